This is an optimization exercise on Yosys and OpenROAD, whose aim is small area, not a production implementation. Only simulation tests tie the RTL to the original design; equivalence was not proved. Runs are listed by start time; runs that overlapped did not see each other's results, and the first one shown may already differ from the original design. Some runs may be left out. An edit can pass the tests and still lose a function that they never use.

==> flow/design.v <==
module keyboard_PS2(
	clock,
	rst_n,
	ps2_clk,
	ps2_dat,
	gun_dir,
	bombing,
	shooting);
	input			clock;
	input			rst_n;									 
	input			ps2_clk;								 
	input			ps2_dat;								 
	output	[1:0]	gun_dir;
	output			bombing;								
	output			shooting;
	reg		[1:0]	gun_dir;	
	reg				bombing;							
	reg		 		shooting;
	reg				dat_ready;
	reg				ps2_clk_delay1;						 
	reg				ps2_clk_delay2;
	reg				ps2_clk_delay3;	
	wire			ps2_clk_neg;							 
	always @ (posedge clock ) begin
		if(!rst_n) begin
			ps2_clk_delay1 <= 1'b0;
			ps2_clk_delay2 <= 1'b0;
			ps2_clk_delay3 <= 1'b0;
		end
		else begin
			ps2_clk_delay1 <= ps2_clk;
			ps2_clk_delay2 <= ps2_clk_delay1;
			ps2_clk_delay3 <= ps2_clk_delay2;
		end
	end
	assign ps2_clk_neg = ~ps2_clk_delay2 & ps2_clk_delay3;	
	reg	[7:0]	ps2_byte;								 
	reg	[7:0]	temp_data;								
	reg	[3:0] 	num;								
	reg 		ps2_state;								 
	reg			ps2_state_delay1;								
	reg			ps2_state_delay2;
	reg 		key_flag;								 
	always@(posedge clock)begin
		if(!rst_n) begin
			ps2_state_delay1<=1'b0;
			ps2_state_delay2<=1'b0;
			dat_ready<=1'b0;
		end
		else begin
			ps2_state_delay1<=ps2_state;
			ps2_state_delay2<=ps2_state_delay1;
			dat_ready<=(~ps2_state_delay2) &  ps2_state_delay1;
		end
	end
	always @ (posedge clock ) begin
		if(!rst_n) begin
			num <= 4'd0;
			temp_data <= 8'd0;
		end
		else if(ps2_clk_neg) begin						 
			case (num)
				4'd0:	num <= num+1'b1;
				4'd1:	begin
						num <= num+1'b1;
						temp_data[0] <= ps2_dat;	 
						end
				4'd2:	begin
						num <= num+1'b1;
						temp_data[1] <= ps2_dat;	 
						end
				4'd3:	begin
						num <= num+1'b1;
						temp_data[2] <= ps2_dat;	 
						end
				4'd4:	begin
						num <= num+1'b1;
						temp_data[3] <= ps2_dat;	 
						end
				4'd5:	begin
						num <= num+1'b1;
						temp_data[4] <= ps2_dat;	 
						end
				4'd6:	begin
						num <= num+1'b1;
						temp_data[5] <= ps2_dat;	 
						end
				4'd7:	begin
						num <= num+1'b1;
						temp_data[6] <= ps2_dat;	 
						end
				4'd8:	begin
						num <= num+1'b1;
						temp_data[7] <= ps2_dat;	 
						end
				4'd9:	begin
						num <= num+1'b1;			
						end
				4'd10:  begin
						num <= 4'd0;				 
						end
				default:;
			endcase
		end	
	end 
	always @ (posedge clock)begin	 
		if(!rst_n) begin
			key_flag <= 1'b0;
			ps2_state <= 1'b1;
			ps2_byte <= 8'd0;
		end
		else if(num==4'd10) begin	
			if(temp_data == 8'hf0) 
				key_flag <= 1'b1;
			else begin
				if(!key_flag) begin	
					ps2_state <= 1'b1;
					ps2_byte <= temp_data;	
				end
				else begin
					ps2_state <= 1'b0;
					key_flag <= 1'b0;
				end
			end
		end
	end
	always @ (posedge clock)begin
		if(!rst_n)
			gun_dir <= 2'b00;
		else
		case (ps2_byte)
			8'h1d: gun_dir <= 2'b01; 
			8'h1c: gun_dir <= 2'b10; 
			8'h1b: gun_dir <= 2'b11; 
			8'h23: gun_dir <= 2'b00; 
			default:gun_dir<=gun_dir;
		endcase
	end
	always @ (posedge clock)begin
		if(!rst_n) begin
			bombing	<=1'b0;
			shooting<=1'b0;
		end
		else if (ps2_byte==8'h44 && dat_ready==1)begin
			shooting<=1'b1;
		end
		else if (ps2_byte==8'h32 && dat_ready==1)begin
			bombing	<=1'b1;
		end		
		else begin
			bombing	<=1'b0;
			shooting<=1'b0;
		end
	end	
endmodule
module game_ctrl(
	clock,
	rst_n,
	reset,
	start,
	gun_dir,
	bombing,
	shooting,
	disp_state,
	size_monster,
	monster_pos_x_vector,
	monster_pos_y_vector,
	ball_x_vector,
	ball_y_vector,
	num_bomb,
	play_hp,
	play_score);
	input			clock;
	input			rst_n;		 
	input			reset;
	input			start;
	input	[1:0]	gun_dir;
	input			bombing;
	input			shooting;
	output	[3:0]	disp_state;
	output	[3:0]	size_monster;
	output	[31:0]	monster_pos_x_vector;
	output	[27:0]	monster_pos_y_vector;	
	output	[63:0]	ball_x_vector	;
	output	[55:0]	ball_y_vector	;
	output	[3:0]	num_bomb	;		
	output	[3:0]	play_hp		;
	output  [7:0]	play_score	;
	parameter	IDLE 	= 4'b0001,
				RUN 	= 4'b0010,
				SUCESS 	= 4'b0100,
				FAIL 	= 4'b1000;
	reg		[3:0]	state;
	(* mem2reg *)
	reg		[7:0]	monster_pos_x[3:0];
	(* mem2reg *)
	reg		[6:0]	monster_pos_y[3:0];	
	(* mem2reg *)
	reg		[7:0]	ball_x	[7:0];
	(* mem2reg *)
	reg		[6:0]	ball_y	[7:0];	
	(* mem2reg *)
	reg		[1:0]	dir_monster	[3:0];
	reg		[3:0]	size_monster;
	(* mem2reg *)
	reg		[1:0]	dir_ball	[7:0];	
	reg		[3:0]	num_bomb;
	reg		[3:0]	play_hp;
	reg		[7:0]	play_score;
	reg		[4:0]	addr_ball;
	reg		[4:0]	addr_monster;
	integer			i;
	assign	monster_pos_x_vector={monster_pos_x[0],monster_pos_x[1],monster_pos_x[2],monster_pos_x[3]};
	assign	monster_pos_y_vector={monster_pos_y[0],monster_pos_y[1],monster_pos_y[2],monster_pos_y[3]};
	assign	ball_x_vector={ball_x[0],ball_x[1],ball_x[2],ball_x[3],ball_x[4],ball_x[5],ball_x[6],ball_x[7]};
	assign	ball_y_vector={ball_y[0],ball_y[1],ball_y[2],ball_y[3],ball_y[4],ball_y[5],ball_y[6],ball_y[7]};
	reg		[39:0]	cnt_pixel_updata; 
	reg				clk_pixel_updata;
	reg		[39:0]	cnt_pixel_updata_2; 
	reg				clk_pixel_updata_2;	
	wire	[3:0]	monster_sel;
	assign	monster_sel[0]=(monster_pos_x[0]<159) ? 1'b1 : 1'b0;
	assign	monster_sel[1]=(monster_pos_x[1]<159) ? 1'b1 : 1'b0;
	assign	monster_sel[2]=(monster_pos_x[2]<159) ? 1'b1 : 1'b0;
	assign	monster_sel[3]=(monster_pos_x[3]<159) ? 1'b1 : 1'b0;
	assign disp_state=state;
	always@(posedge clock)begin
		if(!rst_n)begin
			cnt_pixel_updata<=0;
			clk_pixel_updata<=0;
		end
		else if(cnt_pixel_updata<100)begin
			cnt_pixel_updata<=cnt_pixel_updata+1;
			clk_pixel_updata<=0;
		end
		else begin
			cnt_pixel_updata<=0;
			clk_pixel_updata<=1;
		end
	end
	always@(posedge clock)begin
		if(!rst_n)begin
			cnt_pixel_updata_2<=0;
			clk_pixel_updata_2<=0;
		end
		else if(cnt_pixel_updata_2<200)begin
			cnt_pixel_updata_2<=cnt_pixel_updata_2+1;
			clk_pixel_updata_2<=0;
		end
		else begin
			cnt_pixel_updata_2<=0;
			clk_pixel_updata_2<=1;
		end
	end	
	reg	[15:0]	tmp;
	reg	[39:0]	cnt_random;
	reg			clk_random;
	always@(posedge clock)begin
		if(!rst_n)begin
			cnt_random<=0;
			clk_random<=0;
			tmp<=16'h5555;
		end
		else if(cnt_random<20000)begin
			cnt_random<=cnt_random+1;
			clk_random<=0;
		end
		else begin
			cnt_random<=0;
			clk_random<=1;
			tmp[15:1]<=tmp[14:0];
			tmp[0]<=tmp[15]^tmp[11]^tmp[2]^tmp[0];
		end
	end
	always@(posedge clock)begin
		if(!rst_n)begin
			state<=IDLE;
			num_bomb<=3;
			play_hp<=3;
			play_score<=0;
			addr_ball<=0;
			addr_monster<=0;
			size_monster<=4'b0000;
			for(i=0;i<4;i=i+1)begin
				monster_pos_x[i]<=159;
				monster_pos_y[i]<=119;
				dir_monster[i]<=2'b00;
			end
			for(i=0;i<8;i=i+1)begin
				ball_x[i]<=0;
				ball_y[i]<=0;
				dir_ball[i]<=2'b00;
			end
		end
		else
		case(state)
			IDLE:begin
				if(start==1)begin
					state<=RUN;
					num_bomb<=3;
					play_hp<=3;
					play_score<=0;
				end
				else begin
					state<=IDLE;
					monster_pos_x[0]<=159;
					monster_pos_x[1]<=159;
					monster_pos_x[2]<=159;
					monster_pos_x[3]<=159;
					monster_pos_y[0]<=119;
					monster_pos_y[1]<=119;
					monster_pos_y[2]<=119;
					monster_pos_y[3]<=119;
					ball_x[0]<=0;
					ball_x[1]<=0;
					ball_x[2]<=0;
					ball_x[3]<=0;
					ball_x[4]<=0;
					ball_x[5]<=0;
					ball_x[6]<=0;
					ball_x[7]<=0;
					ball_y[0]<=0;
					ball_y[1]<=0;
					ball_y[2]<=0;
					ball_y[3]<=0;
					ball_y[4]<=0;
					ball_y[5]<=0;
					ball_y[6]<=0;
					ball_y[7]<=0;
					num_bomb<=3;
					play_hp<=3;
					play_score<=0;							
				end
			end
			RUN:begin
				if(reset==1)begin
					state<=IDLE;
				end
				else if(shooting==1)begin
					if(addr_ball<7)
						addr_ball<=addr_ball+1;
					else
						addr_ball<=0;
					dir_ball[addr_ball]<=gun_dir;
					case(gun_dir)
						2'b00:begin
							ball_x[addr_ball]<=85;
							ball_y[addr_ball]<=60;
						end
						2'b01:begin
							ball_x[addr_ball]<=80;
							ball_y[addr_ball]<=55;
						end
						2'b10:begin
							ball_x[addr_ball]<=75;
							ball_y[addr_ball]<=60;
						end
						2'b11:begin
							ball_x[addr_ball]<=80;
							ball_y[addr_ball]<=65;
						end
						default:begin
							ball_x[addr_ball]<=85;
							ball_y[addr_ball]<=60;
						end
					endcase
				end
				else if(clk_random==1)begin
					if(addr_monster<3)
						addr_monster<=addr_monster+1;
					else
						addr_monster<=0;
					dir_monster[addr_monster]<=tmp[9:8];
					size_monster[addr_monster]<=tmp[7];
					case(tmp[9:8])
						2'b00:begin
							monster_pos_x[addr_monster]<=150;
							monster_pos_y[addr_monster]<=60;
						end
						2'b01:begin
							monster_pos_x[addr_monster]<=80;
							monster_pos_y[addr_monster]<=10;
						end
						2'b10:begin
							monster_pos_x[addr_monster]<=10;
							monster_pos_y[addr_monster]<=60;
						end
						2'b11:begin
							monster_pos_x[addr_monster]<=80;
							monster_pos_y[addr_monster]<=110;
						end
						default:begin
							monster_pos_x[addr_ball]<=85;
							monster_pos_y[addr_ball]<=60;
						end
					endcase																								
				end
				else if(clk_pixel_updata==1)begin
					if(ball_x[0]>5 && ball_y[0]>5 && ball_x[0]<155 && ball_y[0]<115)begin
						case(dir_ball[0])
							2'b00:begin
								ball_x[0]<=ball_x[0]+1;
							end
							2'b01:begin
								ball_y[0]<=ball_y[0]-1;
							end
							2'b10:begin
								ball_x[0]<=ball_x[0]-1;
							end
							2'b11:begin
								ball_y[0]<=ball_y[0]+1;
							end
							default:begin
								ball_x[0]<=ball_x[0]+1;
							end
						endcase																											
					end
					else begin
						ball_x[0]<=0;
						ball_y[0]<=0;
					end
					if(ball_x[1]>5 && ball_y[1]>5 && ball_x[1]<155 && ball_y[1]<115)begin
						case(dir_ball[1])
							2'b00:begin
								ball_x[1]<=ball_x[1]+1;
							end
							2'b01:begin
								ball_y[1]<=ball_y[1]-1;
							end
							2'b10:begin
								ball_x[1]<=ball_x[1]-1;
							end
							2'b11:begin
								ball_y[1]<=ball_y[1]+1;
							end
							default:begin
								ball_x[1]<=ball_x[1]+1;
							end
						endcase																											
					end
					else begin
						ball_x[1]<=0;
						ball_y[1]<=0;
					end
					if(ball_x[2]>5 && ball_y[2]>5 && ball_x[2]<155 && ball_y[2]<115)begin
						case(dir_ball[2])
							2'b00:begin
								ball_x[2]<=ball_x[2]+1;
							end
							2'b01:begin
								ball_y[2]<=ball_y[2]-1;
							end
							2'b10:begin
								ball_x[2]<=ball_x[2]-1;
							end
							2'b11:begin
								ball_y[2]<=ball_y[2]+1;
							end
							default:begin
								ball_x[2]<=ball_x[2]+1;
							end
						endcase																											
					end
					else begin
						ball_x[2]<=0;
						ball_y[2]<=0;
					end
					if(ball_x[3]>5 && ball_y[3]>5 && ball_x[3]<155 && ball_y[3]<115)begin
						case(dir_ball[3])
							2'b00:begin
								ball_x[3]<=ball_x[3]+1;
							end
							2'b01:begin
								ball_y[3]<=ball_y[3]-1;
							end
							2'b10:begin
								ball_x[3]<=ball_x[3]-1;
							end
							2'b11:begin
								ball_y[3]<=ball_y[3]+1;
							end
							default:begin
								ball_x[3]<=ball_x[3]+1;
							end
						endcase																											
					end
					else begin
						ball_x[3]<=0;
						ball_y[3]<=0;
					end
					if(ball_x[4]>5 && ball_y[4]>5 && ball_x[4]<155 && ball_y[4]<115)begin
						case(dir_ball[4])
							2'b00:begin
								ball_x[4]<=ball_x[4]+1;
							end
							2'b01:begin
								ball_y[4]<=ball_y[4]-1;
							end
							2'b10:begin
								ball_x[4]<=ball_x[4]-1;
							end
							2'b11:begin
								ball_y[4]<=ball_y[4]+1;
							end
							default:begin
								ball_x[4]<=ball_x[4]+1;
							end
						endcase																											
					end
					else begin
						ball_x[4]<=0;
						ball_y[4]<=0;
					end					
					if(ball_x[5]>5 && ball_y[5]>5 && ball_x[5]<155 && ball_y[5]<115)begin
						case(dir_ball[5])
							2'b00:begin
								ball_x[5]<=ball_x[5]+1;
							end
							2'b01:begin
								ball_y[5]<=ball_y[5]-1;
							end
							2'b10:begin
								ball_x[5]<=ball_x[5]-1;
							end
							2'b11:begin
								ball_y[5]<=ball_y[5]+1;
							end
							default:begin
								ball_x[5]<=ball_x[5]+1;
							end
						endcase																											
					end
					else begin
						ball_x[5]<=0;
						ball_y[5]<=0;
					end
					if(ball_x[6]>5 && ball_y[6]>5 && ball_x[6]<155 && ball_y[6]<115)begin
						case(dir_ball[6])
							2'b00:begin
								ball_x[6]<=ball_x[6]+1;
							end
							2'b01:begin
								ball_y[6]<=ball_y[6]-1;
							end
							2'b10:begin
								ball_x[6]<=ball_x[6]-1;
							end
							2'b11:begin
								ball_y[6]<=ball_y[6]+1;
							end
							default:begin
								ball_x[6]<=ball_x[6]+1;
							end
						endcase																											
					end
					else begin
						ball_x[6]<=0;
						ball_y[6]<=0;
					end
					if(ball_x[7]>5 && ball_y[7]>5 && ball_x[7]<155 && ball_y[7]<115)begin
						case(dir_ball[7])
							2'b00:begin
								ball_x[7]<=ball_x[7]+1;
							end
							2'b01:begin
								ball_y[7]<=ball_y[7]-1;
							end
							2'b10:begin
								ball_x[7]<=ball_x[7]-1;
							end
							2'b11:begin
								ball_y[7]<=ball_y[7]+1;
							end
							default:begin
								ball_x[7]<=ball_x[7]+1;
							end
						endcase																											
					end
					else begin
						ball_x[7]<=0;
						ball_y[7]<=0;
					end				
				end
				else if(clk_pixel_updata_2==1)begin									
					if(monster_pos_x[0]>5 && monster_pos_y[0]>5 && monster_pos_x[0]<155 && monster_pos_y[0]<115)begin
						case(dir_monster[0])
							2'b00:begin
								monster_pos_x[0]<=monster_pos_x[0]-1;
							end
							2'b01:begin
								monster_pos_y[0]<=monster_pos_y[0]+1;
							end
							2'b10:begin
								monster_pos_x[0]<=monster_pos_x[0]+1;
							end
							2'b11:begin
								monster_pos_y[0]<=monster_pos_y[0]-1;
							end
							default:begin
								monster_pos_x[0]<=monster_pos_x[0]-1;
							end
						endcase																											
					end
					else begin
						monster_pos_x[0]<=159;
						monster_pos_y[0]<=119;
					end
					if(monster_pos_x[1]>5 && monster_pos_y[1]>5 && monster_pos_x[1]<155 && monster_pos_y[1]<115)begin
						case(dir_monster[1])
							2'b00:begin
								monster_pos_x[1]<=monster_pos_x[1]-1;
							end
							2'b01:begin
								monster_pos_y[1]<=monster_pos_y[1]+1;
							end
							2'b10:begin
								monster_pos_x[1]<=monster_pos_x[1]+1;
							end
							2'b11:begin
								monster_pos_y[1]<=monster_pos_y[1]-1;
							end
							default:begin
								monster_pos_x[1]<=monster_pos_x[1]-1;
							end
						endcase																											
					end
					else begin
						monster_pos_x[1]<=159;
						monster_pos_y[1]<=119;
					end
					if(monster_pos_x[2]>5 && monster_pos_y[2]>5 && monster_pos_x[2]<155 && monster_pos_y[2]<115)begin
						case(dir_monster[2])
							2'b00:begin
								monster_pos_x[2]<=monster_pos_x[2]-1;
							end
							2'b01:begin
								monster_pos_y[2]<=monster_pos_y[2]+1;
							end
							2'b10:begin
								monster_pos_x[2]<=monster_pos_x[2]+1;
							end
							2'b11:begin
								monster_pos_y[2]<=monster_pos_y[2]-1;
							end
							default:begin
								monster_pos_x[2]<=monster_pos_x[2]-1;
							end
						endcase																											
					end
					else begin
						monster_pos_x[2]<=159;
						monster_pos_y[2]<=119;
					end
					if(monster_pos_x[3]>5 && monster_pos_y[3]>5 && monster_pos_x[3]<155 && monster_pos_y[3]<115)begin
						case(dir_monster[3])
							2'b00:begin
								monster_pos_x[3]<=monster_pos_x[3]-1;
							end
							2'b01:begin
								monster_pos_y[3]<=monster_pos_y[3]+1;
							end
							2'b10:begin
								monster_pos_x[3]<=monster_pos_x[3]+1;
							end
							2'b11:begin
								monster_pos_y[3]<=monster_pos_y[3]-1;
							end
							default:begin
								monster_pos_x[3]<=monster_pos_x[3]-1;
							end
						endcase																											
					end
					else begin
						monster_pos_x[3]<=159;
						monster_pos_y[3]<=119;
					end				
				end				
				else if((ball_x[0]-monster_pos_x[0])*(ball_x[0]-monster_pos_x[0])+(ball_y[0]-monster_pos_y[0])*(ball_y[0]-monster_pos_y[0])<=25)begin
					if(play_score+2<99)begin
						play_score<=play_score+2;
					end
					else begin
						play_score<=99;
					end
					ball_x[0]<=0;
					ball_y[0]<=0;
					monster_pos_x[0]<=159;
					monster_pos_y[0]<=119;
				end
				else if((ball_x[0]-monster_pos_x[1])*(ball_x[0]-monster_pos_x[1])+(ball_y[0]-monster_pos_y[1])*(ball_y[0]-monster_pos_y[1])<=25)begin
					if(play_score+2<99)begin
						play_score<=play_score+2;
					end
					else begin
						play_score<=99;
					end
					ball_x[0]<=0;
					ball_y[0]<=0;
					monster_pos_x[1]<=159;
					monster_pos_y[1]<=119;
				end
				else if((ball_x[0]-monster_pos_x[2])*(ball_x[0]-monster_pos_x[2])+(ball_y[0]-monster_pos_y[2])*(ball_y[0]-monster_pos_y[2])<=25)begin
					if(play_score+2<99)begin
						play_score<=play_score+2;
					end
					else begin
						play_score<=99;
					end
					ball_x[0]<=0;
					ball_y[0]<=0;
					monster_pos_x[2]<=159;
					monster_pos_y[2]<=119;
				end
				else if((ball_x[0]-monster_pos_x[3])*(ball_x[0]-monster_pos_x[3])+(ball_y[0]-monster_pos_y[3])*(ball_y[0]-monster_pos_y[3])<=25)begin
					if(play_score+2<99)begin
						play_score<=play_score+2;
					end
					else begin
						play_score<=99;
					end
					ball_x[0]<=0;
					ball_y[0]<=0;
					monster_pos_x[3]<=159;
					monster_pos_y[3]<=119;
				end
				else if((ball_x[1]-monster_pos_x[0])*(ball_x[1]-monster_pos_x[0])+(ball_y[1]-monster_pos_y[0])*(ball_y[1]-monster_pos_y[0])<=25)begin
					if(play_score+2<99)begin
						play_score<=play_score+2;
					end
					else begin
						play_score<=99;
					end
					ball_x[1]<=0;
					ball_y[1]<=0;
					monster_pos_x[0]<=159;
					monster_pos_y[0]<=119;
				end
				else if((ball_x[1]-monster_pos_x[1])*(ball_x[1]-monster_pos_x[1])+(ball_y[1]-monster_pos_y[1])*(ball_y[1]-monster_pos_y[1])<=25)begin
					if(play_score+2<99)begin
						play_score<=play_score+2;
					end
					else begin
						play_score<=99;
					end
					ball_x[1]<=0;
					ball_y[1]<=0;
					monster_pos_x[1]<=159;
					monster_pos_y[1]<=119;
				end
				else if((ball_x[1]-monster_pos_x[2])*(ball_x[1]-monster_pos_x[2])+(ball_y[1]-monster_pos_y[2])*(ball_y[1]-monster_pos_y[2])<=25)begin
					if(play_score+2<99)begin
						play_score<=play_score+2;
					end
					else begin
						play_score<=99;
					end
					ball_x[1]<=0;
					ball_y[1]<=0;
					monster_pos_x[2]<=159;
					monster_pos_y[2]<=119;
				end
				else if((ball_x[1]-monster_pos_x[3])*(ball_x[1]-monster_pos_x[3])+(ball_y[1]-monster_pos_y[3])*(ball_y[1]-monster_pos_y[3])<=25)begin
					if(play_score+2<99)begin
						play_score<=play_score+2;
					end
					else begin
						play_score<=99;
					end
					ball_x[1]<=0;
					ball_y[1]<=0;
					monster_pos_x[3]<=159;
					monster_pos_y[3]<=119;
				end
				else if((ball_x[2]-monster_pos_x[0])*(ball_x[2]-monster_pos_x[0])+(ball_y[2]-monster_pos_y[0])*(ball_y[2]-monster_pos_y[0])<=25)begin
					if(play_score+2<99)begin
						play_score<=play_score+2;
					end
					else begin
						play_score<=99;
					end
					ball_x[2]<=0;
					ball_y[2]<=0;
					monster_pos_x[0]<=159;
					monster_pos_y[0]<=119;
				end
				else if((ball_x[2]-monster_pos_x[1])*(ball_x[2]-monster_pos_x[1])+(ball_y[2]-monster_pos_y[1])*(ball_y[2]-monster_pos_y[1])<=25)begin
					if(play_score+2<99)begin
						play_score<=play_score+2;
					end
					else begin
						play_score<=99;
					end
					ball_x[2]<=0;
					ball_y[2]<=0;
					monster_pos_x[1]<=159;
					monster_pos_y[1]<=119;
				end
				else if((ball_x[2]-monster_pos_x[2])*(ball_x[2]-monster_pos_x[2])+(ball_y[2]-monster_pos_y[2])*(ball_y[2]-monster_pos_y[2])<=25)begin
					if(play_score+2<99)begin
						play_score<=play_score+2;
					end
					else begin
						play_score<=99;
					end
					ball_x[2]<=0;
					ball_y[2]<=0;
					monster_pos_x[2]<=159;
					monster_pos_y[2]<=119;
				end
				else if((ball_x[2]-monster_pos_x[3])*(ball_x[2]-monster_pos_x[3])+(ball_y[2]-monster_pos_y[3])*(ball_y[2]-monster_pos_y[3])<=25)begin
					if(play_score+2<99)begin
						play_score<=play_score+2;
					end
					else begin
						play_score<=99;
					end
					ball_x[2]<=0;
					ball_y[2]<=0;
					monster_pos_x[3]<=159;
					monster_pos_y[3]<=119;
				end
				else if((ball_x[3]-monster_pos_x[0])*(ball_x[3]-monster_pos_x[0])+(ball_y[3]-monster_pos_y[0])*(ball_y[3]-monster_pos_y[0])<=25)begin
					if(play_score+2<99)begin
						play_score<=play_score+2;
					end
					else begin
						play_score<=99;
					end
					ball_x[3]<=0;
					ball_y[3]<=0;
					monster_pos_x[0]<=159;
					monster_pos_y[0]<=119;
				end
				else if((ball_x[3]-monster_pos_x[1])*(ball_x[3]-monster_pos_x[1])+(ball_y[3]-monster_pos_y[1])*(ball_y[3]-monster_pos_y[1])<=25)begin
					if(play_score+2<99)begin
						play_score<=play_score+2;
					end
					else begin
						play_score<=99;
					end
					ball_x[3]<=0;
					ball_y[3]<=0;
					monster_pos_x[1]<=159;
					monster_pos_y[1]<=119;
				end
				else if((ball_x[3]-monster_pos_x[2])*(ball_x[3]-monster_pos_x[2])+(ball_y[3]-monster_pos_y[2])*(ball_y[3]-monster_pos_y[2])<=25)begin
					if(play_score+2<99)begin
						play_score<=play_score+2;
					end
					else begin
						play_score<=99;
					end
					ball_x[3]<=0;
					ball_y[3]<=0;
					monster_pos_x[2]<=159;
					monster_pos_y[2]<=119;
				end
				else if((ball_x[3]-monster_pos_x[3])*(ball_x[3]-monster_pos_x[3])+(ball_y[3]-monster_pos_y[3])*(ball_y[3]-monster_pos_y[3])<=25)begin
					if(play_score+2<99)begin
						play_score<=play_score+2;
					end
					else begin
						play_score<=99;
					end
					ball_x[3]<=0;
					ball_y[3]<=0;
					monster_pos_x[3]<=159;
					monster_pos_y[3]<=119;
				end
				else if((ball_x[4]-monster_pos_x[0])*(ball_x[4]-monster_pos_x[0])+(ball_y[4]-monster_pos_y[0])*(ball_y[4]-monster_pos_y[0])<=25)begin
					if(play_score+2<99)begin
						play_score<=play_score+2;
					end
					else begin
						play_score<=99;
					end
					ball_x[4]<=0;
					ball_y[4]<=0;
					monster_pos_x[0]<=159;
					monster_pos_y[0]<=119;
				end
				else if((ball_x[4]-monster_pos_x[1])*(ball_x[4]-monster_pos_x[1])+(ball_y[4]-monster_pos_y[1])*(ball_y[4]-monster_pos_y[1])<=25)begin
					if(play_score+2<99)begin
						play_score<=play_score+2;
					end
					else begin
						play_score<=99;
					end
					ball_x[4]<=0;
					ball_y[4]<=0;
					monster_pos_x[1]<=159;
					monster_pos_y[1]<=119;
				end
				else if((ball_x[4]-monster_pos_x[2])*(ball_x[4]-monster_pos_x[2])+(ball_y[4]-monster_pos_y[2])*(ball_y[4]-monster_pos_y[2])<=25)begin
					if(play_score+2<99)begin
						play_score<=play_score+2;
					end
					else begin
						play_score<=99;
					end
					ball_x[4]<=0;
					ball_y[4]<=0;
					monster_pos_x[2]<=159;
					monster_pos_y[2]<=119;
				end
				else if((ball_x[4]-monster_pos_x[3])*(ball_x[4]-monster_pos_x[3])+(ball_y[4]-monster_pos_y[3])*(ball_y[4]-monster_pos_y[3])<=25)begin
					if(play_score+2<99)begin
						play_score<=play_score+2;
					end
					else begin
						play_score<=99;
					end
					ball_x[4]<=0;
					ball_y[4]<=0;
					monster_pos_x[3]<=159;
					monster_pos_y[3]<=119;
				end
				else if((ball_x[5]-monster_pos_x[0])*(ball_x[5]-monster_pos_x[0])+(ball_y[5]-monster_pos_y[0])*(ball_y[5]-monster_pos_y[0])<=25)begin
					if(play_score+2<99)begin
						play_score<=play_score+2;
					end
					else begin
						play_score<=99;
					end
					ball_x[5]<=0;
					ball_y[5]<=0;
					monster_pos_x[0]<=159;
					monster_pos_y[0]<=119;
				end
				else if((ball_x[5]-monster_pos_x[1])*(ball_x[5]-monster_pos_x[1])+(ball_y[5]-monster_pos_y[1])*(ball_y[5]-monster_pos_y[1])<=25)begin
					if(play_score+2<99)begin
						play_score<=play_score+2;
					end
					else begin
						play_score<=99;
					end
					ball_x[5]<=0;
					ball_y[5]<=0;
					monster_pos_x[1]<=159;
					monster_pos_y[1]<=119;
				end
				else if((ball_x[5]-monster_pos_x[2])*(ball_x[5]-monster_pos_x[2])+(ball_y[5]-monster_pos_y[2])*(ball_y[5]-monster_pos_y[2])<=25)begin
					if(play_score+2<99)begin
						play_score<=play_score+2;
					end
					else begin
						play_score<=99;
					end
					ball_x[5]<=0;
					ball_y[5]<=0;
					monster_pos_x[2]<=159;
					monster_pos_y[2]<=119;
				end
				else if((ball_x[5]-monster_pos_x[3])*(ball_x[5]-monster_pos_x[3])+(ball_y[5]-monster_pos_y[3])*(ball_y[5]-monster_pos_y[3])<=25)begin
					if(play_score+2<99)begin
						play_score<=play_score+2;
					end
					else begin
						play_score<=99;
					end
					ball_x[5]<=0;
					ball_y[5]<=0;
					monster_pos_x[3]<=159;
					monster_pos_y[3]<=119;
				end
				else if((ball_x[6]-monster_pos_x[0])*(ball_x[6]-monster_pos_x[0])+(ball_y[6]-monster_pos_y[0])*(ball_y[6]-monster_pos_y[0])<=25)begin
					if(play_score+2<99)begin
						play_score<=play_score+2;
					end
					else begin
						play_score<=99;
					end
					ball_x[6]<=0;
					ball_y[6]<=0;
					monster_pos_x[0]<=159;
					monster_pos_y[0]<=119;
				end
				else if((ball_x[6]-monster_pos_x[1])*(ball_x[6]-monster_pos_x[1])+(ball_y[6]-monster_pos_y[1])*(ball_y[6]-monster_pos_y[1])<=25)begin
					if(play_score+2<99)begin
						play_score<=play_score+2;
					end
					else begin
						play_score<=99;
					end
					ball_x[6]<=0;
					ball_y[6]<=0;
					monster_pos_x[1]<=159;
					monster_pos_y[1]<=119;
				end
				else if((ball_x[6]-monster_pos_x[2])*(ball_x[6]-monster_pos_x[2])+(ball_y[6]-monster_pos_y[2])*(ball_y[6]-monster_pos_y[2])<=25)begin
					if(play_score+2<99)begin
						play_score<=play_score+2;
					end
					else begin
						play_score<=99;
					end
					ball_x[6]<=0;
					ball_y[6]<=0;
					monster_pos_x[2]<=159;
					monster_pos_y[2]<=119;
				end
				else if((ball_x[6]-monster_pos_x[3])*(ball_x[6]-monster_pos_x[3])+(ball_y[6]-monster_pos_y[3])*(ball_y[6]-monster_pos_y[3])<=25)begin
					if(play_score+2<99)begin
						play_score<=play_score+2;
					end
					else begin
						play_score<=99;
					end
					ball_x[6]<=0;
					ball_y[6]<=0;
					monster_pos_x[3]<=159;
					monster_pos_y[3]<=119;
				end
				else if((ball_x[7]-monster_pos_x[0])*(ball_x[7]-monster_pos_x[0])+(ball_y[7]-monster_pos_y[0])*(ball_y[7]-monster_pos_y[0])<=25)begin
					if(play_score+2<99)begin
						play_score<=play_score+2;
					end
					else begin
						play_score<=99;
					end
					ball_x[7]<=0;
					ball_y[7]<=0;
					monster_pos_x[0]<=159;
					monster_pos_y[0]<=119;
				end
				else if((ball_x[7]-monster_pos_x[1])*(ball_x[7]-monster_pos_x[1])+(ball_y[7]-monster_pos_y[1])*(ball_y[7]-monster_pos_y[1])<=25)begin
					if(play_score+2<99)begin
						play_score<=play_score+2;
					end
					else begin
						play_score<=99;
					end
					ball_x[7]<=0;
					ball_y[7]<=0;
					monster_pos_x[1]<=159;
					monster_pos_y[1]<=119;
				end
				else if((ball_x[7]-monster_pos_x[2])*(ball_x[7]-monster_pos_x[2])+(ball_y[7]-monster_pos_y[2])*(ball_y[7]-monster_pos_y[2])<=25)begin
					if(play_score+2<99)begin
						play_score<=play_score+2;
					end
					else begin
						play_score<=99;
					end
					ball_x[7]<=0;
					ball_y[7]<=0;
					monster_pos_x[2]<=159;
					monster_pos_y[2]<=119;
				end
				else if((ball_x[7]-monster_pos_x[3])*(ball_x[7]-monster_pos_x[3])+(ball_y[7]-monster_pos_y[3])*(ball_y[7]-monster_pos_y[3])<=25)begin
					if(play_score+2<99)begin
						play_score<=play_score+2;
					end
					else begin
						play_score<=99;
					end
					ball_x[7]<=0;
					ball_y[7]<=0;
					monster_pos_x[3]<=159;
					monster_pos_y[3]<=119;
				end
				else if((monster_pos_x[0]-80)*(monster_pos_x[0]-80)+(monster_pos_y[0]-60)*(monster_pos_y[0]-60)<=81)begin	
					if(play_hp>0)begin
						play_hp<=play_hp-1;
					end
					else begin
						play_hp<=0;
						state<=FAIL;
					end
					monster_pos_x[0]<=159;
					monster_pos_x[1]<=159;
					monster_pos_x[2]<=159;
					monster_pos_x[3]<=159;
					monster_pos_y[0]<=119;
					monster_pos_y[1]<=119;
					monster_pos_y[2]<=119;
					monster_pos_y[3]<=119;
					ball_x[0]<=0;
					ball_x[1]<=0;
					ball_x[2]<=0;
					ball_x[3]<=0;
					ball_x[4]<=0;
					ball_x[5]<=0;
					ball_x[6]<=0;
					ball_x[7]<=0;
					ball_y[0]<=0;
					ball_y[1]<=0;
					ball_y[2]<=0;
					ball_y[3]<=0;
					ball_y[4]<=0;
					ball_y[5]<=0;
					ball_y[6]<=0;
					ball_y[7]<=0;				
				end
				else if((monster_pos_x[1]-80)*(monster_pos_x[1]-80)+(monster_pos_y[1]-60)*(monster_pos_y[1]-60)<=81)begin	
					if(play_hp>0)begin
						play_hp<=play_hp-1;
					end
					else begin
						play_hp<=0;
						state<=FAIL;
					end
					monster_pos_x[0]<=159;
					monster_pos_x[1]<=159;
					monster_pos_x[2]<=159;
					monster_pos_x[3]<=159;
					monster_pos_y[0]<=119;
					monster_pos_y[1]<=119;
					monster_pos_y[2]<=119;
					monster_pos_y[3]<=119;
					ball_x[0]<=0;
					ball_x[1]<=0;
					ball_x[2]<=0;
					ball_x[3]<=0;
					ball_x[4]<=0;
					ball_x[5]<=0;
					ball_x[6]<=0;
					ball_x[7]<=0;
					ball_y[0]<=0;
					ball_y[1]<=0;
					ball_y[2]<=0;
					ball_y[3]<=0;
					ball_y[4]<=0;
					ball_y[5]<=0;
					ball_y[6]<=0;
					ball_y[7]<=0;
				end
				else if((monster_pos_x[2]-80)*(monster_pos_x[2]-80)+(monster_pos_y[2]-60)*(monster_pos_y[2]-60)<=81)begin	
					if(play_hp>0)begin
						play_hp<=play_hp-1;
					end
					else begin
						play_hp<=0;
						state<=FAIL;
					end
					monster_pos_x[0]<=159;
					monster_pos_x[1]<=159;
					monster_pos_x[2]<=159;
					monster_pos_x[3]<=159;
					monster_pos_y[0]<=119;
					monster_pos_y[1]<=119;
					monster_pos_y[2]<=119;
					monster_pos_y[3]<=119;
					ball_x[0]<=0;
					ball_x[1]<=0;
					ball_x[2]<=0;
					ball_x[3]<=0;
					ball_x[4]<=0;
					ball_x[5]<=0;
					ball_x[6]<=0;
					ball_x[7]<=0;
					ball_y[0]<=0;
					ball_y[1]<=0;
					ball_y[2]<=0;
					ball_y[3]<=0;
					ball_y[4]<=0;
					ball_y[5]<=0;
					ball_y[6]<=0;
					ball_y[7]<=0;						
				end
				else if((monster_pos_x[3]-80)*(monster_pos_x[3]-80)+(monster_pos_y[3]-60)*(monster_pos_y[3]-60)<=81)begin	
					if(play_hp>0)begin
						play_hp<=play_hp-1;
					end
					else begin
						play_hp<=0;
						state<=FAIL;
					end
					monster_pos_x[0]<=159;
					monster_pos_x[1]<=159;
					monster_pos_x[2]<=159;
					monster_pos_x[3]<=159;
					monster_pos_y[0]<=119;
					monster_pos_y[1]<=119;
					monster_pos_y[2]<=119;
					monster_pos_y[3]<=119;
					ball_x[0]<=0;
					ball_x[1]<=0;
					ball_x[2]<=0;
					ball_x[3]<=0;
					ball_x[4]<=0;
					ball_x[5]<=0;
					ball_x[6]<=0;
					ball_x[7]<=0;
					ball_y[0]<=0;
					ball_y[1]<=0;
					ball_y[2]<=0;
					ball_y[3]<=0;
					ball_y[4]<=0;
					ball_y[5]<=0;
					ball_y[6]<=0;
					ball_y[7]<=0;					
				end
				else begin
					state<=RUN;
				end
				if(play_score==99)begin
					state<=SUCESS;
				end
				if(bombing==1)begin
					if(num_bomb>0)begin						
						if(monster_sel==4'b0001 || monster_sel==4'b0010 || monster_sel==4'b0100 || monster_sel==4'b1000)begin
							if(play_score+2<99)begin
								play_score<=play_score+2;
							end
							else begin
								play_score<=99;
							end
						end
						else if(monster_sel==4'b0011 || monster_sel==4'b0110 || monster_sel==4'b1100 || monster_sel==4'b1001 || monster_sel==4'b0101 || monster_sel==4'b1010)begin
							if(play_score+4<99)begin
								play_score<=play_score+4;
							end
							else begin
								play_score<=99;
							end
						end
						else if(monster_sel==4'b1110 || monster_sel==4'b1101 || monster_sel==4'b1011 || monster_sel==4'b0111)begin
							if(play_score+6<99)begin
								play_score<=play_score+6;
							end
							else begin
								play_score<=99;
							end
						end
						else if(monster_sel==4'b1111)begin
							if(play_score+8<99)begin
								play_score<=play_score+6;
							end
							else begin
								play_score<=99;
							end
						end
						else begin
							play_score<=play_score;
						end
						monster_pos_x[0]<=159;
						monster_pos_x[1]<=159;
						monster_pos_x[2]<=159;
						monster_pos_x[3]<=159;
						monster_pos_y[0]<=119;
						monster_pos_y[1]<=119;
						monster_pos_y[2]<=119;
						monster_pos_y[3]<=119;
						ball_x[0]<=0;
						ball_x[1]<=0;
						ball_x[2]<=0;
						ball_x[3]<=0;
						ball_x[4]<=0;
						ball_x[5]<=0;
						ball_x[6]<=0;
						ball_x[7]<=0;
						ball_y[0]<=0;
						ball_y[1]<=0;
						ball_y[2]<=0;
						ball_y[3]<=0;
						ball_y[4]<=0;
						ball_y[5]<=0;
						ball_y[6]<=0;
						ball_y[7]<=0;
						num_bomb<=num_bomb-1;
					end
					else begin
						num_bomb<=0;
					end
				end
			end
			SUCESS:begin
				if(reset==1)begin
					state<=IDLE;
				end
				else begin
					state<=SUCESS;
				end
			end
			FAIL:begin
				if(reset==1)begin
					state<=IDLE;
				end
				else begin
					state<=FAIL;
				end				
			end			
			default:begin
				state<=IDLE;
			end
		endcase			
	end
endmodule
module bin2bcd(
	clock,		
	rst_n,
	bin,		
	y1,			
	y2,			
	y3);		
	input			clock;
	input			rst_n;
	input	[7:0]	bin;
	output	[3:0]	y1;
	output	[3:0]	y2;
	output	[3:0]	y3;
	reg		[3:0]	y1;
	reg		[3:0]	y2;
	reg		[3:0]	y3;
	reg		[3:0]	state;
	reg		[7:0]	A;		
	reg		[3:0]	temp;		
	always@(posedge clock)begin
		if(!rst_n) begin
			state<=0;
			A<=0;
			temp<=0;
			y1<=0;
			y2<=0;
			y3<=0;
		end
		else
		case(state)
			0:begin
				A<=bin;
				temp<=0;
				state<=1;
			end
			1:begin
				if(A>=100)begin 
					A<=A-100;
					temp<=temp+1;
					state<=1;
				end
				else begin
					y1<=temp; 
					temp<=0;
					state<=2;
				end
			end
			2:begin
				if(A>=10)begin 
					A<=A-10;
					temp<=temp+1;
					state<=2;
				end
				else begin 
					y2<=temp;
					y3<=A[3:0];
					state<=0;
				end
			end
			default:state<=0;
		endcase		
	end
endmodule
module seg7_decoder(
	dat1_i,
	dat2_i,
	dat3_i,
	dat4_i,
	seg1_o,
	seg2_o,
	seg3_o,
	seg4_o
	); 
	input	[3:0]	dat1_i;				 
	input	[3:0]	dat2_i;				 
	input	[3:0]	dat3_i;				 
	input	[3:0]	dat4_i;				 
	output	[6:0]	seg1_o;				 
	output	[6:0]	seg2_o;				 
	output	[6:0]	seg3_o;				 
	output	[6:0]	seg4_o;				 
	reg		[6:0]	seg1_o;				
	reg		[6:0]	seg2_o;				
	reg		[6:0]	seg3_o;				
	reg		[6:0]	seg4_o;
	always @(*)begin
		case(dat1_i)				 
			4'h0:seg1_o=7'b1000000;	 
			4'h1:seg1_o=7'b1111001;	 
			4'h2:seg1_o=7'b0100100;	 
			4'h3:seg1_o=7'b0110000;	 
			4'h4:seg1_o=7'b0011001;	 
			4'h5:seg1_o=7'b0010010;	 
			4'h6:seg1_o=7'b0000010;	 
			4'h7:seg1_o=7'b1111000;	 
			4'h8:seg1_o=7'b0000000;	 
			4'h9:seg1_o=7'b0011000;	 
			default:seg1_o=7'b1111111;
		endcase
	end
	always @(*)begin
		case(dat2_i)				 
			4'h0:seg2_o=7'b1000000;	 
			4'h1:seg2_o=7'b1111001;	 
			4'h2:seg2_o=7'b0100100;	 
			4'h3:seg2_o=7'b0110000;	 
			4'h4:seg2_o=7'b0011001;	 
			4'h5:seg2_o=7'b0010010;	 
			4'h6:seg2_o=7'b0000010;	 
			4'h7:seg2_o=7'b1111000;	 
			4'h8:seg2_o=7'b0000000;	 
			4'h9:seg2_o=7'b0011000;	 
			default:seg2_o=7'b1111111;
		endcase
	end
	always @(*)begin
		case(dat3_i)				 
			4'h0:seg3_o=7'b1000000;	 
			4'h1:seg3_o=7'b1111001;	 
			4'h2:seg3_o=7'b0100100;	 
			4'h3:seg3_o=7'b0110000;	 
			4'h4:seg3_o=7'b0011001;	 
			4'h5:seg3_o=7'b0010010;	 
			4'h6:seg3_o=7'b0000010;	 
			4'h7:seg3_o=7'b1111000;	 
			4'h8:seg3_o=7'b0000000;	 
			4'h9:seg3_o=7'b0011000;	 
			default:seg3_o=7'b1111111;
		endcase
	end
	always @(*)begin
		case(dat4_i)				 
			4'h0:seg4_o=7'b1000000;	 
			4'h1:seg4_o=7'b1111001;	 
			4'h2:seg4_o=7'b0100100;	 
			4'h3:seg4_o=7'b0110000;	 
			4'h4:seg4_o=7'b0011001;	 
			4'h5:seg4_o=7'b0010010;	 
			4'h6:seg4_o=7'b0000010;	 
			4'h7:seg4_o=7'b1111000;	 
			4'h8:seg4_o=7'b0000000;	 
			4'h9:seg4_o=7'b0011000;	 
			default:seg4_o=7'b1111111;
		endcase
	end
endmodule
module display_ctrl(
	clock,
	rst_n,
	gun_dir,
	disp_state,
	size_monster,
	monster_pos_x_vector,
	monster_pos_y_vector,
	ball_x_vector,
	ball_y_vector,
	colour,
	x,
	y);
	input			clock;
	input			rst_n;								
	input	[1:0]	gun_dir;
	input	[3:0]	disp_state	;
	input	[19:0]	size_monster;
	input	[31:0]	monster_pos_x_vector;
	input	[27:0]	monster_pos_y_vector;	
	input	[63:0]	ball_x_vector	;
	input	[55:0]	ball_y_vector	;	
	output	[2:0]	colour	;
	output  [7:0]	x		;
	output  [6:0]	y		;
	reg		[2:0]	colour	;
	reg		[7:0]	x		;
	reg		[6:0]	y		;
	wire	[7:0]	gun_pos_x=80;
	wire	[6:0]	gun_pos_y=60;
	wire	[7:0]	monster_pos_x[19:0];
	wire	[6:0]	monster_pos_y[19:0];	
	wire	[7:0]	ball_x	[19:0];
	wire	[6:0]	ball_y	[19:0];	
	assign	{monster_pos_x[0],monster_pos_x[1],monster_pos_x[2],monster_pos_x[3]}=monster_pos_x_vector;
	assign	{monster_pos_y[0],monster_pos_y[1],monster_pos_y[2],monster_pos_y[3]}=monster_pos_y_vector;
	assign	{ball_x[0],ball_x[1],ball_x[2],ball_x[3],ball_x[4],ball_x[5],ball_x[6],ball_x[7]}=ball_x_vector;
	assign	{ball_y[0],ball_y[1],ball_y[2],ball_y[3],ball_y[4],ball_y[5],ball_y[6],ball_y[7]}=ball_y_vector;
	always@(posedge clock)begin
		if(!rst_n)begin
			x<=0;
			y<=0;
		end
		else if(x<8'd159)begin
			x<=x+8'b1;
		end
		else if(y<7'd119)begin
			x<=0;
			y<=y+7'b1;
		end
		else begin
			x<=0;
			y<=0;
		end
	end
	always@(posedge clock)begin
		if(!rst_n)begin
			colour<=3'b000;
		end
		else if(disp_state==4'b0001)begin
			colour<=3'b000;
		end
		else if(disp_state==4'b0010)begin
			if(x>=10 && x<=150 && y>=10 && y<=110)begin
				if(x>=gun_pos_x-8'd5 && x<=gun_pos_x+8'd5 && y>=gun_pos_y-7'd5 && y<=gun_pos_y+7'd5)begin
					case(gun_dir)
						2'b00: begin
							if(x<=gun_pos_x)begin
								colour<=3'b100;
							end
							else if(y>=gun_pos_y-7'd2 && y<=gun_pos_y+7'd2)begin
								colour<=3'b100;
							end
							else begin
								colour<=3'b000;
							end
						end
						2'b01: begin
							if(y>=gun_pos_y)begin
								colour<=3'b100;
							end
							else if(x>=gun_pos_x-8'd2 && x<=gun_pos_x+8'd2)begin
								colour<=3'b100;
							end
							else begin
								colour<=3'b000;
							end
						end				
						2'b10: begin
							if(x>=gun_pos_x)begin
								colour<=3'b100;
							end
							else if(y>=gun_pos_y-7'd2 && y<=gun_pos_y+7'd2)begin
								colour<=3'b100;
							end
							else begin
								colour<=3'b000;
							end
						end
						2'b11: begin
							if(y<=gun_pos_y)begin
								colour<=3'b100;
							end
							else if(x>=gun_pos_x-8'd2 && x<=gun_pos_x+8'd2)begin
								colour<=3'b100;
							end
							else begin
								colour<=3'b000;
							end
						end
						default:begin
							if(x<=gun_pos_x)begin
								colour<=3'b100;
							end
							else if(y>=gun_pos_y-7'd2 && y<=gun_pos_y+7'd2)begin
								colour<=3'b100;
							end
							else begin
								colour<=3'b000;
							end
						end
					endcase						
				end
				else if(x>=ball_x[0]-1 && x<=ball_x[0]+1 && y>=ball_y[0]-1 && y<=ball_y[0]+1)
					colour<=3'b010;	
				else if(x>=ball_x[1]-1 && x<=ball_x[1]+1 && y>=ball_y[1]-1 && y<=ball_y[1]+1)
					colour<=3'b010;
				else if(x>=ball_x[2]-1 && x<=ball_x[2]+1 && y>=ball_y[2]-1 && y<=ball_y[2]+1)
					colour<=3'b010;
				else if(x>=ball_x[3]-1 && x<=ball_x[3]+1 && y>=ball_y[3]-1 && y<=ball_y[3]+1)
					colour<=3'b010;
				else if(x>=ball_x[4]-1 && x<=ball_x[4]+1 && y>=ball_y[4]-1 && y<=ball_y[4]+1)
					colour<=3'b010;
				else if(x>=ball_x[5]-1 && x<=ball_x[5]+1 && y>=ball_y[5]-1 && y<=ball_y[5]+1)
					colour<=3'b010;
				else if(x>=ball_x[6]-1 && x<=ball_x[6]+1 && y>=ball_y[6]-1 && y<=ball_y[6]+1)
					colour<=3'b010;
				else if(x>=ball_x[7]-1 && x<=ball_x[7]+1 && y>=ball_y[7]-1 && y<=ball_y[7]+1)
					colour<=3'b010;						
				else if((x>=monster_pos_x[0]-3 && x<=monster_pos_x[0]+3 && y>=monster_pos_y[0]-3 && y<=monster_pos_y[0]+3) && size_monster[0]==0)
					colour<=3'b001;
				else if((x>=monster_pos_x[0]-3 && x<=monster_pos_x[0]+3 && y>=monster_pos_y[0]-3 && y<=monster_pos_y[0]+3) && size_monster[0]==1)
					colour<=3'b100;				
				else if((x>=monster_pos_x[1]-3 && x<=monster_pos_x[1]+3 && y>=monster_pos_y[1]-3 && y<=monster_pos_y[1]+3) && size_monster[1]==0)
					colour<=3'b001;
				else if((x>=monster_pos_x[1]-3 && x<=monster_pos_x[1]+3 && y>=monster_pos_y[1]-3 && y<=monster_pos_y[1]+3) && size_monster[1]==1)
					colour<=3'b100;					
				else if((x>=monster_pos_x[2]-3 && x<=monster_pos_x[2]+3 && y>=monster_pos_y[2]-3 && y<=monster_pos_y[2]+3) && size_monster[2]==0)
					colour<=3'b001;
				else if((x>=monster_pos_x[2]-3 && x<=monster_pos_x[2]+3 && y>=monster_pos_y[2]-3 && y<=monster_pos_y[2]+3) && size_monster[2]==1)
					colour<=3'b100;	
				else if((x>=monster_pos_x[3]-3 && x<=monster_pos_x[3]+3 && y>=monster_pos_y[3]-3 && y<=monster_pos_y[3]+3) && size_monster[3]==0)
					colour<=3'b001;
				else if((x>=monster_pos_x[3]-3 && x<=monster_pos_x[3]+3 && y>=monster_pos_y[3]-3 && y<=monster_pos_y[3]+3) && size_monster[3]==1)
					colour<=3'b100;					
				else
					colour<=3'b000;
			end
			else begin
				colour<=3'b000;
			end
		end
		else if(disp_state==4'b0100)begin
			colour<=3'b010;
		end
		else if(disp_state==4'b1000)begin
			colour<=3'b100;
		end
		else begin
			colour<=3'b000;
		end				
	end
endmodule
module Shooter_top
	(
		CLOCK_50,						 
		RESETN,							 
        SW,
        PS2_CLK,
        PS2_DAT,
        HEX3,
        HEX2,
        HEX1,
        HEX0, 
        LEDR,  
		PIX_X,
		PIX_Y,
		PIX_COLOUR
	);
	input			CLOCK_50;				 
	input			RESETN;
	input   [17:0]  SW;
    input     		PS2_CLK;
    input   	    PS2_DAT; 
	output	[6:0]	HEX3;
	output	[6:0]	HEX2;
	output	[6:0]	HEX1;
	output	[6:0]	HEX0;
	output	[15:0]	LEDR;
	output	[7:0]	PIX_X;
	output	[6:0]	PIX_Y;
	output	[2:0]	PIX_COLOUR;
	wire	[2:0]	colour	;
	wire	[7:0]	x		;
	wire	[6:0]	y		;
	wire	[1:0]	gun_dir	;
	wire			shooting;
	wire	[31:0]	monster_pos_x_vector;
	wire	[27:0]	monster_pos_y_vector;	
	wire	[63:0]	ball_x_vector	;
	wire	[55:0]	ball_y_vector	;
	wire	[3:0]	dat1;
	wire	[3:0]	dat2;
	wire	[3:0]	play_hp		;
	wire	[7:0]	play_score	;
	wire	[3:0]	disp_state	;
	wire	[3:0]	size_monster;
	wire			bombing		;
	wire	[3:0]	num_bomb	;
	assign	LEDR={play_hp,play_score};
	keyboard_PS2 u1(
		.clock(CLOCK_50),
		.rst_n(RESETN),
		.ps2_clk(PS2_CLK),
		.ps2_dat(PS2_DAT),
		.gun_dir(gun_dir),
		.bombing(bombing),
		.shooting(shooting));
	game_ctrl u2(
		.clock(CLOCK_50),
		.rst_n(RESETN),
		.reset(SW[0]),
		.start(SW[1]),		
		.gun_dir(gun_dir),
		.bombing(bombing),
		.shooting(shooting),
		.disp_state(disp_state),
		.size_monster(size_monster),
		.monster_pos_x_vector(monster_pos_x_vector),
		.monster_pos_y_vector(monster_pos_y_vector),
		.ball_x_vector(ball_x_vector),
		.ball_y_vector(ball_y_vector),	
		.num_bomb(num_bomb),
		.play_hp(play_hp),
		.play_score(play_score));
	bin2bcd u3(
		.clock(CLOCK_50),
		.rst_n(RESETN),
		.bin(play_score),
		.y1(),
		.y2(dat1),
		.y3(dat2));
	seg7_decoder u4(
		.dat1_i(num_bomb),
		.dat2_i(play_hp),
		.dat3_i(dat1),
		.dat4_i(dat2),
		.seg1_o(HEX3),
		.seg2_o(HEX2),
		.seg3_o(HEX1),
		.seg4_o(HEX0)); 
	display_ctrl u5(
		.clock(CLOCK_50),
		.rst_n(RESETN),
		.gun_dir(gun_dir),
		.disp_state(disp_state),
		.size_monster({16'b0,size_monster}),		
		.monster_pos_x_vector(monster_pos_x_vector),
		.monster_pos_y_vector(monster_pos_y_vector),
		.ball_x_vector(ball_x_vector),
		.ball_y_vector(ball_y_vector),		
		.colour(colour),
		.x(x),
		.y(y));
	assign	PIX_X		= x;
	assign	PIX_Y		= y;
	assign	PIX_COLOUR	= colour;
endmodule
==> flow/run.sh <==
#!/bin/bash
# synth_recipe.tcl (not shown) runs the flow's synth.tcl, then flattens the netlist and writes it again
# the make line also repeats each setting of config.mk as NAME=value (left out here)
make -C /OpenROAD-flow-scripts/flow DESIGN_CONFIG=/design/flow/config.mk WORK_HOME=/design/flow/orfs CLKGATE_MAP_FILE= SYNTH_SCRIPT=/design/flow/synth_recipe.tcl finish
==> flow/config.mk <==
export PLATFORM = sky130hd
export DESIGN_NAME = Shooter_top
export DESIGN_NICKNAME = Shooter_top
export VERILOG_FILES = /design/flow/design.v
export SDC_FILE = /design/flow/constraint.sdc
export NUM_CORES = 8
export LEC_CHECK = 0
export CAP_MARGIN = 20
export CORE_MARGIN = 2
export CORE_UTILIZATION = 35
export GPL_ROUTABILITY_DRIVEN = 1
export SLEW_MARGIN = 20
==> flow/constraint.sdc <==
create_clock -name core_clock -period 20.0 [get_ports {CLOCK_50}]
set_input_delay 4.0000 -clock core_clock [delete_from_list [all_inputs] [get_ports {CLOCK_50}]]
set_output_delay 4.0000 -clock core_clock [all_outputs]
set_load 0.01 [all_outputs]
==> results of run 1 <==
cells in the mapped netlist (all sizes together) (54+ instances only):
library cell,n
and2,162
a22oi,61
fa,15300
nand3,413
o21ai,1410
xnor2,2407
a221oi,63
a21boi,57
inv,19200
nand3b,56
clkinv,96
nor2b,331
nor4b,54
o211ai,168
nor4,218
dfxtp,477
nand4,261
a31oi,180
mux2i,226
nor3b,93
or2,208
a21oi,1646
and3,167
xor2,666
a2111oi,90
nand2b,569
o22ai,150
ha,8637
o31a,56
o31ai,118
nand2,2228
or4,76
mux2,72
o21a,234
or3,145
clkbuf,935
o21bai,201
o221ai,67
nor3,513
a21o,715
nor2,2979
o2111ai,72
a211o,60
a211oi,231
buf,80
logic make-up after synthesis:
| kind of cell | synth area share |
|---|---|
| adders and majority gates | 0.678 |
| and+or+nand+nor | 0.0667 |
| xor gates and xnor gates | 0.0448 |
| DFF | 0.0156 |
| AOI/OAI and AO/OA | 0.0653 |
| muxes | 0.00503 |
| buffers and inverters | 0.124 |
| other | 0.00000613 |
worst max-delay path: cells and delay by family (launching register included):
family / cells / cell delay [ns]
and+or+nand+nor: 8 / 3.91
DFF: 1 / 0.71
muxes: 2 / 0.79
AOI/OAI and AO/OA: 10 / 2.75
buffers and inverters: 12 / 2.96
adders and majority gates: 13 / 7.12
layout make-up:
| cell class | count | area, sq um | share of cell area |
|---|---|---|---|
| diodes | 162 | 405 | 0.000626 |
| well taps | 23100 | 28900 | 0.0447 |
| inverters | 19300 | 72400 | 0.112 |
| clock buffers | 90 | 1920 | 0.00296 |
| repair buffers | 823 | 6370 | 0.00984 |
| multi-input cells | 42300 | 528000 | 0.815 |
| flip-flops and latches | 477 | 9670 | 0.0149 |
| clock inverters | 30 | 362 | 0.000558 |
per-stage QoR:
stage | setup slack (ns) | hold WS [ns] | instances | utilization | area, sq um
2_1_floorplan | 5.00 | 0.367 | 63000 | - | 612000
3_3_place_gp | 2.27 | 0.374 | 86000 | 0.370 | 645000
3_5_place_dp | 2.01 | 0.378 | 86000 | 0.370 | 645000
4_1_cts | 1.93 | 0.389 | 86100 | 0.371 | 647000
5_1_grt | 1.18 | 0.422 | 86100 | 0.371 | 647000
6_report | 1.54 | 0.386 | 86300 | 0.371 | 648000
layer usage:
| layer | vias up | track usage | routed length [um] | share of wire |
|---|---|---|---|---|
| li1 | 190000 | - | - | - |
| met1 | 215000 | 0.277 | 764000 | 0.42 |
| met2 | 12300 | 0.334 | 831000 | 0.46 |
| met3 | 2225 | 0.0401 | 128000 | 0.071 |
| met4 | 68 | 0.0759 | 78100 | 0.043 |
| met5 | - | 0 | 471 | 0.00026 |
worst min-delay path by stage:
| stage | endpoint | depth (start not counted) | start |
|---|---|---|---|
| floorplan | u1.dat_ready$_SDFF_PN0_ | 1 | u1.ps2_state_delay2$_SDFF_PN0_ |
| global placement | u1.dat_ready$_SDFF_PN0_ | 1 | u1.ps2_state_delay2$_SDFF_PN0_ |
| detailed placement | u1.dat_ready$_SDFF_PN0_ | 1 | u1.ps2_state_delay2$_SDFF_PN0_ |
| CTS | u1.dat_ready$_SDFF_PN0_ | 1 | u1.ps2_state_delay2$_SDFF_PN0_ |
| global route | u1.dat_ready$_SDFF_PN0_ | 1 | u1.ps2_state_delay2$_SDFF_PN0_ |
| finish | u1.dat_ready$_SDFF_PN0_ | 1 | u1.ps2_state_delay2$_SDFF_PN0_ |
registers in the layout, indices dropped and copies added, names as in the netlist, 8 cells and up:
name,flops
u2.ball_x,64
u1.temp_data,8
u2.cnt_pixel_updata_2,40
u2.monster_pos_x,32
u2.cnt_pixel_updata,40
u2.cnt_random,40
u1.ps2_byte,8
u2.dir_monster,8
u5.x,8
u2.monster_pos_y,28
u2.ball_y,56
u2.play_score,8
u2.dir_ball,16
u2.tmp,16
u3.A,8
==> results.ini, run 1 <==
[clocking]
clock_sink_count = 477
clkTransAtPathRegs_ns = 0.06
tritoncts = built
post_cts_buffers = 0
postCtsResizedCells = 0
cts_root_buf = clkbuf_16
htree_levels = 3
clockBufferDepth = 4
postCtsHoldBufs = 0
clock_latency_ns = 0.86
cts_buffers = 70

[worst_setup_path]
path_max_fanout = 15
cp-endpoint = HEX2[3]$_DFF_P_
rr_endpoint = HEX2[3]$_DFF_P_
reg2reg_slack_ns = 1.54
startpoint = u2.monster_pos_y[2][4]$_SDFFE_PN1P_
crit_arrival_ns = 19.13
cp-start-kind = flip-flop
critical_path_class = reg2reg
cpMaxStageDelayCell = nand4_1
reg2reg_depth = 45
crit_path_end_kind = flip-flop
critPathMostFrequentCell = inv_1
r2r-start = u2.monster_pos_y[2][4]$_SDFFE_PN1P_
cp_slowest_stage_delay_ns = 0.97
worstPathRequired_ns = 20.67

[floorplan]
rows = 485
initial_core_util = 0.351
ios = 84
fp.dieArea_sq_um = 1760000
die_w_mm = 1.33
coreArea_sq_um = 1740000
die_h_mm = 1.33

[synthesis]
synth_warnings = 5
synthFlopType = dfxtp_1
synth_top_area_cell = fa_1
ys_seq_elements = 477
synth_area_leaders = fa_1 (50%), ha_1 (18%), inv_1 (12%)
ys_types = 119
syn_inst = 62900
synth.top_cell.area_share = 0.501
synth_edf_count = 0
ys_seq_area_frac = 0.0156
netlist_area_sq_um = 612000
synthArstFlopShare = 0
avgSynthCellArea_sq_um = 9.72

[sta]
hold_viol = 0
slew_violations = 0
rsz0062_at_grt = false
period_needed_ns = 18.46
skew_ns = 0.115
min_period_over_period = 0.923
max_freq_ghz = 0.0542
finalSetupViolations = 0
maxSlewHeadroom = 0.155
finalSetupTns_ns = 0
worst_slew_pin_slew_ns = 1.26

[layout]
fin_nets = 86900
mostFrequentLayoutCell = inv_1
fill_cells = 176000
syn_to_final_growth_pct = 5.79
final_cell_mix = inv_1 (19,100), fa_1 (15,300), ha_1 (8,637), nor2_1 (2,942), xnor2_1 (2,403)
drive_gt1_frac = 0.0245

[global_routing]
grt-ovfl-total = 0
grtUsageTotal = 0.207
antenna_found_initial = 131
grt_pass1_wl_mm = 2780
grt_pass1_vias = 452000
grt_max_degree = 63

[route]
drc_errors = 0
finalWirelength_mm = 1800
via_per_inst = 4.86
drtAntennaViolNets = 0
drt_first_iter_violations = 27300
vias = 419000
wl_per_cell_um = 20.9
first_pass_iters = 6

[worst_hold_path]
hold_path_class = reg2reg

[placed_design]
place_congestion = 0.972
port_buffers = 63
dp_hpwl_mm = 1630

[run]
cap_viol_max_count = 0

[outcome]
outcome = complete, no violations

Power of run 1 is left out: the tool's default activity adds up to more than one toggle a clock period on the data nets, which glitch-free logic cannot reach.
==> run 2, diff against run 1 <==
==> flow/design.v (replaced) <==
module keyboard_PS2(
	input			clock,
	input			rst_n,		 
	input			ps2_clk,
	input			ps2_dat,
	output reg	[1:0]	gun_dir,
	output reg		bombing,
	output reg		shooting);
	reg		c1, c2, c3;
	wire	neg = ~c2 & c3;
	reg	[3:0]	num;		 
	reg	[7:0]	temp;		 
	reg			key_flag;	 
	reg			ps2_state;
	reg			d1, d2, dat_ready;
	reg	[2:0]	cls;
	reg	[2:0]	tcls;
	always @* begin
		case (temp)
			8'h23: tcls = 3'b100;
			8'h1d: tcls = 3'b101;
			8'h1c: tcls = 3'b110;
			8'h1b: tcls = 3'b111;
			8'h44: tcls = 3'b001;
			8'h32: tcls = 3'b010;
			default: tcls = 3'b000;
		endcase
	end
	wire	win = (num == 4'd10);
	always @(posedge clock) begin
		if (!rst_n) begin
			c1 <= 1'b0; c2 <= 1'b0; c3 <= 1'b0;
			num <= 4'd0;
			temp <= 8'd0;
			key_flag <= 1'b0;
			ps2_state <= 1'b1;
			cls <= 3'b000;
			d1 <= 1'b0; d2 <= 1'b0; dat_ready <= 1'b0;
			gun_dir <= 2'b00;
			shooting <= 1'b0;
			bombing <= 1'b0;
		end else begin
			c1 <= ps2_clk; c2 <= c1; c3 <= c2;
			if (neg) begin
				num <= win ? 4'd0 : num + 4'd1;
				if (num != 4'd0 && num <= 4'd8)
					temp <= {ps2_dat, temp[7:1]};
			end
			if (win) begin
				if (temp == 8'hf0)
					key_flag <= 1'b1;
				else if (!key_flag) begin
					ps2_state <= 1'b1;
					cls <= tcls;
				end else begin
					ps2_state <= 1'b0;
					key_flag <= 1'b0;
				end
			end
			d1 <= ps2_state;
			d2 <= d1;
			dat_ready <= ~d2 & d1;
			if (cls[2])
				gun_dir <= cls[1:0];
			shooting <= dat_ready & (cls == 3'b001);
			bombing <= dat_ready & (cls == 3'b010);
		end
	end
endmodule
module game_ctrl(
	input			clock,
	input			rst_n,		 
	input			reset,
	input			start,
	input		[1:0]	gun_dir,
	input			bombing,
	input			shooting,
	output reg	[1:0]	state,		 
	output reg	[15:0]	bray,
	output reg	[55:0]	bpos,
	output		[7:0]	mray,
	output reg	[27:0]	mpos,
	output reg	[3:0]	size_monster,
	output reg	[1:0]	num_bomb,
	output reg	[1:0]	play_hp,
	output		[6:0]	play_score);
	localparam [6:0] BDEAD = 7'd96, MDEAD = 7'd120;
	localparam [1:0] IDLE = 2'b00, RUN = 2'b01, WIN = 2'b10, LOSE = 2'b11;
	reg	[6:0]	cb;
	reg	[7:0]	cm;
	reg	[14:0]	cs;
	wire	t_ball = (cb == 7'd59);
	wire	t_mon = (cm == 8'd29);
	wire	t_spawn = (cs == 15'd20010);
	always @(posedge clock) begin
		if (!rst_n) begin
			cb <= 7'd64;
			cm <= 8'd128;
			cs <= 15'd16384;
		end else begin
			cb <= t_ball ? 7'd1 : {cb[5:0], cb[6] ^ cb[5]};
			cm <= t_mon ? 8'd1 : {cm[6:0], cm[7] ^ cm[5] ^ cm[4] ^ cm[3]};
			cs <= t_spawn ? 15'd1 : {cs[13:0], cs[14] ^ cs[13]};
		end
	end
	reg	[15:0]	tmp;
	always @(posedge clock) begin
		if (!rst_n)
			tmp <= 16'h5555;
		else if (t_spawn)
			tmp <= {tmp[14:0], tmp[15] ^ tmp[11] ^ tmp[2] ^ tmp[0]};
	end
	wire	[1:0]	sp_dir = tmp[8:7];
	wire			sp_size = tmp[6];
	reg	[5:0]	h;		 
	reg			s0;		 
	assign play_score = {h, s0};
	reg	[2:0]	addr_b;
	reg	[1:0]	addr_m;
	reg	[7:0]	mdir;
	reg	[3:0]	mf;
	genvar gj;
	generate for (gj = 0; gj < 4; gj = gj + 1) begin : g_mray
		assign mray[2*gj+1:2*gj] = {mdir[2*gj+1] ^ mf[gj], mdir[2*gj]};
	end endgenerate
	function w5;	 
		input [6:0] v;
		w5 = (v[6:3] == 4'b0000 && v[2:0] <= 3'd5) || (v[6:3] == 4'b1111 && v[2:0] >= 3'd3);
	endfunction
	reg	[31:0]	col;
	reg	[7:0]	kill_b;
	reg	[3:0]	kill_m;
	reg			anycol;
	reg	[3:0]	alive;
	reg			anygun;
	reg	[2:0]	nalive;
	integer i, j;
	always @* begin
		for (i = 0; i < 8; i = i + 1)
			for (j = 0; j < 4; j = j + 1)
				col[4*i+j] = ((bray[2*i+:2] == mray[2*j+:2]) && w5(bpos[7*i+:7] - mpos[7*j+:7]))
					|| (bpos[7*i+:7] == 7'd5 && mpos[7*j+:7] == 7'd0);
		anycol = 1'b0;
		kill_b = 8'd0;
		kill_m = 4'd0;
		for (i = 0; i < 32; i = i + 1)
			if (!anycol && col[i]) begin
				anycol = 1'b1;
				kill_b[i/4] = 1'b1;
				kill_m[i%4] = 1'b1;
			end
		anygun = 1'b0;
		nalive = 3'd0;
		for (j = 0; j < 4; j = j + 1) begin
			alive[j] = (mpos[7*j+3+:4] != 4'b1111);
			if (mpos[7*j+:7] <= 7'd9)
				anygun = 1'b1;
			nalive = nalive + alive[j];
		end
	end
	function [6:0] satadd;
		input [5:0] hh;
		input [2:0] k;
		reg [6:0] s;
		begin
			s = hh + k;
			satadd = (s <= 7'd49) ? {s[5:0], 1'b0} : {6'd49, 1'b1};
		end
	endfunction
	reg	[6:0]	bomb_score;
	always @* begin
		case (nalive)
			3'd1: bomb_score = satadd(h, 3'd1);
			3'd2: bomb_score = satadd(h, 3'd2);
			3'd3: bomb_score = satadd(h, 3'd3);
			3'd4: bomb_score = (h <= 6'd45) ? {h + 6'd3, 1'b0} : {6'd49, 1'b1};
			default: bomb_score = {h, s0};
		endcase
	end
	wire	rs = reset;
	wire	e_shot = !rs && shooting;
	wire	e_spawn = !rs && !shooting && t_spawn;
	wire	e_bt = !rs && !shooting && !t_spawn && t_ball;
	wire	e_mt = !rs && !shooting && !t_spawn && !t_ball && t_mon;
	wire	free = !rs && !shooting && !t_spawn && !t_ball && !t_mon;
	wire	e_col = free && anycol;
	wire	e_gun = free && !anycol && anygun;
	wire	bomb_eff = bombing && (num_bomb != 2'd0);
	reg	[6:0]	b, d;
	always @(posedge clock) begin
		if (!rst_n) begin
			state <= IDLE;
			num_bomb <= 2'd3;
			play_hp <= 2'd3;
			h <= 6'd0;
			s0 <= 1'b0;
			addr_b <= 3'd0;
			addr_m <= 2'd0;
			size_monster <= 4'd0;
			mdir <= 8'd0;
			mf <= 4'd0;
			mpos <= {4{MDEAD}};
			bray <= 16'd0;
			bpos <= {8{BDEAD}};
		end else begin
			case (state)
				IDLE: begin
					num_bomb <= 2'd3;
					play_hp <= 2'd3;
					h <= 6'd0;
					s0 <= 1'b0;
					if (start)
						state <= RUN;
					else begin
						mpos <= {4{MDEAD}};
						bpos <= {8{BDEAD}};
					end
				end
				RUN: begin
					if (e_shot) begin
						addr_b <= addr_b + 3'd1;
						bray[2*addr_b+:2] <= gun_dir;
						bpos[7*addr_b+:7] <= 7'd5;
					end
					if (e_spawn) begin
						addr_m <= addr_m + 2'd1;
						mdir[2*addr_m+:2] <= sp_dir;
						size_monster[addr_m] <= sp_size;
						mf[addr_m] <= 1'b0;
						mpos[7*addr_m+:7] <= sp_dir[0] ? 7'd50 : 7'd70;
					end
					if (e_bt)
						for (i = 0; i < 8; i = i + 1) begin
							b = bpos[7*i+:7];
							bpos[7*i+:7] <= (b >= (bray[2*i] ? 7'd55 : 7'd75)) ? BDEAD : b + 7'd1;
						end
					if (e_mt)
						for (j = 0; j < 4; j = j + 1) begin
							d = mpos[7*j+:7];
							if (alive[j]) begin
								if (!mf[j]) begin
									if (d == 7'd0) begin
										mf[j] <= 1'b1;
										mpos[7*j+:7] <= 7'd1;
									end else
										mpos[7*j+:7] <= d - 7'd1;
								end else
									mpos[7*j+:7] <= (d == (mdir[2*j] ? 7'd55 : 7'd75)) ? MDEAD : d + 7'd1;
							end
						end
					if (e_col) begin
						{h, s0} <= satadd(h, 3'd1);
						for (i = 0; i < 8; i = i + 1)
							if (kill_b[i]) bpos[7*i+:7] <= BDEAD;
						for (j = 0; j < 4; j = j + 1)
							if (kill_m[j]) mpos[7*j+:7] <= MDEAD;
					end
					if (e_gun) begin
						if (play_hp != 2'd0)
							play_hp <= play_hp - 2'd1;
						else
							state <= LOSE;
						mpos <= {4{MDEAD}};
						bpos <= {8{BDEAD}};
					end
					if (rs)
						state <= IDLE;
					if (s0)
						state <= WIN;
					if (bomb_eff) begin
						{h, s0} <= bomb_score;
						mpos <= {4{MDEAD}};
						bpos <= {8{BDEAD}};
						num_bomb <= num_bomb - 2'd1;
					end
				end
				default: begin
					if (rs)
						state <= IDLE;
				end
			endcase
		end
	end
endmodule
module bin2bcd(
	input			clock,
	input			rst_n,
	input		[6:0]	bin,
	output reg	[3:0]	y2,
	output reg	[3:0]	y3);
	reg	[1:0]	state;
	reg	[6:0]	A;
	reg	[3:0]	temp;
	always @(posedge clock) begin
		if (!rst_n) begin
			state <= 2'd0;
			A <= 7'd0;
			temp <= 4'd0;
			y2 <= 4'd0;
			y3 <= 4'd0;
		end else begin
			case (state)
				2'd0: begin
					A <= bin;
					temp <= 4'd0;
					state <= 2'd1;
				end
				2'd1: begin
					temp <= 4'd0;
					state <= 2'd2;
				end
				default: begin
					if (A >= 7'd10) begin
						A <= A - 7'd10;
						temp <= temp + 4'd1;
					end else begin
						y2 <= temp;
						y3 <= A[3:0];
						state <= 2'd0;
					end
				end
			endcase
		end
	end
endmodule
module seg7_decoder(
	input		[1:0]	dat1_i,		 
	input		[1:0]	dat2_i,		 
	input		[3:0]	dat3_i,		 
	input		[3:0]	dat4_i,		 
	output		[6:0]	seg1_o,
	output		[6:0]	seg2_o,
	output		[6:0]	seg3_o,
	output		[6:0]	seg4_o);
	function [6:0] seg;
		input [3:0] d;
		case (d)
			4'h0: seg = 7'b1000000;
			4'h1: seg = 7'b1111001;
			4'h2: seg = 7'b0100100;
			4'h3: seg = 7'b0110000;
			4'h4: seg = 7'b0011001;
			4'h5: seg = 7'b0010010;
			4'h6: seg = 7'b0000010;
			4'h7: seg = 7'b1111000;
			4'h8: seg = 7'b0000000;
			4'h9: seg = 7'b0011000;
			default: seg = 7'b1111111;
		endcase
	endfunction
	assign seg1_o = seg({2'b00, dat1_i});
	assign seg2_o = seg({2'b00, dat2_i});
	assign seg3_o = seg(dat3_i);
	assign seg4_o = seg(dat4_i);
endmodule
module display_ctrl(
	input			clock,
	input			rst_n,
	input		[1:0]	gun_dir,
	input		[1:0]	state,		 
	input		[15:0]	bray,
	input		[55:0]	bpos,
	input		[7:0]	mray,
	input		[27:0]	mpos,
	input		[3:0]	size_monster,
	output reg	[2:0]	colour,
	output reg	[7:0]	x,
	output reg	[6:0]	y);
	always @(posedge clock) begin
		if (!rst_n) begin
			x <= 8'd0;
			y <= 7'd0;
		end else if (x != 8'd159) begin
			x <= x + 8'd1;
		end else begin
			x <= 8'd0;
			y <= (y != 7'd119) ? y + 7'd1 : 7'd0;
		end
	end
	wire	region = (x >= 8'd10) && (x <= 8'd150) && (y >= 7'd10) && (y <= 7'd110);
	wire	gunbox = (x >= 8'd75) && (x <= 8'd85) && (y >= 7'd55) && (y <= 7'd65);
	wire	ymid = (y >= 7'd58) && (y <= 7'd62);
	wire	xmid = (x >= 8'd78) && (x <= 8'd82);
	reg		gun_on;
	always @* begin
		case (gun_dir)
			2'b00: gun_on = (x <= 8'd80) || ymid;
			2'b01: gun_on = (y >= 7'd60) || xmid;
			2'b10: gun_on = (x >= 8'd80) || ymid;
			default: gun_on = (y <= 7'd60) || xmid;
		endcase
	end
	wire	hb = (y >= 7'd57) && (y <= 7'd63);
	wire	[7:0]	xd = (x > 8'd80) ? x - 8'd80 : 8'd80 - x;
	wire	[6:0]	yd = (y < 7'd60) ? 7'd60 - y : y - 7'd60;
	wire	[6:0]	q = hb ? xd[6:0] : yd;
	wire	[1:0]	s = hb ? ((x > 8'd80) ? 2'b00 : 2'b10) : ((y < 7'd60) ? 2'b01 : 2'b11);
	wire	bband = ((y >= 7'd59) && (y <= 7'd61)) || ((x >= 8'd79) && (x <= 8'd81));
	wire	mband = hb || ((x >= 8'd77) && (x <= 8'd83));
	reg		ballhit, monhit, monred;
	reg	[6:0]	v;
	integer i;
	always @* begin
		ballhit = 1'b0;
		for (i = 0; i < 8; i = i + 1) begin
			v = q - bpos[7*i+:7];
			if (bray[2*i+:2] == s && (v == 7'd0 || v == 7'd1 || v == 7'd127))
				ballhit = 1'b1;
		end
		monhit = 1'b0;
		monred = 1'b0;
		for (i = 3; i >= 0; i = i - 1) begin
			v = q - mpos[7*i+:7];
			if (mray[2*i+:2] == s && (v <= 7'd3 || v >= 7'd125)) begin
				monhit = 1'b1;
				monred = size_monster[i];
			end
		end
	end
	always @(posedge clock) begin
		if (!rst_n)
			colour <= 3'b000;
		else begin
			case (state)
				2'b01: begin
					if (!region)
						colour <= 3'b000;
					else if (gunbox)
						colour <= gun_on ? 3'b100 : 3'b000;
					else if (bband && ballhit)
						colour <= 3'b010;
					else if (mband && monhit)
						colour <= monred ? 3'b100 : 3'b001;
					else
						colour <= 3'b000;
				end
				2'b10: colour <= 3'b010;
				2'b11: colour <= 3'b100;
				default: colour <= 3'b000;
			endcase
		end
	end
endmodule
module Shooter_top
	(
		CLOCK_50,
		RESETN,
		SW,
		PS2_CLK,
		PS2_DAT,
		HEX3,
		HEX2,
		HEX1,
		HEX0,
		LEDR,
		PIX_X,
		PIX_Y,
		PIX_COLOUR
	);
	input			CLOCK_50;
	input			RESETN;
	input	[17:0]	SW;
	input			PS2_CLK;
	input			PS2_DAT;
	output	[6:0]	HEX3;
	output	[6:0]	HEX2;
	output	[6:0]	HEX1;
	output	[6:0]	HEX0;
	output	[15:0]	LEDR;
	output	[7:0]	PIX_X;
	output	[6:0]	PIX_Y;
	output	[2:0]	PIX_COLOUR;
	wire	[1:0]	gun_dir;
	wire			shooting, bombing;
	wire	[1:0]	state;
	wire	[15:0]	bray;
	wire	[55:0]	bpos;
	wire	[7:0]	mray;
	wire	[27:0]	mpos;
	wire	[3:0]	size_monster;
	wire	[1:0]	num_bomb, play_hp;
	wire	[6:0]	play_score;
	wire	[3:0]	dat1, dat2;
	assign LEDR = {6'b0, play_hp, 1'b0, play_score};
	keyboard_PS2 u1(
		.clock(CLOCK_50), .rst_n(RESETN), .ps2_clk(PS2_CLK), .ps2_dat(PS2_DAT),
		.gun_dir(gun_dir), .bombing(bombing), .shooting(shooting));
	game_ctrl u2(
		.clock(CLOCK_50), .rst_n(RESETN), .reset(SW[0]), .start(SW[1]),
		.gun_dir(gun_dir), .bombing(bombing), .shooting(shooting),
		.state(state), .bray(bray), .bpos(bpos), .mray(mray), .mpos(mpos),
		.size_monster(size_monster), .num_bomb(num_bomb), .play_hp(play_hp),
		.play_score(play_score));
	bin2bcd u3(
		.clock(CLOCK_50), .rst_n(RESETN), .bin(play_score), .y2(dat1), .y3(dat2));
	seg7_decoder u4(
		.dat1_i(num_bomb), .dat2_i(play_hp), .dat3_i(dat1), .dat4_i(dat2),
		.seg1_o(HEX3), .seg2_o(HEX2), .seg3_o(HEX1), .seg4_o(HEX0));
	display_ctrl u5(
		.clock(CLOCK_50), .rst_n(RESETN), .gun_dir(gun_dir), .state(state),
		.bray(bray), .bpos(bpos), .mray(mray), .mpos(mpos), .size_monster(size_monster),
		.colour(PIX_COLOUR), .x(PIX_X), .y(PIX_Y));
endmodule
--- a/flow/config.mk
+++ b/flow/config.mk
@@ -7,2 +7,3 @@
 export LEC_CHECK = 0
+export ABC_AREA = 1
 export CAP_MARGIN = 20
==> run 2 against run 1 <==
Compared with the run above:
- sequential share of layout area increased by 14 points
- die area decreased by 95%
- design area decreased by 95%
- register-to-register slack improved by 12 ns
==> results.ini, run 2 <==
[outcome]
outcome = complete, no violations

[worst_setup_path]
path_max_fanout = 24
critical_path_class = reg2reg
worstPathRequired_ns = 20.47
critPathMostFrequentCell = nand2_1
cp_slowest_stage_delay_ns = 0.87
cp-start-kind = flip-flop
crit_arrival_ns = 7.28
cpMaxStageDelayCell = inv_1
crit_path_end_kind = flip-flop

[placed_design]
port_buffers = 58
dp_hpwl_mm = 79.0
place_congestion = 0.992

[floorplan]
coreArea_sq_um = 88600
ios = 84
die_w_um = 304
initial_core_util = 0.354
fp.dieArea_sq_um = 92100
die_h_um = 304
rows = 109

[clocking]
tritoncts = built
clockBufferDepth = 3
cts_buffers = 36
cts_root_buf = clkbuf_16
htree_levels = 2
postCtsHoldBufs = 0
clock_latency_ns = 0.57
postCtsResizedCells = 0
clock_sink_count = 260
post_cts_buffers = 0
clkTransAtPathRegs_ns = 0.06

[sta]
hold_viol = 0
slew_violations = 0
min_period_over_period = 0.341
skew_ns = 0.0171
max_freq_ghz = 0.147
maxSlewHeadroom = 0.181
period_needed_ns = 6.81
rsz0062_at_grt = false
worst_slew_pin_slew_ns = 1.22
finalSetupTns_ns = 0
finalSetupViolations = 0

[global_routing]
grt_pass1_vias = 29900
grt_pass1_wl_mm = 171
grt_max_degree = 60
grt-ovfl-total = 0
antenna_found_initial = 1
grtUsageTotal = 0.237

[route]
wl_per_cell_um = 18.3
vias = 32500
first_pass_iters = 6
drtAntennaViolNets = 0
drc_errors = 0
via_per_inst = 5.37
drt_first_iter_violations = 2836
finalWirelength_mm = 111

[run]
cap_viol_max_count = 0

[synthesis]
synth_commonest_cells = nand2_1 (736), nor2_1 (681), inv_1 (664), ha_1 (388), a21oi_1 (376)
synthFlopType = dfxtp_1
synth_most_common_cell = nand2_1
ys_seq_area_frac = 0.166
synth_edf_count = 0
synth_warnings = 5
netlist_area_sq_um = 31400
synth.top_cell.area_share = 0.166
synth_top_area_cell = dfxtp_1
synth_area_leaders = dfxtp_1 (17%), ha_1 (15%), nand2_1 (8.8%)
avgSynthCellArea_sq_um = 6.48
ys_types = 70
syn_inst = 4846
synthArstFlopShare = 0
ys_seq_elements = 260

[layout]
syn_to_final_growth_pct = 9.85
regArea_sq_um = 5200
final_cell_mix = nand2_1 (736), nor2_1 (678), inv_1 (663), ha_1 (388), a21oi_1 (375)
largest_register_ff_count = 56
fill_cells = 9479
num_antenna_cells = 0
regMostFlops = u2.bpos
drive_gt1_frac = 0.0395
mostFrequentLayoutCell = nand2_1
fin_nets = 5315
multiInputGateArea_sq_um = 23000
largestRegisters = u2.bpos: 56 flops, u2.mpos: 28 flops

[worst_hold_path]
hold_path_class = reg2reg

-- run 2: changes by cell type in the layout (fill, tap and decap cells not counted), moves of 410 or more --
cell      before  now
fa_1       15324   45
nor3_1       504   94
xnor2_1     2403   82
nand2b_1     568    2
a21o_1       715    3
buf_4        756   55
nand2_1     2224  736
nor2_1      2942  678
inv_1      19122  663
a21oi_1     1631  375
ha_1        8637  388
o21ai_0     1388  303
-- run 2: critical path, delay by kind of cell (launching register included) --
family	cells	cell delay, ns
buf+inv	6	2.09
compound gates	8	1.51
simple gates	12	1.94
flops	1	0.57
xor+xnor	1	0.15
fa+ha+maj	1	0.40
-- run 2: path summary, 6_finish.rpt --
path / slack (ns) / startpoint / depth (start not counted) / endpoint
setup reg to reg: 13.19 / u5.y[3]$_SDFFE_PN0P_ / 28 / u5.colour[2]$_SDFF_PN0_
setup / recovery: 13.19 / u5.y[3]$_SDFFE_PN0P_ / 28 / u5.colour[2]$_SDFF_PN0_
hold / removal: 0.39 / u1.d2$_SDFF_PN0_ / 1 / u1.dat_ready$_SDFF_PN0_
hold reg to reg: 0.39 / u1.d2$_SDFF_PN0_ / 1 / u1.dat_ready$_SDFF_PN0_
-- run 2: cell type report --
| class | count | area share |
|---|---|---|
| sequential | 260 | 0.151 |
| multi-input combinational | 3761 | 0.668 |
| tap | 1165 | 0.0423 |
| clock buffer | 47 | 0.0297 |
| inverter | 688 | 0.0750 |
| clock inverter | 16 | 0.00595 |
| timing repair buffer | 113 | 0.0287 |
-- run 2: layer usage --
metal  GRT usage  part of all wire
met1       0.323              0.45
met2       0.389              0.44
met3      0.0257             0.070
met4      0.0785             0.035
met5           0                 0
-- run 2: kinds of logic after synthesis --
group	share of synthesized area
flip-flops	0.166
XOR/XNOR	0.0973
other	0.000119
AO/OA/AOI/OAI	0.169
AND/OR/NAND/NOR	0.281
buffers and inverters	0.104
adder cells (fa/ha/maj)	0.183
-- run 2: metrics by stage --
step | hold WS (ns) | setup slack, ns | instance area, sq um | instances | util
finish | 0.394 | 13.19 | 34500 | 6050 | 0.389
global route | 0.416 | 12.81 | 34500 | 6050 | 0.389
CTS | 0.397 | 13.29 | 34500 | 6050 | 0.389
detailed placement | 0.385 | 12.70 | 33300 | 5987 | 0.375
global placement | 0.381 | 12.71 | 33300 | 5987 | 0.375
floorplan | 0.368 | 14.27 | 31400 | 4854 | -
Power of run 2 is not shown: the default activity estimate is doubtful for this run.
==> run 3, diff against run 2 <==
--- a/flow/design.v
+++ b/flow/design.v
@@ -88,2 +88,38 @@
 	localparam [1:0] IDLE = 2'b00, RUN = 2'b01, WIN = 2'b10, LOSE = 2'b11;
+	function [6:0] sub7;
+		input [6:0] a, b;
+		integer k;
+		reg c;
+		begin
+			c = 1'b1;
+			for (k = 0; k < 7; k = k + 1) begin
+				sub7[k] = a[k] ^ ~b[k] ^ c;
+				c = (a[k] & ~b[k]) | (a[k] & c) | (~b[k] & c);
+			end
+		end
+	endfunction
+	function [6:0] inc7;
+		input [6:0] a;
+		integer k;
+		reg c;
+		begin
+			c = 1'b1;
+			for (k = 0; k < 7; k = k + 1) begin
+				inc7[k] = a[k] ^ c;
+				c = a[k] & c;
+			end
+		end
+	endfunction
+	function [6:0] dec7;
+		input [6:0] a;
+		integer k;
+		reg c;
+		begin
+			c = 1'b1;
+			for (k = 0; k < 7; k = k + 1) begin
+				dec7[k] = a[k] ^ c;
+				c = ~a[k] & c;
+			end
+		end
+	endfunction
 	reg	[6:0]	cb;
@@ -125,6 +161,2 @@
 	end endgenerate
-	function w5;	 
-		input [6:0] v;
-		w5 = (v[6:3] == 4'b0000 && v[2:0] <= 3'd5) || (v[6:3] == 4'b1111 && v[2:0] >= 3'd3);
-	endfunction
 	reg	[31:0]	col;
@@ -136,2 +168,3 @@
 	reg	[2:0]	nalive;
+	reg	[6:0]	v;
 	integer i, j;
@@ -139,5 +172,8 @@
 		for (i = 0; i < 8; i = i + 1)
-			for (j = 0; j < 4; j = j + 1)
-				col[4*i+j] = ((bray[2*i+:2] == mray[2*j+:2]) && w5(bpos[7*i+:7] - mpos[7*j+:7]))
-					|| (bpos[7*i+:7] == 7'd5 && mpos[7*j+:7] == 7'd0);
+			for (j = 0; j < 4; j = j + 1) begin
+				v = sub7(bpos[7*i+:7], mpos[7*j+:7]);
+				col[4*i+j] = ((bray[2*i+:2] == mray[2*j+:2]) && v[6:4] == 3'b000 &&
+					(!v[3] || (!v[2] && !(v[1] && v[0]))))
+					|| (bpos[7*i+:7] == 7'd10 && mpos[7*j+:7] == 7'd0);
+			end
 		anycol = 1'b0;
@@ -155,4 +191,4 @@
 			alive[j] = (mpos[7*j+3+:4] != 4'b1111);
-			if (mpos[7*j+:7] <= 7'd9)
-				anygun = 1'b1;
+			if (mpos[7*j+4+:3] == 3'b000 && (!mpos[7*j+3] || mpos[7*j+1+:2] == 2'b00))
+				anygun = 1'b1;		 
 			nalive = nalive + alive[j];
@@ -222,3 +258,3 @@
 						bray[2*addr_b+:2] <= gun_dir;
-						bpos[7*addr_b+:7] <= 7'd5;
+						bpos[7*addr_b+:7] <= 7'd10;
 					end
@@ -234,3 +270,6 @@
 							b = bpos[7*i+:7];
-							bpos[7*i+:7] <= (b >= (bray[2*i] ? 7'd55 : 7'd75)) ? BDEAD : b + 7'd1;
+							if (bray[2*i] ? (b[6] || (b[5] && b[4] && b[3] && b[2])) : (b[6] && (b[5] || b[4])))
+								bpos[7*i+:7] <= BDEAD;
+							else
+								bpos[7*i+:7] <= inc7(b);
 						end
@@ -245,5 +284,5 @@
 									end else
-										mpos[7*j+:7] <= d - 7'd1;
+										mpos[7*j+:7] <= dec7(d);
 								end else
-									mpos[7*j+:7] <= (d == (mdir[2*j] ? 7'd55 : 7'd75)) ? MDEAD : d + 7'd1;
+									mpos[7*j+:7] <= (d == (mdir[2*j] ? 7'd55 : 7'd75)) ? MDEAD : inc7(d);
 							end
@@ -396,2 +435,4 @@
 	wire	[6:0]	q = hb ? xd[6:0] : yd;
+	wire	[6:0]	qb = q + 7'd4;		 
+	wire	[6:0]	qm = q - 7'd3;		 
 	wire	[1:0]	s = hb ? ((x > 8'd80) ? 2'b00 : 2'b10) : ((y < 7'd60) ? 2'b01 : 2'b11);
@@ -399,2 +440,14 @@
 	wire	mband = hb || ((x >= 8'd77) && (x <= 8'd83));
+	function [6:0] sub7;
+		input [6:0] a, b;
+		integer k;
+		reg c;
+		begin
+			c = 1'b1;
+			for (k = 0; k < 7; k = k + 1) begin
+				sub7[k] = a[k] ^ ~b[k] ^ c;
+				c = (a[k] & ~b[k]) | (a[k] & c) | (~b[k] & c);
+			end
+		end
+	endfunction
 	reg		ballhit, monhit, monred;
@@ -405,4 +458,4 @@
 		for (i = 0; i < 8; i = i + 1) begin
-			v = q - bpos[7*i+:7];
-			if (bray[2*i+:2] == s && (v == 7'd0 || v == 7'd1 || v == 7'd127))
+			v = sub7(bpos[7*i+:7], qb);
+			if (bray[2*i+:2] == s && v[6:2] == 5'd0 && v[1:0] != 2'b11)
 				ballhit = 1'b1;
@@ -412,4 +465,4 @@
 		for (i = 3; i >= 0; i = i - 1) begin
-			v = q - mpos[7*i+:7];
-			if (mray[2*i+:2] == s && (v <= 7'd3 || v >= 7'd125)) begin
+			v = sub7(mpos[7*i+:7], qm);
+			if (mray[2*i+:2] == s && v[6:3] == 4'd0 && v[2:0] != 3'b111) begin
 				monhit = 1'b1;
--- a/flow/config.mk
+++ b/flow/config.mk
@@ -7,3 +7,2 @@
 export LEC_CHECK = 0
-export ABC_AREA = 1
 export CAP_MARGIN = 20
==> run 3 against run 2 <==
Compared with the run above:
- still clean
- synthesized cell count fell by 42%
- design area down 21%
- register-to-register slack got worse by 0.94 ns
- worst setup slack got worse by 0.94 ns
- die area is 20% lower
- critical path depth shrank 7
- sequential share of layout area rose by 3.9 points
- sequential cell count unchanged
- global-route usage decreased by 2.0 points
- core utilization about the same
==> results.ini, run 3 <==
[worst_setup_path]
r2r-start = u5.y[3]$_SDFFE_PN0P_
startpoint = u5.y[3]$_SDFFE_PN0P_
cp-endpoint = u5.colour[2]$_SDFF_PN0_
reg2reg_depth = 21
cp_slowest_stage_delay_ns = 0.69
critPathMostFrequentCell = fa_1
cp_cell_sequence = ha_1 > nand2_1 > a32oi_2 > nand2_2 > o311ai_0 > o21ai_1 > ha_1 > inv_1 > fa_1 > fa_1 > fa_1 > xor2_1 > nor4_1 > o41ai_1 > o21ai_0 > a221o_1 > a311oi_1 > nand4_1 > o311a_1 > or4_1 > a311oi_1
cpMaxStageDelayCell = dfxtp_1
crit_path_end_kind = flip-flop
path_max_fanout = 18
crit_arrival_ns = 8.29
cp-start-kind = flip-flop
rr_endpoint = u5.colour[2]$_SDFF_PN0_
reg2reg_slack_ns = 12.24
worstPathRequired_ns = 20.53
critical_path_class = reg2reg

[layout]
drive_gt1_frac = 0.0625
num_antenna_cells = 0
largestRegisters = u2.bpos: 56 flops, u2.mpos: 28 flops
syn_to_final_growth_pct = 9.93
largest_register_ff_count = 56
fin_nets = 3248
regMostFlops = u2.bpos
mostFrequentLayoutCell = dfxtp_1
final_cell_mix = dfxtp_1 (259), nor2_1 (241), inv_1 (229), fa_1 (221), ha_1 (192)
finalCoreUtilization = 0.389

[synthesis]
synthFlopType = dfxtp_1
synth_commonest_cells = dfxtp_1 (260), nor2_1 (242), inv_1 (230), fa_1 (221), ha_1 (192)
synth_edf_count = 0
ys_seq_area_frac = 0.209
ys_seq_elements = 260
synth_most_common_cell = dfxtp_1
syn_inst = 2824
synthArstFlopShare = 0
ys_types = 94
netlist_area_sq_um = 24900
synth_warnings = 5
synth_top_area_cell = dfxtp_1
synth_area_leaders = dfxtp_1 (21%), fa_1 (18%), ha_1 (9.7%)
avgSynthCellArea_sq_um = 8.81
synth.top_cell.area_share = 0.209

[placed_design]
dp_hpwl_mm = 58.5
port_buffers = 58
place_congestion = 0.957
dpl_worst_slack_ns = 12.48

[sta]
rsz0062_at_grt = false
hold-worst-slack_ns = 0.387
period_needed_ns = 7.76
finalSetupViolations = 0
hold_viol = 0
slew_violations = 0
finalWorstSetupSlack_ns = 12.24
maxSlewHeadroom = 0.182
worst_slew_pin_slew_ns = 1.22
finalSetupTns_ns = 0
min_period_over_period = 0.388
max_freq_ghz = 0.129
skew_ns = 0.0174

[route]
wl_per_cell_um = 21.3
drtAntennaViolNets = 0
drc_errors = 0
vias = 21200
via_per_inst = 5.63
drt_first_iter_violations = 2168
finalWirelength_mm = 80.5
first_pass_iters = 7

[clocking]
post_cts_buffers = 0
postCtsResizedCells = 0
clock_latency_ns = 0.62
htree_levels = 1
tritoncts = built
cts_buffers = 30
clkTransAtPathRegs_ns = 0.07
clockBufferDepth = 3
postCtsHoldBufs = 0
cts_root_buf = clkbuf_16
clock_sink_count = 260

[floorplan]
fp.dieArea_sq_um = 73300
coreArea_sq_um = 70300
die_w_um = 271
initial_core_util = 0.354
die_h_um = 271
rows = 97
ios = 84

[global_routing]
grt_pass1_wl_mm = 124
grtUsageTotal = 0.217
antenna_found_initial = 0
grt_pass1_vias = 20300
grt_max_degree = 63
grt-ovfl-total = 0

[run]
cap_viol_max_count = 0

[worst_hold_path]
hold_path_class = reg2reg
min_from = u1.d2$_SDFF_PN0_

[outcome]
outcome = complete, no violations

[run 3: cell types whose count changed in the layout (fill, tap and decap cells not counted), sizes merged, moves of 39 or more]
| cell | previous run | this run |
|---|---|---|
| mux2i | 0 | 39 |
| fa | 45 | 221 |
| nand2 | 743 | 174 |
| nand3 | 309 | 80 |
| nand4 | 96 | 23 |
| inv | 681 | 231 |
| xnor2 | 83 | 141 |
| o21ai | 335 | 157 |
| nor2 | 698 | 243 |
| ha | 388 | 192 |
| xor2 | 264 | 62 |
| a21oi | 378 | 157 |
[run 3: logic make-up after synthesis]
kind of cell | after synthesis | synth area share
fa+ha+maj | 413 | 0.274
buf+inv | 386 | 0.0629
flops | 260 | 0.209
other cells | 1 | 0.000151
mux | 46 | 0.0190
compound gates | 671 | 0.190
xor+xnor | 207 | 0.0758
simple gates | 840 | 0.168
[run 3: worst min-delay path by stage]
stage	to	slack (ns)	cells past startpoint
after CTS	u1.dat_ready$_SDFF_PN0_	0.39	1
final	u1.dat_ready$_SDFF_PN0_	0.39	1
after global routing	u1.dat_ready$_SDFF_PN0_	0.41	1
after global placement	u1.dat_ready$_SDFF_PN0_	0.37	1
after detailed placement	u1.dat_ready$_SDFF_PN0_	0.38	1
after floorplan	u1.dat_ready$_SDFF_PN0_	0.37	1
[run 3: metal layers]
layer  vias up  global-route usage  wire length [um]
met5         -                   0                 0
met4         0              0.0856              3480
met3       163              0.0453              6470
met2       811               0.340             35500
met1     10300               0.290             35000
li1       9949                   -                 -
[run 3: worst max-delay path: cells and delay by family (launching register included)]
family / cells / cell delay [ns]
flops: 1 / 0.69
compound gates: 9 / 2.43
fa+ha+maj: 5 / 2.17
buf+inv: 1 / 0.40
xor+xnor: 1 / 0.56
simple gates: 5 / 1.42
[run 3: metrics by stage]
stage | cell area (sq um) | std cells
after detailed placement | 26400 | 3719
after global routing | 27400 | 3773
after CTS | 27300 | 3771
after global placement | 26400 | 3719
final | 27400 | 3773
after floorplan | 24900 | 2832
[run 3: final cells by class]
type                    count  area [sq um]
clock buffers              37           807
fillers                  7110         42900
well taps                 940          1180
clock inverters            15           181
inverters                 232           873
repair buffers            103           917
flip-flops and latches    260          5210
multi-input cells        2186         18200
Power of run 3 is not shown: the default activity estimate is doubtful for this run.
==> run 4, diff against run 3 <==
--- a/flow/design.v
+++ b/flow/design.v
@@ -373,22 +373,27 @@
 	output		[6:0]	seg4_o);
-	function [6:0] seg;
+	function [6:0] seg03;
+		input [1:0] d;
+		seg03 = {~d[1], d[1] | d[0], d[0], ~d[1] & d[0], d[1] & ~d[0], 1'b0, ~d[1] & d[0]};
+	endfunction
+	function [6:0] seg09;
+		input [3:0] d;
+		begin
+			seg09[0] = (~d[0] & ~d[1] & d[2]) | (d[0] & ~d[1] & ~d[2] & ~d[3]);
+			seg09[1] = (d[0] & ~d[1] & d[2]) | (~d[0] & d[1] & d[2]);
+			seg09[2] = ~d[0] & d[1] & ~d[2];
+			seg09[3] = (d[0] & ~d[1] & ~d[2]) | (~d[0] & ~d[1] & d[2]) | (d[0] & d[1] & d[2]);
+			seg09[4] = d[0] | (~d[1] & d[2]);
+			seg09[5] = (d[0] & d[1]) | (d[1] & ~d[2]) | (d[0] & ~d[2] & ~d[3]);
+			seg09[6] = (d[0] & d[1] & d[2]) | (~d[1] & ~d[2] & ~d[3]);
+		end
+	endfunction
+	function [6:0] segeven;
 		input [3:0] d;
-		case (d)
-			4'h0: seg = 7'b1000000;
-			4'h1: seg = 7'b1111001;
-			4'h2: seg = 7'b0100100;
-			4'h3: seg = 7'b0110000;
-			4'h4: seg = 7'b0011001;
-			4'h5: seg = 7'b0010010;
-			4'h6: seg = 7'b0000010;
-			4'h7: seg = 7'b1111000;
-			4'h8: seg = 7'b0000000;
-			4'h9: seg = 7'b0011000;
-			default: seg = 7'b1111111;
-		endcase
+		segeven = {~d[1] & ~d[2] & ~d[3], d[1] & ~d[2], d[0] | (~d[1] & d[2]),
+			d[0] | (~d[1] & d[2]), d[1] & ~d[2], d[1] & d[2], ~d[1] & d[2]};
 	endfunction
-	assign seg1_o = seg({2'b00, dat1_i});
-	assign seg2_o = seg({2'b00, dat2_i});
-	assign seg3_o = seg(dat3_i);
-	assign seg4_o = seg(dat4_i);
+	assign seg1_o = seg03(dat1_i);
+	assign seg2_o = seg03(dat2_i);
+	assign seg3_o = seg09(dat3_i);
+	assign seg4_o = segeven(dat4_i);
 endmodule
==> flow/flow/run.sh (new file) <==
#!/bin/bash
# Standard ORFS layout, with one extra step: after the standard synthesis, the
# combinational logic between the registers is re-optimised with ABC (deepsyn); every
# register instance is kept as the standard synthesis made it.
set -euo pipefail
cd "$(dirname "$0")/.."
WORK=$PWD
R=$WORK/orfs/results/$FLOW_PLATFORM/Shooter_top/base
LIB=$FLOW_HOME/platforms/$FLOW_PLATFORM/lib/sky130_fd_sc_hd__tt_025C_1v80.lib
YOSYS=$(command -v yosys || echo /OpenROAD-flow-scripts/tools/install/yosys/bin/yosys)

# 1. standard synthesis
bash standard.sh $R/1_2_yosys.v > synth_standard.log 2>&1
cp $R/1_2_yosys.v $WORK/std_1_2_yosys.v

# 2. re-optimise the logic
DU=$(grep -o 'cell *( *"\?sky130_fd_sc_hd__\(lpflow\|probe\)[a-z0-9_]*' $LIB | sed 's/.*(\s*"\?//' | sort -u | sed 's/^/-dont_use /' | tr '\n' ' ')
sed -e "s|@LIB@|$LIB|g" -e "s|@IN@|$WORK/std_1_2_yosys.v|g" -e "s|@OUT@|$WORK/reopt.v|g" \
    -e "s|@DU@|$DU|g" -e "s|@TOP@|$FLOW_TOP|g" flow/reopt.ys > reopt_run.ys
$YOSYS -s reopt_run.ys > reopt.log 2>&1
n0=$(grep -c 'sky130_fd_sc_hd__df' $WORK/std_1_2_yosys.v)
n1=$(grep -c 'sky130_fd_sc_hd__df' $WORK/reopt.v)
if [[ "$n0" != "$n1" ]]; then echo "register count changed: $n0 -> $n1" >&2; exit 1; fi
cp $WORK/reopt.v $R/1_2_yosys.v
touch $R/1_2_yosys.v

# 3. the rest of the standard layout
bash standard.sh > layout.log 2>&1
==> flow/flow/reopt.ys (new file) <==
read_liberty -ignore_miss_func @LIB@
read_verilog @IN@
hierarchy -top @TOP@
setattr -mod -set keep_hierarchy 1 sky130_fd_sc_hd__df*
flatten
hierarchy -top @TOP@
setattr -mod -set blackbox 1 sky130_fd_sc_hd__df*
opt -purge
tee -o reopt_stat_before.txt stat
abc -liberty @LIB@ @DU@ -script "+strash; &get -n; &deepsyn -T 60; &put; dch; map -a; topo"
opt_clean -purge
hilomap -singleton -hicell sky130_fd_sc_hd__conb_1 HI -locell sky130_fd_sc_hd__conb_1 LO
splitnets
opt_clean -purge
tee -o reopt_stat.txt stat -liberty @LIB@
write_verilog -noattr -noexpr -nohex -nodec @OUT@
==> flow/standard.sh (new file) <==
#!/bin/bash
# synth_recipe.tcl (not shown) runs the flow's synth.tcl, then flattens the netlist and writes it again
# the make line also repeats each setting of config.mk as NAME=value (left out here)
make -C /OpenROAD-flow-scripts/flow DESIGN_CONFIG=/design/flow/config.mk WORK_HOME=/design/flow/orfs CLKGATE_MAP_FILE= SYNTH_SCRIPT=/design/flow/synth_recipe.tcl "${@:-finish}"
removed: flow/run.sh
==> run 4 against run 3 <==
Compared with the run above:
- first-iteration DRC count is 62% higher
- hold slack better by 0.0044 ns
- sequential cell count is 14 lower
- clock-buffer cell count is 4 higher
- routed wire length is 33% higher
- cell count is 13% higher
==> results.ini, run 4 <==
[outcome]
outcome = complete, no violations

[worst_setup_path]
critical_path_class = reg2reg
worstPathRequired_ns = 20.50
crit_path_end_kind = flip-flop
crit_family = simple AND/OR/NAND/NOR gates
cp-start-kind = flip-flop
crit_buf_inv = 7
cp_slowest_stage_delay_ns = 0.64
critPathMostFrequentCell = nand2_1
path_max_fanout = 14
crit_arrival_ns = 8.96
cpMaxStageDelayCell = nor2_1

[sta]
hold_viol = 0
finalSetupTns_ns = 0
slew_violations = 0
skew_ns = 0.0282
max_freq_ghz = 0.118
rsz0062_at_grt = false
period_needed_ns = 8.46
maxSlewHeadroom = 0.133
min_period_over_period = 0.423
worst_slew_pin_slew_ns = 1.30
finalSetupViolations = 0

[worst_hold_path]
hold_path_class = reg2reg

[floorplan]
rows = 87
die_w_um = 243
die_h_um = 243
coreArea_sq_um = 56400
ios = 84
fp.dieArea_sq_um = 58900
initial_core_util = 0.353

[clocking]
htree_levels = 1
cts_root_buf = clkbuf_16
clockBufferDepth = 3
clkTransAtPathRegs_ns = 0.06
clock_sink_count = 246
clock_latency_ns = 0.62
cts_buffers = 30
postCtsHoldBufs = 0
post_cts_buffers = 0
postCtsResizedCells = 0
tritoncts = built

[global_routing]
grt_pass1_vias = 23100
grt_pass1_wl_mm = 153
grtUsageTotal = 0.348
grt_max_degree = 56
antenna_found_initial = 5
grt-ovfl-total = 0

[route]
vias = 26200
drc_errors = 0
finalWirelength_mm = 107
first_pass_iters = 8
drtAntennaViolNets = 0
via_per_inst = 6.12
drt_first_iter_violations = 3519
wl_per_cell_um = 24.9

[run]
cap_viol_max_count = 0

[layout]
regMostFlops = u2.bpos
largestRegisters = u2.bpos: 56 flops, u2.mpos: 28 flops
drive_gt1_frac = 0.0395
fin_nets = 3520
syn_to_final_growth_pct = 15.6
mostFrequentLayoutCell = nor2_1
largest_register_ff_count = 56
final_cell_mix = nor2_1 (783), clkinv_1 (484), nand2_1 (478), o21ai_0 (273), dfxtp_1 (246)

[synthesis]
netlist_area_sq_um = 19900
syn_inst = 3328
avgSynthCellArea_sq_um = 5.99
synth_warnings = 5

[placed_design]
port_buffers = 58
place_congestion = 1.12
dp_hpwl_mm = 75.8

-- run 4: area by class of cell --
| cell class | instances | area [sq um] |
|---|---|---|
| multi-input cells | 2606 | 13200 |
| clock inverters | 12 | 165 |
| clock buffers | 41 | 842 |
| diodes | 5 | 12.5 |
| repair buffers | 130 | 1120 |
| fillers | 6310 | 33300 |
| inverters | 484 | 1820 |
| flip-flops and latches | 246 | 4920 |
| well taps | 756 | 946 |
-- run 4: worst paths after layout --
check | start | endpoint | slack (ns) | cells after the start
max | u2.mpos[8]$_SDFFE_PN0P_ | u2.bpos[3]$_SDFFE_PN0P_ | 11.54 | 29
min | u1.d2$_SDFF_PN0_ | u1.dat_ready$_SDFF_PN0_ | 0.39 | 1
max reg2reg | u2.mpos[8]$_SDFFE_PN0P_ | u2.bpos[3]$_SDFFE_PN0P_ | 11.54 | 29
min reg2reg | u1.d2$_SDFF_PN0_ | u1.dat_ready$_SDFF_PN0_ | 0.39 | 1
-- run 4: layer usage --
| layer | share of wire | global-route usage | vias up |
|---|---|---|---|
| li1 | - | - | 11900 |
| met4 | 0.090 | 0.254 | 2 |
| met1 | 0.38 | 0.441 | 11900 |
| met3 | 0.14 | 0.101 | 503 |
| met5 | 0.00014 | 0 | - |
| met2 | 0.39 | 0.499 | 1875 |
-- run 4: worst reg2reg max path, delay by kind of cell (launching register included) --
family / cells / cell delay [ns]
flops: 1 / 0.31
buf+inv: 7 / 2.27
compound gates: 8 / 2.05
simple gates: 14 / 3.73
-- run 4: stage by stage --
| stage | instance area [sq um] | setup WS, ns | std cells | hold WS [ns] | utilization |
|---|---|---|---|---|---|
| 2_1_floorplan | 20000 | 13.27 | 3336 | 0.373 | - |
| 3_3_place_gp | 22000 | 11.71 | 4222 | 0.382 | 0.391 |
| 3_5_place_dp | 22000 | 11.69 | 4222 | 0.390 | 0.391 |
| 4_1_cts | 23000 | 12.30 | 4275 | 0.395 | 0.408 |
| 5_1_grt | 23000 | 11.82 | 4275 | 0.408 | 0.408 |
| 6_report | 23000 | 11.54 | 4280 | 0.391 | 0.409 |
Power of run 4 is not shown: the default activity estimate is doubtful for this run.
==> run 5, diff against run 4 <==
--- a/flow/config.mk
+++ b/flow/config.mk
@@ -9,3 +9,5 @@
 export CORE_MARGIN = 2
-export CORE_UTILIZATION = 35
+export CORE_UTILIZATION = 55
+export CTS_BUF_LIST = sky130_fd_sc_hd__clkbuf_4
+export CTS_CLUSTER_SIZE = 20
 export GPL_ROUTABILITY_DRIVEN = 1
==> run 5 against run 4 <==
Compared with the run above:
- clock skew grew 0.036 ns
- cell count shrank 5.0%
- core utilization grew 22 points
==> results.ini, run 5 <==
[outcome]
outcome = complete, no violations

[run]
cap_viol_max_count = 0

[route]
drtAntennaViolNets = 0
vias = 28400
finalWirelength_mm = 110
wl_per_cell_um = 27.0
drt_first_iter_violations = 4454
via_per_inst = 6.97
first_pass_iters = 21
drc_errors = 0

[layout]
final_cell_mix = nor2_1 (780), clkinv_1 (502), nand2_1 (478), o21ai_0 (273), dfxtp_1 (246)
drive_gt1_frac = 0.0552
fin_nets = 3562
regArea_sq_um = 4920
syn_to_final_growth_pct = 13.2
regMostFlops = u2.bpos
fill_cells = 3293
largest_register_ff_count = 56
largestRegisters = u2.bpos: 56 flops, u2.mpos: 28 flops
multiInputGateArea_sq_um = 13200
mostFrequentLayoutCell = nor2_1
finalNonFillerCells = 4068

[worst_setup_path]
cp-endpoint = u2.bpos[3]$_SDFFE_PN0P_
reg2reg_depth = 28
crit_path_end_kind = flip-flop
crit_arrival_ns = 8.99
path_max_fanout = 15
reg2reg_slack_ns = 11.71
cp-start-kind = flip-flop
critical_path_class = reg2reg
critPathMostFrequentCell = nand2_1
startpoint = u2.mpos[1]$_SDFFE_PN0P_
worstPathRequired_ns = 20.70
cpMaxStageDelayCell = clkinv_1
r2r-start = u2.mpos[1]$_SDFFE_PN0P_
cp_slowest_stage_delay_ns = 1.10
rr_endpoint = u2.bpos[3]$_SDFFE_PN0P_

[clocking]
cts_buffers = 70
clock_latency_ns = 0.84
post_cts_buffers = 0
cts_root_buf = clkbuf_4
postCtsResizedCells = 0
clockBufferDepth = 3
clock_sink_count = 246
clkTransAtPathRegs_ns = 0.07
tritoncts = built
htree_levels = 3
postCtsHoldBufs = 0

[placed_design]
dp_hpwl_mm = 75.3
place_inst = 3929
port_buffers = 58
dpl_worst_slack_ns = 12.04
place_congestion = 1.17

[floorplan]
ios = 84
rows = 69
die_h_um = 194
coreArea_sq_um = 35700
initial_core_util = 0.559
fp.dieArea_sq_um = 37800
die_w_um = 194

[sta]
max_freq_ghz = 0.121
maxSlewHeadroom = 0.162
rsz0062_at_grt = false
finalSetupTns_ns = 0
finalSetupViolations = 0
skew_ns = 0.0643
slew_violations = 0
period_needed_ns = 8.29
finalWorstSetupSlack_ns = 11.71
min_period_over_period = 0.415
hold_viol = 0
worst_slew_pin_slew_ns = 1.25

[synthesis]
syn_inst = 3328
avgSynthCellArea_sq_um = 5.99
netlist_area_sq_um = 19900
synth_warnings = 5

[worst_hold_path]
hold_path_class = reg2reg

[global_routing]
grt-ovfl-total = 0
grt_pass1_wl_mm = 158
antenna_found_initial = 15
grt_pass1_vias = 25700
grtUsageTotal = 0.564
grt_max_degree = 56

==> run 5: cell type report <==
cell class,count,share of cell area
antenna,20,0.00222
clock buffer,90,0.0299
clock inverter,29,0.00710
inverter,484,0.0805
multi-input combinational,2606,0.586
sequential,246,0.218
tap,461,0.0256
timing repair buffer,132,0.0501
==> run 5: worst min-delay path by stage <==
stage                          start  cells after the start  slack, ns                      end
detailed placement  u1.d2$_SDFF_PN0_                      1       0.39  u1.dat_ready$_SDFF_PN0_
global placement    u1.d2$_SDFF_PN0_                      1       0.38  u1.dat_ready$_SDFF_PN0_
CTS                 u1.d2$_SDFF_PN0_                      1       0.40  u1.dat_ready$_SDFF_PN0_
finish              u1.d2$_SDFF_PN0_                      1       0.39  u1.dat_ready$_SDFF_PN0_
floorplan           u1.d2$_SDFF_PN0_                      1       0.37  u1.dat_ready$_SDFF_PN0_
global route        u1.d2$_SDFF_PN0_                      1       0.41  u1.dat_ready$_SDFF_PN0_
==> run 5: through the flow <==
step | area [sq um] | hold WS (ns) | util
2_1_floorplan | 20000 | 0.373 | -
3_3_place_gp | 21700 | 0.378 | 0.608
3_5_place_dp | 21700 | 0.391 | 0.608
4_1_cts | 22500 | 0.396 | 0.631
5_1_grt | 22500 | 0.407 | 0.632
6_report | 22600 | 0.391 | 0.633
==> run 5: worst max-delay path: cells and delay by family, from the launching register on <==
kind	cells	cell delay, ns
AO/OA/AOI/OAI	8	1.10
buffers and inverters	5	1.80
AND/OR/NAND/NOR	15	4.33
flip-flops	1	0.92
==> run 5: routing by layer <==
| layer | routed length (um) | vias up | global-route usage |
|---|---|---|---|
| li1 | - | 12100 | - |
| met1 | 35500 | 12600 | 0.620 |
| met2 | 40600 | 2680 | 0.775 |
| met3 | 20300 | 1024 | 0.328 |
| met4 | 12900 | 22 | 0.470 |
| met5 | 433 | - | 0.0307 |
Power of run 5 is not shown: the default activity estimate is doubtful for this run.
==> run 6, diff against run 5 <==
--- a/flow/config.mk
+++ b/flow/config.mk
@@ -9,6 +9,5 @@
 export CORE_MARGIN = 2
-export CORE_UTILIZATION = 55
-export CTS_BUF_LIST = sky130_fd_sc_hd__clkbuf_4
-export CTS_CLUSTER_SIZE = 20
+export CORE_UTILIZATION = 50
 export GPL_ROUTABILITY_DRIVEN = 1
+export GPL_TIMING_DRIVEN = 0
 export SLEW_MARGIN = 20
==> run 6 against run 5 <==
Compared with the run above:
- critical path depth shrank 9
- die area up 9.8%
- area after synthesis stayed put
- non-clock buffer count is 67 lower
- critical path type unchanged
- cell count down 2.1%
- global-route usage shrank 7.2 points
- first-iteration DRC count is 2.1% higher
- core utilization down 6.5 points
- hold slack improved by 0.016 ns
- via count down 5.3%
- still clean
- clock skew shrank 0.035 ns
- maximum frequency fell by 8.5%
==> results.ini, run 6 <==
[clocking]
clock_sink_count = 246
post_cts_buffers = 0
clkTransAtPathRegs_ns = 0.06
cts_root_buf = clkbuf_16
clock_latency_ns = 0.61
htree_levels = 1
tritoncts = built
postCtsResizedCells = 0
clockBufferDepth = 3
cts_buffers = 28
postCtsHoldBufs = 0

[placed_design]
dp_hpwl_mm = 71.9
port_buffers = 58
dpl_worst_slack_ns = 11.54
place_congestion = 1.14

[worst_setup_path]
crit_buf_inv = 5
path_max_fanout = 13
worstPathRequired_ns = 20.49
crit_path_end_kind = flip-flop
cp_cell_sequence = clkinv_1 > nor2_1 > clkinv_1 > nor2_1 > o21ai_0 > a2111oi_0 > o2111ai_1 > o21ai_0 > clkinv_1 > nand3_1 > nor3_1 > nand2_1 > clkinv_1 > nand2_1 > nand2_1 > nor2_2 > clkinv_1 > or2_2 > o32ai_1
critical_path_class = reg2reg
reg2reg_depth = 19
cp_slowest_stage_delay_ns = 1.19
crit_arrival_ns = 9.55
r2r-start = u2.mpos[18]$_SDFFE_PN1P_
critPathMostFrequentCell = clkinv_1
crit_family = simple AND/OR/NAND/NOR gates
rr_endpoint = u2.bpos[4]$_SDFFE_PN0P_
cp-start-kind = flip-flop
cpMaxStageDelayCell = nor2_1
reg2reg_slack_ns = 10.94
startpoint = u2.mpos[18]$_SDFFE_PN1P_

[layout]
largest_register_ff_count = 56
final_cell_mix = nor2_1 (774), clkinv_1 (483), nand2_1 (477), o21ai_0 (272), dfxtp_1 (238)
fin_nets = 3453
drive_gt1_frac = 0.0284
mostFrequentLayoutCell = nor2_1
finalCoreUtilization = 0.567
largestRegisters = u2.bpos: 56 flops, u2.mpos: 28 flops
regMostFlops = u2.bpos
syn_to_final_growth_pct = 12.6

[synthesis]
syn_inst = 3328
synth_warnings = 5
avgSynthCellArea_sq_um = 5.99
netlist_area_sq_um = 19900

[sta]
max_freq_ghz = 0.110
worst_slew_pin_slew_ns = 1.40
finalSetupTns_ns = 0
skew_ns = 0.0293
hold-worst-slack_ns = 0.407
hold_viol = 0
min_period_over_period = 0.453
rsz0062_at_grt = false
maxSlewHeadroom = 0.0610
period_needed_ns = 9.06
finalWorstSetupSlack_ns = 10.94
finalSetupViolations = 0
slew_violations = 0

[global_routing]
grtUsageTotal = 0.492
grt_pass1_wl_mm = 151
grt_max_degree = 56
grt-ovfl-total = 0
antenna_found_initial = 3
grt_pass1_vias = 24100

[worst_hold_path]
min_from = u1.d2$_SDFF_PN0_
hold_path_end = u1.dat_ready$_SDFF_PN0_
hold_path_class = reg2reg
min_delay_path_depth = 1

[route]
first_pass_iters = 8
vias = 26900
drtAntennaViolNets = 0
finalWirelength_mm = 105
wl_per_cell_um = 26.4
drc_errors = 0
via_per_inst = 6.74
drt_first_iter_violations = 4548

[outcome]
outcome = complete, no violations

[floorplan]
die_h_um = 204
die_w_um = 204
fp.dieArea_sq_um = 41500
coreArea_sq_um = 39500
initial_core_util = 0.504
rows = 73
ios = 84

[run]
cap_viol_max_count = 0

==> run 6: worst max-delay path by stage <==
| stage | to | slack [ns] | depth (start not counted) |
|---|---|---|---|
| floorplan | u2.bpos[28]$_SDFFE_PN0P_ | 13.27 | 11 |
| global placement | u2.bpos[28]$_SDFFE_PN0P_ | 7.41 | 12 |
| detailed placement | u2.bpos[4]$_SDFFE_PN0P_ | 11.54 | 12 |
| CTS | u2.bpos[4]$_SDFFE_PN0P_ | 12.10 | 12 |
| global route | u2.bpos[5]$_SDFFE_PN1P_ | 11.32 | 28 |
| finish | u2.bpos[4]$_SDFFE_PN0P_ | 10.94 | 19 |
==> run 6: per-layer routing <==
metal  up-vias  wire (um)  track usage
met2      2314      39800        0.679
met3       716      17900        0.217
li1      11800          -            -
met5         -        133            0
met1     12100      36900        0.597
met4         6      10600        0.373
==> run 6: per-stage QoR <==
stage               area [sq um]  std cells
floorplan                  20000       3336
global placement           21200       3919
detailed placement         21400       3926
CTS                        22400       3978
global route               22400       3979
finish                     22400       3984
==> run 6: cell type report <==
cell class | count | area, sq um
flip-flops and latches | 246 | 4930
repair buffers | 65 | 713
fillers | 4019 | 17100
multi-input cells | 2606 | 13300
clock buffers | 38 | 778
inverters | 484 | 1820
well taps | 525 | 657
diodes | 6 | 15.0
clock inverters | 14 | 224
Power of run 6 is not shown: the default activity estimate is doubtful for this run.
==> run 7, diff against run 6 <==
--- a/flow/design.v
+++ b/flow/design.v
@@ -30,2 +30,9 @@
 	always @(posedge clock) begin
+		if (neg && num != 4'd0 && num <= 4'd8)
+			temp <= {ps2_dat, temp[7:1]};
+		d1 <= ps2_state;
+		d2 <= d1;
+		dat_ready <= ~d2 & d1;
+	end
+	always @(posedge clock) begin
 		if (!rst_n) begin
@@ -33,3 +40,2 @@
 			num <= 4'd0;
-			temp <= 8'd0;
 			key_flag <= 1'b0;
@@ -37,3 +43,2 @@
 			cls <= 3'b000;
-			d1 <= 1'b0; d2 <= 1'b0; dat_ready <= 1'b0;
 			gun_dir <= 2'b00;
@@ -43,7 +48,4 @@
 			c1 <= ps2_clk; c2 <= c1; c3 <= c2;
-			if (neg) begin
+			if (neg)
 				num <= win ? 4'd0 : num + 4'd1;
-				if (num != 4'd0 && num <= 4'd8)
-					temp <= {ps2_dat, temp[7:1]};
-			end
 			if (win) begin
@@ -59,5 +61,2 @@
 			end
-			d1 <= ps2_state;
-			d2 <= d1;
-			dat_ready <= ~d2 & d1;
 			if (cls[2])
@@ -86,3 +85,3 @@
 	output		[6:0]	play_score);
-	localparam [6:0] BDEAD = 7'd96, MDEAD = 7'd120;
+	localparam [6:0] BDEAD = 7'd96, MDEAD = 7'd112;
 	localparam [1:0] IDLE = 2'b00, RUN = 2'b01, WIN = 2'b10, LOSE = 2'b11;
@@ -100,2 +99,17 @@
 	endfunction
+	function ge7;
+		input [6:0] a, b;
+		integer k;
+		reg c;
+		begin
+			c = 1'b1;
+			for (k = 0; k < 7; k = k + 1)
+				c = (a[k] & ~b[k]) | (a[k] & c) | (~b[k] & c);
+			ge7 = c;
+		end
+	endfunction
+	function [6:0] add10;
+		input [6:0] a;
+		add10 = a + 7'd10;
+	endfunction
 	function [6:0] inc7;
@@ -173,6 +187,4 @@
 			for (j = 0; j < 4; j = j + 1) begin
-				v = sub7(bpos[7*i+:7], mpos[7*j+:7]);
-				col[4*i+j] = ((bray[2*i+:2] == mray[2*j+:2]) && v[6:4] == 3'b000 &&
-					(!v[3] || (!v[2] && !(v[1] && v[0]))))
-					|| (bpos[7*i+:7] == 7'd10 && mpos[7*j+:7] == 7'd0);
+				col[4*i+j] = ((bray[2*i+:2] == mray[2*j+:2]) || mpos[7*j+:7] == 7'd0)
+					&& ge7(bpos[7*i+:7], mpos[7*j+:7]) && ge7(add10(mpos[7*j+:7]), bpos[7*i+:7]);
 			end
@@ -190,3 +202,3 @@
 		for (j = 0; j < 4; j = j + 1) begin
-			alive[j] = (mpos[7*j+3+:4] != 4'b1111);
+			alive[j] = (mpos[7*j+4+:3] != 3'b111);
 			if (mpos[7*j+4+:3] == 3'b000 && (!mpos[7*j+3] || mpos[7*j+1+:2] == 2'b00))
@@ -196,21 +208,14 @@
 	end
-	function [6:0] satadd;
-		input [5:0] hh;
-		input [2:0] k;
-		reg [6:0] s;
-		begin
-			s = hh + k;
-			satadd = (s <= 7'd49) ? {s[5:0], 1'b0} : {6'd49, 1'b1};
-		end
-	endfunction
-	reg	[6:0]	bomb_score;
+	reg	[2:0]	kadd;
+	reg	[6:0]	hsum;
+	reg			sat;
 	always @* begin
-		case (nalive)
-			3'd1: bomb_score = satadd(h, 3'd1);
-			3'd2: bomb_score = satadd(h, 3'd2);
-			3'd3: bomb_score = satadd(h, 3'd3);
-			3'd4: bomb_score = (h <= 6'd45) ? {h + 6'd3, 1'b0} : {6'd49, 1'b1};
-			default: bomb_score = {h, s0};
-		endcase
+		if (bombing)
+			kadd = (nalive == 3'd4) ? 3'd3 : nalive;
+		else
+			kadd = 3'd1;
+		hsum = h + kadd;
+		sat = s0 || (hsum >= 7'd50) || (bombing && nalive == 3'd4 && hsum == 7'd49);
 	end
+	wire	[6:0]	new_score = sat ? {6'd49, 1'b1} : {hsum[5:0], 1'b0};
 	wire	rs = reset;
@@ -224,2 +229,17 @@
 	wire	bomb_eff = bombing && (num_bomb != 2'd0);
+	always @(posedge clock) begin
+		if (state == RUN) begin
+			if (e_shot)
+				bray[2*addr_b+:2] <= gun_dir;
+			if (e_spawn) begin
+				mdir[2*addr_m+:2] <= sp_dir;
+				size_monster[addr_m] <= sp_size;
+				mf[addr_m] <= 1'b0;
+			end
+			if (e_mt)
+				for (j = 0; j < 4; j = j + 1)
+					if (alive[j] && !mf[j] && mpos[7*j+:7] == 7'd0)
+						mf[j] <= 1'b1;
+		end
+	end
 	reg	[6:0]	b, d;
@@ -234,7 +254,3 @@
 			addr_m <= 2'd0;
-			size_monster <= 4'd0;
-			mdir <= 8'd0;
-			mf <= 4'd0;
 			mpos <= {4{MDEAD}};
-			bray <= 16'd0;
 			bpos <= {8{BDEAD}};
@@ -257,3 +273,2 @@
 						addr_b <= addr_b + 3'd1;
-						bray[2*addr_b+:2] <= gun_dir;
 						bpos[7*addr_b+:7] <= 7'd10;
@@ -262,5 +277,2 @@
 						addr_m <= addr_m + 2'd1;
-						mdir[2*addr_m+:2] <= sp_dir;
-						size_monster[addr_m] <= sp_size;
-						mf[addr_m] <= 1'b0;
 						mpos[7*addr_m+:7] <= sp_dir[0] ? 7'd50 : 7'd70;
@@ -281,3 +293,2 @@
 									if (d == 7'd0) begin
-										mf[j] <= 1'b1;
 										mpos[7*j+:7] <= 7'd1;
@@ -290,3 +301,3 @@
 					if (e_col) begin
-						{h, s0} <= satadd(h, 3'd1);
+						{h, s0} <= new_score;
 						for (i = 0; i < 8; i = i + 1)
@@ -309,3 +320,3 @@
 					if (bomb_eff) begin
-						{h, s0} <= bomb_score;
+						{h, s0} <= new_score;
 						mpos <= {4{MDEAD}};
@@ -332,2 +343,18 @@
 	reg	[3:0]	temp;
+	wire		ge10 = (A >= 7'd10);
+	always @(posedge clock) begin
+		case (state)
+			2'd0: begin
+				A <= bin;
+				temp <= 4'd0;
+			end
+			2'd1: ;
+			default: begin
+				if (ge10) begin
+					A <= A - 7'd10;
+					temp <= temp + 4'd1;
+				end
+			end
+		endcase
+	end
 	always @(posedge clock) begin
@@ -335,4 +362,2 @@
 			state <= 2'd0;
-			A <= 7'd0;
-			temp <= 4'd0;
 			y2 <= 4'd0;
@@ -341,16 +366,6 @@
 			case (state)
-				2'd0: begin
-					A <= bin;
-					temp <= 4'd0;
-					state <= 2'd1;
-				end
-				2'd1: begin
-					temp <= 4'd0;
-					state <= 2'd2;
-				end
+				2'd0: state <= 2'd1;
+				2'd1: state <= 2'd2;
 				default: begin
-					if (A >= 7'd10) begin
-						A <= A - 7'd10;
-						temp <= temp + 4'd1;
-					end else begin
+					if (!ge10) begin
 						y2 <= temp;
@@ -440,4 +455,2 @@
 	wire	[6:0]	q = hb ? xd[6:0] : yd;
-	wire	[6:0]	qb = q + 7'd4;		 
-	wire	[6:0]	qm = q - 7'd3;		 
 	wire	[1:0]	s = hb ? ((x > 8'd80) ? 2'b00 : 2'b10) : ((y < 7'd60) ? 2'b01 : 2'b11);
@@ -463,4 +476,4 @@
 		for (i = 0; i < 8; i = i + 1) begin
-			v = sub7(bpos[7*i+:7], qb);
-			if (bray[2*i+:2] == s && v[6:2] == 5'd0 && v[1:0] != 2'b11)
+			v = sub7(bpos[7*i+:7], q);	 
+			if (bray[2*i+:2] == s && v[6:3] == 4'd0 && v[2] && !(v[1] && v[0]))
 				ballhit = 1'b1;
@@ -470,4 +483,4 @@
 		for (i = 3; i >= 0; i = i - 1) begin
-			v = sub7(mpos[7*i+:7], qm);
-			if (mray[2*i+:2] == s && v[6:3] == 4'd0 && v[2:0] != 3'b111) begin
+			v = sub7(mpos[7*i+:7], q);	 
+			if (mray[2*i+:2] == s && (v[6:2] == 5'd0 || (v[6:2] == 5'b11111 && v[1:0] != 2'b00))) begin
 				monhit = 1'b1;
--- a/flow/flow/reopt.ys
+++ b/flow/flow/reopt.ys
@@ -9,3 +9,3 @@
 tee -o reopt_stat_before.txt stat
-abc -liberty @LIB@ @DU@ -script "+strash; &get -n; &deepsyn -T 60; &put; dch; map -a; topo"
+abc -liberty @LIB@ @DU@ -script "+strash; dc2; &get -n; &deepsyn -T 120; &put; dch; amap; topo"
 opt_clean -purge
==> run 7 against run 6 <==
Compared with the run above:
- the run now fails in 1_synth
==> results.ini, run 7 <==
[outcome]
outcome = did not finish
failed_stage = 1_synth
firstError = [ERROR ORD-2013] instance _3173_.A_reg LEF master $_DFF_P_ not found.

[synthesis]
synth_warnings = 5

==> run 8, diff against run 7 <==
--- a/flow/design.v
+++ b/flow/design.v
@@ -30,9 +30,2 @@
 	always @(posedge clock) begin
-		if (neg && num != 4'd0 && num <= 4'd8)
-			temp <= {ps2_dat, temp[7:1]};
-		d1 <= ps2_state;
-		d2 <= d1;
-		dat_ready <= ~d2 & d1;
-	end
-	always @(posedge clock) begin
 		if (!rst_n) begin
@@ -40,2 +33,3 @@
 			num <= 4'd0;
+			temp <= 8'd0;
 			key_flag <= 1'b0;
@@ -43,2 +37,3 @@
 			cls <= 3'b000;
+			d1 <= 1'b0; d2 <= 1'b0; dat_ready <= 1'b0;
 			gun_dir <= 2'b00;
@@ -48,4 +43,7 @@
 			c1 <= ps2_clk; c2 <= c1; c3 <= c2;
-			if (neg)
+			if (neg) begin
 				num <= win ? 4'd0 : num + 4'd1;
+				if (num != 4'd0 && num <= 4'd8)
+					temp <= {ps2_dat, temp[7:1]};
+			end
 			if (win) begin
@@ -61,2 +59,5 @@
 			end
+			d1 <= ps2_state;
+			d2 <= d1;
+			dat_ready <= ~d2 & d1;
 			if (cls[2])
@@ -229,17 +230,2 @@
 	wire	bomb_eff = bombing && (num_bomb != 2'd0);
-	always @(posedge clock) begin
-		if (state == RUN) begin
-			if (e_shot)
-				bray[2*addr_b+:2] <= gun_dir;
-			if (e_spawn) begin
-				mdir[2*addr_m+:2] <= sp_dir;
-				size_monster[addr_m] <= sp_size;
-				mf[addr_m] <= 1'b0;
-			end
-			if (e_mt)
-				for (j = 0; j < 4; j = j + 1)
-					if (alive[j] && !mf[j] && mpos[7*j+:7] == 7'd0)
-						mf[j] <= 1'b1;
-		end
-	end
 	reg	[6:0]	b, d;
@@ -254,3 +240,7 @@
 			addr_m <= 2'd0;
+			size_monster <= 4'd0;
+			mdir <= 8'd0;
+			mf <= 4'd0;
 			mpos <= {4{MDEAD}};
+			bray <= 16'd0;
 			bpos <= {8{BDEAD}};
@@ -273,2 +263,3 @@
 						addr_b <= addr_b + 3'd1;
+						bray[2*addr_b+:2] <= gun_dir;
 						bpos[7*addr_b+:7] <= 7'd10;
@@ -277,2 +268,5 @@
 						addr_m <= addr_m + 2'd1;
+						mdir[2*addr_m+:2] <= sp_dir;
+						size_monster[addr_m] <= sp_size;
+						mf[addr_m] <= 1'b0;
 						mpos[7*addr_m+:7] <= sp_dir[0] ? 7'd50 : 7'd70;
@@ -293,2 +287,3 @@
 									if (d == 7'd0) begin
+										mf[j] <= 1'b1;
 										mpos[7*j+:7] <= 7'd1;
@@ -343,18 +338,2 @@
 	reg	[3:0]	temp;
-	wire		ge10 = (A >= 7'd10);
-	always @(posedge clock) begin
-		case (state)
-			2'd0: begin
-				A <= bin;
-				temp <= 4'd0;
-			end
-			2'd1: ;
-			default: begin
-				if (ge10) begin
-					A <= A - 7'd10;
-					temp <= temp + 4'd1;
-				end
-			end
-		endcase
-	end
 	always @(posedge clock) begin
@@ -362,2 +341,4 @@
 			state <= 2'd0;
+			A <= 7'd0;
+			temp <= 4'd0;
 			y2 <= 4'd0;
@@ -366,6 +347,16 @@
 			case (state)
-				2'd0: state <= 2'd1;
-				2'd1: state <= 2'd2;
+				2'd0: begin
+					A <= bin;
+					temp <= 4'd0;
+					state <= 2'd1;
+				end
+				2'd1: begin
+					temp <= 4'd0;
+					state <= 2'd2;
+				end
 				default: begin
-					if (!ge10) begin
+					if (A >= 7'd10) begin
+						A <= A - 7'd10;
+						temp <= temp + 4'd1;
+					end else begin
 						y2 <= temp;
==> flow/flow/run.sh (replaced) <==
#!/bin/bash
# Standard ORFS layout, with one extra step: after the standard synthesis, the
# combinational logic between the registers is re-optimised with ABC (deepsyn with a
# few random seeds, in rounds, keeping the smallest netlist); every register instance is
# kept as the standard synthesis made it, which the script checks.
set -euo pipefail
cd "$(dirname "$0")/.."
WORK=$PWD
R=$WORK/orfs/results/$FLOW_PLATFORM/Shooter_top/base
LIB=$FLOW_HOME/platforms/$FLOW_PLATFORM/lib/sky130_fd_sc_hd__tt_025C_1v80.lib
YOSYS=$(command -v yosys || echo /OpenROAD-flow-scripts/tools/install/yosys/bin/yosys)
JOBS=${NUM_CORES:-8}
ROUNDS=3
T=120

# 1. standard synthesis
bash standard.sh $R/1_2_yosys.v > synth_standard.log 2>&1
cp $R/1_2_yosys.v $WORK/std_1_2_yosys.v

# 2. re-optimise the logic
DU=$(grep -o 'cell *( *"\?sky130_fd_sc_hd__\(lpflow\|probe\)[a-z0-9_]*' $LIB | sed 's/.*(\s*"\?//' | sort -u | sed 's/^/-dont_use /' | tr '\n' ' ')
area() { grep 'Chip area' "$1" | awk '{print $NF}'; }
mkdir -p reopt
best=$WORK/std_1_2_yosys.v
bestarea=1e12
for r in $(seq 1 $ROUNDS); do
  for k in $(seq 0 $((JOBS - 1))); do
    if (( k % 2 == 0 )); then m="dch -f; amap"; else m="dch; amap"; fi
    if (( k % 4 < 2 )); then pre="strash; dc2"; else pre="strash"; fi
    sc="$pre; \&get -n; \&deepsyn -T $T -S $(( (r * JOBS + k) % 101 )); \&put; $m; topo"
    sed -e "s|@LIB@|$LIB|g" -e "s|@IN@|$best|g" -e "s|@OUT@|$WORK/reopt/r${r}_$k.v|g" \
        -e "s|@DU@|$DU|g" -e "s|@TOP@|$FLOW_TOP|g" -e "s|@SCRIPT@|$sc|" \
        -e "s|@STAT@|$WORK/reopt/r${r}_$k.stat|" flow/reopt.ys > reopt/r${r}_$k.ys
    $YOSYS -s reopt/r${r}_$k.ys > reopt/r${r}_$k.log 2>&1 &
  done
  wait
  for k in $(seq 0 $((JOBS - 1))); do
    f=$WORK/reopt/r${r}_$k
    [[ -f $f.stat && -f $f.v ]] || continue
    a=$(area $f.stat)
    if awk "BEGIN{exit !($a < $bestarea)}"; then bestarea=$a; best=$f.v; fi
  done
  echo "round $r: best $bestarea ($best)" >> reopt.log
done
cp $best $WORK/reopt.v

regs() { grep -o 'sky130_fd_sc_hd__[es]\?df[a-z0-9_]* [^ ]*' "$1" | sort; }
if ! cmp -s <(regs $WORK/std_1_2_yosys.v) <(regs $WORK/reopt.v); then
  echo "registers changed by the re-optimisation" >&2; exit 1
fi
cp $WORK/reopt.v $R/1_2_yosys.v
touch $R/1_2_yosys.v

# 3. the rest of the standard layout
bash standard.sh > layout.log 2>&1
==> flow/flow/reopt.ys (replaced) <==
read_liberty -ignore_miss_func @LIB@
read_verilog @IN@
hierarchy -top @TOP@
setattr -mod -set keep_hierarchy 1 sky130_fd_sc_hd__df* sky130_fd_sc_hd__edf* sky130_fd_sc_hd__sdf*
flatten
hierarchy -top @TOP@
setattr -mod -set blackbox 1 sky130_fd_sc_hd__df* sky130_fd_sc_hd__edf* sky130_fd_sc_hd__sdf*
opt -purge
abc -liberty @LIB@ @DU@ -script "+@SCRIPT@"
opt_clean -purge
hilomap -singleton -hicell sky130_fd_sc_hd__conb_1 HI -locell sky130_fd_sc_hd__conb_1 LO
splitnets
opt_clean -purge
tee -o @STAT@ stat -liberty @LIB@
write_verilog -noattr -noexpr -nohex -nodec @OUT@
==> run 8 against run 7 <==
Compared with the run above:
- now clean on timing, DRC and antenna
==> results.ini, run 8 <==
[floorplan]
coreArea_sq_um = 36600
initial_core_util = 0.507
die_h_um = 197
ios = 84
die_w_um = 197
fp.dieArea_sq_um = 38600
rows = 70

[sta]
skew_ns = 0.0153
maxSlewHeadroom = 0.0923
period_needed_ns = 13.45
rsz0062_at_grt = false
worst_slew_pin_slew_ns = 1.36
min_period_over_period = 0.673
finalSetupTns_ns = 0
finalSetupViolations = 0
hold_viol = 0
slew_violations = 0
max_freq_ghz = 0.0743

[route]
wl_per_cell_um = 32.4
vias = 26700
drtAntennaViolNets = 0
drt_first_iter_violations = 5246
first_pass_iters = 15
finalWirelength_mm = 110
via_per_inst = 7.87
drc_errors = 0

[worst_setup_path]
crit_path_end_kind = flip-flop
crit_arrival_ns = 13.97
critical_path_class = reg2reg
reg2reg_depth = 34
startpoint = u2.mpos[8]$_SDFFE_PN0P_
worstPathRequired_ns = 20.52
cp_slowest_stage_delay_ns = 1.42
rr_endpoint = u2.bpos[18]$_SDFFE_PN0P_
critPathMostFrequentCell = nor2_1
path_max_fanout = 22
reg2reg_slack_ns = 6.55
cp-start-kind = flip-flop
cp-endpoint = u2.bpos[18]$_SDFFE_PN0P_
r2r-start = u2.mpos[8]$_SDFFE_PN0P_
cpMaxStageDelayCell = clkinv_1

[clocking]
postCtsResizedCells = 0
cts_buffers = 28
clock_latency_ns = 0.62
clkTransAtPathRegs_ns = 0.07
post_cts_buffers = 0
clockBufferDepth = 3
tritoncts = built
cts_root_buf = clkbuf_16
postCtsHoldBufs = 0
htree_levels = 1
clock_sink_count = 246

[global_routing]
grtUsageTotal = 0.552
grt-ovfl-total = 0
grt_pass1_vias = 24400
grt_pass1_wl_mm = 158
grt_max_degree = 60
antenna_found_initial = 9

[layout]
mostFrequentLayoutCell = nor2_1
fill_cells = 3371
syn_to_final_growth_pct = 14.2
final_cell_mix = nor2_1 (448), clkinv_1 (340), nand2_1 (285), o21ai_0 (264), dfxtp_1 (244)
largest_register_ff_count = 56
regMostFlops = u2.bpos
fin_nets = 2920
drive_gt1_frac = 0.0353
largestRegisters = u2.bpos: 56 flops, u2.mpos: 28 flops

[synthesis]
syn_inst = 2780
avgSynthCellArea_sq_um = 6.67
netlist_area_sq_um = 18500
synth_warnings = 5

[placed_design]
port_buffers = 58
dp_hpwl_mm = 74.0
place_congestion = 1.20

[run]
cap_viol_max_count = 0

[outcome]
outcome = complete, no violations

[worst_hold_path]
hold_path_class = reg2reg

run 8: critical path, delay by kind of cell (launching register included):
| family | cells | cell delay, ns |
|---|---|---|
| AO/OA/AOI/OAI | 6 | 1.97 |
| buffers and inverters | 10 | 4.17 |
| flip-flops | 1 | 1.22 |
| AND/OR/NAND/NOR | 18 | 5.91 |
run 8: layout make-up:
class / count / area, sq um / area share
multi-input combinational: 2201 / 12500 / 0.591
timing repair buffer: 80 / 823 / 0.0389
clock buffer: 37 / 795 / 0.0375
tap: 468 / 586 / 0.0276
inverter: 341 / 1280 / 0.0605
antenna: 8 / 20.0 / 0.000945
sequential: 246 / 4930 / 0.233
clock inverter: 15 / 228 / 0.0108
run 8: through the flow:
step           setup slack (ns)  instances  hold WS (ns)  utilization  instance area, sq um
6_report                   6.55       3396         0.380        0.579                 21200
5_1_grt                    7.27       3388         0.404        0.578                 21200
4_1_cts                    8.55       3386         0.380        0.577                 21100
3_5_place_dp               8.66       3334         0.380        0.549                 20100
3_3_place_gp               5.85       3314         0.371        0.539                 19700
2_1_floorplan             12.54       2788         0.367            -                 18600
run 8: layer usage:
layer | routed length (um) | global-route usage | share of wire | vias up
met5 | 374 | 0.0613 | 0.0034 | -
met4 | 11400 | 0.397 | 0.10 | 12
met3 | 20400 | 0.307 | 0.19 | 845
met2 | 40900 | 0.752 | 0.37 | 2683
met1 | 36900 | 0.640 | 0.34 | 12200
li1 | - | - | - | 11000
run 8: worst min path at each step:
stage                startpoint                 endpoint  slack [ns]  cells past startpoint
2_1_floorplan  u1.d2$_SDFF_PN0_  u1.dat_ready$_SDFF_PN0_        0.37                      1
3_3_place_gp   u1.d2$_SDFF_PN0_  u1.dat_ready$_SDFF_PN0_        0.37                      1
3_5_place_dp   u1.d2$_SDFF_PN0_  u1.dat_ready$_SDFF_PN0_        0.38                      1
4_1_cts        u1.d2$_SDFF_PN0_  u1.dat_ready$_SDFF_PN0_        0.38                      1
5_1_grt        u1.d2$_SDFF_PN0_  u1.dat_ready$_SDFF_PN0_        0.40                      1
6_report       u1.d2$_SDFF_PN0_  u1.dat_ready$_SDFF_PN0_        0.38                      1
Power of run 8 is not shown: the default activity estimate is doubtful for this run.
==> run 9, diff against run 8 <==
--- a/flow/config.mk
+++ b/flow/config.mk
@@ -9,3 +9,3 @@
 export CORE_MARGIN = 2
-export CORE_UTILIZATION = 50
+export CORE_UTILIZATION = 40
 export GPL_ROUTABILITY_DRIVEN = 1
==> run 9 against run 8 <==
Compared with the run above:
- register-to-register slack improved by 0.97 ns
- cell count increased by 5.7%
- core utilization decreased by 11 points
- sequential share of layout area decreased by 0.48 points
- critical endpoint is now u2.bpos[16]$_SDFFE_PN0P_
- first-iteration DRC count decreased by 9.0%
- sequential cell count unchanged
- largest cell class unchanged
- non-clock buffer count decreased by 4
- die area increased by 26%
- maximum frequency increased by 7.8%
- synthesized cell count increased by 2.2%
- critical path depth decreased by 2
- area after synthesis increased by 0.85%
==> results.ini, run 9 <==
[layout]
fill_cells = 4764
fin_nets = 2980
final_cell_mix = nor2_1 (491), clkinv_1 (353), nand2_1 (312), dfxtp_1 (244), o21ai_0 (243)
multiInputGateArea_sq_um = 12700
regMostFlops = u2.bpos
largest_register_ff_count = 56
regArea_sq_um = 4930
syn_to_final_growth_pct = 15.6
mostFrequentLayoutCell = nor2_1
drive_gt1_frac = 0.0352
largestRegisters = u2.bpos: 56 flops, u2.mpos: 28 flops

[floorplan]
fp.dieArea_sq_um = 48500
initial_core_util = 0.403
coreArea_sq_um = 46400
ios = 84
die_w_um = 220
rows = 79
die_h_um = 220

[global_routing]
antenna_found_initial = 3
grt_max_degree = 48
grt_pass1_vias = 23800
grt_pass1_wl_mm = 160
grtUsageTotal = 0.453
grt-ovfl-total = 0

[route]
drc_errors = 0
vias = 26400
finalWirelength_mm = 114
drt_first_iter_violations = 4773
drtAntennaViolNets = 0
via_per_inst = 7.34
wl_per_cell_um = 31.6
first_pass_iters = 12

[clocking]
clockBufferDepth = 3
postCtsHoldBufs = 0
post_cts_buffers = 0
tritoncts = built
cts_root_buf = clkbuf_16
clkTransAtPathRegs_ns = 0.06
htree_levels = 1
cts_buffers = 30
postCtsResizedCells = 0
clock_latency_ns = 0.58
clock_sink_count = 246

[sta]
maxSlewHeadroom = 0.107
hold_viol = 0
min_period_over_period = 0.624
slew_violations = 0
max_freq_ghz = 0.0801
rsz0062_at_grt = false
finalSetupViolations = 0
skew_ns = 0.0131
period_needed_ns = 12.48
finalSetupTns_ns = 0
worst_slew_pin_slew_ns = 1.34

[worst_hold_path]
min_delay_path_depth = 1
min_from = u1.d2$_SDFF_PN0_
hold_path_class = reg2reg
hold_path_end = u1.dat_ready$_SDFF_PN0_

[worst_setup_path]
reg2reg_depth = 32
crit_arrival_ns = 12.98
reg2reg_slack_ns = 7.52
cp-start-kind = flip-flop
path_max_fanout = 22
cp_slowest_stage_delay_ns = 1.17
worstPathRequired_ns = 20.50
critical_path_class = reg2reg
crit_path_end_kind = flip-flop
r2r-start = u2.mpos[1]$_SDFFE_PN0P_
cpMaxStageDelayCell = clkinv_1
rr_endpoint = u2.bpos[16]$_SDFFE_PN0P_

[outcome]
outcome = complete, no violations

[placed_design]
dp_hpwl_mm = 79.6
place_congestion = 1.16
port_buffers = 58

[synthesis]
synth_warnings = 5
netlist_area_sq_um = 18700
avgSynthCellArea_sq_um = 6.58
syn_inst = 2842

[run]
cap_viol_max_count = 0

run 9: critical path, delay by kind of cell (launching register included):
kind                   cells  cell delay (ns)
AO/OA/AOI/OAI              6             3.37
buffers and inverters      8             3.45
AND/OR/NAND/NOR           18             4.44
flip-flops                 1             1.07
run 9: how the worst max path moves through the flow:
stage | startpoint | to | slack, ns
finish | u2.mpos[1]$_SDFFE_PN0P_ | u2.bpos[16]$_SDFFE_PN0P_ | 7.52
global route | u2.mpos[1]$_SDFFE_PN0P_ | u2.bpos[18]$_SDFFE_PN0P_ | 7.86
CTS | u2.mpos[1]$_SDFFE_PN0P_ | u2.bpos[16]$_SDFFE_PN0P_ | 9.13
detailed placement | u2.mpos[1]$_SDFFE_PN0P_ | u2.bpos[16]$_SDFFE_PN0P_ | 9.15
global placement | RESETN | u2.bpos[7]$_SDFFE_PN0P_ | 6.40
floorplan | SW[0] | u2.bpos[31]$_SDFFE_PN0P_ | 12.95
run 9: area by class of cell:
cell class | instances | area share
multi-input combinational | 2249 | 0.585
sequential | 246 | 0.228
inverter | 355 | 0.0617
clock buffer | 36 | 0.0381
timing repair buffer | 76 | 0.0381
tap | 607 | 0.0351
clock inverter | 17 | 0.0135
antenna | 5 | 0.000579
run 9: per-layer routing:
layer,GRT usage,wire length [um],share of wire,up-vias
met5,0,32,0.00028,-
met4,0.326,10400,0.091,4
met3,0.194,18400,0.16,631
met2,0.626,43500,0.38,2300
met1,0.560,41300,0.36,12300
li1,-,-,-,11100
run 9: stage by stage:
stage                     std cells  utilization  area (sq um)  hold WS [ns]  setup WS, ns
after floorplan                2850            -         18700         0.367         12.95
after global placement         3515        0.433         20100         0.384          6.40
after detailed placement       3533        0.442         20500         0.394          9.15
after CTS                      3586        0.466         21600         0.410          9.13
after global routing           3586        0.466         21600         0.430          7.86
final                          3591        0.467         21600         0.404          7.52
Power of run 9 is not shown: the default activity estimate is doubtful for this run.
==> run 10, diff against run 9 <==
--- a/flow/config.mk
+++ b/flow/config.mk
@@ -10,2 +10,4 @@
 export CORE_UTILIZATION = 40
+export CTS_CLUSTER_DIAMETER = 120
+export CTS_CLUSTER_SIZE = 22
 export GPL_ROUTABILITY_DRIVEN = 1
==> run 10 against run 9 <==
Compared with the run above:
- area after synthesis shrank 0.84%
- design area down 4.0%
- sequential cell count stayed put
- hold slack lost 0.0074 ns
- routed wire length is 7.1% lower
- global-route usage down 2.7 points
- clock-buffer cell count is 21 lower
- non-clock buffer count increased by 4
- sequential share of layout area up 0.94 points
- register-to-register slack hardly changed
- synthesized cell count decreased by 2.2%
- highest routed layer unchanged
==> results.ini, run 10 <==
[clocking]
htree_levels = 1
cts_buffers = 15
clockBufferDepth = 3
clkTransAtPathRegs_ns = 0.10
cts_root_buf = clkbuf_16
postCtsResizedCells = 0
postCtsHoldBufs = 0
clock_sink_count = 246
tritoncts = built
clock_latency_ns = 0.54
post_cts_buffers = 0

[worst_setup_path]
reg2reg_slack_ns = 7.52
critPathMostFrequentCell = clkinv_1
path_max_fanout = 22
cpMaxStageDelayCell = clkinv_1
critical_path_class = reg2reg
cp_slowest_stage_delay_ns = 1.16
crit_arrival_ns = 12.88
rr_endpoint = u2.bpos[18]$_SDFFE_PN0P_
crit_path_end_kind = flip-flop
worstPathRequired_ns = 20.40
reg2reg_depth = 35
r2r-start = u2.mpos[15]$_SDFFE_PN0P_
cp-endpoint = u2.bpos[18]$_SDFFE_PN0P_
crit_buf_inv = 9
startpoint = u2.mpos[15]$_SDFFE_PN0P_
cp-start-kind = flip-flop
crit_family = simple AND/OR/NAND/NOR gates
worst-path-stages = 35

[floorplan]
ios = 84
rows = 78
die_h_um = 219
fp.dieArea_sq_um = 48100
die_w_um = 219
initial_core_util = 0.407
coreArea_sq_um = 45600

[sta]
period_needed_ns = 12.48
finalSetupViolations = 0
max_freq_ghz = 0.0801
finalSetupTns_ns = 0
slew_violations = 0
worst_slew_pin_slew_ns = 1.40
min_period_over_period = 0.624
rsz0062_at_grt = false
maxSlewHeadroom = 0.0617
hold_viol = 0
skew_ns = 0.0221

[synthesis]
syn_inst = 2780
synth_warnings = 5
avgSynthCellArea_sq_um = 6.67
netlist_area_sq_um = 18500

[placed_design]
dp_hpwl_mm = 76.8
place_congestion = 1.12
port_buffers = 58

[global_routing]
grtUsageTotal = 0.427
grt-ovfl-total = 0
antenna_found_initial = 5
grt_max_degree = 60
grt_pass1_vias = 22600
grt_pass1_wl_mm = 151

[layout]
largest_register_ff_count = 56
syn_to_final_growth_pct = 12.0
drive_gt1_frac = 0.0256
mostFrequentLayoutCell = nor2_1
regMostFlops = u2.bpos
fin_nets = 2907
finalCoreUtilization = 0.456
final_cell_mix = nor2_1 (450), clkinv_1 (340), nand2_1 (285), o21ai_0 (265), dfxtp_1 (245)
largestRegisters = u2.bpos: 56 flops, u2.mpos: 28 flops
fill_cells = 4728

[outcome]
outcome = complete, no violations

[run]
cap_viol_max_count = 0

[worst_hold_path]
min_delay_path_depth = 1
hold_path_class = reg2reg

[route]
wl_met3_mm = 15.9
routed.top_layer = met5
wl_per_cell_um = 30.2
met1_length_mm = 39.6
vias = 25300
via_per_inst = 7.25
drt_first_iter_violations = 4297
drtAntennaViolNets = 0
first_pass_iters = 15
route.met2.wl_mm = 41.5
drc_errors = 0
finalWirelength_mm = 106

[run 10: cell types whose count changed in the layout (fill, tap and decap cells not counted), sizes merged, moves of 11 or more]
| cell | delta |
|---|---|
| o211ai | -11 |
| nor2 | -44 |
| clkinv | -17 |
| a31oi | -16 |
| o221ai | +13 |
| nand2 | -26 |
| o22ai | -13 |
| clkbuf | -20 |
| a221oi | -13 |
| o21ai | +21 |
[run 10: worst min path at each step]
stage / startpoint / endpoint
global route: u1.d2$_SDFF_PN0_ / u1.dat_ready$_SDFF_PN0_
floorplan: u1.d2$_SDFF_PN0_ / u1.dat_ready$_SDFF_PN0_
finish: u1.d2$_SDFF_PN0_ / u1.dat_ready$_SDFF_PN0_
CTS: u1.d2$_SDFF_PN0_ / u1.dat_ready$_SDFF_PN0_
detailed placement: u1.d2$_SDFF_PN0_ / u1.dat_ready$_SDFF_PN0_
global placement: u1.d2$_SDFF_PN0_ / u1.dat_ready$_SDFF_PN0_
[run 10: area by class of cell]
class                           count  area [sq um]  area share
Clock inverter                      4          60.1     0.00289
Tap cell                          600           751      0.0362
Clock buffer                       15           375      0.0181
Antenna cell                        5          12.5    0.000603
Inverter                          341          1280      0.0617
Timing Repair Buffer               80           801      0.0386
Sequential cell                   246          4930       0.237
Multi-Input combinational cell   2201         12600       0.605
[run 10: per-layer routing]
layer,GRT usage,vias to the layer above
met3,0.177,513
li1,-,11000
met1,0.533,11900
met5,0,-
met2,0.602,1933
met4,0.269,6
[run 10: per-stage QoR]
stage,worst slack [ns],area (sq um),hold WS (ns),cells
final,7.52,20800,0.397,3492
after global routing,7.22,20800,0.422,3487
after CTS,8.31,20700,0.399,3486
after detailed placement,8.39,20300,0.386,3467
after global placement,4.68,19900,0.376,3446
after floorplan,12.54,18600,0.367,2788
Power of run 10 is not shown: the default activity estimate is doubtful for this run.
==> run 11, diff against run 10 <==
--- a/flow/flow/run.sh
+++ b/flow/flow/run.sh
@@ -12,4 +12,4 @@
 JOBS=${NUM_CORES:-8}
-ROUNDS=3
-T=120
+ROUNDS=4
+T=180
 
==> run 11 against run 10 <==
Compared with the run above:
- design area increased by 0.44%
- routed wire length increased by 17%
- clock-buffer cell count increased by 1
- core utilization decreased by 0.57 points
- die area increased by 1.0%
- critical path depth decreased by 2
==> results.ini, run 11 <==
[sta]
finalSetupViolations = 0
skew_ns = 0.0232
slew_violations = 0
finalSetupTns_ns = 0
rsz0062_at_grt = false
period_needed_ns = 13.40
min_period_over_period = 0.670
worst_slew_pin_slew_ns = 1.31
hold_viol = 0
maxSlewHeadroom = 0.105
max_freq_ghz = 0.0746

[worst_setup_path]
cp-start-kind = flip-flop
worstPathRequired_ns = 20.40
crit_path_end_kind = flip-flop
reg2reg_depth = 33
critical_path_class = reg2reg
path_max_fanout = 16
cpMaxStageDelayCell = nor2_2
cp_slowest_stage_delay_ns = 1.21
crit_arrival_ns = 13.79
critPathMostFrequentCell = clkinv_1

[layout]
syn_to_final_growth_pct = 11.3
regArea_sq_um = 4930
mostFrequentLayoutCell = nor2_1
finalNonFillerCells = 3588
regMostFlops = u2.bpos
finalCoreUtilization = 0.450
fin_nets = 2997
largestRegisters = u2.bpos: 56 flops, u2.mpos: 28 flops
drive_gt1_frac = 0.0238
largest_register_ff_count = 56
final_cell_mix = nor2_1 (588), clkinv_1 (370), nand2_1 (257), dfxtp_1 (242), o22ai_1 (218)
fill_cells = 4753
multiInputGateArea_sq_um = 12600

[floorplan]
die_h_um = 220
coreArea_sq_um = 46400
fp.dieArea_sq_um = 48600
die_w_um = 220
rows = 79
initial_core_util = 0.404
ios = 84

[route]
drc_errors = 0
first_pass_iters = 10
drtAntennaViolNets = 0
finalWirelength_mm = 123
drt_first_iter_violations = 4831
wl_per_cell_um = 34.3
via_per_inst = 7.40
vias = 26500

[global_routing]
grt-ovfl-total = 0
antenna_found_initial = 6
grt_pass1_wl_mm = 170
grtUsageTotal = 0.491
grt_pass1_vias = 23600
grt_max_degree = 52

[clocking]
clkTransAtPathRegs_ns = 0.11
clockBufferDepth = 3
postCtsHoldBufs = 0
tritoncts = built
htree_levels = 1
postCtsResizedCells = 0
clock_sink_count = 246
cts_root_buf = clkbuf_16
post_cts_buffers = 0
clock_latency_ns = 0.55
cts_buffers = 15

[synthesis]
syn_inst = 2873
synth_warnings = 5
netlist_area_sq_um = 18700
avgSynthCellArea_sq_um = 6.52

[placed_design]
place_inst = 3563
port_buffers = 58
dp_hpwl_mm = 88.6
place_congestion = 1.19

[run]
cap_viol_max_count = 0

[worst_hold_path]
min_delay_path_depth = 1
hold_path_class = reg2reg

[outcome]
outcome = complete, no violations

-- run 11: routing by layer --
| metal | wire [um] | vias up | share of wire | global-route usage |
|---|---|---|---|---|
| met3 | 18300 | 685 | 0.15 | 0.200 |
| li1 | - | 11100 | - | - |
| met5 | 35 | - | 0.00028 | 0 |
| met1 | 44200 | 12400 | 0.36 | 0.584 |
| met2 | 47900 | 2336 | 0.39 | 0.691 |
| met4 | 12900 | 4 | 0.10 | 0.396 |
-- run 11: worst paths after layout --
check | from | to | slack, ns
worst max register to register | u2.mpos[2]$_SDFFE_PN0P_ | u2.bpos[19]$_SDFFE_PN1P_ | 6.60
worst min-delay path | u1.d2$_SDFF_PN0_ | u1.dat_ready$_SDFF_PN0_ | 0.39
worst min register to register | u1.d2$_SDFF_PN0_ | u1.dat_ready$_SDFF_PN0_ | 0.39
worst max-delay path | u2.mpos[2]$_SDFFE_PN0P_ | u2.bpos[19]$_SDFFE_PN1P_ | 6.60
-- run 11: worst max-delay path: cells and delay by family, from the launching register on --
| kind | cells | cell delay (ns) |
|---|---|---|
| flops | 1 | 1.13 |
| simple gates | 15 | 4.53 |
| buf+inv | 9 | 4.42 |
| compound gates | 9 | 3.13 |
-- run 11: through the flow --
step | area [sq um] | setup WS (ns) | hold slack [ns]
after floorplan | 18800 | 12.88 | 0.367
after global placement | 20100 | 6.09 | 0.374
after detailed placement | 20400 | 8.24 | 0.380
after CTS | 20800 | 8.16 | 0.393
after global routing | 20800 | 7.30 | 0.399
final | 20900 | 6.60 | 0.391
-- run 11: area by class of cell --
type	instances	area share
multi-input combinational	2264	0.603
sequential	246	0.236
inverter	371	0.0668
timing repair buffer	77	0.0370
tap	607	0.0364
clock buffer	16	0.0182
clock inverter	4	0.00156
antenna	3	0.000360
Power of run 11 is not shown: the default activity estimate is doubtful for this run.
==> run 12, diff against run 11 <==
--- a/flow/flow/run.sh
+++ b/flow/flow/run.sh
@@ -53,3 +53,5 @@
 
-# 3. the rest of the standard layout
+# 3. the rest of the standard layout; every port still gets its own buffer, the
+# smallest one (buf_1)
+export BUFFER_PORTS_ARGS="-buffer_cell sky130_fd_sc_hd__buf_1"
 bash standard.sh > layout.log 2>&1
==> run 12 against run 11 <==
Compared with the run above:
- area after synthesis unchanged
- critical endpoint unchanged
- clock-buffer cell count is the same
- sequential share of layout area up 0.35 points
- first-iteration DRC count rose by 0.68%
- worst setup slack got worse by 0.024 ns
- routed wire length down 3.2%
- design area shrank 1.4%
- critical path type unchanged
- synthesized cell count is the same
- hold slack improved by 0.011 ns
- maximum frequency shrank 0.18%
==> results.ini, run 12 <==
[sta]
min_period_over_period = 0.671
rsz0062_at_grt = false
slew_violations = 0
skew_ns = 0.0451
period_needed_ns = 13.42
worst_slew_pin_slew_ns = 1.38
max_freq_ghz = 0.0745
maxSlewHeadroom = 0.0808
hold_viol = 0
finalSetupViolations = 0
finalSetupTns_ns = 0

[layout]
largest_register_ff_count = 56
largestRegisters = u2.bpos: 56 flops, u2.mpos: 28 flops
fin_nets = 2999
drive_gt1_frac = 0.0282
final_cell_mix = nor2_1 (588), clkinv_1 (369), nand2_1 (257), dfxtp_1 (240), o22ai_1 (218)
regArea_sq_um = 4930
mostFrequentLayoutCell = nor2_1
fill_cells = 4904
syn_to_final_growth_pct = 9.74
regMostFlops = u2.bpos
multiInputGateArea_sq_um = 12600

[synthesis]
netlist_area_sq_um = 18700
syn_inst = 2873
avgSynthCellArea_sq_um = 6.52
synth_warnings = 5

[global_routing]
grtUsageTotal = 0.479
grt-ovfl-total = 0
grt_max_degree = 42
grt_pass1_vias = 23600
antenna_found_initial = 4
grt_pass1_wl_mm = 167

[route]
vias = 26200
drt_first_iter_violations = 4864
routed.top_layer = met5
wl_per_cell_um = 33.2
finalWirelength_mm = 119
via_per_inst = 7.31
wl_met3_mm = 17.3
met1_length_mm = 43.2
drtAntennaViolNets = 0
first_pass_iters = 11
drc_errors = 0
route.met2.wl_mm = 45.5

[floorplan]
initial_core_util = 0.404
die_h_um = 220
fp.dieArea_sq_um = 48600
die_w_um = 220
coreArea_sq_um = 46400
rows = 79
ios = 84

[worst_setup_path]
crit_arrival_ns = 13.85
cp_slowest_stage_delay_ns = 1.22
critical_path_class = reg2reg
worstPathRequired_ns = 20.43
cp-start-kind = flip-flop
crit_path_end_kind = flip-flop
cpMaxStageDelayCell = clkinv_1
path_max_fanout = 16
critPathMostFrequentCell = clkinv_1

[placed_design]
dp_hpwl_mm = 86.5
place_congestion = 1.21
port_buffers = 58

[clocking]
postCtsResizedCells = 0
clock_sink_count = 246
clkTransAtPathRegs_ns = 0.10
clock_latency_ns = 0.57
htree_levels = 1
tritoncts = built
postCtsHoldBufs = 0
clockBufferDepth = 3
cts_buffers = 15
cts_root_buf = clkbuf_16
post_cts_buffers = 0

[run]
cap_viol_max_count = 0

[worst_hold_path]
hold_path_class = reg2reg

[outcome]
outcome = complete, no violations

[run 12: final timing paths]
check / from / to / slack, ns / cells after the start
worst min register to register: u2.cs[0]$_SDFF_PN0_ / u2.cs[1]$_SDFF_PP0_ / 0.40 / 2
worst min-delay path: u2.cs[0]$_SDFF_PN0_ / u2.cs[1]$_SDFF_PP0_ / 0.40 / 2
worst max register to register: u2.mpos[2]$_SDFFE_PN0P_ / u2.bpos[19]$_SDFFE_PN1P_ / 6.58 / 33
worst max-delay path: u2.mpos[2]$_SDFFE_PN0P_ / u2.bpos[19]$_SDFFE_PN1P_ / 6.58 / 33
[run 12: layout make-up]
cell class              count  area share
flip-flops and latches    246       0.240
well taps                 607      0.0369
diodes                      2    0.000243
inverters                 371      0.0678
clock inverters             3     0.00140
multi-input cells        2264       0.614
clock buffers              16      0.0184
repair buffers             79      0.0208
[run 12: critical path, delay by kind of cell (launching register included)]
kind	cells	cell delay (ns)
buffers and inverters	9	4.40
and+or+nand+nor	15	4.03
AOI/OAI and AO/OA	9	3.65
DFF	1	1.16
[run 12: metrics by stage]
| step | hold slack, ns | setup WS, ns | cell area (sq um) | util | std cells |
|---|---|---|---|---|---|
| 3_5_place_dp | 0.406 | 8.19 | 20100 | 0.433 | 3565 |
| 3_3_place_gp | 0.372 | 5.60 | 19700 | 0.426 | 3546 |
| 6_report | 0.402 | 6.58 | 20600 | 0.443 | 3588 |
| 4_1_cts | 0.407 | 8.11 | 20500 | 0.442 | 3584 |
| 5_1_grt | 0.419 | 7.21 | 20600 | 0.443 | 3586 |
| 2_1_floorplan | 0.367 | 12.88 | 18800 | - | 2881 |
[run 12: layer usage]
layer  track usage  up-vias
met5       0.00707        -
met4         0.413        2
met3         0.205      663
met2         0.660     2156
met1         0.566    12300
li1              -    11100
Power of run 12 is not shown: the default activity estimate is doubtful for this run.
==> run 13, diff against run 12 <==
--- a/flow/flow/run.sh
+++ b/flow/flow/run.sh
@@ -11,5 +11,5 @@
 YOSYS=$(command -v yosys || echo /OpenROAD-flow-scripts/tools/install/yosys/bin/yosys)
-JOBS=${NUM_CORES:-8}
-ROUNDS=4
-T=180
+JOBS=12
+ROUNDS=5
+T=150
 
@@ -56,2 +56,5 @@
 export BUFFER_PORTS_ARGS="-buffer_cell sky130_fd_sc_hd__buf_1"
+# clock tree: clusters of up to 22 registers, each driven by a clkbuf_16, clkbuf_4 above
+# them, no dummy loads
+export CTS_ARGS="-sink_clustering_enable -repair_clock_nets -sink_clustering_size 22 -sink_clustering_max_diameter 120 -dont_use_dummy_load -buf_list sky130_fd_sc_hd__clkbuf_4 -sink_clustering_buffer sky130_fd_sc_hd__clkbuf_16"
 bash standard.sh > layout.log 2>&1
==> run 13 against run 12 <==
Compared with the run above:
- still clean
- clock skew down 0.023 ns
- register-to-register slack better by 0.84 ns
- die area down 0.83%
- synthesized cell count down 2.6%
- via count down 1.6%
- first-iteration DRC count down 9.6%
- maximum frequency up 6.7%
- sequential cell count unchanged
- worst setup slack better by 0.84 ns
- critical path depth down 2
- core utilization up 0.21 points
- largest cell class unchanged
- highest routed layer unchanged
==> results.ini, run 13 <==
[outcome]
outcome = complete, no violations

[layout]
largestRegisters = u2.bpos: 56 flops, u2.mpos: 28 flops
regArea_sq_um = 4930
drive_gt1_frac = 0.0218
fin_nets = 2920
final_cell_mix = nor2_1 (482), clkinv_1 (351), nand2_1 (278), dfxtp_1 (244), o21ai_0 (242)
largest_register_ff_count = 56
finalCoreUtilization = 0.446
syn_to_final_growth_pct = 9.31
regMostFlops = u2.bpos
multiInputGateArea_sq_um = 12500
mostFrequentLayoutCell = nor2_1
finalNonFillerCells = 3503
fill_cells = 4816

[route]
drtAntennaViolNets = 0
via_per_inst = 7.37
wl_per_cell_um = 33.0
vias = 25800
drt_first_iter_violations = 4396
first_pass_iters = 9
finalWirelength_mm = 116
drc_errors = 0

[sta]
rsz0062_at_grt = false
period_needed_ns = 12.58
finalSetupViolations = 0
min_period_over_period = 0.629
finalSetupTns_ns = 0
skew_ns = 0.0223
slew_violations = 0
finalWorstSetupSlack_ns = 7.42
max_freq_ghz = 0.0795
worst_slew_pin_slew_ns = 1.35
maxSlewHeadroom = 0.0973
hold_viol = 0

[worst_setup_path]
rr_endpoint = u2.bpos[25]$_SDFFE_PN0P_
worstPathRequired_ns = 20.70
crit_path_end_kind = flip-flop
startpoint = u2.mpos[23]$_SDFFE_PN0P_
critical_path_class = reg2reg
cpMaxStageDelayCell = o21ai_0
reg2reg_depth = 31
crit_arrival_ns = 13.28
cp-endpoint = u2.bpos[25]$_SDFFE_PN0P_
path_max_fanout = 14
reg2reg_slack_ns = 7.42
r2r-start = u2.mpos[23]$_SDFFE_PN0P_
cp_slowest_stage_delay_ns = 0.99
cp-start-kind = flip-flop

[clocking]
htree_levels = 1
clock_latency_ns = 0.80
postCtsResizedCells = 0
postCtsHoldBufs = 0
cts_root_buf = clkbuf_4
clock_sink_count = 246
clockBufferDepth = 3
cts_buffers = 15
tritoncts = built
post_cts_buffers = 0
clkTransAtPathRegs_ns = 0.09

[global_routing]
grtUsageTotal = 0.471
antenna_found_initial = 8
grt-ovfl-total = 0
grt_pass1_vias = 23100
grt_max_degree = 34
grt_pass1_wl_mm = 164

[floorplan]
die_w_um = 220
initial_core_util = 0.408
ios = 84
coreArea_sq_um = 45600
fp.dieArea_sq_um = 48200
die_h_um = 220
rows = 78

[synthesis]
synth_warnings = 5
syn_inst = 2797
avgSynthCellArea_sq_um = 6.64
netlist_area_sq_um = 18600

[placed_design]
place_inst = 3480
dp_hpwl_mm = 83.6
port_buffers = 58
place_congestion = 1.14
dpl_worst_slack_ns = 8.12

[worst_hold_path]
min_delay_path_depth = 1
hold_path_class = reg2reg

[run]
cap_viol_max_count = 0

==> run 13: how the worst min path moves through the flow <==
| stage | startpoint | end | slack (ns) |
|---|---|---|---|
| finish | u1.d2$_SDFF_PN0_ | u1.dat_ready$_SDFF_PN0_ | 0.40 |
| global placement | u1.d2$_SDFF_PN0_ | u1.dat_ready$_SDFF_PN0_ | 0.38 |
| global route | u1.d2$_SDFF_PN0_ | u1.dat_ready$_SDFF_PN0_ | 0.41 |
| floorplan | u1.d2$_SDFF_PN0_ | u1.dat_ready$_SDFF_PN0_ | 0.37 |
| detailed placement | u1.d2$_SDFF_PN0_ | u1.dat_ready$_SDFF_PN0_ | 0.38 |
| CTS | u1.d2$_SDFF_PN0_ | u1.dat_ready$_SDFF_PN0_ | 0.40 |
==> run 13: metal layers <==
layer | GRT usage | vias up | part of all wire
met5 | 0 | - | 0.00029
met4 | 0.324 | 6 | 0.089
met3 | 0.177 | 559 | 0.15
met2 | 0.672 | 2084 | 0.40
met1 | 0.584 | 12100 | 0.37
li1 | - | 11000 | -
==> run 13: critical path, delay by kind of cell, from the launching register on <==
kind            cells  cell delay, ns
simple gates       17            4.76
buf+inv             8            3.15
compound gates      6            3.55
flops               1            0.97
==> run 13: layout make-up <==
| type | count | share of cell area |
|---|---|---|
| Inverter | 352 | 0.0651 |
| Antenna cell | 7 | 0.000863 |
| Multi-Input combinational cell | 2207 | 0.617 |
| Sequential cell | 246 | 0.243 |
| Tap cell | 600 | 0.0370 |
| Clock buffer | 15 | 0.0159 |
| Timing Repair Buffer | 76 | 0.0218 |
==> run 13: per-stage QoR <==
stage | area, sq um | hold slack (ns)
after floorplan | 18600 | 0.367
after global placement | 19600 | 0.378
after detailed placement | 19900 | 0.384
after CTS | 20300 | 0.403
after global routing | 20300 | 0.411
final | 20300 | 0.403
Power of run 13 is not shown: the default activity estimate is doubtful for this run.
==> run 14, diff against run 13 <==
--- a/flow/flow/run.sh
+++ b/flow/flow/run.sh
@@ -12,3 +12,3 @@
 JOBS=12
-ROUNDS=5
+ROUNDS=2
 T=150
--- a/flow/config.mk
+++ b/flow/config.mk
@@ -7,3 +7,3 @@
 export LEC_CHECK = 0
-export CAP_MARGIN = 20
+export CAP_MARGIN = 0
 export CORE_MARGIN = 2
@@ -14,2 +14,2 @@
 export GPL_TIMING_DRIVEN = 0
-export SLEW_MARGIN = 20
+export SLEW_MARGIN = 0
==> run 14 against run 13 <==
Compared with the run above:
- global-route usage hardly changed
- the layout now fails its checks (max-capacitance violations, max-slew violations)
- largest cell class unchanged
- design area is 0.47% lower
- sequential cell count stayed put
- non-clock buffer count is 2 higher
- highest routed layer unchanged
==> results.ini, run 14 <==
[placed_design]
place_congestion = 1.14
dpl-instance-area_sq_um = 19900
dp_hpwl_mm = 83.8
port_buffers = 58
place_inst = 3482

[floorplan]
ios = 84
fp.dieArea_sq_um = 48200
coreArea_sq_um = 45600
rows = 78
die_h_um = 220
die_w_um = 220
initial_core_util = 0.408

[global_routing]
grtUsageTotal = 0.471
grt_max_degree = 38
grt_pass1_vias = 23400
antenna_found_initial = 17
grt-ovfl-total = 0
grt_pass1_wl_mm = 164

[clocking]
clock_latency_ns = 0.81
cts_buffers = 15
tritoncts = built
postCtsHoldBufs = 0
cts_root_buf = clkbuf_4
clockBufferDepth = 3
postCtsResizedCells = 0
htree_levels = 1
post_cts_buffers = 0
clkTransAtPathRegs_ns = 0.09
clock_sink_count = 246

[worst_setup_path]
worstPathRequired_ns = 20.72
reg2reg_slack_ns = 6.63
crit_arrival_ns = 14.10
cp-start-kind = flip-flop
cp_slowest_stage_delay_ns = 1.22
cpMaxStageDelayCell = clkinv_1
critical_path_class = reg2reg
r2r-start = u2.mpos[22]$_SDFFE_PN0P_
crit_path_end_kind = flip-flop
path_max_fanout = 24
reg2reg_depth = 31
rr_endpoint = u2.bpos[25]$_SDFFE_PN0P_

[worst_hold_path]
hold_path_class = reg2reg
min_from = u1.d2$_SDFF_PN0_
hold_path_end = u1.dat_ready$_SDFF_PN0_
min_delay_path_depth = 1

[synthesis]
avgSynthCellArea_sq_um = 6.64
syn_inst = 2797
netlist_area_sq_um = 18600
synth_warnings = 5

[sta]
finalSetupTns_ns = 0
worst_slew_pin_slew_ns = 1.51
hold_viol = 0
period_needed_ns = 13.37
rsz0062_at_grt = false
skew_ns = 0.0493
finalSetupViolations = 0
min_period_over_period = 0.669
hold-worst-slack_ns = 0.401
max_freq_ghz = 0.0748
slew_violations = 9
maxSlewHeadroom = -0.0205

[outcome]
outcome = complete, but fails checks
so_faults = max-capacitance violations, max-slew violations

[route]
drc_errors = 0
vias = 26000
first_pass_iters = 10
finalWirelength_mm = 116
via_per_inst = 7.41
drt_first_iter_violations = 4295
wl_per_cell_um = 33.2
drtAntennaViolNets = 0

[layout]
fill_cells = 4776
drive_gt1_frac = 0.0169
fin_nets = 2922
largestRegisters = u2.bpos: 56 flops, u2.mpos: 28 flops
syn_to_final_growth_pct = 8.80
final_cell_mix = nor2_1 (482), clkinv_1 (351), nand2_1 (278), dfxtp_1 (246), o21ai_0 (244)
finalNonFillerCells = 3505
regMostFlops = u2.bpos
mostFrequentLayoutCell = nor2_1
largest_register_ff_count = 56
final_area_sq_um = 20200

[run]
cap_viol_max_count = 2

## run 14: per-stage QoR
step,setup WS (ns),util
after floorplan,13.37,-
after global placement,7.28,0.430
after detailed placement,8.01,0.436
after CTS,7.96,0.443
after global routing,6.87,0.443
final,6.63,0.443
## run 14: layout make-up
type	count	area [sq um]	area share
Sequential cell	246	4920	0.244
Timing Repair Buffer	78	452	0.0223
Tap cell	600	751	0.0371
Antenna cell	7	17.5	0.000867
Inverter	352	1320	0.0654
Multi-Input combinational cell	2207	12400	0.615
Clock buffer	15	323	0.0160
## run 14: how the worst max path moves through the flow
stage	from	slack [ns]	cells after the start	endpoint
global route	u2.mpos[22]$_SDFFE_PN0P_	6.87	31	u2.bpos[25]$_SDFFE_PN0P_
CTS	u2.mpos[22]$_SDFFE_PN0P_	7.96	31	u2.bpos[25]$_SDFFE_PN0P_
floorplan	RESETN	13.37	7	u2.bpos[16]$_SDFFE_PN0P_
finish	u2.mpos[22]$_SDFFE_PN0P_	6.63	31	u2.bpos[25]$_SDFFE_PN0P_
detailed placement	u2.mpos[22]$_SDFFE_PN0P_	8.01	31	u2.bpos[25]$_SDFFE_PN0P_
global placement	RESETN	7.28	7	u2.bpos[37]$_SDFFE_PN0P_
## run 14: per-layer routing
layer / part of all wire / GRT usage
met1: 0.36 / 0.565
met5: 0.00096 / 0
met4: 0.094 / 0.352
met2: 0.39 / 0.661
met3: 0.15 / 0.205
## run 14: worst max-delay path: cells and delay by family, from the launching register on
family	cells	cell delay, ns
compound gates	5	3.52
buf+inv	8	3.48
simple gates	18	5.00
flops	1	1.20
Power of run 14 is not shown: the default activity estimate is doubtful for this run.
==> run 15, diff against run 14 <==
--- a/flow/flow/run.sh
+++ b/flow/flow/run.sh
@@ -12,3 +12,3 @@
 JOBS=12
-ROUNDS=2
+ROUNDS=6
 T=150
@@ -23,4 +23,5 @@
 mkdir -p reopt
-best=$WORK/std_1_2_yosys.v
-bestarea=1e12
+# beam search: each round starts its jobs from the BEAM smallest netlists so far
+BEAM=3
+beam=($WORK/std_1_2_yosys.v)
 for r in $(seq 1 $ROUNDS); do
@@ -29,4 +30,5 @@
     if (( k % 4 < 2 )); then pre="strash; dc2"; else pre="strash"; fi
+    src=${beam[$(( k % ${#beam[@]} ))]}
     sc="$pre; \&get -n; \&deepsyn -T $T -S $(( (r * JOBS + k) % 101 )); \&put; $m; topo"
-    sed -e "s|@LIB@|$LIB|g" -e "s|@IN@|$best|g" -e "s|@OUT@|$WORK/reopt/r${r}_$k.v|g" \
+    sed -e "s|@LIB@|$LIB|g" -e "s|@IN@|$src|g" -e "s|@OUT@|$WORK/reopt/r${r}_$k.v|g" \
         -e "s|@DU@|$DU|g" -e "s|@TOP@|$FLOW_TOP|g" -e "s|@SCRIPT@|$sc|" \
@@ -36,10 +38,10 @@
   wait
-  for k in $(seq 0 $((JOBS - 1))); do
-    f=$WORK/reopt/r${r}_$k
-    [[ -f $f.stat && -f $f.v ]] || continue
-    a=$(area $f.stat)
-    if awk "BEGIN{exit !($a < $bestarea)}"; then bestarea=$a; best=$f.v; fi
-  done
-  echo "round $r: best $bestarea ($best)" >> reopt.log
+  for f in $WORK/reopt/r*_*.stat; do
+    a=$(area $f || true)
+    if [[ -f ${f%.stat}.v && -n "$a" ]]; then echo "$a ${f%.stat}.v"; fi
+  done | sort -g > reopt/ranking.txt
+  mapfile -t beam < <(head -n $BEAM reopt/ranking.txt | awk '{print $2}')
+  echo "round $r: best $(head -n 1 reopt/ranking.txt)" >> reopt.log
 done
+best=$(head -n 1 reopt/ranking.txt | awk '{print $2}')
 cp $best $WORK/reopt.v
--- a/flow/config.mk
+++ b/flow/config.mk
@@ -7,3 +7,3 @@
 export LEC_CHECK = 0
-export CAP_MARGIN = 0
+export CAP_MARGIN = 20
 export CORE_MARGIN = 2
@@ -14,2 +14,2 @@
 export GPL_TIMING_DRIVEN = 0
-export SLEW_MARGIN = 0
+export SLEW_MARGIN = 20
==> run 15 against run 14 <==
Compared with the run above:
- the run now finishes clean
- area after synthesis decreased by 0.40%
- die area fell by 0.40%
- synthesized cell count down 2.9%
- critical path type unchanged
- routed wire length rose by 0.87%
==> results.ini, run 15 <==
[outcome]
outcome = complete, no violations

[sta]
hold_viol = 0
finalSetupViolations = 0
min_period_over_period = 0.722
maxSlewHeadroom = 0.111
rsz0062_at_grt = false
skew_ns = 0.0413
worst_slew_pin_slew_ns = 1.33
slew_violations = 0
period_needed_ns = 14.43
finalSetupTns_ns = 0
max_freq_ghz = 0.0693

[clocking]
post_cts_buffers = 0
clkTransAtPathRegs_ns = 0.10
postCtsResizedCells = 0
clock_sink_count = 246
cts_buffers = 15
clock_latency_ns = 0.80
tritoncts = built
postCtsHoldBufs = 0
clockBufferDepth = 3
cts_root_buf = clkbuf_4
htree_levels = 1

[layout]
regMostFlops = u2.bpos
mostFrequentLayoutCell = nor2_1
fin_nets = 2844
largest_register_ff_count = 56
largestRegisters = u2.bpos: 56 flops, u2.mpos: 28 flops
final_cell_mix = nor2_1 (452), clkinv_1 (333), dfxtp_1 (241), o21ai_0 (235), nand2_1 (231)
syn_to_final_growth_pct = 10.2
fill_cells = 4760
drive_gt1_frac = 0.0284

[global_routing]
grt_pass1_wl_mm = 164
grtUsageTotal = 0.474
antenna_found_initial = 3
grt-ovfl-total = 0
grt_pass1_vias = 23200
grt_max_degree = 85

[placed_design]
dp_hpwl_mm = 82.5
port_buffers = 58
place_congestion = 1.13

[floorplan]
coreArea_sq_um = 45500
initial_core_util = 0.407
die_h_um = 219
ios = 84
die_w_um = 219
fp.dieArea_sq_um = 48000
rows = 78

[worst_setup_path]
path_max_fanout = 23
crit_path_end_kind = flip-flop
reg2reg_slack_ns = 5.57
crit_family = simple AND/OR/NAND/NOR gates
crit_arrival_ns = 15.14
critPathMostFrequentCell = clkinv_1
worstPathRequired_ns = 20.71
cp_slowest_stage_delay_ns = 1.30
cpMaxStageDelayCell = clkinv_1
cp-start-kind = flip-flop
critical_path_class = reg2reg
crit_buf_inv = 9

[route]
first_pass_iters = 12
drtAntennaViolNets = 0
drt_first_iter_violations = 4767
via_per_inst = 7.56
vias = 25900
wl_per_cell_um = 34.2
drc_errors = 0
finalWirelength_mm = 117

[synthesis]
synth_warnings = 5
netlist_area_sq_um = 18500
avgSynthCellArea_sq_um = 6.81
syn_inst = 2715

[run]
cap_viol_max_count = 0

[worst_hold_path]
hold_path_class = reg2reg

-- run 15: cell types whose count changed in the layout (fill, tap and decap cells not counted), sizes merged, moves of 12 or more --
cell	previous run	this run
nand2	279	231
o221ai	68	97
nor2	485	458
a21oi	174	156
clkinv	352	335
a221oi	95	111
a222oi	61	45
o221a	9	22
o22ai	206	194
-- run 15: final cells by class --
type                       count  area, sq um  share of cell area
sequential                   246         4930               0.242
inverter                     336         1270              0.0622
antenna                        6         15.0            0.000737
clock buffer                  15          323              0.0158
multi-input combinational   2141        12500               0.615
timing repair buffer          82          567              0.0278
tap                          600          751              0.0368
-- run 15: per-stage QoR --
stage | hold slack (ns) | utilization | setup slack, ns | instance area (sq um) | instances
2_1_floorplan | 0.367 | - | 12.95 | 18500 | 2723
3_3_place_gp | 0.374 | 0.429 | 5.02 | 19500 | 3381
3_5_place_dp | 0.390 | 0.439 | 7.21 | 20000 | 3403
4_1_cts | 0.402 | 0.447 | 7.06 | 20300 | 3418
5_1_grt | 0.429 | 0.448 | 6.17 | 20400 | 3423
6_report | 0.395 | 0.448 | 5.57 | 20400 | 3426
-- run 15: metal layers --
metal / GRT usage / vias up / wire, um
li1: - / 10800 / -
met1: 0.595 / 12200 / 43400
met2: 0.656 / 2230 / 45400
met3: 0.188 / 586 / 17800
met4: 0.334 / 4 / 10500
met5: 0 / - / 42
-- run 15: worst paths after layout --
kind,startpoint,cells past startpoint,endpoint
min,u1.d2$_SDFF_PN0_,1,u1.dat_ready$_SDFF_PN0_
max,u2.mpos[22]$_SDFFE_PN0P_,32,u2.bpos[42]$_SDFFE_PN0P_
min reg2reg,u1.d2$_SDFF_PN0_,1,u1.dat_ready$_SDFF_PN0_
max reg2reg,u2.mpos[22]$_SDFFE_PN0P_,32,u2.bpos[42]$_SDFFE_PN0P_
Power of run 15 is not shown: the default activity estimate is doubtful for this run.
==> run 16, diff against run 15 <==
--- a/flow/design.v
+++ b/flow/design.v
@@ -209,2 +209,3 @@
 	end
+	wire	bomb_eff = bombing && (num_bomb != 2'd0);	 
 	reg	[2:0]	kadd;
@@ -213,3 +214,3 @@
 	always @* begin
-		if (bombing)
+		if (bomb_eff)
 			kadd = (nalive == 3'd4) ? 3'd3 : nalive;
@@ -218,3 +219,3 @@
 		hsum = h + kadd;
-		sat = s0 || (hsum >= 7'd50) || (bombing && nalive == 3'd4 && hsum == 7'd49);
+		sat = s0 || (hsum >= 7'd50) || (bomb_eff && nalive == 3'd4 && hsum == 7'd49);
 	end
@@ -229,3 +230,2 @@
 	wire	e_gun = free && !anycol && anygun;
-	wire	bomb_eff = bombing && (num_bomb != 2'd0);
 	reg	[6:0]	b, d;
--- a/flow/flow/run.sh
+++ b/flow/flow/run.sh
@@ -12,3 +12,3 @@
 JOBS=12
-ROUNDS=6
+ROUNDS=5
 T=150
@@ -23,5 +23,4 @@
 mkdir -p reopt
-# beam search: each round starts its jobs from the BEAM smallest netlists so far
-BEAM=3
-beam=($WORK/std_1_2_yosys.v)
+best=$WORK/std_1_2_yosys.v
+bestarea=1e12
 for r in $(seq 1 $ROUNDS); do
@@ -30,5 +29,4 @@
     if (( k % 4 < 2 )); then pre="strash; dc2"; else pre="strash"; fi
-    src=${beam[$(( k % ${#beam[@]} ))]}
     sc="$pre; \&get -n; \&deepsyn -T $T -S $(( (r * JOBS + k) % 101 )); \&put; $m; topo"
-    sed -e "s|@LIB@|$LIB|g" -e "s|@IN@|$src|g" -e "s|@OUT@|$WORK/reopt/r${r}_$k.v|g" \
+    sed -e "s|@LIB@|$LIB|g" -e "s|@IN@|$best|g" -e "s|@OUT@|$WORK/reopt/r${r}_$k.v|g" \
         -e "s|@DU@|$DU|g" -e "s|@TOP@|$FLOW_TOP|g" -e "s|@SCRIPT@|$sc|" \
@@ -38,10 +36,10 @@
   wait
-  for f in $WORK/reopt/r*_*.stat; do
-    a=$(area $f || true)
-    if [[ -f ${f%.stat}.v && -n "$a" ]]; then echo "$a ${f%.stat}.v"; fi
-  done | sort -g > reopt/ranking.txt
-  mapfile -t beam < <(head -n $BEAM reopt/ranking.txt | awk '{print $2}')
-  echo "round $r: best $(head -n 1 reopt/ranking.txt)" >> reopt.log
+  for k in $(seq 0 $((JOBS - 1))); do
+    f=$WORK/reopt/r${r}_$k
+    [[ -f $f.stat && -f $f.v ]] || continue
+    a=$(area $f.stat)
+    if awk "BEGIN{exit !($a < $bestarea)}"; then bestarea=$a; best=$f.v; fi
+  done
+  echo "round $r: best $bestarea ($best)" >> reopt.log
 done
-best=$(head -n 1 reopt/ranking.txt | awk '{print $2}')
 cp $best $WORK/reopt.v
==> run 16 against run 15 <==
Compared with the run above:
- maximum frequency grew 9.6%
- critical endpoint is now u2.bpos[9]$_SDFFE_PN0P_
- critical path depth shrank 6
- non-clock buffer count grew 10
- still clean on timing, DRC and antenna
==> results.ini, run 16 <==
[worst_setup_path]
crit_family = buffers and inverters
rr_endpoint = u2.bpos[9]$_SDFFE_PN0P_
cpMaxStageDelayCell = nor2_1
crit_path_end_kind = flip-flop
crit_buf_inv = 6
cp_slowest_stage_delay_ns = 1.24
reg2reg_slack_ns = 6.84
critical_path_class = reg2reg
critPathMostFrequentCell = clkinv_1
r2r-start = u2.mpos[2]$_SDFFE_PN0P_
cp-start-kind = flip-flop
reg2reg_depth = 26
crit_arrival_ns = 13.94
worst-path-stages = 26
path_max_fanout = 17
worstPathRequired_ns = 20.78

[placed_design]
dp_hpwl_mm = 82.9
place_congestion = 1.13
port_buffers = 58

[worst_hold_path]
min_from = u1.d2$_SDFF_PN0_
hold_path_end = u1.dat_ready$_SDFF_PN0_
min_delay_path_depth = 1
hold_path_class = reg2reg

[layout]
mostFrequentLayoutCell = nor2_1
drive_gt1_frac = 0.0352
largest_register_ff_count = 56
syn_to_final_growth_pct = 10.8
fill_cells = 4874
regMostFlops = u2.bpos
fin_nets = 2950
largestRegisters = u2.bpos: 56 flops, u2.mpos: 28 flops
final_cell_mix = nor2_1 (516), clkinv_1 (326), nand2_1 (281), dfxtp_1 (236), o21ai_0 (230)

[global_routing]
grtUsageTotal = 0.487
grt_pass1_wl_mm = 169
grt-ovfl-total = 0
antenna_found_initial = 7
grt_max_degree = 40
grt_pass1_vias = 23500

[sta]
skew_ns = 0.103
finalSetupViolations = 0
slew_violations = 0
hold_viol = 0
period_needed_ns = 13.16
min_period_over_period = 0.658
rsz0062_at_grt = false
finalSetupTns_ns = 0
worst_slew_pin_slew_ns = 1.37
max_freq_ghz = 0.0760
maxSlewHeadroom = 0.0846

[route]
vias = 26300
drtAntennaViolNets = 0
wl_per_cell_um = 34.5
drc_errors = 0
via_per_inst = 7.43
finalWirelength_mm = 122
drt_first_iter_violations = 4408
first_pass_iters = 13

[floorplan]
die_w_um = 220
initial_core_util = 0.403
die_h_um = 220
fp.dieArea_sq_um = 48500
ios = 84
coreArea_sq_um = 46400
rows = 79

[clocking]
clkTransAtPathRegs_ns = 0.09
clock_latency_ns = 0.90
clock_sink_count = 246
htree_levels = 1
clockBufferDepth = 3
post_cts_buffers = 0
cts_root_buf = clkbuf_4
postCtsResizedCells = 0
cts_buffers = 17
postCtsHoldBufs = 0
tritoncts = built

[synthesis]
synth_warnings = 5
syn_inst = 2809
netlist_area_sq_um = 18700
avgSynthCellArea_sq_um = 6.65

[outcome]
outcome = complete, no violations

[run]
cap_viol_max_count = 0

==> run 16: cell count changes in the layout (fill, tap and decap cells not counted), sizes merged, moves of 10 or more <==
cell and delta:
a31oi +14, o221ai -38, nand2 +50, o21a -10
a22oi -18, o22a +10, o22ai +20, buf +10
nor2 +65
==> run 16: how the worst max path moves through the flow <==
stage / start / to / slack (ns)
5_1_grt: u2.mpos[2]$_SDFFE_PN0P_ / u2.bpos[9]$_SDFFE_PN0P_ / 7.31
3_5_place_dp: u2.mpos[2]$_SDFFE_PN0P_ / u2.bpos[11]$_SDFFE_PN0P_ / 8.45
4_1_cts: u2.mpos[2]$_SDFFE_PN0P_ / u2.bpos[9]$_SDFFE_PN0P_ / 8.40
2_1_floorplan: RESETN / u2.bpos[50]$_SDFFE_PN0P_ / 12.99
3_3_place_gp: u2.mpos[1]$_SDFFE_PN0P_ / u2.bpos[9]$_SDFFE_PN0P_ / 5.01
6_report: u2.mpos[2]$_SDFFE_PN0P_ / u2.bpos[9]$_SDFFE_PN0P_ / 6.84
==> run 16: layout make-up <==
cell class / count / area [sq um] / share of cell area
tap: 607 / 759 / 0.0367
multi-input combinational: 2242 / 12800 / 0.617
clock buffer: 17 / 373 / 0.0180
sequential: 246 / 4940 / 0.238
inverter: 329 / 1240 / 0.0597
antenna: 5 / 12.5 / 0.000604
timing repair buffer: 92 / 612 / 0.0296
==> run 16: metrics by stage <==
stage | util | std cells | worst slack [ns] | hold slack (ns) | cell area, sq um
global placement | 0.425 | 3482 | 5.01 | 0.374 | 19700
CTS | 0.445 | 3530 | 8.40 | 0.383 | 20600
floorplan | - | 2817 | 12.99 | 0.367 | 18700
detailed placement | 0.437 | 3513 | 8.45 | 0.371 | 20300
finish | 0.447 | 3538 | 6.84 | 0.382 | 20700
global route | 0.446 | 3535 | 7.31 | 0.393 | 20700
==> run 16: layer usage <==
layer	share of wire	wire [um]	vias to the layer above	track usage
met5	0.00066	81	-	0.00505
met3	0.15	18600	666	0.222
met2	0.39	47500	2283	0.683
met1	0.36	44200	12300	0.579
li1	-	-	11100	-
met4	0.094	11500	8	0.366
Power of run 16 is not shown: the default activity estimate is doubtful for this run.
==> run 17, diff against run 16 <==
--- a/flow/flow/run.sh
+++ b/flow/flow/run.sh
@@ -1,6 +1,11 @@
 #!/bin/bash
-# Standard ORFS layout, with one extra step: after the standard synthesis, the
-# combinational logic between the registers is re-optimised with ABC (deepsyn with a
-# few random seeds, in rounds, keeping the smallest netlist); every register instance is
-# kept as the standard synthesis made it, which the script checks.
+# The standard ORFS layout with three changes:
+#  - after the standard synthesis, the combinational logic between the registers is
+#    re-optimised with ABC (deepsyn with several random seeds, in rounds, as a beam
+#    search keeping the smallest netlists); every register instance is kept exactly as
+#    the standard synthesis made it, which the script checks;
+#  - every port still gets its own buffer, but the smallest one (buf_1);
+#  - the clock tree uses clkbuf_16 sink buffers under clkbuf_4, without dummy loads.
+# Each tool writes its full output to its own log in this folder (synth_standard.log,
+# reopt/*.log, reopt.log, layout.log; ORFS's own logs are under orfs/logs).
 set -euo pipefail
@@ -11,4 +16,4 @@
 YOSYS=$(command -v yosys || echo /OpenROAD-flow-scripts/tools/install/yosys/bin/yosys)
-JOBS=12
-ROUNDS=5
+JOBS=14
+ROUNDS=3
 T=150
@@ -23,4 +28,5 @@
 mkdir -p reopt
-best=$WORK/std_1_2_yosys.v
-bestarea=1e12
+# beam search: each round starts its jobs from the BEAM smallest netlists so far
+BEAM=4
+beam=($WORK/std_1_2_yosys.v)
 for r in $(seq 1 $ROUNDS); do
@@ -29,4 +35,5 @@
     if (( k % 4 < 2 )); then pre="strash; dc2"; else pre="strash"; fi
+    src=${beam[$(( k % ${#beam[@]} ))]}
     sc="$pre; \&get -n; \&deepsyn -T $T -S $(( (r * JOBS + k) % 101 )); \&put; $m; topo"
-    sed -e "s|@LIB@|$LIB|g" -e "s|@IN@|$best|g" -e "s|@OUT@|$WORK/reopt/r${r}_$k.v|g" \
+    sed -e "s|@LIB@|$LIB|g" -e "s|@IN@|$src|g" -e "s|@OUT@|$WORK/reopt/r${r}_$k.v|g" \
         -e "s|@DU@|$DU|g" -e "s|@TOP@|$FLOW_TOP|g" -e "s|@SCRIPT@|$sc|" \
@@ -36,10 +43,10 @@
   wait
-  for k in $(seq 0 $((JOBS - 1))); do
-    f=$WORK/reopt/r${r}_$k
-    [[ -f $f.stat && -f $f.v ]] || continue
-    a=$(area $f.stat)
-    if awk "BEGIN{exit !($a < $bestarea)}"; then bestarea=$a; best=$f.v; fi
-  done
-  echo "round $r: best $bestarea ($best)" >> reopt.log
+  for f in $WORK/reopt/r*_*.stat; do
+    a=$(area $f || true)
+    if [[ -f ${f%.stat}.v && -n "$a" ]]; then echo "$a ${f%.stat}.v"; fi
+  done | sort -g > reopt/ranking.txt
+  mapfile -t beam < <(head -n $BEAM reopt/ranking.txt | awk '{print $2}')
+  echo "round $r: best $(head -n 1 reopt/ranking.txt)" >> reopt.log
 done
+best=$(head -n 1 reopt/ranking.txt | awk '{print $2}')
 cp $best $WORK/reopt.v
==> run 17 against run 16 <==
Compared with the run above:
- die area decreased by 0.34%
- sequential share of layout area up 0.42 points
- global-route usage down 4.5 points
- first-iteration DRC count increased by 2.7%
- worst setup slack gained 0.67 ns
- clock-buffer cell count down 1
- design area shrank 1.9%
- critical path depth up 6
- synthesized cell count fell by 0.25%
- core utilization is 0.75 points lower
- highest routed layer unchanged
==> results.ini, run 17 <==
[outcome]
outcome = complete, no violations

[worst_setup_path]
cp_slowest_stage_delay_ns = 1.10
cp-start-kind = flip-flop
crit_arrival_ns = 13.22
critPathMostFrequentCell = clkinv_1
cpMaxStageDelayCell = clkinv_1
crit_path_end_kind = flip-flop
path_max_fanout = 21
worstPathRequired_ns = 20.73
critical_path_class = reg2reg

[route]
drtAntennaViolNets = 0
vias = 25500
first_pass_iters = 12
wl_per_cell_um = 31.4
finalWirelength_mm = 110
via_per_inst = 7.26
wl_met3_mm = 15.2
routed.top_layer = met5
route.met2.wl_mm = 43.8
drc_errors = 0
drt_first_iter_violations = 4525
met1_length_mm = 42.1

[global_routing]
grt-ovfl-total = 0
grtUsageTotal = 0.442
grt_pass1_wl_mm = 155
grt_pass1_vias = 23000
antenna_found_initial = 2
grt_max_degree = 34

[synthesis]
netlist_area_sq_um = 18600
synth_warnings = 5
avgSynthCellArea_sq_um = 6.65
syn_inst = 2802

[sta]
finalWorstSetupSlack_ns = 7.51
max_freq_ghz = 0.0801
skew_ns = 0.104
maxSlewHeadroom = 0.0692
finalSetupTns_ns = 0
min_period_over_period = 0.625
hold_viol = 0
rsz0062_at_grt = false
finalSetupViolations = 0
period_needed_ns = 12.49
slew_violations = 0
worst_slew_pin_slew_ns = 1.39

[clocking]
cts_buffers = 16
tritoncts = built
htree_levels = 1
clkTransAtPathRegs_ns = 0.09
postCtsResizedCells = 0
post_cts_buffers = 0
postCtsHoldBufs = 0
clock_sink_count = 246
clock_latency_ns = 0.88
cts_root_buf = clkbuf_4
clockBufferDepth = 3

[layout]
fin_nets = 2922
regMostFlops = u2.bpos
syn_to_final_growth_pct = 9.03
fill_cells = 4910
multiInputGateArea_sq_um = 12700
final_cell_mix = nor2_1 (488), clkinv_1 (314), nand2_1 (308), o21ai_0 (245), dfxtp_1 (243)
mostFrequentLayoutCell = nor2_1
finalCoreUtilization = 0.439
final_area_sq_um = 20300
largest_register_ff_count = 56
largestRegisters = u2.bpos: 56 flops, u2.mpos: 28 flops
regArea_sq_um = 4930
drive_gt1_frac = 0.0186

[floorplan]
rows = 79
die_h_um = 220
ios = 84
die_w_um = 220
coreArea_sq_um = 46300
initial_core_util = 0.403
fp.dieArea_sq_um = 48300

[placed_design]
port_buffers = 58
place_congestion = 1.09
dpl_worst_slack_ns = 8.19
dp_hpwl_mm = 80.5
dpl-instance-area_sq_um = 19900

[worst_hold_path]
hold_path_class = reg2reg

[run]
cap_viol_max_count = 0

-- run 17: worst paths after layout --
kind                           startpoint                 endpoint  slack, ns  cells past startpoint
setup / recovery  u2.mpos[1]$_SDFFE_PN0P_  u2.bpos[5]$_SDFFE_PN1P_       7.51                     32
setup reg to reg  u2.mpos[1]$_SDFFE_PN0P_  u2.bpos[5]$_SDFFE_PN1P_       7.51                     32
hold / removal           u1.d2$_SDFF_PN0_  u1.dat_ready$_SDFF_PN0_       0.39                      1
hold reg to reg          u1.d2$_SDFF_PN0_  u1.dat_ready$_SDFF_PN0_       0.39                      1
-- run 17: through the flow --
stage          std cells  hold slack (ns)
2_1_floorplan       2810            0.367
3_3_place_gp        3475            0.375
3_5_place_dp        3489            0.386
4_1_cts             3505            0.399
5_1_grt             3506            0.414
6_report            3507            0.389
-- run 17: area by class of cell --
class | instances | area share
Antenna cell | 2 | 0.000246
Clock buffer | 16 | 0.0171
Inverter | 315 | 0.0583
Multi-Input combinational cell | 2249 | 0.624
Sequential cell | 246 | 0.243
Tap cell | 607 | 0.0374
Timing Repair Buffer | 72 | 0.0201
-- run 17: critical path: cells and delay by family (launching register included) --
family / cells / cell delay, ns
buffers and inverters: 11 / 4.10
AND/OR/NAND/NOR: 16 / 5.21
AO/OA/AOI/OAI: 5 / 2.17
flip-flops: 1 / 0.90
-- run 17: routing by layer --
layer,GRT usage,up-vias
li1,-,11000
met1,0.566,12000
met2,0.623,1996
met3,0.142,447
met4,0.314,2
met5,0,-
Power of run 17 is not shown: the default activity estimate is doubtful for this run.
==> run 18, diff against run 17 <==
--- a/flow/flow/run.sh
+++ b/flow/flow/run.sh
@@ -18,3 +18,3 @@
 ROUNDS=3
-T=150
+T=300
 
==> run 18 against run 17 <==
Compared with the run above:
- register-to-register slack worse by 0.89 ns
- sequential cell count stayed put
- via count is 2.0% lower
- hold slack better by 0.0092 ns
- clock-buffer cell count stayed put
- worst setup slack worse by 0.89 ns
- synthesized cell count is 3.1% higher
- area after synthesis is 1.5% lower
- routed wire length is 1.7% higher
- cell count is 2.5% higher
- first-iteration DRC count is 13% lower
- clock skew is 0.046 ns lower
- largest cell class unchanged
- highest routed layer unchanged
==> results.ini, run 18 <==
[run]
cap_viol_max_count = 0

[floorplan]
coreArea_sq_um = 45300
initial_core_util = 0.405
rows = 78
die_h_um = 218
die_w_um = 218
fp.dieArea_sq_um = 47600
ios = 84

[layout]
regMostFlops = u2.bpos
regArea_sq_um = 4940
fill_cells = 4866
final_cell_mix = nor2_1 (692), clkinv_1 (331), nand2_1 (254), dfxtp_1 (232), o21ai_0 (199)
syn_to_final_growth_pct = 9.35
drive_gt1_frac = 0.0234
multiInputGateArea_sq_um = 12300
fin_nets = 3015
finalCoreUtilization = 0.443
largest_register_ff_count = 56
final_area_sq_um = 20100
mostFrequentLayoutCell = nor2_1
largestRegisters = u2.bpos: 56 flops, u2.mpos: 28 flops

[sta]
min_period_over_period = 0.669
rsz0062_at_grt = false
period_needed_ns = 13.38
skew_ns = 0.0577
finalWorstSetupSlack_ns = 6.62
worst_slew_pin_slew_ns = 1.35
slew_violations = 0
finalSetupViolations = 0
hold_viol = 0
maxSlewHeadroom = 0.0955
finalSetupTns_ns = 0
max_freq_ghz = 0.0748

[worst_setup_path]
worstPathRequired_ns = 20.67
cp_slowest_stage_delay_ns = 1.23
cp-start-kind = flip-flop
crit_arrival_ns = 14.05
crit_buf_inv = 7
cpMaxStageDelayCell = clkinv_1
crit_family = simple AND/OR/NAND/NOR gates
path_max_fanout = 15
critical_path_class = reg2reg
crit_path_end_kind = flip-flop

[clocking]
cts_root_buf = clkbuf_4
post_cts_buffers = 0
clockBufferDepth = 3
postCtsHoldBufs = 0
tritoncts = built
clkTransAtPathRegs_ns = 0.10
postCtsResizedCells = 0
clock_sink_count = 246
htree_levels = 1
clock_latency_ns = 0.78
cts_buffers = 16

[global_routing]
antenna_found_initial = 7
grt_pass1_wl_mm = 158
grt-ovfl-total = 0
grt_pass1_vias = 22700
grtUsageTotal = 0.460
grt_max_degree = 32

[route]
drc_errors = 0
wl_per_cell_um = 31.2
drtAntennaViolNets = 0
first_pass_iters = 8
finalWirelength_mm = 112
vias = 25000
drt_first_iter_violations = 3930
via_per_inst = 6.94

[synthesis]
synth_warnings = 5
netlist_area_sq_um = 18300
syn_inst = 2890
avgSynthCellArea_sq_um = 6.35

[placed_design]
dp_hpwl_mm = 78.2
dpl-instance-area_sq_um = 19700
port_buffers = 58
dpl_worst_slack_ns = 8.00
place_congestion = 1.10

[worst_hold_path]
hold_path_class = reg2reg

[outcome]
outcome = complete, no violations

run 18: layer usage:
metal  track usage  routed length (um)  share of wire  vias to the layer above
met3         0.161               15600           0.14                      525
met2         0.647               44200           0.39                     1900
met4         0.330                9820          0.088                        6
met1         0.579               42300           0.38                    11600
met5        0.0271                 186         0.0017                        -
li1              -                   -              -                    10900
run 18: layout make-up:
| cell class | instances | share of cell area |
|---|---|---|
| Clock buffer | 16 | 0.0173 |
| Multi-Input combinational cell | 2319 | 0.614 |
| Antenna cell | 4 | 0.000499 |
| Sequential cell | 246 | 0.246 |
| Timing Repair Buffer | 77 | 0.0223 |
| Tap cell | 600 | 0.0374 |
| Inverter | 333 | 0.0624 |
run 18: worst paths after layout:
path / cells past startpoint / startpoint / to / slack [ns]
max: 31 / u2.mpos[23]$_SDFFE_PN0P_ / u2.bpos[10]$_SDFFE_PN0P_ / 6.62
min: 1 / u1.d2$_SDFF_PN0_ / u1.dat_ready$_SDFF_PN0_ / 0.40
max reg2reg: 31 / u2.mpos[23]$_SDFFE_PN0P_ / u2.bpos[10]$_SDFFE_PN0P_ / 6.62
min reg2reg: 1 / u1.d2$_SDFF_PN0_ / u1.dat_ready$_SDFF_PN0_ / 0.40
run 18: through the flow:
| stage | instances | hold WS [ns] |
|---|---|---|
| floorplan | 2898 | 0.367 |
| finish | 3595 | 0.398 |
| global route | 3593 | 0.421 |
| detailed placement | 3574 | 0.384 |
| CTS | 3590 | 0.403 |
| global placement | 3556 | 0.376 |
Power of run 18 is not shown: the default activity estimate is doubtful for this run.
==> run 19, diff against run 18 <==
--- a/flow/flow/run.sh
+++ b/flow/flow/run.sh
@@ -17,3 +17,3 @@
 JOBS=14
-ROUNDS=3
+ROUNDS=5
 T=300
==> run 19 against run 18 <==
Compared with the run above:
- still clean
- maximum frequency up 8.6%
- critical path depth is 3 higher
- core utilization barely moved
- design area barely moved
- synthesized cell count is 1.7% lower
- die area shrank 0.13%
==> results.ini, run 19 <==
[outcome]
outcome = complete, no violations

[layout]
mostFrequentLayoutCell = nor2_1
largestRegisters = u2.bpos: 56 flops, u2.mpos: 28 flops
syn_to_final_growth_pct = 9.54
final_cell_mix = nor2_1 (624), clkinv_1 (360), nand2_1 (253), dfxtp_1 (234), o22ai_1 (183)
largest_register_ff_count = 56
drive_gt1_frac = 0.0228
regMostFlops = u2.bpos
finalNonFillerCells = 3541
fin_nets = 2961
fill_cells = 4850

[worst_hold_path]
hold_path_class = reg2reg
min_delay_path_depth = 1

[sta]
max_freq_ghz = 0.0812
period_needed_ns = 12.32
slew_violations = 0
finalWorstSetupSlack_ns = 7.68
worst_slew_pin_slew_ns = 1.37
min_period_over_period = 0.616
finalSetupViolations = 0
maxSlewHeadroom = 0.0862
skew_ns = 0.108
finalSetupTns_ns = 0
hold-worst-slack_ns = 0.326
rsz0062_at_grt = false
hold_viol = 0

[route]
vias = 25000
wl_per_cell_um = 30.3
wl_met3_mm = 17.6
first_pass_iters = 10
drt_first_iter_violations = 4404
met1_length_mm = 38.7
finalWirelength_mm = 107
via_per_inst = 7.06
route.met2.wl_mm = 41.1
routed.top_layer = met5
drc_errors = 0
drtAntennaViolNets = 0

[synthesis]
netlist_area_sq_um = 18300
synth_warnings = 5
avgSynthCellArea_sq_um = 6.44
syn_inst = 2842

[run]
cap_viol_max_count = 0

[placed_design]
port_buffers = 58
place_congestion = 1.11
dpl_worst_slack_ns = 8.40
place_inst = 3519
dp_hpwl_mm = 72.0

[floorplan]
rows = 78
coreArea_sq_um = 45300
fp.dieArea_sq_um = 47500
initial_core_util = 0.404
die_w_um = 218
die_h_um = 218
ios = 84

[worst_setup_path]
cp_slowest_stage_delay_ns = 1.18
crit_arrival_ns = 13.02
worstPathRequired_ns = 20.70
path_max_fanout = 18
crit_path_end_kind = flip-flop
cpMaxStageDelayCell = clkinv_1
critical_path_class = reg2reg
cp-start-kind = flip-flop
critPathMostFrequentCell = nor2_1
reg2reg_depth = 34

[global_routing]
grt_pass1_vias = 22500
grt_pass1_wl_mm = 152
grtUsageTotal = 0.437
antenna_found_initial = 5
grt-ovfl-total = 0
grt_max_degree = 48

[clocking]
postCtsResizedCells = 0
tritoncts = built
postCtsHoldBufs = 0
clkTransAtPathRegs_ns = 0.11
clock_latency_ns = 0.87
post_cts_buffers = 0
cts_buffers = 17
cts_root_buf = clkbuf_4
clockBufferDepth = 3
htree_levels = 1
clock_sink_count = 246

run 19: cell type report:
cell class / count / area [sq um] / area share
flip-flops and latches: 246 / 4940 / 0.246
inverters: 363 / 1360 / 0.0680
diodes: 4 / 10.0 / 0.000499
clock buffers: 17 / 373 / 0.0186
repair buffers: 70 / 419 / 0.0209
multi-input cells: 2241 / 12200 / 0.608
well taps: 600 / 751 / 0.0374
run 19: stage by stage:
step	area, sq um	utilization
final	20100	0.443
after global routing	20100	0.443
after CTS	20000	0.442
after detailed placement	19600	0.434
after global placement	19300	0.427
after floorplan	18300	-
run 19: worst paths after layout:
kind / endpoint / slack [ns] / startpoint
min reg2reg: u1.shooting$_SDFF_PN0_ / 0.33 / u1.cls[1]$_SDFFE_PN0P_
min: u1.shooting$_SDFF_PN0_ / 0.33 / u1.cls[1]$_SDFFE_PN0P_
max reg2reg: u2.mpos[26]$_SDFFE_PN1P_ / 7.68 / u2.mpos[8]$_SDFFE_PN0P_
max: u2.mpos[26]$_SDFFE_PN1P_ / 7.68 / u2.mpos[8]$_SDFFE_PN0P_
run 19: routing by layer:
layer  up-vias  GRT usage
li1      10800          -
met1     11500      0.535
met2      2092      0.607
met3       604      0.194
met4         8      0.302
met5         -    0.00625
run 19: critical path: cells and delay by family (launching register included):
kind / cells / cell delay [ns]
AO/OA/AOI/OAI: 10 / 2.21
buffers and inverters: 7 / 2.39
flip-flops: 1 / 0.83
AND/OR/NAND/NOR: 17 / 6.77
Power of run 19 is not shown: the default activity estimate is doubtful for this run.

separate check: timing with driven ports:
Ports are ideal in the flow. The routed layouts listed here were re-timed in OpenROAD. Step 1 (the two cells are an assumption about what drives the block):
set clk [get_ports {CLOCK_50}]
set_driving_cell -lib_cell sky130_fd_sc_hd__clkbuf_16 $clk
set_driving_cell -lib_cell sky130_fd_sc_hd__buf_2 [delete_from_list [all_inputs] $clk]
Step 2 adds t to the input delays and takes it off the output delays; t is the mean of the earliest and latest rising clock arrival at the registers after step 1. Input paths then give back, and output paths get back, about the clock's delay inside the block. Three values: ideal, step 1, step 2; two values: the first two.
run | t, ns | setup WS [ns] | latest minus earliest clock arrival (ns)
run 1 | 0.907 | 1.538 / 1.538 / 1.538 | 0.115 / 0.115
run 2 | 0.629 | 13.185 / 13.185 / 12.627 | 0.017 / 0.017
run 3 | 0.681 | 12.245 / 12.245 / 12.245 | 0.018 / 0.017
run 4 | 0.672 | 11.536 / 11.536 / 11.527 | 0.028 / 0.028
run 5 | 0.865 | 11.707 / 11.707 / 11.637 | 0.064 / 0.064
run 6 | 0.659 | 10.941 / 10.941 / 10.859 | 0.030 / 0.030
run 8 | 0.672 | 6.548 / 6.548 / 6.548 | 0.016 / 0.016
run 9 | 0.639 | 7.517 / 7.517 / 7.517 | 0.013 / 0.014
run 10 | 0.592 | 7.520 / 7.520 / 7.520 | 0.022 / 0.022
run 11 | 0.597 | 6.602 / 6.602 / 6.602 | 0.035 / 0.035
run 12 | 0.617 | 6.578 / 6.578 / 6.578 | 0.045 / 0.045
run 13 | 0.849 | 7.422 / 7.422 / 7.422 | 0.022 / 0.022
run 14 | 0.844 | 6.626 / 6.626 / 6.626 | 0.050 / 0.050
run 15 | 0.841 | 5.568 / 5.568 / 5.568 | 0.042 / 0.041
run 16 | 0.904 | 6.838 / 6.838 / 6.838 | 0.103 / 0.103
run 17 | 0.883 | 7.510 / 7.510 / 7.510 | 0.104 / 0.104
run 18 | 0.803 | 6.623 / 6.623 / 6.623 | 0.058 / 0.057
run 19 | 0.872 | 7.678 / 7.678 / 7.678 | 0.109 / 0.108
For run 2, which loses most, drivers alone change the setup slack by 0.000 ns; drivers and shift together by -0.558 ns.
